This is an optimization exercise on Yosys and OpenROAD, whose aim is small area and a short achievable clock period, not a production implementation. RTL that was checked went through simulation tests only; none was proved equivalent to the original. Runs are listed by start time; runs that overlapped did not see each other's results, and the first one shown may already differ from the original design. Not every run is shown, and edits may drop behaviour that the tests do not exercise. For run 15, only the layout was checked, not whether the RTL still works.

===== design/flow/run.sh =====
#!/bin/bash
# synth_recipe.tcl (not shown) runs the flow's synth.tcl, then flattens the netlist and writes it again
# the make line also repeats each setting of config.mk as NAME=value (left out here)
make -C /OpenROAD-flow-scripts/flow DESIGN_CONFIG=/design/flow/config.mk WORK_HOME=/design/flow/orfs CLKGATE_MAP_FILE= SYNTH_SCRIPT=/design/flow/synth_recipe.tcl finish

===== design/flow/config.mk =====
export PLATFORM = sky130hd
export DESIGN_NAME = mbox
export DESIGN_NICKNAME = mbox
export VERILOG_FILES = /design/flow/design.v
export SDC_FILE = /design/flow/constraint.sdc
export NUM_CORES = 4
export LEC_CHECK = 0
export CAP_MARGIN = 20
export CORE_MARGIN = 2
export CORE_UTILIZATION = 40
export SLEW_MARGIN = 20

===== design/flow/design.v =====
module mbox(
 			 clk,
  			 rst,
  			 op1,
  			 op2,
  			 mdsel,
			 out  			 
);
  parameter XLEN = 32;
  input logic clk;
  input logic rst;
  input logic [(XLEN/2)-1:0] op1;
  input logic [(XLEN/2)-1:0] op2;
  input logic mdsel;
  output logic [XLEN-1:0] out;
  always @(posedge clk) begin
    if(rst) 
      out <= 0;
    else if(mdsel == 0)
      out <= op1 * op2;
    else if(op2 == 0)
      out <= {XLEN{1'b1}};
    else
      out <= op1 / op2;
  end
endmodule

===== design/flow/constraint.sdc =====
create_clock -name core_clock -period 125.0 [get_ports {clk}]
set_input_delay 25.0000 -clock core_clock [delete_from_list [all_inputs] [get_ports {clk}]]
set_output_delay 25.0000 -clock core_clock [all_outputs]
set_load 0.01 [all_outputs]

==> impl_metrics.ini, run 1 <==
[synthesis]
synthesis.instances = 4199
leading_register_cell_type_out_of_synthesis = sky130_fd_sc_hd__dfxtp_1
postSynthRegisterBits = 32
syn_area_per_cell_um2 = 7.41
synth_edf_count = 0
netlist_area_mm2 = 0.0311
async_reset_ff_share_pct = 0
ys.warnings.count = 1
yosysUniqueCellTypes = 128
synth-seq-area-share_pct = 2.06

[detailed_routing]
vias = 30800
route.detailed.drc = 0
wl_um = 99500
route.detailed.vias_per_inst = 5.88
avgRoutedWirePerCell_um = 19.0
antenna_violating_nets_post_route = 0
dr.first_iter.drc_count = 2229
drt_first_pass_iters = 6

[timing]
timing.final.max_slew_violations = 0
fin_crit_ps = 118070
slew-limit-headroom_pct = 26.7
setup_viol = 0
period_share_pct = 94.5
report.final.hold_viol_count = 0
setup_tns_ps = 0
clock.fmax_ghz = 0.00847
timing_worst_slew_pin_value_ps = 1080

[critical_path]
crit_slowest_cell = sky130_fd_sc_hd__or4b_2
setup.worst_path.start_class = input pin
required_time_of_the_critical_path_ps = 125180
slowest_delay_ps = 600
crit_path_end_kind = flop
crit_path_max_fanout = 32
criticalPathCategory = input pin to flop
critical_path_arrival_ps = 118240
crit_path_frequent_cell = sky130_fd_sc_hd__o21a_1

[cells_and_area]
most_common_library_cell_in_the_layout_ignoring_fill_and_taps = sky130_fd_sc_hd__ha_1
syn_to_final_growth_pct = 7.31
nets = 4933
layout_common_cells = sky130_fd_sc_hd__ha_1 (500), sky130_fd_sc_hd__nand2_1 (445), sky130_fd_sc_hd__nor2_1 (393), sky130_fd_sc_hd__inv_1 (301), sky130_fd_sc_hd__a21oi_1 (275)
finish.instance_area_mm2 = 0.0334
fin_util_pct = 43.2
largestRegisters = out: 32 flops
regMostFlops = out
nFillCells = 7955
largest_reg_flops = 32
post_route_cells_drive_above_1_share_pct = 8.63

[die]
floorplan.io_pins = 67
initial_utilization_pct = 40.3
number_of_placement_rows = 102
chipWidth_um = 283
design.core.area_mm2 = 0.0772
floorplan.die_area_mm2 = 0.0800
dieHeight_um = 283

[placement]
buffer_ports.inserted = 66
detailed_place_hpwl_um = 76500
placement.cell_area_mm2 = 0.0329
routability_congestion = 0.974

[clock_tree]
clock_tree.root_cell = sky130_fd_sc_hd__clkbuf_16
tritoncts_num_sinks = 32
tritoncts = built
htree_num_levels = 2
clock_path_buffers = 2
cts_hold_buf = 0
tritoncts.num_buffers = 5
cts.clk_slew.worst_paths_ps = 70

[global_routing]
grt_pass1_vias = 29400
grt_max_degree = 43
globalRouteOverflowTotal = 0
grt_use_total_pct = 24.6
first_pass_grt_wire_length_um = 158000
initial_antenna_violation_count = 2

[hold_path]
worstHoldPathType = input pin to flop

[status]
status = finished clean

[job]
timing.max_cap.violations = 0
==> cells in the mapped netlist (all sizes together) (25+ instances only) <==
master  instances  area share (%)
dfxtp          32             2.1
o22ai          33            0.66
o31ai          76             1.9
nor2b          28            0.56
buf            49             1.0
nor4           37            0.92
and2           83             1.7
o21ai         154             2.6
o21bai         32            0.78
a21o           85             2.1
or3            40            0.80
o211ai         48             1.2
clkbuf        106             1.3
ha            500              20
o21a          188             4.5
xor2           70             2.0
a31oi          41            0.84
nand2         451             5.5
nand3          59             1.0
a21oi         280             4.5
a211oi         55             1.4
nand2b         30            0.60
nor3          225             3.8
mux2           83             3.0
nor2          405             4.9
fa            194              12
inv           306             3.7
or2            81             1.6
xnor2         129             3.6
mux2i          25            0.80
==> timing repair <==
item / CTS / global route
endpoints found under the setup margin: 0 / 2
hold endpoints to repair: 0 / 0
buffers inserted: 0 / 5
gates resized for setup: 0 / 54
==> final timing paths <==
check / start / endpoint / slack (ps) / cells after the start
setup / recovery: op2[0] / out[0]$_SDFF_PP0_ / 6930 / 413
hold / removal: rst / out[6]$_SDFF_PP0_ / 25560 / 3
==> layer usage <==
metal / routed length [µm] / part of all wire (%) / GRT usage (%)
met1: 47200 / 47 / 34.4
met2: 44500 / 45 / 40.8
met3: 5260 / 5.3 / 1.61
met4: 2570 / 2.6 / 6.25
met5: 0 / 0 / 0
==> through the flow <==
stage	std cells	worst slack, ps	hold WS, ps
after global routing	5246	-12.9	25610
after CTS	5237	1570	25560
after floorplan	4214	10980	25070
final	5246	6930	25560
after detailed placement	5229	1600	25740
after global placement	5229	3520	25740
==> area by class of cell <==
cell class / count / area [µm²] / area share [%]
timing repair buffer: 135 / 1180 / 3.53
sequential: 32 / 641 / 1.92
tap: 1040 / 1300 / 3.90
inverter: 308 / 1160 / 3.46
clock inverter: 1 / 30.0 / 0.0900
multi-input combinational: 3722 / 28900 / 86.6
clock buffer: 7 / 153 / 0.457
antenna: 1 / 2.50 / 0.00750
==> worst max-delay path: cells and delay by family <==
family / cells / cell delay [ps]
buf+inv: 15 / 3270
mux: 9 / 2780
fa+ha+maj: 30 / 9170
compound gates: 259 / 56940
simple gates: 100 / 20830
==> logic make-up (layout without fill, tap and decap cells) <==
| logic type | Yosys count | count (layout) | share of synthesized area [%] |
|---|---|---|---|
| xor gates and xnor gates | 199 | 199 | 5.60 |
| buffers and inverters | 463 | 451 | 6.04 |
| and+or+nand+nor | 1530 | 1533 | 23.7 |
| AOI/OAI and AO/OA | 1171 | 1171 | 26.2 |
| DFF | 32 | 32 | 2.06 |
| muxes | 108 | 108 | 3.82 |
| other | 1 | 17 | 0.0121 |
| adders and majority gates | 695 | 695 | 32.6 |
Power of run 1 is not shown: default switching activity piles up to over one toggle a cycle in this logic, so the estimate is an artifact.
==> run 2: changes to the inputs <==
==> design/flow/design.v (replaced) <==
module mbox(
  clk,
  rst,
  op1,
  op2,
  mdsel,
  out
);
  parameter XLEN = 32;
  localparam N = XLEN/2;
  input logic clk;
  input logic rst;
  input logic [N-1:0] op1;
  input logic [N-1:0] op2;
  input logic mdsel;
  output logic [XLEN-1:0] out;
  logic [N:0]   ms [0:N-1];    
  logic [N-1:0] mc [0:N-1];    
  logic [XLEN-1:0] prod;
  genvar i, j, k;
  generate
    for (j = 0; j < N; j = j + 1) begin : g_r0
      assign ms[0][j] = op1[j] & op2[0];
      assign mc[0][j] = 1'b0;
    end
    assign ms[0][N] = 1'b0;
    for (i = 1; i < N; i = i + 1) begin : g_row
      assign ms[i][N] = 1'b0;
      for (j = 0; j < N; j = j + 1) begin : g_col
        logic a, b, c;
        assign a = op1[j] & op2[i];
        assign b = ms[i-1][j+1];
        assign c = mc[i-1][j];
        assign ms[i][j] = a ^ b ^ c;
        assign mc[i][j] = (a & b) | (c & (a | b));
      end
    end
    for (i = 0; i < N; i = i + 1) begin : g_plo
      assign prod[i] = ms[i][0];
    end
    logic [N:0] fc;
    assign fc[0] = 1'b0;
    for (j = 0; j < N; j = j + 1) begin : g_fin
      logic a, b;
      assign a = ms[N-1][j+1];
      assign b = mc[N-1][j];
      assign prod[N+j] = a ^ b ^ fc[j];
      assign fc[j+1] = (a & b) | (fc[j] & (a | b));
    end
  endgenerate
  logic [N:0] hz;
  assign hz[N] = 1'b1;
  generate
    for (j = N-1; j >= 0; j = j - 1) begin : g_hz
      assign hz[j] = hz[j+1] & ~op2[j];
    end
  endgenerate
  logic [N-1:0] quo;
  logic [N-1:0] rem [0:N];     
  assign rem[0] = '0;
  generate
    for (k = N-1; k >= 0; k = k - 1) begin : g_div
      localparam W = N - k;
      logic [W-1:0] t, d;
      logic [W:0] cy;
      if (W > 1) begin : g_t
        assign t = {rem[W-1][W-2:0], op1[k]};
      end else begin : g_t1
        assign t = op1[k];
      end
      assign cy[0] = 1'b1;
      for (j = 0; j < W; j = j + 1) begin : g_bit
        logic nb;
        assign nb = ~op2[j];
        assign d[j] = t[j] ^ nb ^ cy[j];
        assign cy[j+1] = (t[j] & nb) | (cy[j] & (t[j] | nb));
      end
      assign quo[k] = hz[W] & cy[W];
      if (k > 0) begin : g_rem
        assign rem[W] = {{(N-W){1'b0}}, (quo[k] ? d : t)};
      end else begin : g_last
        assign rem[W] = '0;
      end
    end
  endgenerate
  logic [XLEN-1:0] divres;
  assign divres = {{N{hz[0]}}, quo};
  always @(posedge clk) begin
    if (rst)
      out <= 0;
    else if (mdsel == 0)
      out <= prod;
    else
      out <= divres;
  end
endmodule
==> run 2 against run 1 <==
  * Synthesized cell count is 67% lower
  * Die area is 59% lower
  * Highest routed layer unchanged
  * Maximum frequency is 52% higher
  * Critical endpoint unchanged
  * Non-clock buffer count is 43 lower
  * Critical path depth is 217 lower
==> impl_metrics.ini, run 2 <==
[placement]
routability_congestion = 0.857
placement.cell_area_mm2 = 0.0137
placedCellCount = 1813
detailed_place_hpwl_um = 27800
buffer_ports.inserted = 66

[detailed_routing]
drt_first_pass_iters = 5
antenna_violating_nets_post_route = 0
route.detailed.drc = 0
avgRoutedWirePerCell_um = 18.8
vias = 9908
route.detailed.vias_per_inst = 5.44
wl_um = 34200
dr.first_iter.drc_count = 489

[critical_path]
crit_slowest_cell = sky130_fd_sc_hd__clkdlybuf4s50_1
crit_path_max_fanout = 25
crit_path_frequent_cell = sky130_fd_sc_hd__fa_1
slowest_delay_ps = 780
setup.worst_path.start_class = input pin
criticalPathCategory = input pin to flop
required_time_of_the_critical_path_ps = 125110
critical_path_arrival_ps = 77670
crit_path_end_kind = flop

[job]
timing.max_cap.violations = 0

[clock_tree]
tritoncts_num_sinks = 32
clock_path_buffers = 2
cts_hold_buf = 0
post-cts-setup-buffer-count = 0
cts.clk_slew.worst_paths_ps = 50
htree_num_levels = 2
clock_tree.root_cell = sky130_fd_sc_hd__clkbuf_16
tritoncts = built
cts.repair.resized = 0
tritoncts.num_buffers = 5

[global_routing]
globalRouteOverflowTotal = 0
grt_use_total_pct = 22.0
first_pass_grt_wire_length_um = 57400
grt_max_degree = 48
grt_pass1_vias = 10800
initial_antenna_violation_count = 0

[cells_and_area]
layout_common_cells = sky130_fd_sc_hd__fa_1 (322), sky130_fd_sc_hd__nor2_1 (287), sky130_fd_sc_hd__inv_1 (161), sky130_fd_sc_hd__nand2_1 (129)
largest_reg_flops = 32
antenna-diode-count = 0
fin_util_pct = 44.2
finish.instance_area_mm2 = 0.0139
nets = 1828
largestRegisters = out: 32 flops
most_common_library_cell_in_the_layout_ignoring_fill_and_taps = sky130_fd_sc_hd__fa_1
syn_to_final_growth_pct = 9.37
fin_cells = 1821
regMostFlops = out
post_route_cells_drive_above_1_share_pct = 5.21

[synthesis]
synth_largest_type_area_fraction_pct = 50.8
cell_with_the_most_instances_after_synthesis = sky130_fd_sc_hd__fa_1
synthTopCellsByArea = sky130_fd_sc_hd__fa_1 (51%), sky130_fd_sc_hd__nor2_1 (8.5%), sky130_fd_sc_hd__ha_1 (5.2%)
synthesis.instances = 1402
postSynthRegisterBits = 32
netlist_top_cells_count = sky130_fd_sc_hd__fa_1 (322), sky130_fd_sc_hd__nor2_1 (287), sky130_fd_sc_hd__inv_1 (161)
async_reset_ff_share_pct = 0
leading_register_cell_type_out_of_synthesis = sky130_fd_sc_hd__dfxtp_1
synth-seq-area-share_pct = 5.05
netlist.top_cell.by_area = sky130_fd_sc_hd__fa_1
syn_area_per_cell_um2 = 9.05
yosysUniqueCellTypes = 85
netlist_area_mm2 = 0.0127
synth_edf_count = 0
ys.warnings.count = 4

[status]
status = finished clean

[hold_path]
worstHoldPathType = input pin to flop
hold_depth = 3

[timing]
timing.final.max_slew_violations = 0
timing_worst_slew_pin_value_ps = 876
unrepaired_setup_endpoints_after_global_routing = no
period_share_pct = 62.0
report.final.hold_viol_count = 0
clock.fmax_ghz = 0.0129
setup_tns_ps = 0
setup_viol = 0
slew-limit-headroom_pct = 41.1
fin_crit_ps = 77560

[die]
initial_utilization_pct = 40.4
floorplan.die_area_mm2 = 0.0332
dieHeight_um = 182
number_of_placement_rows = 65
chipWidth_um = 182
floorplan.io_pins = 67
design.core.area_mm2 = 0.0314
## run 2: changes by cell type after synthesis, sizes merged, moves of 76 or more
cell   delta
o21a    -185
nor3    -210
a21o     -80
xnor2   -126
inv     -145
nand2   -322
fa      +128
a21oi   -213
ha      -447
or2      -76
nor2    -117
o21ai   -124
## run 2: final timing paths
| kind | to | start |
|---|---|---|
| worst min-delay path | out[3]$_SDFF_PP0_ | rst |
| worst max-delay path | out[0]$_SDFF_PP0_ | op2[14] |
## run 2: layout make-up
| type | count | area (µm²) |
|---|---|---|
| multi-input cells | 1126 | 11100 |
| clock inverters | 1 | 30.0 |
| fillers | 3103 | 17500 |
| inverters | 161 | 604 |
| well taps | 402 | 503 |
| flip-flops and latches | 32 | 641 |
| clock buffers | 7 | 153 |
| repair buffers | 92 | 856 |
## run 2: worst max-delay path, delay by kind of cell
family	cells	cell delay, ps
mux	4	1530
fa+ha+maj	103	34830
compound gates	22	3650
buf+inv	35	3580
simple gates	32	9070
## run 2: metal layers
metal  global-route usage [%]  part of all wire (%)  wire length [µm]
met1                     28.8                    42             14400
met2                     39.0                    51             17400
met4                     6.32                   3.1              1060
met3                     2.22                   4.1              1400
met5                        0                     0                 0
## run 2: cell families (layout without fill, tap and decap cells)
kind of cell	Yosys count	count (layout)	synth area share (%)
multiplexers	25	25	2.09
XOR/XNOR	7	7	0.483
flip-flops	32	32	5.05
AND/OR/NAND/NOR	527	527	18.4
buffers and inverters	244	261	7.61
AO/OA/AOI/OAI	187	187	9.90
adder cells (fa/ha/maj)	380	380	56.4
## run 2: through the flow
| stage | setup slack, ps | hold slack, ps |
|---|---|---|
| global route | 44510 | 25570 |
| global placement | 48010 | 25740 |
| finish | 47440 | 25530 |
| CTS | 47590 | 25530 |
| detailed placement | 47510 | 25740 |
| floorplan | 52420 | 25070 |
Power of run 2 is left out for the same reason.
==> run 3: changes to the inputs <==
==> design/flow/design.v (replaced) <==
module mbox(
  clk,
  rst,
  op1,
  op2,
  mdsel,
  out
);
  parameter XLEN = 32;
  localparam N = XLEN/2;
  input logic clk;
  input logic rst;
  input logic [N-1:0] op1;
  input logic [N-1:0] op2;
  input logic mdsel;
  output logic [XLEN-1:0] out;
  logic [N:0]   msn [0:N-1];   
  logic [N-1:0] mcn [0:N-1];   
  logic [XLEN-1:0] prodn;
  genvar i, j, k;
  generate
    for (j = 0; j < N; j = j + 1) begin : g_r0
      assign msn[0][j] = ~(op1[j] & op2[0]);
      assign mcn[0][j] = 1'b1;
    end
    assign msn[0][N] = 1'b1;
    for (i = 1; i < N; i = i + 1) begin : g_row
      assign msn[i][N] = 1'b1;
      for (j = 0; j < N; j = j + 1) begin : g_col
        logic a, b, c;
        assign a = ~(op1[j] & op2[i]);
        assign b = msn[i-1][j+1];
        assign c = mcn[i-1][j];
        assign msn[i][j] = a ^ b ^ c;
        assign mcn[i][j] = (a & b) | (c & (a | b));
      end
    end
    for (i = 0; i < N; i = i + 1) begin : g_plo
      assign prodn[i] = msn[i][0];
    end
    logic [N:0] fcn;
    assign fcn[0] = 1'b1;
    for (j = 0; j < N; j = j + 1) begin : g_fin
      logic a, b;
      assign a = msn[N-1][j+1];
      assign b = mcn[N-1][j];
      assign prodn[N+j] = a ^ b ^ fcn[j];
      assign fcn[j+1] = (a & b) | (fcn[j] & (a | b));
    end
  endgenerate
  logic [N:0] hz;
  assign hz[N] = 1'b1;
  generate
    for (j = N-1; j >= 0; j = j - 1) begin : g_hz
      assign hz[j] = hz[j+1] & ~op2[j];
    end
  endgenerate
  logic [N-1:0] quo;
  logic [N-1:0] rem [0:N];     
  assign rem[0] = '0;
  generate
    for (k = N-1; k >= 0; k = k - 1) begin : g_div
      localparam W = N - k;
      logic [W-1:0] t, dx;
      logic [W:0] cy;
      if (W > 1) begin : g_t
        assign t = {rem[W-1][W-2:0], op1[k]};
      end else begin : g_t1
        assign t = op1[k];
      end
      assign cy[0] = 1'b1;
      for (j = 0; j < W; j = j + 1) begin : g_bit
        logic nb;
        assign nb = ~op2[j];
        assign dx[j] = nb ^ cy[j];
        assign cy[j+1] = (t[j] & nb) | (cy[j] & (t[j] | nb));
      end
      assign quo[k] = hz[W] & cy[W];
      if (k > 0) begin : g_rem
        assign rem[W] = {{(N-W){1'b0}}, (t ^ ({W{quo[k]}} & dx))};
      end else begin : g_last
        assign rem[W] = '0;
      end
    end
  endgenerate
  logic [XLEN-1:0] divres;
  assign divres = {{N{hz[0]}}, quo};
  always @(posedge clk) begin
    if (rst)
      out <= 0;
    else if (mdsel == 0)
      out <= ~prodn;
    else
      out <= divres;
  end
endmodule
--- a/design/flow/config.mk
+++ b/design/flow/config.mk
@@ -5,6 +5,7 @@
 export SDC_FILE = /design/flow/constraint.sdc
 export NUM_CORES = 4
 export LEC_CHECK = 0
+export ABC_AREA = 1
 export CAP_MARGIN = 20
 export CORE_MARGIN = 2
 export CORE_UTILIZATION = 40
==> run 3 against run 2 <==
  * Still clean on timing, DRC and antenna
  * Cell count is 48% higher
  * Maximum frequency rose by 80%
  * Worst setup slack improved by 35000 ps
  * Via count up 31%
  * Global-route usage decreased by 1.6 points
  * Sequential share of layout area is 0.57 points lower
  * Sequential cell count unchanged
  * Area after synthesis is 19% higher
  * Clock-buffer cell count is 2 lower
  * Core utilization fell by 1.9 points
  * Non-clock buffer count fell by 7
  * First-iteration DRC count up 39%
  * Critical endpoint unchanged
  * Highest routed layer unchanged
==> impl_metrics.ini, run 3 <==
[status]
status = finished clean

[synthesis]
synth-seq-area-share_pct = 4.25
synth-adder-area-share_pct = 31.1
synth-simple-area-share_pct = 36.4
netlist_area_mm2 = 0.0151
synthXorXnorAreaFrac_pct = 5.80
synth_largest_type_area_fraction_pct = 29.8
combinational_family_with_the_most_area_after_synthesis = simple AND/OR/NAND/NOR gates
cell_with_the_most_instances_after_synthesis = sky130_fd_sc_hd__nand2_1
syn_area_per_cell_um2 = 6.82
synth_edf_count = 0
async_reset_ff_share_pct = 0
ys.warnings.count = 4
yosysUniqueCellTypes = 52
synthesis.instances = 2209
netlist_top_cells_count = sky130_fd_sc_hd__nand2_1 (672), sky130_fd_sc_hd__inv_1 (478), sky130_fd_sc_hd__fa_1 (224)
synthTopCellsByArea = sky130_fd_sc_hd__fa_1 (30%), sky130_fd_sc_hd__nand2_1 (17%), sky130_fd_sc_hd__inv_1 (12%)
postSynthRegisterBits = 32
synth.mux.area_fraction_pct = 0
synth_compound_gate_area_share_pct = 3.38
leading_register_cell_type_out_of_synthesis = sky130_fd_sc_hd__dfxtp_1
netlist.top_cell.by_area = sky130_fd_sc_hd__fa_1

[timing]
timing.final.max_slew_violations = 0
fin_crit_ps = 43020
clock.fmax_ghz = 0.0232
setup_viol = 0
report.final.hold_viol_count = 0
setup_tns_ps = 0
period_share_pct = 34.4
slew-limit-headroom_pct = 26.9
timing_worst_slew_pin_value_ps = 1090
unrepaired_setup_endpoints_after_global_routing = no
final_critical_path_setup_slack_ps = 81980

[die]
initial_utilization_pct = 40.3
floorplan.die_area_mm2 = 0.0392
design.core.area_mm2 = 0.0374
chipWidth_um = 198
dieHeight_um = 198
number_of_placement_rows = 71
floorplan.io_pins = 67

[global_routing]
grt_pass1_vias = 13300
initial_antenna_violation_count = 0
grt_max_degree = 46
grt_use_total_pct = 20.4
first_pass_grt_wire_length_um = 64700
globalRouteOverflowTotal = 0

[critical_path]
criticalPathCategory = input pin to flop
startpoint = op2[14]
crit_slowest_cell = sky130_fd_sc_hd__clkdlybuf4s50_1
setup.worst_path.start_class = input pin
critical_path_arrival_ps = 43270
required_time_of_the_critical_path_ps = 125250
crit_path_end_kind = flop
slowest_delay_ps = 870
crit_path_max_fanout = 20
worstSetupEndpoint = out[0]$_SDFF_PP0_
crit_path_frequent_cell = sky130_fd_sc_hd__nand3_2

[clock_tree]
clock_tree.root_cell = sky130_fd_sc_hd__clkbuf_16
tritoncts_num_sinks = 32
tritoncts = built
cts.repair.resized = 0
cts.clk_slew.worst_paths_ps = 80
cts_hold_buf = 0
clock_path_buffers = 2
tritoncts.num_buffers = 5
htree_num_levels = 2
post-cts-setup-buffer-count = 0

[cells_and_area]
largest_reg_flops = 32
regMostFlops = out
post_route_cells_drive_above_1_share_pct = 11.7
area.sequential_um2 = 641
multi_input_area_mm2 = 0.0116
fin_cells = 2704
syn_to_final_growth_pct = 5.19
nFillCells = 3896
nets = 2467
most_common_library_cell_in_the_layout_ignoring_fill_and_taps = sky130_fd_sc_hd__nand2_1
antenna-diode-count = 0
largestRegisters = out: 32 flops
layout_common_cells = sky130_fd_sc_hd__nand2_1 (672), sky130_fd_sc_hd__inv_1 (478), sky130_fd_sc_hd__fa_1 (224), sky130_fd_sc_hd__nand3_1 (152), sky130_fd_sc_hd__xor2_1 (80)

[job]
timing.max_cap.violations = 0

[placement]
preCtsSetupSlack_ps = 81810
routability_congestion = 0.885
buffer_ports.inserted = 66
detailed_place_hpwl_um = 29700
placedCellCount = 2696

[detailed_routing]
avgRoutedWirePerCell_um = 13.9
route.detailed.vias_per_inst = 4.79
antenna_violating_nets_post_route = 0
drt_first_pass_iters = 5
route.detailed.drc = 0
wl_um = 37700
vias = 13000
dr.first_iter.drc_count = 682

[hold_path]
hold_depth = 6
worstHoldPathType = input pin to flop
[run 3: area by class of cell]
cell class                 count  share of cell area, %
multi-input combinational   1549                   73.0
inverter                     519                   12.9
timing repair buffer          85                   4.95
sequential                    32                   4.04
tap                          511                   4.04
clock buffer                   5                  0.790
clock inverter                 3                  0.292
[run 3: worst max-delay path, delay by kind of cell]
family | cells | cell delay [ps]
xor+xnor | 7 | 1380
compound gates | 3 | 610
buf+inv | 22 | 2540
simple gates | 147 | 13700
[run 3: kinds of logic after synthesis]
family / count (synthesis)
adder cells (fa/ha/maj): 240
flip-flops: 32
AND/OR/NAND/NOR: 1119
AO/OA/AOI/OAI: 92
buffers and inverters: 628
XOR/XNOR: 98
[run 3: how the worst min path moves through the flow]
stage / from / slack, ps / endpoint
finish: op2[0] / 25410 / out[0]$_SDFF_PP0_
global route: op2[0] / 25480 / out[0]$_SDFF_PP0_
CTS: op2[0] / 25400 / out[0]$_SDFF_PP0_
detailed placement: out[4]$_SDFF_PP0_ / 25740 / out[4]
global placement: out[4]$_SDFF_PP0_ / 25740 / out[4]
floorplan: mdsel / 25180 / out[23]$_SDFF_PP0_
[run 3: routing by layer]
| metal | global-route usage, % | part of all wire (%) | vias up |
|---|---|---|---|
| li1 | - | - | 6436 |
| met1 | 24.5 | 43 | 6229 |
| met2 | 38.4 | 52 | 218 |
| met3 | 1.19 | 2.6 | 68 |
| met4 | 7.02 | 3.2 | 0 |
| met5 | 0 | 0 | - |
[run 3: per-stage QoR]
stage	hold slack, ps	instance area, µm²	utilization (%)
global placement	25740	15700	41.9
finish	25410	15800	42.4
CTS	25400	15800	42.4
global route	25480	15800	42.4
detailed placement	25740	15700	41.9
floorplan	25180	15100	-
Power of run 3 is not shown: the default activity estimate is doubtful for this run.
--- run 4: outline of the changes from run 3 ---
design/flow/design.v: 96 -> 1408 lines; modules unchanged: 0
  c_inv: new, 1 line
  c_nand2: new, 1 line
  c_nor2: new, 1 line
  c_aoi21: new, 3 lines
  c_oai21: new, 3 lines
  c_xor2: new, 1 line
  c_xnor2: new, 1 line
  c_fa: new, 4 lines
  c_ha: new, 4 lines
  mbox: edited, 96 -> 1389 lines, shown in part
==> module c_inv as of run 4 <==
module c_inv  (input logic a, output logic y); assign y = ~a; endmodule
==> module c_nand2 as of run 4 <==
module c_nand2(input logic a, input logic b, output logic y); assign y = ~(a & b); endmodule
==> module c_nor2 as of run 4 <==
module c_nor2 (input logic a, input logic b, output logic y); assign y = ~(a | b); endmodule
==> module c_aoi21 as of run 4 <==
module c_aoi21(input logic a1, input logic a2, input logic b1, output logic y);
  assign y = ~((a1 & a2) | b1);
endmodule
==> module c_oai21 as of run 4 <==
module c_oai21(input logic a1, input logic a2, input logic b1, output logic y);
  assign y = ~((a1 | a2) & b1);
endmodule
==> module c_xor2 as of run 4 <==
module c_xor2 (input logic a, input logic b, output logic y); assign y = a ^ b; endmodule
==> module c_xnor2 as of run 4 <==
module c_xnor2(input logic a, input logic b, output logic y); assign y = ~(a ^ b); endmodule
==> module c_fa as of run 4 <==
module c_fa (input logic a, input logic b, input logic c, output logic s, output logic co);
  assign s  = a ^ b ^ c;
  assign co = (a & b) | (c & (a | b));
endmodule
==> module c_ha as of run 4 <==
module c_ha (input logic a, input logic b, output logic s, output logic co);
  assign s  = a ^ b;
  assign co = a & b;
endmodule
==> module mbox as of run 4, first 47 of 1389 lines <==
module mbox(clk, rst, op1, op2, mdsel, out);
  parameter XLEN = 32;
  input logic clk;
  input logic rst;
  input logic [(XLEN/2)-1:0] op1;
  input logic [(XLEN/2)-1:0] op2;
  input logic mdsel;
  output logic [XLEN-1:0] out;
  logic [15:0] a_n, b_n;    
  c_inv u1 (.a(op1[0]), .y(a_n[0]));
  c_inv u2 (.a(op2[0]), .y(b_n[0]));
  c_inv u3 (.a(op1[1]), .y(a_n[1]));
  c_inv u4 (.a(op2[1]), .y(b_n[1]));
  c_inv u5 (.a(op1[2]), .y(a_n[2]));
  c_inv u6 (.a(op2[2]), .y(b_n[2]));
  c_inv u7 (.a(op1[3]), .y(a_n[3]));
  c_inv u8 (.a(op2[3]), .y(b_n[3]));
  c_inv u9 (.a(op1[4]), .y(a_n[4]));
  c_inv u10 (.a(op2[4]), .y(b_n[4]));
  c_inv u11 (.a(op1[5]), .y(a_n[5]));
  c_inv u12 (.a(op2[5]), .y(b_n[5]));
  c_inv u13 (.a(op1[6]), .y(a_n[6]));
  c_inv u14 (.a(op2[6]), .y(b_n[6]));
  c_inv u15 (.a(op1[7]), .y(a_n[7]));
  c_inv u16 (.a(op2[7]), .y(b_n[7]));
  c_inv u17 (.a(op1[8]), .y(a_n[8]));
  c_inv u18 (.a(op2[8]), .y(b_n[8]));
  c_inv u19 (.a(op1[9]), .y(a_n[9]));
  c_inv u20 (.a(op2[9]), .y(b_n[9]));
  c_inv u21 (.a(op1[10]), .y(a_n[10]));
  c_inv u22 (.a(op2[10]), .y(b_n[10]));
  c_inv u23 (.a(op1[11]), .y(a_n[11]));
  c_inv u24 (.a(op2[11]), .y(b_n[11]));
  c_inv u25 (.a(op1[12]), .y(a_n[12]));
  c_inv u26 (.a(op2[12]), .y(b_n[12]));
  c_inv u27 (.a(op1[13]), .y(a_n[13]));
  c_inv u28 (.a(op2[13]), .y(b_n[13]));
  c_inv u29 (.a(op1[14]), .y(a_n[14]));
  c_inv u30 (.a(op2[14]), .y(b_n[14]));
  c_inv u31 (.a(op1[15]), .y(a_n[15]));
  c_inv u32 (.a(op2[15]), .y(b_n[15]));
  logic [31:0] prod;
  logic pp [0:15][0:15];    
  c_nor2 u33 (.a(a_n[0]), .b(b_n[0]), .y(pp[0][0]));
  c_nor2 u34 (.a(a_n[1]), .b(b_n[0]), .y(pp[0][1]));
  c_nor2 u35 (.a(a_n[2]), .b(b_n[0]), .y(pp[0][2]));
  c_nor2 u36 (.a(a_n[3]), .b(b_n[0]), .y(pp[0][3]));
--- a/design/flow/config.mk
+++ b/design/flow/config.mk
@@ -5,8 +5,9 @@
 export SDC_FILE = /design/flow/constraint.sdc
 export NUM_CORES = 4
 export LEC_CHECK = 0
-export ABC_AREA = 1
 export CAP_MARGIN = 20
 export CORE_MARGIN = 2
 export CORE_UTILIZATION = 40
 export SLEW_MARGIN = 20
+export SYNTH_HIERARCHICAL = 1
+export SYNTH_MINIMUM_KEEP_SIZE = 0
==> run 4 against run 3 <==
  * Synthesized cell count is 36% lower
  * Via count down 26%
  * Non-clock buffer count stayed put
==> impl_metrics.ini, run 4 <==
[timing]
fin_crit_ps = 58550
period_share_pct = 46.8
whs_ps = 25640
timing.final.max_slew_violations = 0
unrepaired_setup_endpoints_after_global_routing = no
clock.fmax_ghz = 0.0171
report.final.hold_viol_count = 0
setup_viol = 0
setup_tns_ps = 0
slew-limit-headroom_pct = 33.6
timing_worst_slew_pin_value_ps = 988

[global_routing]
top_usage_layer_grt = met2
globalRouteOverflowTotal = 0
grt_use_total_pct = 21.1
grt.met2_usage_pct = 37.2
first_pass_grt_wire_length_um = 51000
grt_max_degree = 47
grtUsageMet1_pct = 29.1
grt_pass1_vias = 9747
use_met3_pct = 1.97
initial_antenna_violation_count = 1

[synthesis]
synthTopCellsByArea = sky130_fd_sc_hd__fa_1 (39%), sky130_fd_sc_hd__xor2_1 (13%), sky130_fd_sc_hd__nor2_1 (13%)
synth-adder-area-share_pct = 42.3
combinational_family_with_the_most_area_after_synthesis = adder cells
yosysUniqueCellTypes = 35
synth.mux.area_fraction_pct = 0.175
synth-seq-area-share_pct = 5.59
postSynthRegisterBits = 32
synthXorXnorAreaFrac_pct = 17.3
netlist_area_mm2 = 0.0115
synth_compound_gate_area_share_pct = 9.20
synth-simple-area-share_pct = 23.9
synth_edf_count = 0
netlist_top_cells_count = sky130_fd_sc_hd__nor2_1 (392), sky130_fd_sc_hd__nand2_1 (287), sky130_fd_sc_hd__fa_1 (224)
ys.warnings.count = 12
synthesis.instances = 1415
netlist.top_cell.by_area = sky130_fd_sc_hd__fa_1
leading_register_cell_type_out_of_synthesis = sky130_fd_sc_hd__dfxtp_1
synth_largest_type_area_fraction_pct = 39.1
syn_area_per_cell_um2 = 8.10
async_reset_ff_share_pct = 0
cell_with_the_most_instances_after_synthesis = sky130_fd_sc_hd__nor2_1

[detailed_routing]
wl_um = 30200
avgRoutedWirePerCell_um = 16.1
dr.first_iter.drc_count = 569
antenna_violating_nets_post_route = 0
drt_first_pass_iters = 6
route.detailed.vias_per_inst = 5.10
route.detailed.drc = 0
vias = 9583

[clock_tree]
cts_hold_buf = 0
tritoncts = built
clock_path_buffers = 2
tritoncts_num_sinks = 32
clock_tree.root_cell = sky130_fd_sc_hd__clkbuf_16
post-cts-setup-buffer-count = 0
cts.repair.resized = 0
tritoncts.num_buffers = 5
cts.clk_slew.worst_paths_ps = 70
htree_num_levels = 2

[cells_and_area]
most_common_library_cell_in_the_layout_ignoring_fill_and_taps = sky130_fd_sc_hd__nor2_1
multi_input_area_mm2 = 0.0106
antenna-diode-count = 0
syn_to_final_growth_pct = 12.2
largestRegisters = out: 32 flops
largest_reg_flops = 32
area.sequential_um2 = 641
fin_util_pct = 45.9
layout_common_cells = sky130_fd_sc_hd__nor2_1 (392), sky130_fd_sc_hd__nand2_1 (287), sky130_fd_sc_hd__fa_1 (224), sky130_fd_sc_hd__xor2_1 (170)
regMostFlops = out
nFillCells = 2827
post_route_cells_drive_above_1_share_pct = 7.07
nets = 1787

[die]
dieHeight_um = 173
floorplan.die_area_mm2 = 0.0300
floorplan.io_pins = 67
chipWidth_um = 173
number_of_placement_rows = 61
initial_utilization_pct = 40.9
design.core.area_mm2 = 0.0280

[job]
timing.max_cap.violations = 0

[placement]
buffer_ports.inserted = 66
detailed_place_hpwl_um = 23700
routability_congestion = 0.826

[critical_path]
startpoint = op2[13]
slowest_delay_ps = 790
crit_path_frequent_cell = sky130_fd_sc_hd__a21oi_2
criticalPathCategory = input pin to flop
critical_path_arrival_ps = 58780
crit_path_end_kind = flop
crit_path_max_fanout = 24
crit_slowest_cell = sky130_fd_sc_hd__nor3_1
setup.worst_path.start_class = input pin
required_time_of_the_critical_path_ps = 125230

[hold_path]
worstHoldPathType = input pin to flop
hp-start = rst

[status]
status = finished clean
run 4: area by class of cell:
cell class | instances | share of cell area, %
clock buffers | 5 | 0.973
clock inverters | 3 | 0.331
repair buffers | 85 | 6.17
well taps | 378 | 3.68
inverters | 36 | 1.05
flip-flops and latches | 32 | 4.98
multi-input cells | 1339 | 82.8
run 4: final timing paths:
check / end / depth (start not counted) / slack (ps)
setup / recovery: out[0]$_SDFF_PP0_ / 190 / 66450
hold / removal: out[2]$_SDFF_PP0_ / 2 / 25640
run 4: routing by layer:
| layer | share of wire (%) | wire length [µm] | up-vias |
|---|---|---|---|
| met2 | 49 | 14900 | 192 |
| met4 | 0.56 | 170 | 0 |
| met1 | 46 | 13800 | 4762 |
| met3 | 4.5 | 1350 | 19 |
| li1 | - | - | 4610 |
| met5 | 0 | 0 | - |
run 4: worst max-delay path: cells and delay by family:
family | cells | cell delay (ps)
AO/OA/AOI/OAI | 116 | 17780
AND/OR/NAND/NOR | 54 | 10440
XOR/XNOR | 15 | 3910
buffers and inverters | 5 | 1500
run 4: per-stage QoR:
step	setup WS (ps)	area [µm²]	cells
2_1_floorplan	70800	11500	1415
3_3_place_gp	67280	12700	1870
6_report	66450	12900	1878
3_5_place_dp	66300	12700	1870
4_1_cts	66530	12900	1878
5_1_grt	62700	12900	1878
run 4: kinds of logic (layout without fill, tap and decap cells):
group           after synthesis  in the layout
simple gates                707            707
fa+ha+maj                   253            253
xor+xnor                    226            226
compound gates              150            150
buf+inv                      44            129
flops                        32             32
mux                           2              2
other cells                   1              1
run 4: Yosys stat by module, one instance, submodules excluded:
module / area [µm²] / times used
c_oai21: 5.00 / 56
c_xnor2: 8.76 / 56
c_ha: 12.5 / 29
c_nand2: 3.75 / 256
c_aoi21: 8.76 / 64
c_nor2: 3.75 / 376
c_fa: 20.0 / 224
c_inv: 3.75 / 32
c_xor2: 8.76 / 170
mbox: 1310 / 1
Power of run 4 is left out: the tool's default activity adds up to more than one toggle a clock period on the data nets, which glitch-free logic cannot reach.
==> run 5: changes to the inputs <==
==> design/flow/design.v (replaced) <==
module c_inv  (input logic a, output logic y); assign y = ~a; endmodule
module c_nand2(input logic a, input logic b, output logic y); assign y = ~(a & b); endmodule
module c_nor2 (input logic a, input logic b, output logic y); assign y = ~(a | b); endmodule
module c_aoi21(input logic a1, input logic a2, input logic b1, output logic y);
  assign y = ~((a1 & a2) | b1);
endmodule
module c_oai21(input logic a1, input logic a2, input logic b1, output logic y);
  assign y = ~((a1 | a2) & b1);
endmodule
module c_xor2 (input logic a, input logic b, output logic y); assign y = a ^ b; endmodule
module c_xnor2(input logic a, input logic b, output logic y); assign y = ~(a ^ b); endmodule
module c_fa (input logic a, input logic b, input logic c, output logic s, output logic co);
  assign s  = a ^ b ^ c;
  assign co = (a & b) | (c & (a | b));
endmodule
module c_ha (input logic a, input logic b, output logic s, output logic co);
  assign s  = a ^ b;
  assign co = a & b;
endmodule
module mb_div (input logic [15:0] n, input logic [15:0] d,
               output logic [15:0] q, output logic dz);
  localparam N = 16;
  logic [N:0] hz;      
  assign hz[N] = 1'b1;
  genvar j, k;
  generate
    for (j = N-1; j >= 0; j = j - 1) begin : g_hz
      assign hz[j] = hz[j+1] & ~d[j];
    end
  endgenerate
  assign dz = hz[0];
  logic [N-1:0] rem [0:N];     
  assign rem[0] = '0;
  generate
    for (k = N-1; k >= 0; k = k - 1) begin : g_row
      localparam W = N - k;
      logic [W-1:0] t, dx;
      logic [W:0] cy;
      if (W > 1) begin : g_t
        assign t = {rem[W-1][W-2:0], n[k]};
      end else begin : g_t1
        assign t = n[k];
      end
      assign cy[0] = 1'b1;
      for (j = 0; j < W; j = j + 1) begin : g_bit
        logic nb;
        assign nb = ~d[j];
        assign dx[j] = nb ^ cy[j];
        assign cy[j+1] = (t[j] & nb) | (cy[j] & (t[j] | nb));
      end
      assign q[k] = hz[W] & cy[W];
      if (k > 0) begin : g_rem
        assign rem[W] = {{(N-W){1'b0}}, (t ^ ({W{q[k]}} & dx))};
      end else begin : g_last
        assign rem[W] = '0;
      end
    end
  endgenerate
endmodule
module mbox(clk, rst, op1, op2, mdsel, out);
  parameter XLEN = 32;
  input logic clk;
  input logic rst;
  input logic [(XLEN/2)-1:0] op1;
  input logic [(XLEN/2)-1:0] op2;
  input logic mdsel;
  output logic [XLEN-1:0] out;
  logic [15:0] a_n, b_n;    
  c_inv u1 (.a(op1[0]), .y(a_n[0]));
  c_inv u2 (.a(op2[0]), .y(b_n[0]));
  c_inv u3 (.a(op1[1]), .y(a_n[1]));
  c_inv u4 (.a(op2[1]), .y(b_n[1]));
  c_inv u5 (.a(op1[2]), .y(a_n[2]));
  c_inv u6 (.a(op2[2]), .y(b_n[2]));
  c_inv u7 (.a(op1[3]), .y(a_n[3]));
  c_inv u8 (.a(op2[3]), .y(b_n[3]));
  c_inv u9 (.a(op1[4]), .y(a_n[4]));
  c_inv u10 (.a(op2[4]), .y(b_n[4]));
  c_inv u11 (.a(op1[5]), .y(a_n[5]));
  c_inv u12 (.a(op2[5]), .y(b_n[5]));
  c_inv u13 (.a(op1[6]), .y(a_n[6]));
  c_inv u14 (.a(op2[6]), .y(b_n[6]));
  c_inv u15 (.a(op1[7]), .y(a_n[7]));
  c_inv u16 (.a(op2[7]), .y(b_n[7]));
  c_inv u17 (.a(op1[8]), .y(a_n[8]));
  c_inv u18 (.a(op2[8]), .y(b_n[8]));
  c_inv u19 (.a(op1[9]), .y(a_n[9]));
  c_inv u20 (.a(op2[9]), .y(b_n[9]));
  c_inv u21 (.a(op1[10]), .y(a_n[10]));
  c_inv u22 (.a(op2[10]), .y(b_n[10]));
  c_inv u23 (.a(op1[11]), .y(a_n[11]));
  c_inv u24 (.a(op2[11]), .y(b_n[11]));
  c_inv u25 (.a(op1[12]), .y(a_n[12]));
  c_inv u26 (.a(op2[12]), .y(b_n[12]));
  c_inv u27 (.a(op1[13]), .y(a_n[13]));
  c_inv u28 (.a(op2[13]), .y(b_n[13]));
  c_inv u29 (.a(op1[14]), .y(a_n[14]));
  c_inv u30 (.a(op2[14]), .y(b_n[14]));
  c_inv u31 (.a(op1[15]), .y(a_n[15]));
  c_inv u32 (.a(op2[15]), .y(b_n[15]));
  logic [31:0] prod;
  logic pp [0:15][0:15];    
  c_nor2 u33 (.a(a_n[0]), .b(b_n[0]), .y(pp[0][0]));
  c_nor2 u34 (.a(a_n[1]), .b(b_n[0]), .y(pp[0][1]));
  c_nor2 u35 (.a(a_n[2]), .b(b_n[0]), .y(pp[0][2]));
  c_nor2 u36 (.a(a_n[3]), .b(b_n[0]), .y(pp[0][3]));
  c_nor2 u37 (.a(a_n[4]), .b(b_n[0]), .y(pp[0][4]));
  c_nor2 u38 (.a(a_n[5]), .b(b_n[0]), .y(pp[0][5]));
  c_nor2 u39 (.a(a_n[6]), .b(b_n[0]), .y(pp[0][6]));
  c_nor2 u40 (.a(a_n[7]), .b(b_n[0]), .y(pp[0][7]));
  c_nor2 u41 (.a(a_n[8]), .b(b_n[0]), .y(pp[0][8]));
  c_nor2 u42 (.a(a_n[9]), .b(b_n[0]), .y(pp[0][9]));
  c_nor2 u43 (.a(a_n[10]), .b(b_n[0]), .y(pp[0][10]));
  c_nor2 u44 (.a(a_n[11]), .b(b_n[0]), .y(pp[0][11]));
  c_nor2 u45 (.a(a_n[12]), .b(b_n[0]), .y(pp[0][12]));
  c_nor2 u46 (.a(a_n[13]), .b(b_n[0]), .y(pp[0][13]));
  c_nor2 u47 (.a(a_n[14]), .b(b_n[0]), .y(pp[0][14]));
  c_nor2 u48 (.a(a_n[15]), .b(b_n[0]), .y(pp[0][15]));
  c_nor2 u49 (.a(a_n[0]), .b(b_n[1]), .y(pp[1][0]));
  c_nor2 u50 (.a(a_n[1]), .b(b_n[1]), .y(pp[1][1]));
  c_nor2 u51 (.a(a_n[2]), .b(b_n[1]), .y(pp[1][2]));
  c_nor2 u52 (.a(a_n[3]), .b(b_n[1]), .y(pp[1][3]));
  c_nor2 u53 (.a(a_n[4]), .b(b_n[1]), .y(pp[1][4]));
  c_nor2 u54 (.a(a_n[5]), .b(b_n[1]), .y(pp[1][5]));
  c_nor2 u55 (.a(a_n[6]), .b(b_n[1]), .y(pp[1][6]));
  c_nor2 u56 (.a(a_n[7]), .b(b_n[1]), .y(pp[1][7]));
  c_nor2 u57 (.a(a_n[8]), .b(b_n[1]), .y(pp[1][8]));
  c_nor2 u58 (.a(a_n[9]), .b(b_n[1]), .y(pp[1][9]));
  c_nor2 u59 (.a(a_n[10]), .b(b_n[1]), .y(pp[1][10]));
  c_nor2 u60 (.a(a_n[11]), .b(b_n[1]), .y(pp[1][11]));
  c_nor2 u61 (.a(a_n[12]), .b(b_n[1]), .y(pp[1][12]));
  c_nor2 u62 (.a(a_n[13]), .b(b_n[1]), .y(pp[1][13]));
  c_nor2 u63 (.a(a_n[14]), .b(b_n[1]), .y(pp[1][14]));
  c_nor2 u64 (.a(a_n[15]), .b(b_n[1]), .y(pp[1][15]));
  c_nor2 u65 (.a(a_n[0]), .b(b_n[2]), .y(pp[2][0]));
  c_nor2 u66 (.a(a_n[1]), .b(b_n[2]), .y(pp[2][1]));
  c_nor2 u67 (.a(a_n[2]), .b(b_n[2]), .y(pp[2][2]));
  c_nor2 u68 (.a(a_n[3]), .b(b_n[2]), .y(pp[2][3]));
  c_nor2 u69 (.a(a_n[4]), .b(b_n[2]), .y(pp[2][4]));
  c_nor2 u70 (.a(a_n[5]), .b(b_n[2]), .y(pp[2][5]));
  c_nor2 u71 (.a(a_n[6]), .b(b_n[2]), .y(pp[2][6]));
  c_nor2 u72 (.a(a_n[7]), .b(b_n[2]), .y(pp[2][7]));
  c_nor2 u73 (.a(a_n[8]), .b(b_n[2]), .y(pp[2][8]));
  c_nor2 u74 (.a(a_n[9]), .b(b_n[2]), .y(pp[2][9]));
  c_nor2 u75 (.a(a_n[10]), .b(b_n[2]), .y(pp[2][10]));
  c_nor2 u76 (.a(a_n[11]), .b(b_n[2]), .y(pp[2][11]));
  c_nor2 u77 (.a(a_n[12]), .b(b_n[2]), .y(pp[2][12]));
  c_nor2 u78 (.a(a_n[13]), .b(b_n[2]), .y(pp[2][13]));
  c_nor2 u79 (.a(a_n[14]), .b(b_n[2]), .y(pp[2][14]));
  c_nor2 u80 (.a(a_n[15]), .b(b_n[2]), .y(pp[2][15]));
  c_nor2 u81 (.a(a_n[0]), .b(b_n[3]), .y(pp[3][0]));
  c_nor2 u82 (.a(a_n[1]), .b(b_n[3]), .y(pp[3][1]));
  c_nor2 u83 (.a(a_n[2]), .b(b_n[3]), .y(pp[3][2]));
  c_nor2 u84 (.a(a_n[3]), .b(b_n[3]), .y(pp[3][3]));
  c_nor2 u85 (.a(a_n[4]), .b(b_n[3]), .y(pp[3][4]));
  c_nor2 u86 (.a(a_n[5]), .b(b_n[3]), .y(pp[3][5]));
  c_nor2 u87 (.a(a_n[6]), .b(b_n[3]), .y(pp[3][6]));
  c_nor2 u88 (.a(a_n[7]), .b(b_n[3]), .y(pp[3][7]));
  c_nor2 u89 (.a(a_n[8]), .b(b_n[3]), .y(pp[3][8]));
  c_nor2 u90 (.a(a_n[9]), .b(b_n[3]), .y(pp[3][9]));
  c_nor2 u91 (.a(a_n[10]), .b(b_n[3]), .y(pp[3][10]));
  c_nor2 u92 (.a(a_n[11]), .b(b_n[3]), .y(pp[3][11]));
  c_nor2 u93 (.a(a_n[12]), .b(b_n[3]), .y(pp[3][12]));
  c_nor2 u94 (.a(a_n[13]), .b(b_n[3]), .y(pp[3][13]));
  c_nor2 u95 (.a(a_n[14]), .b(b_n[3]), .y(pp[3][14]));
  c_nor2 u96 (.a(a_n[15]), .b(b_n[3]), .y(pp[3][15]));
  c_nor2 u97 (.a(a_n[0]), .b(b_n[4]), .y(pp[4][0]));
  c_nor2 u98 (.a(a_n[1]), .b(b_n[4]), .y(pp[4][1]));
  c_nor2 u99 (.a(a_n[2]), .b(b_n[4]), .y(pp[4][2]));
  c_nor2 u100 (.a(a_n[3]), .b(b_n[4]), .y(pp[4][3]));
  c_nor2 u101 (.a(a_n[4]), .b(b_n[4]), .y(pp[4][4]));
  c_nor2 u102 (.a(a_n[5]), .b(b_n[4]), .y(pp[4][5]));
  c_nor2 u103 (.a(a_n[6]), .b(b_n[4]), .y(pp[4][6]));
  c_nor2 u104 (.a(a_n[7]), .b(b_n[4]), .y(pp[4][7]));
  c_nor2 u105 (.a(a_n[8]), .b(b_n[4]), .y(pp[4][8]));
  c_nor2 u106 (.a(a_n[9]), .b(b_n[4]), .y(pp[4][9]));
  c_nor2 u107 (.a(a_n[10]), .b(b_n[4]), .y(pp[4][10]));
  c_nor2 u108 (.a(a_n[11]), .b(b_n[4]), .y(pp[4][11]));
  c_nor2 u109 (.a(a_n[12]), .b(b_n[4]), .y(pp[4][12]));
  c_nor2 u110 (.a(a_n[13]), .b(b_n[4]), .y(pp[4][13]));
  c_nor2 u111 (.a(a_n[14]), .b(b_n[4]), .y(pp[4][14]));
  c_nor2 u112 (.a(a_n[15]), .b(b_n[4]), .y(pp[4][15]));
  c_nor2 u113 (.a(a_n[0]), .b(b_n[5]), .y(pp[5][0]));
  c_nor2 u114 (.a(a_n[1]), .b(b_n[5]), .y(pp[5][1]));
  c_nor2 u115 (.a(a_n[2]), .b(b_n[5]), .y(pp[5][2]));
  c_nor2 u116 (.a(a_n[3]), .b(b_n[5]), .y(pp[5][3]));
  c_nor2 u117 (.a(a_n[4]), .b(b_n[5]), .y(pp[5][4]));
  c_nor2 u118 (.a(a_n[5]), .b(b_n[5]), .y(pp[5][5]));
  c_nor2 u119 (.a(a_n[6]), .b(b_n[5]), .y(pp[5][6]));
  c_nor2 u120 (.a(a_n[7]), .b(b_n[5]), .y(pp[5][7]));
  c_nor2 u121 (.a(a_n[8]), .b(b_n[5]), .y(pp[5][8]));
  c_nor2 u122 (.a(a_n[9]), .b(b_n[5]), .y(pp[5][9]));
  c_nor2 u123 (.a(a_n[10]), .b(b_n[5]), .y(pp[5][10]));
  c_nor2 u124 (.a(a_n[11]), .b(b_n[5]), .y(pp[5][11]));
  c_nor2 u125 (.a(a_n[12]), .b(b_n[5]), .y(pp[5][12]));
  c_nor2 u126 (.a(a_n[13]), .b(b_n[5]), .y(pp[5][13]));
  c_nor2 u127 (.a(a_n[14]), .b(b_n[5]), .y(pp[5][14]));
  c_nor2 u128 (.a(a_n[15]), .b(b_n[5]), .y(pp[5][15]));
  c_nor2 u129 (.a(a_n[0]), .b(b_n[6]), .y(pp[6][0]));
  c_nor2 u130 (.a(a_n[1]), .b(b_n[6]), .y(pp[6][1]));
  c_nor2 u131 (.a(a_n[2]), .b(b_n[6]), .y(pp[6][2]));
  c_nor2 u132 (.a(a_n[3]), .b(b_n[6]), .y(pp[6][3]));
  c_nor2 u133 (.a(a_n[4]), .b(b_n[6]), .y(pp[6][4]));
  c_nor2 u134 (.a(a_n[5]), .b(b_n[6]), .y(pp[6][5]));
  c_nor2 u135 (.a(a_n[6]), .b(b_n[6]), .y(pp[6][6]));
  c_nor2 u136 (.a(a_n[7]), .b(b_n[6]), .y(pp[6][7]));
  c_nor2 u137 (.a(a_n[8]), .b(b_n[6]), .y(pp[6][8]));
  c_nor2 u138 (.a(a_n[9]), .b(b_n[6]), .y(pp[6][9]));
  c_nor2 u139 (.a(a_n[10]), .b(b_n[6]), .y(pp[6][10]));
  c_nor2 u140 (.a(a_n[11]), .b(b_n[6]), .y(pp[6][11]));
  c_nor2 u141 (.a(a_n[12]), .b(b_n[6]), .y(pp[6][12]));
  c_nor2 u142 (.a(a_n[13]), .b(b_n[6]), .y(pp[6][13]));
  c_nor2 u143 (.a(a_n[14]), .b(b_n[6]), .y(pp[6][14]));
  c_nor2 u144 (.a(a_n[15]), .b(b_n[6]), .y(pp[6][15]));
  c_nor2 u145 (.a(a_n[0]), .b(b_n[7]), .y(pp[7][0]));
  c_nor2 u146 (.a(a_n[1]), .b(b_n[7]), .y(pp[7][1]));
  c_nor2 u147 (.a(a_n[2]), .b(b_n[7]), .y(pp[7][2]));
  c_nor2 u148 (.a(a_n[3]), .b(b_n[7]), .y(pp[7][3]));
  c_nor2 u149 (.a(a_n[4]), .b(b_n[7]), .y(pp[7][4]));
  c_nor2 u150 (.a(a_n[5]), .b(b_n[7]), .y(pp[7][5]));
  c_nor2 u151 (.a(a_n[6]), .b(b_n[7]), .y(pp[7][6]));
  c_nor2 u152 (.a(a_n[7]), .b(b_n[7]), .y(pp[7][7]));
  c_nor2 u153 (.a(a_n[8]), .b(b_n[7]), .y(pp[7][8]));
  c_nor2 u154 (.a(a_n[9]), .b(b_n[7]), .y(pp[7][9]));
  c_nor2 u155 (.a(a_n[10]), .b(b_n[7]), .y(pp[7][10]));
  c_nor2 u156 (.a(a_n[11]), .b(b_n[7]), .y(pp[7][11]));
  c_nor2 u157 (.a(a_n[12]), .b(b_n[7]), .y(pp[7][12]));
  c_nor2 u158 (.a(a_n[13]), .b(b_n[7]), .y(pp[7][13]));
  c_nor2 u159 (.a(a_n[14]), .b(b_n[7]), .y(pp[7][14]));
  c_nor2 u160 (.a(a_n[15]), .b(b_n[7]), .y(pp[7][15]));
  c_nor2 u161 (.a(a_n[0]), .b(b_n[8]), .y(pp[8][0]));
  c_nor2 u162 (.a(a_n[1]), .b(b_n[8]), .y(pp[8][1]));
  c_nor2 u163 (.a(a_n[2]), .b(b_n[8]), .y(pp[8][2]));
  c_nor2 u164 (.a(a_n[3]), .b(b_n[8]), .y(pp[8][3]));
  c_nor2 u165 (.a(a_n[4]), .b(b_n[8]), .y(pp[8][4]));
  c_nor2 u166 (.a(a_n[5]), .b(b_n[8]), .y(pp[8][5]));
  c_nor2 u167 (.a(a_n[6]), .b(b_n[8]), .y(pp[8][6]));
  c_nor2 u168 (.a(a_n[7]), .b(b_n[8]), .y(pp[8][7]));
  c_nor2 u169 (.a(a_n[8]), .b(b_n[8]), .y(pp[8][8]));
  c_nor2 u170 (.a(a_n[9]), .b(b_n[8]), .y(pp[8][9]));
  c_nor2 u171 (.a(a_n[10]), .b(b_n[8]), .y(pp[8][10]));
  c_nor2 u172 (.a(a_n[11]), .b(b_n[8]), .y(pp[8][11]));
  c_nor2 u173 (.a(a_n[12]), .b(b_n[8]), .y(pp[8][12]));
  c_nor2 u174 (.a(a_n[13]), .b(b_n[8]), .y(pp[8][13]));
  c_nor2 u175 (.a(a_n[14]), .b(b_n[8]), .y(pp[8][14]));
  c_nor2 u176 (.a(a_n[15]), .b(b_n[8]), .y(pp[8][15]));
  c_nor2 u177 (.a(a_n[0]), .b(b_n[9]), .y(pp[9][0]));
  c_nor2 u178 (.a(a_n[1]), .b(b_n[9]), .y(pp[9][1]));
  c_nor2 u179 (.a(a_n[2]), .b(b_n[9]), .y(pp[9][2]));
  c_nor2 u180 (.a(a_n[3]), .b(b_n[9]), .y(pp[9][3]));
  c_nor2 u181 (.a(a_n[4]), .b(b_n[9]), .y(pp[9][4]));
  c_nor2 u182 (.a(a_n[5]), .b(b_n[9]), .y(pp[9][5]));
  c_nor2 u183 (.a(a_n[6]), .b(b_n[9]), .y(pp[9][6]));
  c_nor2 u184 (.a(a_n[7]), .b(b_n[9]), .y(pp[9][7]));
  c_nor2 u185 (.a(a_n[8]), .b(b_n[9]), .y(pp[9][8]));
  c_nor2 u186 (.a(a_n[9]), .b(b_n[9]), .y(pp[9][9]));
  c_nor2 u187 (.a(a_n[10]), .b(b_n[9]), .y(pp[9][10]));
  c_nor2 u188 (.a(a_n[11]), .b(b_n[9]), .y(pp[9][11]));
  c_nor2 u189 (.a(a_n[12]), .b(b_n[9]), .y(pp[9][12]));
  c_nor2 u190 (.a(a_n[13]), .b(b_n[9]), .y(pp[9][13]));
  c_nor2 u191 (.a(a_n[14]), .b(b_n[9]), .y(pp[9][14]));
  c_nor2 u192 (.a(a_n[15]), .b(b_n[9]), .y(pp[9][15]));
  c_nor2 u193 (.a(a_n[0]), .b(b_n[10]), .y(pp[10][0]));
  c_nor2 u194 (.a(a_n[1]), .b(b_n[10]), .y(pp[10][1]));
  c_nor2 u195 (.a(a_n[2]), .b(b_n[10]), .y(pp[10][2]));
  c_nor2 u196 (.a(a_n[3]), .b(b_n[10]), .y(pp[10][3]));
  c_nor2 u197 (.a(a_n[4]), .b(b_n[10]), .y(pp[10][4]));
  c_nor2 u198 (.a(a_n[5]), .b(b_n[10]), .y(pp[10][5]));
  c_nor2 u199 (.a(a_n[6]), .b(b_n[10]), .y(pp[10][6]));
  c_nor2 u200 (.a(a_n[7]), .b(b_n[10]), .y(pp[10][7]));
  c_nor2 u201 (.a(a_n[8]), .b(b_n[10]), .y(pp[10][8]));
  c_nor2 u202 (.a(a_n[9]), .b(b_n[10]), .y(pp[10][9]));
  c_nor2 u203 (.a(a_n[10]), .b(b_n[10]), .y(pp[10][10]));
  c_nor2 u204 (.a(a_n[11]), .b(b_n[10]), .y(pp[10][11]));
  c_nor2 u205 (.a(a_n[12]), .b(b_n[10]), .y(pp[10][12]));
  c_nor2 u206 (.a(a_n[13]), .b(b_n[10]), .y(pp[10][13]));
  c_nor2 u207 (.a(a_n[14]), .b(b_n[10]), .y(pp[10][14]));
  c_nor2 u208 (.a(a_n[15]), .b(b_n[10]), .y(pp[10][15]));
  c_nor2 u209 (.a(a_n[0]), .b(b_n[11]), .y(pp[11][0]));
  c_nor2 u210 (.a(a_n[1]), .b(b_n[11]), .y(pp[11][1]));
  c_nor2 u211 (.a(a_n[2]), .b(b_n[11]), .y(pp[11][2]));
  c_nor2 u212 (.a(a_n[3]), .b(b_n[11]), .y(pp[11][3]));
  c_nor2 u213 (.a(a_n[4]), .b(b_n[11]), .y(pp[11][4]));
  c_nor2 u214 (.a(a_n[5]), .b(b_n[11]), .y(pp[11][5]));
  c_nor2 u215 (.a(a_n[6]), .b(b_n[11]), .y(pp[11][6]));
  c_nor2 u216 (.a(a_n[7]), .b(b_n[11]), .y(pp[11][7]));
  c_nor2 u217 (.a(a_n[8]), .b(b_n[11]), .y(pp[11][8]));
  c_nor2 u218 (.a(a_n[9]), .b(b_n[11]), .y(pp[11][9]));
  c_nor2 u219 (.a(a_n[10]), .b(b_n[11]), .y(pp[11][10]));
  c_nor2 u220 (.a(a_n[11]), .b(b_n[11]), .y(pp[11][11]));
  c_nor2 u221 (.a(a_n[12]), .b(b_n[11]), .y(pp[11][12]));
  c_nor2 u222 (.a(a_n[13]), .b(b_n[11]), .y(pp[11][13]));
  c_nor2 u223 (.a(a_n[14]), .b(b_n[11]), .y(pp[11][14]));
  c_nor2 u224 (.a(a_n[15]), .b(b_n[11]), .y(pp[11][15]));
  c_nor2 u225 (.a(a_n[0]), .b(b_n[12]), .y(pp[12][0]));
  c_nor2 u226 (.a(a_n[1]), .b(b_n[12]), .y(pp[12][1]));
  c_nor2 u227 (.a(a_n[2]), .b(b_n[12]), .y(pp[12][2]));
  c_nor2 u228 (.a(a_n[3]), .b(b_n[12]), .y(pp[12][3]));
  c_nor2 u229 (.a(a_n[4]), .b(b_n[12]), .y(pp[12][4]));
  c_nor2 u230 (.a(a_n[5]), .b(b_n[12]), .y(pp[12][5]));
  c_nor2 u231 (.a(a_n[6]), .b(b_n[12]), .y(pp[12][6]));
  c_nor2 u232 (.a(a_n[7]), .b(b_n[12]), .y(pp[12][7]));
  c_nor2 u233 (.a(a_n[8]), .b(b_n[12]), .y(pp[12][8]));
  c_nor2 u234 (.a(a_n[9]), .b(b_n[12]), .y(pp[12][9]));
  c_nor2 u235 (.a(a_n[10]), .b(b_n[12]), .y(pp[12][10]));
  c_nor2 u236 (.a(a_n[11]), .b(b_n[12]), .y(pp[12][11]));
  c_nor2 u237 (.a(a_n[12]), .b(b_n[12]), .y(pp[12][12]));
  c_nor2 u238 (.a(a_n[13]), .b(b_n[12]), .y(pp[12][13]));
  c_nor2 u239 (.a(a_n[14]), .b(b_n[12]), .y(pp[12][14]));
  c_nor2 u240 (.a(a_n[15]), .b(b_n[12]), .y(pp[12][15]));
  c_nor2 u241 (.a(a_n[0]), .b(b_n[13]), .y(pp[13][0]));
  c_nor2 u242 (.a(a_n[1]), .b(b_n[13]), .y(pp[13][1]));
  c_nor2 u243 (.a(a_n[2]), .b(b_n[13]), .y(pp[13][2]));
  c_nor2 u244 (.a(a_n[3]), .b(b_n[13]), .y(pp[13][3]));
  c_nor2 u245 (.a(a_n[4]), .b(b_n[13]), .y(pp[13][4]));
  c_nor2 u246 (.a(a_n[5]), .b(b_n[13]), .y(pp[13][5]));
  c_nor2 u247 (.a(a_n[6]), .b(b_n[13]), .y(pp[13][6]));
  c_nor2 u248 (.a(a_n[7]), .b(b_n[13]), .y(pp[13][7]));
  c_nor2 u249 (.a(a_n[8]), .b(b_n[13]), .y(pp[13][8]));
  c_nor2 u250 (.a(a_n[9]), .b(b_n[13]), .y(pp[13][9]));
  c_nor2 u251 (.a(a_n[10]), .b(b_n[13]), .y(pp[13][10]));
  c_nor2 u252 (.a(a_n[11]), .b(b_n[13]), .y(pp[13][11]));
  c_nor2 u253 (.a(a_n[12]), .b(b_n[13]), .y(pp[13][12]));
  c_nor2 u254 (.a(a_n[13]), .b(b_n[13]), .y(pp[13][13]));
  c_nor2 u255 (.a(a_n[14]), .b(b_n[13]), .y(pp[13][14]));
  c_nor2 u256 (.a(a_n[15]), .b(b_n[13]), .y(pp[13][15]));
  c_nor2 u257 (.a(a_n[0]), .b(b_n[14]), .y(pp[14][0]));
  c_nor2 u258 (.a(a_n[1]), .b(b_n[14]), .y(pp[14][1]));
  c_nor2 u259 (.a(a_n[2]), .b(b_n[14]), .y(pp[14][2]));
  c_nor2 u260 (.a(a_n[3]), .b(b_n[14]), .y(pp[14][3]));
  c_nor2 u261 (.a(a_n[4]), .b(b_n[14]), .y(pp[14][4]));
  c_nor2 u262 (.a(a_n[5]), .b(b_n[14]), .y(pp[14][5]));
  c_nor2 u263 (.a(a_n[6]), .b(b_n[14]), .y(pp[14][6]));
  c_nor2 u264 (.a(a_n[7]), .b(b_n[14]), .y(pp[14][7]));
  c_nor2 u265 (.a(a_n[8]), .b(b_n[14]), .y(pp[14][8]));
  c_nor2 u266 (.a(a_n[9]), .b(b_n[14]), .y(pp[14][9]));
  c_nor2 u267 (.a(a_n[10]), .b(b_n[14]), .y(pp[14][10]));
  c_nor2 u268 (.a(a_n[11]), .b(b_n[14]), .y(pp[14][11]));
  c_nor2 u269 (.a(a_n[12]), .b(b_n[14]), .y(pp[14][12]));
  c_nor2 u270 (.a(a_n[13]), .b(b_n[14]), .y(pp[14][13]));
  c_nor2 u271 (.a(a_n[14]), .b(b_n[14]), .y(pp[14][14]));
  c_nor2 u272 (.a(a_n[15]), .b(b_n[14]), .y(pp[14][15]));
  c_nor2 u273 (.a(a_n[0]), .b(b_n[15]), .y(pp[15][0]));
  c_nor2 u274 (.a(a_n[1]), .b(b_n[15]), .y(pp[15][1]));
  c_nor2 u275 (.a(a_n[2]), .b(b_n[15]), .y(pp[15][2]));
  c_nor2 u276 (.a(a_n[3]), .b(b_n[15]), .y(pp[15][3]));
  c_nor2 u277 (.a(a_n[4]), .b(b_n[15]), .y(pp[15][4]));
  c_nor2 u278 (.a(a_n[5]), .b(b_n[15]), .y(pp[15][5]));
  c_nor2 u279 (.a(a_n[6]), .b(b_n[15]), .y(pp[15][6]));
  c_nor2 u280 (.a(a_n[7]), .b(b_n[15]), .y(pp[15][7]));
  c_nor2 u281 (.a(a_n[8]), .b(b_n[15]), .y(pp[15][8]));
  c_nor2 u282 (.a(a_n[9]), .b(b_n[15]), .y(pp[15][9]));
  c_nor2 u283 (.a(a_n[10]), .b(b_n[15]), .y(pp[15][10]));
  c_nor2 u284 (.a(a_n[11]), .b(b_n[15]), .y(pp[15][11]));
  c_nor2 u285 (.a(a_n[12]), .b(b_n[15]), .y(pp[15][12]));
  c_nor2 u286 (.a(a_n[13]), .b(b_n[15]), .y(pp[15][13]));
  c_nor2 u287 (.a(a_n[14]), .b(b_n[15]), .y(pp[15][14]));
  c_nor2 u288 (.a(a_n[15]), .b(b_n[15]), .y(pp[15][15]));
  logic ms [0:15][0:15];
  logic mc [1:15][0:15];
  assign ms[0][0] = pp[0][0];
  assign ms[0][1] = pp[0][1];
  assign ms[0][2] = pp[0][2];
  assign ms[0][3] = pp[0][3];
  assign ms[0][4] = pp[0][4];
  assign ms[0][5] = pp[0][5];
  assign ms[0][6] = pp[0][6];
  assign ms[0][7] = pp[0][7];
  assign ms[0][8] = pp[0][8];
  assign ms[0][9] = pp[0][9];
  assign ms[0][10] = pp[0][10];
  assign ms[0][11] = pp[0][11];
  assign ms[0][12] = pp[0][12];
  assign ms[0][13] = pp[0][13];
  assign ms[0][14] = pp[0][14];
  assign ms[0][15] = pp[0][15];
  c_ha u289 (.a(pp[1][0]), .b(ms[0][1]), .s(ms[1][0]), .co(mc[1][0]));
  c_ha u290 (.a(pp[1][1]), .b(ms[0][2]), .s(ms[1][1]), .co(mc[1][1]));
  c_ha u291 (.a(pp[1][2]), .b(ms[0][3]), .s(ms[1][2]), .co(mc[1][2]));
  c_ha u292 (.a(pp[1][3]), .b(ms[0][4]), .s(ms[1][3]), .co(mc[1][3]));
  c_ha u293 (.a(pp[1][4]), .b(ms[0][5]), .s(ms[1][4]), .co(mc[1][4]));
  c_ha u294 (.a(pp[1][5]), .b(ms[0][6]), .s(ms[1][5]), .co(mc[1][5]));
  c_ha u295 (.a(pp[1][6]), .b(ms[0][7]), .s(ms[1][6]), .co(mc[1][6]));
  c_ha u296 (.a(pp[1][7]), .b(ms[0][8]), .s(ms[1][7]), .co(mc[1][7]));
  c_ha u297 (.a(pp[1][8]), .b(ms[0][9]), .s(ms[1][8]), .co(mc[1][8]));
  c_ha u298 (.a(pp[1][9]), .b(ms[0][10]), .s(ms[1][9]), .co(mc[1][9]));
  c_ha u299 (.a(pp[1][10]), .b(ms[0][11]), .s(ms[1][10]), .co(mc[1][10]));
  c_ha u300 (.a(pp[1][11]), .b(ms[0][12]), .s(ms[1][11]), .co(mc[1][11]));
  c_ha u301 (.a(pp[1][12]), .b(ms[0][13]), .s(ms[1][12]), .co(mc[1][12]));
  c_ha u302 (.a(pp[1][13]), .b(ms[0][14]), .s(ms[1][13]), .co(mc[1][13]));
  c_ha u303 (.a(pp[1][14]), .b(ms[0][15]), .s(ms[1][14]), .co(mc[1][14]));
  assign ms[1][15] = pp[1][15];
  assign mc[1][15] = 1'b0;
  c_fa u304 (.a(pp[2][0]), .b(ms[1][1]), .c(mc[1][0]), .s(ms[2][0]), .co(mc[2][0]));
  c_fa u305 (.a(pp[2][1]), .b(ms[1][2]), .c(mc[1][1]), .s(ms[2][1]), .co(mc[2][1]));
  c_fa u306 (.a(pp[2][2]), .b(ms[1][3]), .c(mc[1][2]), .s(ms[2][2]), .co(mc[2][2]));
  c_fa u307 (.a(pp[2][3]), .b(ms[1][4]), .c(mc[1][3]), .s(ms[2][3]), .co(mc[2][3]));
  c_fa u308 (.a(pp[2][4]), .b(ms[1][5]), .c(mc[1][4]), .s(ms[2][4]), .co(mc[2][4]));
  c_fa u309 (.a(pp[2][5]), .b(ms[1][6]), .c(mc[1][5]), .s(ms[2][5]), .co(mc[2][5]));
  c_fa u310 (.a(pp[2][6]), .b(ms[1][7]), .c(mc[1][6]), .s(ms[2][6]), .co(mc[2][6]));
  c_fa u311 (.a(pp[2][7]), .b(ms[1][8]), .c(mc[1][7]), .s(ms[2][7]), .co(mc[2][7]));
  c_fa u312 (.a(pp[2][8]), .b(ms[1][9]), .c(mc[1][8]), .s(ms[2][8]), .co(mc[2][8]));
  c_fa u313 (.a(pp[2][9]), .b(ms[1][10]), .c(mc[1][9]), .s(ms[2][9]), .co(mc[2][9]));
  c_fa u314 (.a(pp[2][10]), .b(ms[1][11]), .c(mc[1][10]), .s(ms[2][10]), .co(mc[2][10]));
  c_fa u315 (.a(pp[2][11]), .b(ms[1][12]), .c(mc[1][11]), .s(ms[2][11]), .co(mc[2][11]));
  c_fa u316 (.a(pp[2][12]), .b(ms[1][13]), .c(mc[1][12]), .s(ms[2][12]), .co(mc[2][12]));
  c_fa u317 (.a(pp[2][13]), .b(ms[1][14]), .c(mc[1][13]), .s(ms[2][13]), .co(mc[2][13]));
  c_fa u318 (.a(pp[2][14]), .b(ms[1][15]), .c(mc[1][14]), .s(ms[2][14]), .co(mc[2][14]));
  assign ms[2][15] = pp[2][15];
  assign mc[2][15] = 1'b0;
  c_fa u319 (.a(pp[3][0]), .b(ms[2][1]), .c(mc[2][0]), .s(ms[3][0]), .co(mc[3][0]));
  c_fa u320 (.a(pp[3][1]), .b(ms[2][2]), .c(mc[2][1]), .s(ms[3][1]), .co(mc[3][1]));
  c_fa u321 (.a(pp[3][2]), .b(ms[2][3]), .c(mc[2][2]), .s(ms[3][2]), .co(mc[3][2]));
  c_fa u322 (.a(pp[3][3]), .b(ms[2][4]), .c(mc[2][3]), .s(ms[3][3]), .co(mc[3][3]));
  c_fa u323 (.a(pp[3][4]), .b(ms[2][5]), .c(mc[2][4]), .s(ms[3][4]), .co(mc[3][4]));
  c_fa u324 (.a(pp[3][5]), .b(ms[2][6]), .c(mc[2][5]), .s(ms[3][5]), .co(mc[3][5]));
  c_fa u325 (.a(pp[3][6]), .b(ms[2][7]), .c(mc[2][6]), .s(ms[3][6]), .co(mc[3][6]));
  c_fa u326 (.a(pp[3][7]), .b(ms[2][8]), .c(mc[2][7]), .s(ms[3][7]), .co(mc[3][7]));
  c_fa u327 (.a(pp[3][8]), .b(ms[2][9]), .c(mc[2][8]), .s(ms[3][8]), .co(mc[3][8]));
  c_fa u328 (.a(pp[3][9]), .b(ms[2][10]), .c(mc[2][9]), .s(ms[3][9]), .co(mc[3][9]));
  c_fa u329 (.a(pp[3][10]), .b(ms[2][11]), .c(mc[2][10]), .s(ms[3][10]), .co(mc[3][10]));
  c_fa u330 (.a(pp[3][11]), .b(ms[2][12]), .c(mc[2][11]), .s(ms[3][11]), .co(mc[3][11]));
  c_fa u331 (.a(pp[3][12]), .b(ms[2][13]), .c(mc[2][12]), .s(ms[3][12]), .co(mc[3][12]));
  c_fa u332 (.a(pp[3][13]), .b(ms[2][14]), .c(mc[2][13]), .s(ms[3][13]), .co(mc[3][13]));
  c_fa u333 (.a(pp[3][14]), .b(ms[2][15]), .c(mc[2][14]), .s(ms[3][14]), .co(mc[3][14]));
  c_ha u334 (.a(pp[3][15]), .b(mc[2][15]), .s(ms[3][15]), .co(mc[3][15]));
  c_fa u335 (.a(pp[4][0]), .b(ms[3][1]), .c(mc[3][0]), .s(ms[4][0]), .co(mc[4][0]));
  c_fa u336 (.a(pp[4][1]), .b(ms[3][2]), .c(mc[3][1]), .s(ms[4][1]), .co(mc[4][1]));
  c_fa u337 (.a(pp[4][2]), .b(ms[3][3]), .c(mc[3][2]), .s(ms[4][2]), .co(mc[4][2]));
  c_fa u338 (.a(pp[4][3]), .b(ms[3][4]), .c(mc[3][3]), .s(ms[4][3]), .co(mc[4][3]));
  c_fa u339 (.a(pp[4][4]), .b(ms[3][5]), .c(mc[3][4]), .s(ms[4][4]), .co(mc[4][4]));
  c_fa u340 (.a(pp[4][5]), .b(ms[3][6]), .c(mc[3][5]), .s(ms[4][5]), .co(mc[4][5]));
  c_fa u341 (.a(pp[4][6]), .b(ms[3][7]), .c(mc[3][6]), .s(ms[4][6]), .co(mc[4][6]));
  c_fa u342 (.a(pp[4][7]), .b(ms[3][8]), .c(mc[3][7]), .s(ms[4][7]), .co(mc[4][7]));
  c_fa u343 (.a(pp[4][8]), .b(ms[3][9]), .c(mc[3][8]), .s(ms[4][8]), .co(mc[4][8]));
  c_fa u344 (.a(pp[4][9]), .b(ms[3][10]), .c(mc[3][9]), .s(ms[4][9]), .co(mc[4][9]));
  c_fa u345 (.a(pp[4][10]), .b(ms[3][11]), .c(mc[3][10]), .s(ms[4][10]), .co(mc[4][10]));
  c_fa u346 (.a(pp[4][11]), .b(ms[3][12]), .c(mc[3][11]), .s(ms[4][11]), .co(mc[4][11]));
  c_fa u347 (.a(pp[4][12]), .b(ms[3][13]), .c(mc[3][12]), .s(ms[4][12]), .co(mc[4][12]));
  c_fa u348 (.a(pp[4][13]), .b(ms[3][14]), .c(mc[3][13]), .s(ms[4][13]), .co(mc[4][13]));
  c_fa u349 (.a(pp[4][14]), .b(ms[3][15]), .c(mc[3][14]), .s(ms[4][14]), .co(mc[4][14]));
  c_ha u350 (.a(pp[4][15]), .b(mc[3][15]), .s(ms[4][15]), .co(mc[4][15]));
  c_fa u351 (.a(pp[5][0]), .b(ms[4][1]), .c(mc[4][0]), .s(ms[5][0]), .co(mc[5][0]));
  c_fa u352 (.a(pp[5][1]), .b(ms[4][2]), .c(mc[4][1]), .s(ms[5][1]), .co(mc[5][1]));
  c_fa u353 (.a(pp[5][2]), .b(ms[4][3]), .c(mc[4][2]), .s(ms[5][2]), .co(mc[5][2]));
  c_fa u354 (.a(pp[5][3]), .b(ms[4][4]), .c(mc[4][3]), .s(ms[5][3]), .co(mc[5][3]));
  c_fa u355 (.a(pp[5][4]), .b(ms[4][5]), .c(mc[4][4]), .s(ms[5][4]), .co(mc[5][4]));
  c_fa u356 (.a(pp[5][5]), .b(ms[4][6]), .c(mc[4][5]), .s(ms[5][5]), .co(mc[5][5]));
  c_fa u357 (.a(pp[5][6]), .b(ms[4][7]), .c(mc[4][6]), .s(ms[5][6]), .co(mc[5][6]));
  c_fa u358 (.a(pp[5][7]), .b(ms[4][8]), .c(mc[4][7]), .s(ms[5][7]), .co(mc[5][7]));
  c_fa u359 (.a(pp[5][8]), .b(ms[4][9]), .c(mc[4][8]), .s(ms[5][8]), .co(mc[5][8]));
  c_fa u360 (.a(pp[5][9]), .b(ms[4][10]), .c(mc[4][9]), .s(ms[5][9]), .co(mc[5][9]));
  c_fa u361 (.a(pp[5][10]), .b(ms[4][11]), .c(mc[4][10]), .s(ms[5][10]), .co(mc[5][10]));
  c_fa u362 (.a(pp[5][11]), .b(ms[4][12]), .c(mc[4][11]), .s(ms[5][11]), .co(mc[5][11]));
  c_fa u363 (.a(pp[5][12]), .b(ms[4][13]), .c(mc[4][12]), .s(ms[5][12]), .co(mc[5][12]));
  c_fa u364 (.a(pp[5][13]), .b(ms[4][14]), .c(mc[4][13]), .s(ms[5][13]), .co(mc[5][13]));
  c_fa u365 (.a(pp[5][14]), .b(ms[4][15]), .c(mc[4][14]), .s(ms[5][14]), .co(mc[5][14]));
  c_ha u366 (.a(pp[5][15]), .b(mc[4][15]), .s(ms[5][15]), .co(mc[5][15]));
  c_fa u367 (.a(pp[6][0]), .b(ms[5][1]), .c(mc[5][0]), .s(ms[6][0]), .co(mc[6][0]));
  c_fa u368 (.a(pp[6][1]), .b(ms[5][2]), .c(mc[5][1]), .s(ms[6][1]), .co(mc[6][1]));
  c_fa u369 (.a(pp[6][2]), .b(ms[5][3]), .c(mc[5][2]), .s(ms[6][2]), .co(mc[6][2]));
  c_fa u370 (.a(pp[6][3]), .b(ms[5][4]), .c(mc[5][3]), .s(ms[6][3]), .co(mc[6][3]));
  c_fa u371 (.a(pp[6][4]), .b(ms[5][5]), .c(mc[5][4]), .s(ms[6][4]), .co(mc[6][4]));
  c_fa u372 (.a(pp[6][5]), .b(ms[5][6]), .c(mc[5][5]), .s(ms[6][5]), .co(mc[6][5]));
  c_fa u373 (.a(pp[6][6]), .b(ms[5][7]), .c(mc[5][6]), .s(ms[6][6]), .co(mc[6][6]));
  c_fa u374 (.a(pp[6][7]), .b(ms[5][8]), .c(mc[5][7]), .s(ms[6][7]), .co(mc[6][7]));
  c_fa u375 (.a(pp[6][8]), .b(ms[5][9]), .c(mc[5][8]), .s(ms[6][8]), .co(mc[6][8]));
  c_fa u376 (.a(pp[6][9]), .b(ms[5][10]), .c(mc[5][9]), .s(ms[6][9]), .co(mc[6][9]));
  c_fa u377 (.a(pp[6][10]), .b(ms[5][11]), .c(mc[5][10]), .s(ms[6][10]), .co(mc[6][10]));
  c_fa u378 (.a(pp[6][11]), .b(ms[5][12]), .c(mc[5][11]), .s(ms[6][11]), .co(mc[6][11]));
  c_fa u379 (.a(pp[6][12]), .b(ms[5][13]), .c(mc[5][12]), .s(ms[6][12]), .co(mc[6][12]));
  c_fa u380 (.a(pp[6][13]), .b(ms[5][14]), .c(mc[5][13]), .s(ms[6][13]), .co(mc[6][13]));
  c_fa u381 (.a(pp[6][14]), .b(ms[5][15]), .c(mc[5][14]), .s(ms[6][14]), .co(mc[6][14]));
  c_ha u382 (.a(pp[6][15]), .b(mc[5][15]), .s(ms[6][15]), .co(mc[6][15]));
  c_fa u383 (.a(pp[7][0]), .b(ms[6][1]), .c(mc[6][0]), .s(ms[7][0]), .co(mc[7][0]));
  c_fa u384 (.a(pp[7][1]), .b(ms[6][2]), .c(mc[6][1]), .s(ms[7][1]), .co(mc[7][1]));
  c_fa u385 (.a(pp[7][2]), .b(ms[6][3]), .c(mc[6][2]), .s(ms[7][2]), .co(mc[7][2]));
  c_fa u386 (.a(pp[7][3]), .b(ms[6][4]), .c(mc[6][3]), .s(ms[7][3]), .co(mc[7][3]));
  c_fa u387 (.a(pp[7][4]), .b(ms[6][5]), .c(mc[6][4]), .s(ms[7][4]), .co(mc[7][4]));
  c_fa u388 (.a(pp[7][5]), .b(ms[6][6]), .c(mc[6][5]), .s(ms[7][5]), .co(mc[7][5]));
  c_fa u389 (.a(pp[7][6]), .b(ms[6][7]), .c(mc[6][6]), .s(ms[7][6]), .co(mc[7][6]));
  c_fa u390 (.a(pp[7][7]), .b(ms[6][8]), .c(mc[6][7]), .s(ms[7][7]), .co(mc[7][7]));
  c_fa u391 (.a(pp[7][8]), .b(ms[6][9]), .c(mc[6][8]), .s(ms[7][8]), .co(mc[7][8]));
  c_fa u392 (.a(pp[7][9]), .b(ms[6][10]), .c(mc[6][9]), .s(ms[7][9]), .co(mc[7][9]));
  c_fa u393 (.a(pp[7][10]), .b(ms[6][11]), .c(mc[6][10]), .s(ms[7][10]), .co(mc[7][10]));
  c_fa u394 (.a(pp[7][11]), .b(ms[6][12]), .c(mc[6][11]), .s(ms[7][11]), .co(mc[7][11]));
  c_fa u395 (.a(pp[7][12]), .b(ms[6][13]), .c(mc[6][12]), .s(ms[7][12]), .co(mc[7][12]));
  c_fa u396 (.a(pp[7][13]), .b(ms[6][14]), .c(mc[6][13]), .s(ms[7][13]), .co(mc[7][13]));
  c_fa u397 (.a(pp[7][14]), .b(ms[6][15]), .c(mc[6][14]), .s(ms[7][14]), .co(mc[7][14]));
  c_ha u398 (.a(pp[7][15]), .b(mc[6][15]), .s(ms[7][15]), .co(mc[7][15]));
  c_fa u399 (.a(pp[8][0]), .b(ms[7][1]), .c(mc[7][0]), .s(ms[8][0]), .co(mc[8][0]));
  c_fa u400 (.a(pp[8][1]), .b(ms[7][2]), .c(mc[7][1]), .s(ms[8][1]), .co(mc[8][1]));
  c_fa u401 (.a(pp[8][2]), .b(ms[7][3]), .c(mc[7][2]), .s(ms[8][2]), .co(mc[8][2]));
  c_fa u402 (.a(pp[8][3]), .b(ms[7][4]), .c(mc[7][3]), .s(ms[8][3]), .co(mc[8][3]));
  c_fa u403 (.a(pp[8][4]), .b(ms[7][5]), .c(mc[7][4]), .s(ms[8][4]), .co(mc[8][4]));
  c_fa u404 (.a(pp[8][5]), .b(ms[7][6]), .c(mc[7][5]), .s(ms[8][5]), .co(mc[8][5]));
  c_fa u405 (.a(pp[8][6]), .b(ms[7][7]), .c(mc[7][6]), .s(ms[8][6]), .co(mc[8][6]));
  c_fa u406 (.a(pp[8][7]), .b(ms[7][8]), .c(mc[7][7]), .s(ms[8][7]), .co(mc[8][7]));
  c_fa u407 (.a(pp[8][8]), .b(ms[7][9]), .c(mc[7][8]), .s(ms[8][8]), .co(mc[8][8]));
  c_fa u408 (.a(pp[8][9]), .b(ms[7][10]), .c(mc[7][9]), .s(ms[8][9]), .co(mc[8][9]));
  c_fa u409 (.a(pp[8][10]), .b(ms[7][11]), .c(mc[7][10]), .s(ms[8][10]), .co(mc[8][10]));
  c_fa u410 (.a(pp[8][11]), .b(ms[7][12]), .c(mc[7][11]), .s(ms[8][11]), .co(mc[8][11]));
  c_fa u411 (.a(pp[8][12]), .b(ms[7][13]), .c(mc[7][12]), .s(ms[8][12]), .co(mc[8][12]));
  c_fa u412 (.a(pp[8][13]), .b(ms[7][14]), .c(mc[7][13]), .s(ms[8][13]), .co(mc[8][13]));
  c_fa u413 (.a(pp[8][14]), .b(ms[7][15]), .c(mc[7][14]), .s(ms[8][14]), .co(mc[8][14]));
  c_ha u414 (.a(pp[8][15]), .b(mc[7][15]), .s(ms[8][15]), .co(mc[8][15]));
  c_fa u415 (.a(pp[9][0]), .b(ms[8][1]), .c(mc[8][0]), .s(ms[9][0]), .co(mc[9][0]));
  c_fa u416 (.a(pp[9][1]), .b(ms[8][2]), .c(mc[8][1]), .s(ms[9][1]), .co(mc[9][1]));
  c_fa u417 (.a(pp[9][2]), .b(ms[8][3]), .c(mc[8][2]), .s(ms[9][2]), .co(mc[9][2]));
  c_fa u418 (.a(pp[9][3]), .b(ms[8][4]), .c(mc[8][3]), .s(ms[9][3]), .co(mc[9][3]));
  c_fa u419 (.a(pp[9][4]), .b(ms[8][5]), .c(mc[8][4]), .s(ms[9][4]), .co(mc[9][4]));
  c_fa u420 (.a(pp[9][5]), .b(ms[8][6]), .c(mc[8][5]), .s(ms[9][5]), .co(mc[9][5]));
  c_fa u421 (.a(pp[9][6]), .b(ms[8][7]), .c(mc[8][6]), .s(ms[9][6]), .co(mc[9][6]));
  c_fa u422 (.a(pp[9][7]), .b(ms[8][8]), .c(mc[8][7]), .s(ms[9][7]), .co(mc[9][7]));
  c_fa u423 (.a(pp[9][8]), .b(ms[8][9]), .c(mc[8][8]), .s(ms[9][8]), .co(mc[9][8]));
  c_fa u424 (.a(pp[9][9]), .b(ms[8][10]), .c(mc[8][9]), .s(ms[9][9]), .co(mc[9][9]));
  c_fa u425 (.a(pp[9][10]), .b(ms[8][11]), .c(mc[8][10]), .s(ms[9][10]), .co(mc[9][10]));
  c_fa u426 (.a(pp[9][11]), .b(ms[8][12]), .c(mc[8][11]), .s(ms[9][11]), .co(mc[9][11]));
  c_fa u427 (.a(pp[9][12]), .b(ms[8][13]), .c(mc[8][12]), .s(ms[9][12]), .co(mc[9][12]));
  c_fa u428 (.a(pp[9][13]), .b(ms[8][14]), .c(mc[8][13]), .s(ms[9][13]), .co(mc[9][13]));
  c_fa u429 (.a(pp[9][14]), .b(ms[8][15]), .c(mc[8][14]), .s(ms[9][14]), .co(mc[9][14]));
  c_ha u430 (.a(pp[9][15]), .b(mc[8][15]), .s(ms[9][15]), .co(mc[9][15]));
  c_fa u431 (.a(pp[10][0]), .b(ms[9][1]), .c(mc[9][0]), .s(ms[10][0]), .co(mc[10][0]));
  c_fa u432 (.a(pp[10][1]), .b(ms[9][2]), .c(mc[9][1]), .s(ms[10][1]), .co(mc[10][1]));
  c_fa u433 (.a(pp[10][2]), .b(ms[9][3]), .c(mc[9][2]), .s(ms[10][2]), .co(mc[10][2]));
  c_fa u434 (.a(pp[10][3]), .b(ms[9][4]), .c(mc[9][3]), .s(ms[10][3]), .co(mc[10][3]));
  c_fa u435 (.a(pp[10][4]), .b(ms[9][5]), .c(mc[9][4]), .s(ms[10][4]), .co(mc[10][4]));
  c_fa u436 (.a(pp[10][5]), .b(ms[9][6]), .c(mc[9][5]), .s(ms[10][5]), .co(mc[10][5]));
  c_fa u437 (.a(pp[10][6]), .b(ms[9][7]), .c(mc[9][6]), .s(ms[10][6]), .co(mc[10][6]));
  c_fa u438 (.a(pp[10][7]), .b(ms[9][8]), .c(mc[9][7]), .s(ms[10][7]), .co(mc[10][7]));
  c_fa u439 (.a(pp[10][8]), .b(ms[9][9]), .c(mc[9][8]), .s(ms[10][8]), .co(mc[10][8]));
  c_fa u440 (.a(pp[10][9]), .b(ms[9][10]), .c(mc[9][9]), .s(ms[10][9]), .co(mc[10][9]));
  c_fa u441 (.a(pp[10][10]), .b(ms[9][11]), .c(mc[9][10]), .s(ms[10][10]), .co(mc[10][10]));
  c_fa u442 (.a(pp[10][11]), .b(ms[9][12]), .c(mc[9][11]), .s(ms[10][11]), .co(mc[10][11]));
  c_fa u443 (.a(pp[10][12]), .b(ms[9][13]), .c(mc[9][12]), .s(ms[10][12]), .co(mc[10][12]));
  c_fa u444 (.a(pp[10][13]), .b(ms[9][14]), .c(mc[9][13]), .s(ms[10][13]), .co(mc[10][13]));
  c_fa u445 (.a(pp[10][14]), .b(ms[9][15]), .c(mc[9][14]), .s(ms[10][14]), .co(mc[10][14]));
  c_ha u446 (.a(pp[10][15]), .b(mc[9][15]), .s(ms[10][15]), .co(mc[10][15]));
  c_fa u447 (.a(pp[11][0]), .b(ms[10][1]), .c(mc[10][0]), .s(ms[11][0]), .co(mc[11][0]));
  c_fa u448 (.a(pp[11][1]), .b(ms[10][2]), .c(mc[10][1]), .s(ms[11][1]), .co(mc[11][1]));
  c_fa u449 (.a(pp[11][2]), .b(ms[10][3]), .c(mc[10][2]), .s(ms[11][2]), .co(mc[11][2]));
  c_fa u450 (.a(pp[11][3]), .b(ms[10][4]), .c(mc[10][3]), .s(ms[11][3]), .co(mc[11][3]));
  c_fa u451 (.a(pp[11][4]), .b(ms[10][5]), .c(mc[10][4]), .s(ms[11][4]), .co(mc[11][4]));
  c_fa u452 (.a(pp[11][5]), .b(ms[10][6]), .c(mc[10][5]), .s(ms[11][5]), .co(mc[11][5]));
  c_fa u453 (.a(pp[11][6]), .b(ms[10][7]), .c(mc[10][6]), .s(ms[11][6]), .co(mc[11][6]));
  c_fa u454 (.a(pp[11][7]), .b(ms[10][8]), .c(mc[10][7]), .s(ms[11][7]), .co(mc[11][7]));
  c_fa u455 (.a(pp[11][8]), .b(ms[10][9]), .c(mc[10][8]), .s(ms[11][8]), .co(mc[11][8]));
  c_fa u456 (.a(pp[11][9]), .b(ms[10][10]), .c(mc[10][9]), .s(ms[11][9]), .co(mc[11][9]));
  c_fa u457 (.a(pp[11][10]), .b(ms[10][11]), .c(mc[10][10]), .s(ms[11][10]), .co(mc[11][10]));
  c_fa u458 (.a(pp[11][11]), .b(ms[10][12]), .c(mc[10][11]), .s(ms[11][11]), .co(mc[11][11]));
  c_fa u459 (.a(pp[11][12]), .b(ms[10][13]), .c(mc[10][12]), .s(ms[11][12]), .co(mc[11][12]));
  c_fa u460 (.a(pp[11][13]), .b(ms[10][14]), .c(mc[10][13]), .s(ms[11][13]), .co(mc[11][13]));
  c_fa u461 (.a(pp[11][14]), .b(ms[10][15]), .c(mc[10][14]), .s(ms[11][14]), .co(mc[11][14]));
  c_ha u462 (.a(pp[11][15]), .b(mc[10][15]), .s(ms[11][15]), .co(mc[11][15]));
  c_fa u463 (.a(pp[12][0]), .b(ms[11][1]), .c(mc[11][0]), .s(ms[12][0]), .co(mc[12][0]));
  c_fa u464 (.a(pp[12][1]), .b(ms[11][2]), .c(mc[11][1]), .s(ms[12][1]), .co(mc[12][1]));
  c_fa u465 (.a(pp[12][2]), .b(ms[11][3]), .c(mc[11][2]), .s(ms[12][2]), .co(mc[12][2]));
  c_fa u466 (.a(pp[12][3]), .b(ms[11][4]), .c(mc[11][3]), .s(ms[12][3]), .co(mc[12][3]));
  c_fa u467 (.a(pp[12][4]), .b(ms[11][5]), .c(mc[11][4]), .s(ms[12][4]), .co(mc[12][4]));
  c_fa u468 (.a(pp[12][5]), .b(ms[11][6]), .c(mc[11][5]), .s(ms[12][5]), .co(mc[12][5]));
  c_fa u469 (.a(pp[12][6]), .b(ms[11][7]), .c(mc[11][6]), .s(ms[12][6]), .co(mc[12][6]));
  c_fa u470 (.a(pp[12][7]), .b(ms[11][8]), .c(mc[11][7]), .s(ms[12][7]), .co(mc[12][7]));
  c_fa u471 (.a(pp[12][8]), .b(ms[11][9]), .c(mc[11][8]), .s(ms[12][8]), .co(mc[12][8]));
  c_fa u472 (.a(pp[12][9]), .b(ms[11][10]), .c(mc[11][9]), .s(ms[12][9]), .co(mc[12][9]));
  c_fa u473 (.a(pp[12][10]), .b(ms[11][11]), .c(mc[11][10]), .s(ms[12][10]), .co(mc[12][10]));
  c_fa u474 (.a(pp[12][11]), .b(ms[11][12]), .c(mc[11][11]), .s(ms[12][11]), .co(mc[12][11]));
  c_fa u475 (.a(pp[12][12]), .b(ms[11][13]), .c(mc[11][12]), .s(ms[12][12]), .co(mc[12][12]));
  c_fa u476 (.a(pp[12][13]), .b(ms[11][14]), .c(mc[11][13]), .s(ms[12][13]), .co(mc[12][13]));
  c_fa u477 (.a(pp[12][14]), .b(ms[11][15]), .c(mc[11][14]), .s(ms[12][14]), .co(mc[12][14]));
  c_ha u478 (.a(pp[12][15]), .b(mc[11][15]), .s(ms[12][15]), .co(mc[12][15]));
  c_fa u479 (.a(pp[13][0]), .b(ms[12][1]), .c(mc[12][0]), .s(ms[13][0]), .co(mc[13][0]));
  c_fa u480 (.a(pp[13][1]), .b(ms[12][2]), .c(mc[12][1]), .s(ms[13][1]), .co(mc[13][1]));
  c_fa u481 (.a(pp[13][2]), .b(ms[12][3]), .c(mc[12][2]), .s(ms[13][2]), .co(mc[13][2]));
  c_fa u482 (.a(pp[13][3]), .b(ms[12][4]), .c(mc[12][3]), .s(ms[13][3]), .co(mc[13][3]));
  c_fa u483 (.a(pp[13][4]), .b(ms[12][5]), .c(mc[12][4]), .s(ms[13][4]), .co(mc[13][4]));
  c_fa u484 (.a(pp[13][5]), .b(ms[12][6]), .c(mc[12][5]), .s(ms[13][5]), .co(mc[13][5]));
  c_fa u485 (.a(pp[13][6]), .b(ms[12][7]), .c(mc[12][6]), .s(ms[13][6]), .co(mc[13][6]));
  c_fa u486 (.a(pp[13][7]), .b(ms[12][8]), .c(mc[12][7]), .s(ms[13][7]), .co(mc[13][7]));
  c_fa u487 (.a(pp[13][8]), .b(ms[12][9]), .c(mc[12][8]), .s(ms[13][8]), .co(mc[13][8]));
  c_fa u488 (.a(pp[13][9]), .b(ms[12][10]), .c(mc[12][9]), .s(ms[13][9]), .co(mc[13][9]));
  c_fa u489 (.a(pp[13][10]), .b(ms[12][11]), .c(mc[12][10]), .s(ms[13][10]), .co(mc[13][10]));
  c_fa u490 (.a(pp[13][11]), .b(ms[12][12]), .c(mc[12][11]), .s(ms[13][11]), .co(mc[13][11]));
  c_fa u491 (.a(pp[13][12]), .b(ms[12][13]), .c(mc[12][12]), .s(ms[13][12]), .co(mc[13][12]));
  c_fa u492 (.a(pp[13][13]), .b(ms[12][14]), .c(mc[12][13]), .s(ms[13][13]), .co(mc[13][13]));
  c_fa u493 (.a(pp[13][14]), .b(ms[12][15]), .c(mc[12][14]), .s(ms[13][14]), .co(mc[13][14]));
  c_ha u494 (.a(pp[13][15]), .b(mc[12][15]), .s(ms[13][15]), .co(mc[13][15]));
  c_fa u495 (.a(pp[14][0]), .b(ms[13][1]), .c(mc[13][0]), .s(ms[14][0]), .co(mc[14][0]));
  c_fa u496 (.a(pp[14][1]), .b(ms[13][2]), .c(mc[13][1]), .s(ms[14][1]), .co(mc[14][1]));
  c_fa u497 (.a(pp[14][2]), .b(ms[13][3]), .c(mc[13][2]), .s(ms[14][2]), .co(mc[14][2]));
  c_fa u498 (.a(pp[14][3]), .b(ms[13][4]), .c(mc[13][3]), .s(ms[14][3]), .co(mc[14][3]));
  c_fa u499 (.a(pp[14][4]), .b(ms[13][5]), .c(mc[13][4]), .s(ms[14][4]), .co(mc[14][4]));
  c_fa u500 (.a(pp[14][5]), .b(ms[13][6]), .c(mc[13][5]), .s(ms[14][5]), .co(mc[14][5]));
  c_fa u501 (.a(pp[14][6]), .b(ms[13][7]), .c(mc[13][6]), .s(ms[14][6]), .co(mc[14][6]));
  c_fa u502 (.a(pp[14][7]), .b(ms[13][8]), .c(mc[13][7]), .s(ms[14][7]), .co(mc[14][7]));
  c_fa u503 (.a(pp[14][8]), .b(ms[13][9]), .c(mc[13][8]), .s(ms[14][8]), .co(mc[14][8]));
  c_fa u504 (.a(pp[14][9]), .b(ms[13][10]), .c(mc[13][9]), .s(ms[14][9]), .co(mc[14][9]));
  c_fa u505 (.a(pp[14][10]), .b(ms[13][11]), .c(mc[13][10]), .s(ms[14][10]), .co(mc[14][10]));
  c_fa u506 (.a(pp[14][11]), .b(ms[13][12]), .c(mc[13][11]), .s(ms[14][11]), .co(mc[14][11]));
  c_fa u507 (.a(pp[14][12]), .b(ms[13][13]), .c(mc[13][12]), .s(ms[14][12]), .co(mc[14][12]));
  c_fa u508 (.a(pp[14][13]), .b(ms[13][14]), .c(mc[13][13]), .s(ms[14][13]), .co(mc[14][13]));
  c_fa u509 (.a(pp[14][14]), .b(ms[13][15]), .c(mc[13][14]), .s(ms[14][14]), .co(mc[14][14]));
  c_ha u510 (.a(pp[14][15]), .b(mc[13][15]), .s(ms[14][15]), .co(mc[14][15]));
  c_fa u511 (.a(pp[15][0]), .b(ms[14][1]), .c(mc[14][0]), .s(ms[15][0]), .co(mc[15][0]));
  c_fa u512 (.a(pp[15][1]), .b(ms[14][2]), .c(mc[14][1]), .s(ms[15][1]), .co(mc[15][1]));
  c_fa u513 (.a(pp[15][2]), .b(ms[14][3]), .c(mc[14][2]), .s(ms[15][2]), .co(mc[15][2]));
  c_fa u514 (.a(pp[15][3]), .b(ms[14][4]), .c(mc[14][3]), .s(ms[15][3]), .co(mc[15][3]));
  c_fa u515 (.a(pp[15][4]), .b(ms[14][5]), .c(mc[14][4]), .s(ms[15][4]), .co(mc[15][4]));
  c_fa u516 (.a(pp[15][5]), .b(ms[14][6]), .c(mc[14][5]), .s(ms[15][5]), .co(mc[15][5]));
  c_fa u517 (.a(pp[15][6]), .b(ms[14][7]), .c(mc[14][6]), .s(ms[15][6]), .co(mc[15][6]));
  c_fa u518 (.a(pp[15][7]), .b(ms[14][8]), .c(mc[14][7]), .s(ms[15][7]), .co(mc[15][7]));
  c_fa u519 (.a(pp[15][8]), .b(ms[14][9]), .c(mc[14][8]), .s(ms[15][8]), .co(mc[15][8]));
  c_fa u520 (.a(pp[15][9]), .b(ms[14][10]), .c(mc[14][9]), .s(ms[15][9]), .co(mc[15][9]));
  c_fa u521 (.a(pp[15][10]), .b(ms[14][11]), .c(mc[14][10]), .s(ms[15][10]), .co(mc[15][10]));
  c_fa u522 (.a(pp[15][11]), .b(ms[14][12]), .c(mc[14][11]), .s(ms[15][11]), .co(mc[15][11]));
  c_fa u523 (.a(pp[15][12]), .b(ms[14][13]), .c(mc[14][12]), .s(ms[15][12]), .co(mc[15][12]));
  c_fa u524 (.a(pp[15][13]), .b(ms[14][14]), .c(mc[14][13]), .s(ms[15][13]), .co(mc[15][13]));
  c_fa u525 (.a(pp[15][14]), .b(ms[14][15]), .c(mc[14][14]), .s(ms[15][14]), .co(mc[15][14]));
  c_ha u526 (.a(pp[15][15]), .b(mc[14][15]), .s(ms[15][15]), .co(mc[15][15]));
  assign prod[0] = ms[0][0];
  assign prod[1] = ms[1][0];
  assign prod[2] = ms[2][0];
  assign prod[3] = ms[3][0];
  assign prod[4] = ms[4][0];
  assign prod[5] = ms[5][0];
  assign prod[6] = ms[6][0];
  assign prod[7] = ms[7][0];
  assign prod[8] = ms[8][0];
  assign prod[9] = ms[9][0];
  assign prod[10] = ms[10][0];
  assign prod[11] = ms[11][0];
  assign prod[12] = ms[12][0];
  assign prod[13] = ms[13][0];
  assign prod[14] = ms[14][0];
  assign prod[15] = ms[15][0];
  logic [15:0] fc;
  c_ha u527 (.a(ms[15][1]), .b(mc[15][0]), .s(prod[16]), .co(fc[1]));
  c_fa u528 (.a(ms[15][2]), .b(mc[15][1]), .c(fc[1]), .s(prod[17]), .co(fc[2]));
  c_fa u529 (.a(ms[15][3]), .b(mc[15][2]), .c(fc[2]), .s(prod[18]), .co(fc[3]));
  c_fa u530 (.a(ms[15][4]), .b(mc[15][3]), .c(fc[3]), .s(prod[19]), .co(fc[4]));
  c_fa u531 (.a(ms[15][5]), .b(mc[15][4]), .c(fc[4]), .s(prod[20]), .co(fc[5]));
  c_fa u532 (.a(ms[15][6]), .b(mc[15][5]), .c(fc[5]), .s(prod[21]), .co(fc[6]));
  c_fa u533 (.a(ms[15][7]), .b(mc[15][6]), .c(fc[6]), .s(prod[22]), .co(fc[7]));
  c_fa u534 (.a(ms[15][8]), .b(mc[15][7]), .c(fc[7]), .s(prod[23]), .co(fc[8]));
  c_fa u535 (.a(ms[15][9]), .b(mc[15][8]), .c(fc[8]), .s(prod[24]), .co(fc[9]));
  c_fa u536 (.a(ms[15][10]), .b(mc[15][9]), .c(fc[9]), .s(prod[25]), .co(fc[10]));
  c_fa u537 (.a(ms[15][11]), .b(mc[15][10]), .c(fc[10]), .s(prod[26]), .co(fc[11]));
  c_fa u538 (.a(ms[15][12]), .b(mc[15][11]), .c(fc[11]), .s(prod[27]), .co(fc[12]));
  c_fa u539 (.a(ms[15][13]), .b(mc[15][12]), .c(fc[12]), .s(prod[28]), .co(fc[13]));
  c_fa u540 (.a(ms[15][14]), .b(mc[15][13]), .c(fc[13]), .s(prod[29]), .co(fc[14]));
  c_fa u541 (.a(ms[15][15]), .b(mc[15][14]), .c(fc[14]), .s(prod[30]), .co(fc[15]));
  c_xor2 u542 (.a(mc[15][15]), .b(fc[15]), .y(prod[31]));
  logic [15:0] quo;
  logic dz;
  mb_div u_div (.n(op1), .d(op2), .q(quo), .dz(dz));
  always @(posedge clk) begin
    if (rst)
      out <= 0;
    else if (mdsel == 0)
      out <= prod;
    else
      out <= {{16{dz}}, quo};
  end
endmodule
--- a/design/flow/config.mk
+++ b/design/flow/config.mk
@@ -5,9 +5,10 @@
 export SDC_FILE = /design/flow/constraint.sdc
 export NUM_CORES = 4
 export LEC_CHECK = 0
+export ABC_AREA = 1
 export CAP_MARGIN = 20
 export CORE_MARGIN = 2
-export CORE_UTILIZATION = 40
+export CORE_UTILIZATION = 65
 export SLEW_MARGIN = 20
 export SYNTH_HIERARCHICAL = 1
 export SYNTH_MINIMUM_KEEP_SIZE = 0
==> run 5 against run 4 <==
  * Global-route usage is 11 points higher
  * Hold slack worse by 170 ps
  * Maximum frequency is 35% higher
  * Cell area is 13% higher
  * Routed wire length is 16% higher
  * Via count is 27% higher
  * Cell count is 17% higher
  * Worst setup slack better by 15000 ps
  * Synthesized cell count is 33% higher
  * First-iteration DRC count is 14% higher
  * Critical path type unchanged
==> impl_metrics.ini, run 5 <==
[timing]
fin_crit_ps = 43380
setup_tns_ps = 0
timing.final.max_slew_violations = 0
timing_worst_slew_pin_value_ps = 1060
period_share_pct = 34.7
final_critical_path_setup_slack_ps = 81620
slew-limit-headroom_pct = 29.3
setup_viol = 0
clock.fmax_ghz = 0.0230
report.final.hold_viol_count = 0
unrepaired_setup_endpoints_after_global_routing = no

[clock_tree]
post-cts-setup-buffer-count = 0
clock_path_buffers = 2
tritoncts.num_buffers = 5
clock_tree.root_cell = sky130_fd_sc_hd__clkbuf_16
htree_num_levels = 2
tritoncts_num_sinks = 32
cts.clk_slew.worst_paths_ps = 70
cts.repair.resized = 0
cts_hold_buf = 0
tritoncts = built

[cells_and_area]
syn_to_final_growth_pct = 5.44
nets = 2213
antenna-diode-count = 0
layout_common_cells = sky130_fd_sc_hd__nand2_1 (443), sky130_fd_sc_hd__nor2_1 (360), sky130_fd_sc_hd__fa_1 (224), sky130_fd_sc_hd__inv_1 (171), sky130_fd_sc_hd__nand3_1 (139)
finish.instance_area_mm2 = 0.0146
regMostFlops = out
post_route_cells_drive_above_1_share_pct = 14.0
largest_reg_flops = 32
largestRegisters = out: 32 flops
fin_util_pct = 69.6
most_common_library_cell_in_the_layout_ignoring_fill_and_taps = sky130_fd_sc_hd__nand2_1

[synthesis]
cell_with_the_most_instances_after_synthesis = sky130_fd_sc_hd__nand2_1
netlist_area_mm2 = 0.0138
yosysUniqueCellTypes = 55
synthTopCellsByArea = sky130_fd_sc_hd__fa_1 (32%), sky130_fd_sc_hd__nand2_1 (12%), sky130_fd_sc_hd__nor2_1 (9.8%)
leading_register_cell_type_out_of_synthesis = sky130_fd_sc_hd__dfxtp_1
synth-seq-area-share_pct = 4.63
netlist_top_cells_count = sky130_fd_sc_hd__nand2_1 (443), sky130_fd_sc_hd__nor2_1 (360), sky130_fd_sc_hd__fa_1 (224)
synthesis.instances = 1889
ys.warnings.count = 14
synth_largest_type_area_fraction_pct = 32.4
synth_edf_count = 0
syn_area_per_cell_um2 = 7.32
postSynthRegisterBits = 32
netlist.top_cell.by_area = sky130_fd_sc_hd__fa_1
async_reset_ff_share_pct = 0

[die]
number_of_placement_rows = 53
chipWidth_um = 150
floorplan.io_pins = 67
dieHeight_um = 150
initial_utilization_pct = 66.0
floorplan.die_area_mm2 = 0.0225
design.core.area_mm2 = 0.0210

[detailed_routing]
avgRoutedWirePerCell_um = 15.9
dr.first_iter.drc_count = 650
route.detailed.vias_per_inst = 5.53
wl_um = 35000
antenna_violating_nets_post_route = 0
drt_first_pass_iters = 6
met3_wirelength_um = 1260
top_layer = met4
wl_met2_um = 18500
route.detailed.drc = 0
routedLengthMet1_um = 14000
vias = 12200

[global_routing]
grt_use_total_pct = 32.1
initial_antenna_violation_count = 0
globalRouteOverflowTotal = 0
first_pass_grt_wire_length_um = 57500
grt_max_degree = 41
grt_pass1_vias = 12200

[critical_path]
required_time_of_the_critical_path_ps = 125180
crit_slowest_cell = sky130_fd_sc_hd__clkdlybuf4s50_1
crit_path_end_kind = flop
crit_path_frequent_cell = sky130_fd_sc_hd__nand3_2
slowest_delay_ps = 830
criticalPathCategory = input pin to flop
critical_path_arrival_ps = 43570
setup.worst_path.start_class = input pin
crit_path_max_fanout = 19

[status]
status = finished clean

[job]
timing.max_cap.violations = 0

[hold_path]
worstHoldPathType = input pin to flop

[placement]
preCtsSetupSlack_ps = 81540
detailed_place_hpwl_um = 28000
placement.cell_area_mm2 = 0.0144
buffer_ports.inserted = 66
routability_congestion = 0.913
## run 5: cells by family (layout without fill, tap and decap cells)
group / Yosys count / in the layout / share of synthesized area (%)
AND/OR/NAND/NOR: 1155 / 1155 / 40.7
XOR/XNOR: 96 / 96 / 6.19
adder cells (fa/ha/maj): 253 / 253 / 35.0
AO/OA/AOI/OAI: 82 / 82 / 3.51
other: 1 / 1 / 0.0271
flip-flops: 32 / 32 / 4.63
buffers and inverters: 270 / 307 / 9.90
## run 5: worst paths after layout
check,from,to,cells after the start
setup / recovery,op2[8],out[0]$_SDFF_PP0_,184
hold / removal,rst,out[27]$_SDFF_PP0_,3
## run 5: area by class of cell
cell class / instances / area [µm²]
clock buffers: 5 / 125
clock inverters: 3 / 23.8
fillers: 1874 / 6370
inverters: 221 / 880
multi-input cells: 1587 / 11800
flip-flops and latches: 32 / 641
well taps: 275 / 344
repair buffers: 78 / 751
## run 5: critical path: cells and delay by family
family                    cells  cell delay, ps
and+or+nand+nor             149           13330
buffers and inverters        27            3350
xor gates and xnor gates      8            1760
## run 5: layer usage
layer	vias up	GRT usage [%]
met5	-	0
met1	5897	37.9
met3	71	2.04
met4	0	11.7
met2	296	60.9
li1	5904	-
## run 5: metrics by stage
step / hold slack [ps] / instances
after detailed placement: 25740 / 2193
after global placement: 25740 / 2193
final: 25470 / 2201
after global routing: 25470 / 2201
after CTS: 25460 / 2201
after floorplan: 25160 / 1889
## run 5: modules after synthesis (local to each module, per instance)
module | cells | flip-flops and latches | times used | cell area [µm²]
c_inv | 1 | 0 | 32 | 3.75
c_nor2 | 1 | 0 | 256 | 3.75
mb_div | 1219 | 0 | 1 | 6810
c_xor2 | 5 | 0 | 1 | 18.8
c_ha | 1 | 0 | 29 | 12.5
c_fa | 1 | 0 | 224 | 20.0
mbox | 124 | 32 | 1 | 1080
Power of run 5 is not shown: the default activity estimate is doubtful for this run.
==> run 6: changes to the inputs <==
==> design/flow/flow/run.sh (new file) <==
#!/bin/bash
# The standard layout, with plain buffers (buf_2) on the ports instead of the
# delay cell that buffer_ports picks by default. Every port still gets a buffer.
set -euo pipefail
export BUFFER_PORTS_ARGS="-buffer_cell sky130_fd_sc_hd__buf_2"
bash standard.sh > standard.log 2>&1
==> design/flow/standard.sh (new file) <==
#!/bin/bash
# synth_recipe.tcl (not shown) runs the flow's synth.tcl, then flattens the netlist and writes it again
# the make line also repeats each setting of config.mk as NAME=value (left out here)
make -C /OpenROAD-flow-scripts/flow DESIGN_CONFIG=/design/flow/config.mk WORK_HOME=/design/flow/orfs CLKGATE_MAP_FILE= SYNTH_SCRIPT=/design/flow/synth_recipe.tcl "${@:-finish}"
removed: design/flow/run.sh
==> run 6 against run 5 <==
  * Routed wire length decreased by 0.66%
  * Worst setup slack better by 790 ps
  * Maximum frequency grew 1.8%
  * First-iteration DRC count fell by 13%
  * Cell count is essentially flat
  * Sequential share of layout area increased by 0.11 points
  * Via count about the same
  * Clock-buffer cell count increased by 2
  * Area after synthesis unchanged
  * Critical path type unchanged
  * Cell area decreased by 2.4%
  * Global-route usage increased by 0.64 points
  * Non-clock buffer count down 4
  * Still clean
==> impl_metrics.ini, run 6 <==
[status]
status = finished clean

[synthesis]
netlist_area_mm2 = 0.0138
ys.warnings.count = 14
synthTopCellsByArea = sky130_fd_sc_hd__fa_1 (32%), sky130_fd_sc_hd__nand2_1 (12%), sky130_fd_sc_hd__nor2_1 (9.8%)
async_reset_ff_share_pct = 0
netlist.top_cell.by_area = sky130_fd_sc_hd__fa_1
postSynthRegisterBits = 32
synth_edf_count = 0
netlist_top_cells_count = sky130_fd_sc_hd__nand2_1 (443), sky130_fd_sc_hd__nor2_1 (360), sky130_fd_sc_hd__fa_1 (224)
synthesis.instances = 1889
leading_register_cell_type_out_of_synthesis = sky130_fd_sc_hd__dfxtp_1
synth-seq-area-share_pct = 4.63
yosysUniqueCellTypes = 55
cell_with_the_most_instances_after_synthesis = sky130_fd_sc_hd__nand2_1
synth_largest_type_area_fraction_pct = 32.4
syn_area_per_cell_um2 = 7.32

[global_routing]
grt_max_degree = 41
globalRouteOverflowTotal = 0
initial_antenna_violation_count = 2
first_pass_grt_wire_length_um = 59100
grt_use_total_pct = 32.7
grt_pass1_vias = 12400

[timing]
setup_viol = 0
setup_tns_ps = 0
clock.fmax_ghz = 0.0235
timing_worst_slew_pin_value_ps = 827
period_share_pct = 34.1
timing.final.max_slew_violations = 0
final_critical_path_setup_slack_ps = 82400
unrepaired_setup_endpoints_after_global_routing = no
slew-limit-headroom_pct = 44.5
report.final.hold_viol_count = 0
fin_crit_ps = 42600

[cells_and_area]
layout_common_cells = sky130_fd_sc_hd__nand2_1 (443), sky130_fd_sc_hd__nor2_1 (360), sky130_fd_sc_hd__fa_1 (224), sky130_fd_sc_hd__inv_1 (171), sky130_fd_sc_hd__nand3_1 (139)
syn_to_final_growth_pct = 2.88
regMostFlops = out
finish.instance_area_mm2 = 0.0142
fin_util_pct = 67.9
largest_reg_flops = 32
most_common_library_cell_in_the_layout_ignoring_fill_and_taps = sky130_fd_sc_hd__nand2_1
nets = 2209
post_route_cells_drive_above_1_share_pct = 17.2
largestRegisters = out: 32 flops

[clock_tree]
clock_path_buffers = 2
cts.clk_slew.worst_paths_ps = 60
tritoncts = built
post-cts-setup-buffer-count = 0
clock_tree.root_cell = sky130_fd_sc_hd__clkbuf_16
cts_hold_buf = 0
htree_num_levels = 2
tritoncts_num_sinks = 32
cts.repair.resized = 0
tritoncts.num_buffers = 5

[die]
floorplan.io_pins = 67
design.core.area_mm2 = 0.0210
dieHeight_um = 150
initial_utilization_pct = 66.0
floorplan.die_area_mm2 = 0.0225
number_of_placement_rows = 53
chipWidth_um = 150

[detailed_routing]
dr.first_iter.drc_count = 566
drt_first_pass_iters = 7
vias = 12200
wl_um = 34700
avgRoutedWirePerCell_um = 15.8
route.detailed.vias_per_inst = 5.53
route.detailed.drc = 0
antenna_violating_nets_post_route = 0

[critical_path]
crit_slowest_cell = sky130_fd_sc_hd__inv_1
setup.worst_path.start_class = input pin
slowest_delay_ps = 630
crit_path_frequent_cell = sky130_fd_sc_hd__nand3_2
criticalPathCategory = input pin to flop
required_time_of_the_critical_path_ps = 125180
critical_path_arrival_ps = 42780
crit_path_max_fanout = 25
crit_path_end_kind = flop

[placement]
placement.cell_area_mm2 = 0.0141
preCtsSetupSlack_ps = 82250
buffer_ports.inserted = 66
routability_congestion = 0.899
detailed_place_hpwl_um = 28200

[job]
timing.max_cap.violations = 0

[hold_path]
worstHoldPathType = input pin to flop
hold_depth = 2
hp-start = rst
hold_end = out[22]$_SDFF_PP0_
run 6: cell counts after synthesis:
No cell type changed its count.
run 6: final cells by class:
class / instances / area, µm²
repair buffers: 74 / 390
flip-flops and latches: 32 / 641
well taps: 275 / 344
fillers: 1932 / 6720
clock inverters: 1 / 7.51
diodes: 2 / 5.00
multi-input cells: 1587 / 11800
inverters: 221 / 880
clock buffers: 7 / 143
run 6: worst max-delay path, delay by kind of cell:
kind	cells	cell delay [ps]
and+or+nand+nor	150	13270
buffers and inverters	28	2920
xor gates and xnor gates	7	1520
run 6: per-layer routing:
metal	track usage [%]	vias to the layer above	wire (µm)
met2	60.2	270	18300
met1	40.0	5921	14100
met5	0	-	0
met3	2.59	77	1270
li1	-	5901	-
met4	12.0	0	1010
run 6: worst max path at each step:
stage,slack (ps),cells after the start,start,endpoint
after floorplan,85400,179,op2[15],out[0]$_SDFF_PP0_
after global placement,82670,185,op2[5],out[0]$_SDFF_PP0_
after detailed placement,82250,185,op2[5],out[0]$_SDFF_PP0_
after CTS,82460,185,op2[5],out[0]$_SDFF_PP0_
after global routing,80340,184,op2[5],out[0]$_SDFF_PP0_
final,82400,185,op2[5],out[0]$_SDFF_PP0_
run 6: cell families (layout without fill, tap and decap cells):
group | count (synthesis) | after routing | share of synthesized area (%)
xor gates and xnor gates | 96 | 96 | 6.19
AOI/OAI and AO/OA | 82 | 82 | 3.51
DFF | 32 | 32 | 4.63
adders and majority gates | 253 | 253 | 35.0
other | 1 | 3 | 0.0271
and+or+nand+nor | 1155 | 1155 | 40.7
buffers and inverters | 270 | 303 | 9.90
run 6: Yosys stat by module (local to each module, per instance):
module | area [µm²] | times used | cells inside | flip-flops and latches
c_fa | 20.0 | 224 | 1 | 0
c_ha | 12.5 | 29 | 1 | 0
c_inv | 3.75 | 32 | 1 | 0
c_nor2 | 3.75 | 256 | 1 | 0
c_xor2 | 18.8 | 1 | 5 | 0
mb_div | 6810 | 1 | 1219 | 0
mbox | 1080 | 1 | 124 | 32
run 6: metrics by stage:
step	std cells	hold slack [ps]
6_report	2199	25120
5_1_grt	2199	25140
4_1_cts	2197	25120
3_5_place_dp	2189	25400
3_3_place_gp	2189	25390
2_1_floorplan	1889	25160
Power of run 6 is not shown: the default activity estimate is doubtful for this run.
==> run 7: changes to the inputs <==
==> design/flow/flow/run.sh (replaced) <==
#!/bin/bash
# The standard layout with two changes:
#  - synthesis maps the logic with ABC using flow/abc.script (a yosys tcl
#    wrapper swaps the script; the rest of the standard synthesis is unchanged);
#  - plain buffers (buf_2) on the ports instead of the delay cell that
#    buffer_ports picks by default. Every port still gets a buffer.
set -euo pipefail
W=$(pwd)
cat > "$W/my_synth.tcl" <<EOT
proc abc {args} {
  set i [lsearch -exact \$args -script]
  if { \$i >= 0 } { lset args [expr {\$i+1}] $W/flow/abc.script }
  yosys abc {*}\$args
}
source $W/synth_recipe.tcl
EOT
sed "s#$W/synth_recipe.tcl#$W/my_synth.tcl#g" standard.sh > my_standard.sh
grep -q my_synth.tcl my_standard.sh
export BUFFER_PORTS_ARGS="-buffer_cell sky130_fd_sc_hd__buf_2"
bash my_standard.sh > standard.log 2>&1
==> design/flow/flow/abc.script (new file) <==
strash
dc2
dch
map -B 0.9
topo
stime -c
==> run 7 against run 6 <==
  * Global-route usage rose by 0.59 points
  * Die area fell by 18%
  * Largest cell class unchanged
  * Critical path depth rose by 62
  * Cell area fell by 15%
  * Cell count fell by 13%
  * Worst setup slack got worse by 9000 ps
  * Clock-buffer cell count fell by 2
  * First-iteration DRC count fell by 4.9%
  * Critical path type unchanged
  * Sequential share of layout area rose by 0.78 points
==> impl_metrics.ini, run 7 <==
[critical_path]
crit_path_max_fanout = 13
startpoint = op2[15]
crit_slowest_cell = sky130_fd_sc_hd__a21oi_1
crit_path_frequent_cell = sky130_fd_sc_hd__nand2_1
setup.worst_path.start_class = input pin
required_time_of_the_critical_path_ps = 125170
criticalPathCategory = input pin to flop
critical_path_arrival_ps = 51770
crit_path_end_kind = flop
slowest_delay_ps = 610

[synthesis]
netlist_area_mm2 = 0.0113
synth.mux.area_fraction_pct = 0
synth_edf_count = 0
synth_largest_type_area_fraction_pct = 39.6
combinational_family_with_the_most_area_after_synthesis = adder cells
cell_with_the_most_instances_after_synthesis = sky130_fd_sc_hd__nand2_1
async_reset_ff_share_pct = 0
ys.warnings.count = 14
syn_area_per_cell_um2 = 7.00
synthesis.instances = 1617
synthXorXnorAreaFrac_pct = 6.42
postSynthRegisterBits = 32
yosysUniqueCellTypes = 20
netlist_top_cells_count = sky130_fd_sc_hd__nand2_1 (407), sky130_fd_sc_hd__nor2_1 (343), sky130_fd_sc_hd__fa_1 (224)
netlist.top_cell.by_area = sky130_fd_sc_hd__fa_1
synth_compound_gate_area_share_pct = 2.92
synthTopCellsByArea = sky130_fd_sc_hd__fa_1 (40%), sky130_fd_sc_hd__nand2_1 (13%), sky130_fd_sc_hd__nor2_1 (11%)
synth-adder-area-share_pct = 42.8
leading_register_cell_type_out_of_synthesis = sky130_fd_sc_hd__dfxtp_1
synth-simple-area-share_pct = 35.4
synth-seq-area-share_pct = 5.66

[timing]
clock.fmax_ghz = 0.0194
setup_viol = 0
report.final.hold_viol_count = 0
final_critical_path_setup_slack_ps = 73400
timing.final.max_slew_violations = 0
slew-limit-headroom_pct = 47.4
period_share_pct = 41.3
fin_crit_ps = 51600
timing_worst_slew_pin_value_ps = 785
whs_ps = 25080
unrepaired_setup_endpoints_after_global_routing = no
setup_tns_ps = 0

[detailed_routing]
avgRoutedWirePerCell_um = 15.0
antenna_violating_nets_post_route = 0
dr.first_iter.drc_count = 538
drt_first_pass_iters = 5
vias = 10700
route.detailed.drc = 0
route.detailed.vias_per_inst = 5.59
wl_um = 28800

[clock_tree]
post-cts-setup-buffer-count = 0
clock_tree.root_cell = sky130_fd_sc_hd__clkbuf_16
cts_hold_buf = 0
clock_path_buffers = 2
tritoncts_num_sinks = 32
tritoncts = built
cts.clk_slew.worst_paths_ps = 60
cts.repair.resized = 0
htree_num_levels = 2
tritoncts.num_buffers = 5

[cells_and_area]
nets = 1981
largest_reg_flops = 32
antenna-diode-count = 0
syn_to_final_growth_pct = 7.26
most_common_library_cell_in_the_layout_ignoring_fill_and_taps = sky130_fd_sc_hd__nand2_1
nFillCells = 1551
largestRegisters = out: 32 flops
fin_cells = 1919
post_route_cells_drive_above_1_share_pct = 4.90
layout_common_cells = sky130_fd_sc_hd__nand2_1 (407), sky130_fd_sc_hd__nor2_1 (343), sky130_fd_sc_hd__fa_1 (224), sky130_fd_sc_hd__nand3_1 (221), sky130_fd_sc_hd__clkinv_1 (203)
regMostFlops = out

[global_routing]
grt_max_degree = 33
globalRouteOverflowTotal = 0
grt_use_total_pct = 33.3
first_pass_grt_wire_length_um = 49200
grt_pass1_vias = 10700
initial_antenna_violation_count = 0

[die]
initial_utilization_pct = 65.9
floorplan.io_pins = 67
dieHeight_um = 136
design.core.area_mm2 = 0.0172
floorplan.die_area_mm2 = 0.0185
number_of_placement_rows = 48
chipWidth_um = 136

[job]
timing.max_cap.violations = 0

[status]
status = finished clean

[placement]
placedCellCount = 1910
detailed_place_hpwl_um = 23500
routability_congestion = 0.941
preCtsSetupSlack_ps = 73540
buffer_ports.inserted = 66

[hold_path]
hp-start = rst
worstHoldPathType = input pin to flop
hold_end = out[24]$_SDFF_PP0_
hold_depth = 2
[run 7: kinds of logic (layout without fill, tap and decap cells)]
logic type | after synthesis | in the layout
AO/OA/AOI/OAI | 60 | 60
adder cells (fa/ha/maj) | 253 | 253
other | 1 | 1
flip-flops | 32 | 32
buffers and inverters | 203 | 280
XOR/XNOR | 83 | 83
AND/OR/NAND/NOR | 985 | 985
[run 7: worst max-delay path: cells and delay by family]
kind	cells	cell delay (ps)
compound gates	4	1050
buf+inv	18	2300
simple gates	214	21450
xor+xnor	11	1970
[run 7: final cells by class]
cell class	count	area (µm²)	area share, %
multi-input cells	1382	9920	81.7
inverters	203	762	6.28
flip-flops and latches	32	641	5.28
repair buffers	69	373	3.07
well taps	225	282	2.32
clock buffers	5	125	1.03
clock inverters	3	42.5	0.350
[run 7: Yosys stat by module, one instance, submodules excluded]
module  cells  area (µm²)  flops+latches  times used
mb_div    955        4380              0           1
mbox      116         996             32           1
c_fa        1        20.0              0         224
c_xor2      5        18.8              0           1
c_ha        1        12.5              0          29
c_inv       1        3.75              0          32
c_nor2      1        3.75              0         256
[run 7: per-stage QoR]
step                instance area [µm²]  utilization, %
floorplan                         11300               -
global placement                  11900            69.6
detailed placement                11900            69.6
CTS                               12100            70.5
global route                      12100            70.7
finish                            12100            70.7
[run 7: layer usage]
metal	up-vias	part of all wire (%)	track usage [%]
met3	84	5.4	3.28
met5	-	0	0
met1	5148	40	41.2
li1	5186	-	-
met4	0	3.3	12.4
met2	316	52	60.5
[run 7: worst max-delay path by stage]
stage | end | slack [ps]
2_1_floorplan | out[0]$_SDFF_PP0_ | 77970
3_3_place_gp | out[0]$_SDFF_PP0_ | 74270
3_5_place_dp | out[0]$_SDFF_PP0_ | 73540
4_1_cts | out[0]$_SDFF_PP0_ | 73770
5_1_grt | out[0]$_SDFF_PP0_ | 69190
6_report | out[0]$_SDFF_PP0_ | 73400
Power of run 7 is not shown: default switching activity piles up to over one toggle a cycle in this logic, so the estimate is an artifact.
==> run 8: changes to the inputs <==
--- a/design/flow/flow/run.sh
+++ b/design/flow/flow/run.sh
@@ -16,5 +16,6 @@
 EOT
 sed "s#$W/synth_recipe.tcl#$W/my_synth.tcl#g" standard.sh > my_standard.sh
 grep -q my_synth.tcl my_standard.sh
+export SETUP_SLACK_MARGIN=87
 export BUFFER_PORTS_ARGS="-buffer_cell sky130_fd_sc_hd__buf_2"
 bash my_standard.sh > standard.log 2>&1
==> design/flow/flow/abc.script (replaced) <==
strash
dch
map
topo
stime -c
buffer -c
upsize -c
dnsize -c
==> run 8 against run 7 <==
  * Sequential share of layout area is 1.5 points lower
  * Core utilization is 13 points higher
  * Synthesized cell count is 12% higher
  * Hold slack worse by 6.2 ps
  * Cell area is 40% higher
  * First-iteration DRC count grew to 3.1 times the previous value
  * Die area is 19% higher
  * Critical endpoint unchanged
  * Sequential cell count stayed put
  * Global-route usage is 4.4 points higher
==> impl_metrics.ini, run 8 <==
[status]
status = finished clean

[synthesis]
async_reset_ff_share_pct = 0
netlist_top_cells_count = sky130_fd_sc_hd__nand2_1 (373), sky130_fd_sc_hd__nor2_1 (352), sky130_fd_sc_hd__fa_1 (224)
synth-seq-area-share_pct = 4.74
cell_with_the_most_instances_after_synthesis = sky130_fd_sc_hd__nand2_1
postSynthRegisterBits = 32
synth_edf_count = 0
synthTopCellsByArea = sky130_fd_sc_hd__fa_1 (33%), sky130_fd_sc_hd__nand2_1 (10%), sky130_fd_sc_hd__nor2_1 (9.8%)
syn_area_per_cell_um2 = 7.44
netlist_area_mm2 = 0.0135
leading_register_cell_type_out_of_synthesis = sky130_fd_sc_hd__dfxtp_1
netlist.top_cell.by_area = sky130_fd_sc_hd__fa_1
yosysUniqueCellTypes = 71
synth_largest_type_area_fraction_pct = 33.2
synthesis.instances = 1815
ys.warnings.count = 14

[cells_and_area]
fin_cells = 2329
antenna-diode-count = 0
most_common_library_cell_in_the_layout_ignoring_fill_and_taps = sky130_fd_sc_hd__nand2_1
multi_input_area_mm2 = 0.0128
post_route_cells_drive_above_1_share_pct = 30.9
layout_common_cells = sky130_fd_sc_hd__nand2_1 (346), sky130_fd_sc_hd__nor2_1 (336), sky130_fd_sc_hd__buf_4 (191), sky130_fd_sc_hd__fa_1 (170), sky130_fd_sc_hd__inv_1 (157)
syn_to_final_growth_pct = 25.6
largestRegisters = out: 32 flops
largest_reg_flops = 32
nets = 2346
regMostFlops = out
nFillCells = 1232
area.sequential_um2 = 641

[critical_path]
crit_path_max_fanout = 10
crit_path_end_kind = flop
required_time_of_the_critical_path_ps = 125210
criticalPathCategory = input pin to flop
crit_slowest_cell = sky130_fd_sc_hd__a21oi_2
setup.worst_path.start_class = input pin
crit_path_frequent_cell = sky130_fd_sc_hd__nand3_2
critical_path_arrival_ps = 43980
slowest_delay_ps = 450

[clock_tree]
cts.clk_slew.worst_paths_ps = 70
tritoncts = built
clock_tree.root_cell = sky130_fd_sc_hd__clkbuf_16
htree_num_levels = 2
clock_path_buffers = 2
tritoncts_num_sinks = 32
tritoncts.num_buffers = 5

[global_routing]
first_pass_grt_wire_length_um = 67100
grt_pass1_vias = 14300
grt_max_degree = 50
initial_antenna_violation_count = 0
grt_use_total_pct = 37.7
globalRouteOverflowTotal = 0

[die]
number_of_placement_rows = 52
chipWidth_um = 148
dieHeight_um = 148
design.core.area_mm2 = 0.0203
floorplan.die_area_mm2 = 0.0219
initial_utilization_pct = 66.5
floorplan.io_pins = 67

[hold_path]
worstHoldPathType = input pin to flop

[timing]
period_share_pct = 35.0
final_critical_path_setup_slack_ps = 81220
setup_viol = 0
unrepaired_setup_endpoints_after_global_routing = yes
slew-limit-headroom_pct = 13.5
report.final.hold_viol_count = 0
fin_crit_ps = 43780
timing_worst_slew_pin_value_ps = 1300
timing.final.max_slew_violations = 0
setup_tns_ps = 0
clock.fmax_ghz = 0.0228

[job]
timing.max_cap.violations = 0

[detailed_routing]
vias = 14700
avgRoutedWirePerCell_um = 20.2
wl_um = 47100
dr.first_iter.drc_count = 1663
antenna_violating_nets_post_route = 0
route.detailed.vias_per_inst = 6.32
drt_first_pass_iters = 6
route.detailed.drc = 0

[placement]
routability_congestion = 0.914
placedCellCount = 2104
buffer_ports.inserted = 66
preCtsSetupSlack_ps = 82030
detailed_place_hpwl_um = 27400
==> run 8: what timing repair did <==
action,4_1_cts,5_1_grt
setup endpoints to repair,8,7
gates resized for setup,175,106
hold buffers,0,0
pin swaps,84,91
cloned,3,1
buffers inserted,160,53
==> run 8: area by class of cell <==
cell class	count	area share [%]
Clock buffer	5	0.738
Clock inverter	3	0.111
Inverter	193	4.73
Multi-Input combinational cell	1543	75.4
Sequential cell	32	3.78
Tap cell	270	1.99
Timing Repair Buffer	283	13.2
==> run 8: through the flow <==
stage          area (µm²)  util, %  hold WS, ps
2_1_floorplan       13600        -        25210
3_3_place_gp        13900     68.4        25370
3_5_place_dp        13900     68.4        25370
4_1_cts             16100     79.2        25080
5_1_grt             17000     83.5        25090
6_report            17000     83.5        25070
==> run 8: worst max-delay path, delay by kind of cell <==
family	cells	cell delay (ps)
xor gates and xnor gates	1	190
and+or+nand+nor	96	11860
buffers and inverters	4	380
AOI/OAI and AO/OA	36	6490
==> run 8: final timing paths <==
path	end	slack, ps	startpoint	depth (start not counted)
worst max-delay path	out[0]$_SDFF_PP0_	81220	op2[15]	137
worst min-delay path	out[30]$_SDFF_PP0_	25070	rst	2
==> run 8: per-module statistics from Yosys, one instance, submodules excluded <==
module / flops+latches / cell area, µm² / cells
mb_div: 0 / 6440 / 1147
mbox: 32 / 1110 / 124
c_fa: 0 / 20.0 / 1
c_inv: 0 / 3.75 / 1
c_nor2: 0 / 3.75 / 1
c_ha: 0 / 12.5 / 1
c_xor2: 0 / 16.3 / 3
==> run 8: kinds of logic after synthesis <==
logic type                 after synthesis  synth area share, %
DFF                                     32                 4.74
other                                    1               0.0278
xor gates and xnor gates               110                 7.13
AOI/OAI and AO/OA                      178                 9.13
adders and majority gates              254                 36.0
buffers and inverters                  241                 8.23
and+or+nand+nor                        999                 34.8
==> run 8: layer usage <==
metal / vias to the layer above / global-route usage (%) / routed length [µm]
li1: 6234 / - / -
met1: 7045 / 44.1 / 15900
met2: 1047 / 68.6 / 23000
met3: 403 / 4.23 / 4170
met4: 0 / 18.9 / 3990
met5: - / 0 / 0
Power of run 8 is not shown: the default activity estimate is doubtful for this run.
==> run 9: changes to the inputs <==
--- a/design/flow/flow/run.sh
+++ b/design/flow/flow/run.sh
@@ -16,6 +16,6 @@
 EOT
 sed "s#$W/synth_recipe.tcl#$W/my_synth.tcl#g" standard.sh > my_standard.sh
 grep -q my_synth.tcl my_standard.sh
-export SETUP_SLACK_MARGIN=87
+export SETUP_SLACK_MARGIN=82
 export BUFFER_PORTS_ARGS="-buffer_cell sky130_fd_sc_hd__buf_2"
 bash my_standard.sh > standard.log 2>&1
==> run 9 against run 8 <==
  * Hold slack improved by 11 ps
  * Area after synthesis did not move
  * Synthesized cell count did not move
  * Global-route usage fell by 5.3 points
  * Non-clock buffer count fell by 142
  * Critical path type unchanged
  * Largest cell class unchanged
==> impl_metrics.ini, run 9 <==
[synthesis]
postSynthRegisterBits = 32
synthTopCellsByArea = sky130_fd_sc_hd__fa_1 (33%), sky130_fd_sc_hd__nand2_1 (10%), sky130_fd_sc_hd__nor2_1 (9.8%)
synth_largest_type_area_fraction_pct = 33.2
netlist_area_mm2 = 0.0135
synth_edf_count = 0
synthesis.instances = 1815
yosysUniqueCellTypes = 71
cell_with_the_most_instances_after_synthesis = sky130_fd_sc_hd__nand2_1
async_reset_ff_share_pct = 0
leading_register_cell_type_out_of_synthesis = sky130_fd_sc_hd__dfxtp_1
netlist.top_cell.by_area = sky130_fd_sc_hd__fa_1
ys.warnings.count = 14
synth-seq-area-share_pct = 4.74
netlist_top_cells_count = sky130_fd_sc_hd__nand2_1 (373), sky130_fd_sc_hd__nor2_1 (352), sky130_fd_sc_hd__fa_1 (224)
syn_area_per_cell_um2 = 7.44

[cells_and_area]
largestRegisters = out: 32 flops
post_route_cells_drive_above_1_share_pct = 20.6
antenna-diode-count = 0
syn_to_final_growth_pct = 13.0
most_common_library_cell_in_the_layout_ignoring_fill_and_taps = sky130_fd_sc_hd__nand2_1
regMostFlops = out
layout_common_cells = sky130_fd_sc_hd__nand2_1 (351), sky130_fd_sc_hd__nor2_1 (346), sky130_fd_sc_hd__fa_1 (224), sky130_fd_sc_hd__inv_1 (169), sky130_fd_sc_hd__xor2_1 (94)
nets = 2205
largest_reg_flops = 32

[global_routing]
first_pass_grt_wire_length_um = 58300
grt_max_degree = 50
grt_pass1_vias = 12400
globalRouteOverflowTotal = 0
initial_antenna_violation_count = 0
grt_use_total_pct = 32.4

[detailed_routing]
avgRoutedWirePerCell_um = 16.5
antenna_violating_nets_post_route = 0
drt_first_pass_iters = 5
route.detailed.vias_per_inst = 5.81
vias = 12700
route.detailed.drc = 0
dr.first_iter.drc_count = 863
wl_um = 36100

[timing]
unrepaired_setup_endpoints_after_global_routing = yes
period_share_pct = 33.7
timing.final.max_slew_violations = 0
report.final.hold_viol_count = 0
setup_tns_ps = 0
setup_viol = 0
slew-limit-headroom_pct = 42.5
clock.fmax_ghz = 0.0237
timing_worst_slew_pin_value_ps = 862
fin_crit_ps = 42170

[die]
dieHeight_um = 148
floorplan.io_pins = 67
initial_utilization_pct = 66.5
design.core.area_mm2 = 0.0203
chipWidth_um = 148
number_of_placement_rows = 52
floorplan.die_area_mm2 = 0.0219

[critical_path]
crit_path_end_kind = flop
crit_slowest_cell = sky130_fd_sc_hd__nor4_4
criticalPathCategory = input pin to flop
critical_path_arrival_ps = 42330
crit_path_max_fanout = 8
setup.worst_path.start_class = input pin
cp_top_family = simple AND/OR/NAND/NOR gates
crit_path_frequent_cell = sky130_fd_sc_hd__nand3_2
slowest_delay_ps = 330
cp.buffers_inverters = 6
required_time_of_the_critical_path_ps = 125160

[clock_tree]
clock_tree.root_cell = sky130_fd_sc_hd__clkbuf_16
tritoncts_num_sinks = 32
tritoncts = built
clock_path_buffers = 2
cts_hold_buf = 0
tritoncts.num_buffers = 5
cts.clk_slew.worst_paths_ps = 70
htree_num_levels = 2

[hold_path]
worstHoldPathType = input pin to flop

[placement]
routability_congestion = 0.883
buffer_ports.inserted = 66
detailed_place_hpwl_um = 27100

[job]
timing.max_cap.violations = 0

[status]
status = finished clean
run 9: cell count changes in the layout (fill, tap and decap cells not counted), moves of 10 or more:
cell	delta
sky130_fd_sc_hd__buf_4	-117
sky130_fd_sc_hd__fa_1	+54
sky130_fd_sc_hd__nand3_2	-13
sky130_fd_sc_hd__nor2_1	+10
sky130_fd_sc_hd__fa_2	-54
sky130_fd_sc_hd__buf_6	-22
sky130_fd_sc_hd__clkinvlp_4	-10
sky130_fd_sc_hd__nand3_1	+12
sky130_fd_sc_hd__inv_1	+12
run 9: layout make-up:
cell class | instances | area (µm²)
repair buffers | 141 | 928
flip-flops and latches | 32 | 641
inverters | 193 | 763
clock inverters | 3 | 18.8
multi-input cells | 1544 | 12400
fillers | 1632 | 5040
clock buffers | 5 | 125
well taps | 270 | 338
run 9: final timing paths:
check,startpoint,to,slack (ps),cells after the start
setup / recovery,op2[14],out[0]$_SDFF_PP0_,82830,141
hold / removal,rst,out[16]$_SDFF_PP0_,25080,2
run 9: metrics by stage:
step / instance area (µm²) / instances / setup slack [ps] / hold WS [ps] / utilization (%)
after floorplan: 13500 / 1815 / 85630 / 25210 / -
after global placement: 13800 / 2105 / 82980 / 25370 / 68.0
after detailed placement: 13800 / 2105 / 82280 / 25370 / 68.0
after CTS: 14000 / 2113 / 82520 / 25070 / 68.8
after global routing: 15300 / 2188 / 81390 / 25110 / 75.1
final: 15300 / 2188 / 82830 / 25080 / 75.1
run 9: per-module statistics from Yosys (local to each module, per instance), a selection:
| module | copies in the design | area [µm²] |
|---|---|---|
| c_ha | 29 | 12.5 |
| mbox | 1 | 1110 |
| c_fa | 224 | 20.0 |
| c_inv | 32 | 3.75 |
| mb_div | 1 | 6440 |
| c_nor2 | 256 | 3.75 |
run 9: logic make-up after synthesis:
family	synth area share (%)
AO/OA/AOI/OAI	9.13
buffers and inverters	8.23
XOR/XNOR	7.13
flip-flops	4.74
other	0.0278
adder cells (fa/ha/maj)	36.0
AND/OR/NAND/NOR	34.8
run 9: layer usage:
layer  track usage (%)  vias up  part of all wire, %
met5                 0        -                    0
met4              9.86        0                  3.0
met3              2.06       96                  5.2
met2              60.8      396                   54
met1              40.0     6273                   38
li1                  -     5942                    -
run 9: timing repair:
item / CTS / global route
buffers inserted: 0 / 73
gates resized for setup: 0 / 142
setup endpoints to repair: 0 / 2
Power of run 9 is not shown: the default activity estimate is doubtful for this run.
==> run 10: changes to the inputs <==
--- a/design/flow/flow/run.sh
+++ b/design/flow/flow/run.sh
@@ -16,6 +16,5 @@
 EOT
 sed "s#$W/synth_recipe.tcl#$W/my_synth.tcl#g" standard.sh > my_standard.sh
 grep -q my_synth.tcl my_standard.sh
-export SETUP_SLACK_MARGIN=82
 export BUFFER_PORTS_ARGS="-buffer_cell sky130_fd_sc_hd__buf_2"
 bash my_standard.sh > standard.log 2>&1
==> run 10 against run 9 <==
  * Still clean
  * Worst setup slack got worse by 550 ps
  * Clock-buffer cell count unchanged
  * Hold slack got worse by 1.3 ps
  * Via count decreased by 4.6%
  * Critical endpoint unchanged
==> impl_metrics.ini, run 10 <==
[synthesis]
async_reset_ff_share_pct = 0
netlist_area_mm2 = 0.0135
synth_largest_type_area_fraction_pct = 33.2
synthTopCellsByArea = sky130_fd_sc_hd__fa_1 (33%), sky130_fd_sc_hd__nand2_1 (10%), sky130_fd_sc_hd__nor2_1 (9.8%)
netlist.top_cell.by_area = sky130_fd_sc_hd__fa_1
netlist_top_cells_count = sky130_fd_sc_hd__nand2_1 (373), sky130_fd_sc_hd__nor2_1 (352), sky130_fd_sc_hd__fa_1 (224)
synthesis.instances = 1815
yosysUniqueCellTypes = 71
leading_register_cell_type_out_of_synthesis = sky130_fd_sc_hd__dfxtp_1
ys.warnings.count = 14
syn_area_per_cell_um2 = 7.44
postSynthRegisterBits = 32
synth_edf_count = 0
cell_with_the_most_instances_after_synthesis = sky130_fd_sc_hd__nand2_1
synth-seq-area-share_pct = 4.74

[global_routing]
initial_antenna_violation_count = 0
grt_max_degree = 50
grt_use_total_pct = 32.4
grt_pass1_vias = 12400
first_pass_grt_wire_length_um = 58300
globalRouteOverflowTotal = 0

[detailed_routing]
met3_wirelength_um = 1380
dr.first_iter.drc_count = 714
antenna_violating_nets_post_route = 0
wl_met2_um = 17800
route.detailed.drc = 0
top_layer = met4
drt_first_pass_iters = 5
wl_um = 33600
vias = 12100
route.detailed.vias_per_inst = 5.74
avgRoutedWirePerCell_um = 15.9
routedLengthMet1_um = 13500

[die]
floorplan.die_area_mm2 = 0.0219
chipWidth_um = 148
number_of_placement_rows = 52
floorplan.io_pins = 67
initial_utilization_pct = 66.5
design.core.area_mm2 = 0.0203
dieHeight_um = 148

[clock_tree]
cts_hold_buf = 0
htree_num_levels = 2
post-cts-setup-buffer-count = 0
tritoncts_num_sinks = 32
tritoncts.num_buffers = 5
clock_tree.root_cell = sky130_fd_sc_hd__clkbuf_16
clock_path_buffers = 2
cts.clk_slew.worst_paths_ps = 70
cts.repair.resized = 0
tritoncts = built

[timing]
timing.final.max_slew_violations = 0
setup_viol = 0
report.final.hold_viol_count = 0
fin_crit_ps = 42720
whs_ps = 25080
setup_tns_ps = 0
timing_worst_slew_pin_value_ps = 820
slew-limit-headroom_pct = 45.4
period_share_pct = 34.2
final_critical_path_setup_slack_ps = 82280
clock.fmax_ghz = 0.0234
unrepaired_setup_endpoints_after_global_routing = no

[critical_path]
crit_path_frequent_cell = sky130_fd_sc_hd__nand3_2
crit_path_max_fanout = 30
crit_slowest_cell = sky130_fd_sc_hd__clkinv_1
setup.worst_path.start_class = input pin
criticalPathCategory = input pin to flop
slowest_delay_ps = 770
required_time_of_the_critical_path_ps = 125160
critical_path_arrival_ps = 42880
crit_path_end_kind = flop

[cells_and_area]
most_common_library_cell_in_the_layout_ignoring_fill_and_taps = sky130_fd_sc_hd__nand2_1
largestRegisters = out: 32 flops
regMostFlops = out
nets = 2130
syn_to_final_growth_pct = 3.34
finish.instance_area_mm2 = 0.0140
post_route_cells_drive_above_1_share_pct = 12.4
antenna-diode-count = 0
largest_reg_flops = 32
nFillCells = 1863
layout_common_cells = sky130_fd_sc_hd__nand2_1 (373), sky130_fd_sc_hd__nor2_1 (352), sky130_fd_sc_hd__fa_1 (224), sky130_fd_sc_hd__inv_1 (172), sky130_fd_sc_hd__xor2_1 (106)

[hold_path]
worstHoldPathType = input pin to flop

[placement]
routability_congestion = 0.883
detailed_place_hpwl_um = 27100
placement.cell_area_mm2 = 0.0138
preCtsSetupSlack_ps = 82280
buffer_ports.inserted = 66

[job]
timing.max_cap.violations = 0

[status]
status = finished clean
run 10: cells by family (layout without fill, tap and decap cells):
group,count (synthesis),after routing,synth area share [%]
buffers and inverters,241,269,8.23
DFF,32,32,4.74
other,1,1,0.0278
and+or+nand+nor,999,999,34.8
xor gates and xnor gates,110,110,7.13
adders and majority gates,254,254,36.0
AOI/OAI and AO/OA,178,178,9.13
run 10: worst paths after layout:
kind	start	to	slack [ps]	depth (start not counted)
setup / recovery	op2[0]	out[0]$_SDFF_PP0_	82280	138
hold / removal	rst	out[16]$_SDFF_PP0_	25080	2
run 10: final cells by class:
type                       count  area (µm²)  area share (%)
timing repair buffer          68         345            2.47
tap                          270         338            2.42
multi-input combinational   1542       11800            84.2
sequential                    32         641            4.59
clock buffer                   5         125           0.897
inverter                     193         736            5.27
clock inverter                 3        18.8           0.134
run 10: stage by stage:
step / utilization, % / instances
after detailed placement: 68.0 / 2105
after global placement: 68.0 / 2105
after global routing: 68.8 / 2113
after CTS: 68.8 / 2113
final: 68.8 / 2113
after floorplan: - / 1815
run 10: worst max-delay path, delay by kind of cell:
family          cells  cell delay (ps)
compound gates     32             5250
buf+inv             4             1430
xor+xnor            3              840
simple gates       99            10300
run 10: per-module statistics from Yosys (local to each module, per instance):
module,area (µm²),cells,copies in the design
c_fa,20.0,1,224
mbox,1110,124,1
mb_div,6440,1147,1
c_ha,12.5,1,29
c_nor2,3.75,1,256
c_xor2,16.3,3,1
c_inv,3.75,1,32
run 10: layer usage:
metal	track usage, %	vias up
met1	40.0	5976
met5	0	-
li1	-	5793
met4	9.86	0
met2	60.8	288
met3	2.06	62
Power of run 10 is not shown: the default activity estimate is doubtful for this run.
==> run 11: changes to the inputs <==
--- a/design/flow/config.mk
+++ b/design/flow/config.mk
@@ -8,7 +8,8 @@
 export ABC_AREA = 1
 export CAP_MARGIN = 20
 export CORE_MARGIN = 2
-export CORE_UTILIZATION = 65
+export CORE_UTILIZATION = 80
+export PLACE_DENSITY = 0.85
 export SLEW_MARGIN = 20
 export SYNTH_HIERARCHICAL = 1
 export SYNTH_MINIMUM_KEEP_SIZE = 0
==> run 11 against run 10 <==
  * Worst setup slack worse by 380 ps
  * Maximum frequency decreased by 0.87%
  * Non-clock buffer count stayed put
  * Sequential share of layout area hardly changed
  * Largest cell class unchanged
  * Cell count fell by 2.4%
==> impl_metrics.ini, run 11 <==
[placement]
preCtsSetupSlack_ps = 82010
routability_congestion = 0.916
buffer_ports.inserted = 66
placedCellCount = 2055
detailed_place_hpwl_um = 29200

[clock_tree]
htree_num_levels = 2
tritoncts.num_buffers = 5
clock_path_buffers = 2
cts.repair.resized = 0
tritoncts = built
cts_hold_buf = 0
tritoncts_num_sinks = 32
post-cts-setup-buffer-count = 0
cts.clk_slew.worst_paths_ps = 60
clock_tree.root_cell = sky130_fd_sc_hd__clkbuf_16

[global_routing]
grt_use_total_pct = 42.0
globalRouteOverflowTotal = 0
initial_antenna_violation_count = 0
grt_pass1_vias = 13300
grt_max_degree = 50
first_pass_grt_wire_length_um = 60500

[cells_and_area]
nets = 2130
regMostFlops = out
largestRegisters = out: 32 flops
most_common_library_cell_in_the_layout_ignoring_fill_and_taps = sky130_fd_sc_hd__nand2_1
nFillCells = 1107
largest_reg_flops = 32
syn_to_final_growth_pct = 3.06
fin_cells = 2063
antenna-diode-count = 0
layout_common_cells = sky130_fd_sc_hd__nand2_1 (373), sky130_fd_sc_hd__nor2_1 (352), sky130_fd_sc_hd__fa_1 (224), sky130_fd_sc_hd__inv_1 (172), sky130_fd_sc_hd__xor2_1 (106)
multi_input_area_mm2 = 0.0118
post_route_cells_drive_above_1_share_pct = 12.4
area.sequential_um2 = 641

[critical_path]
setup.worst_path.start_class = input pin
crit_path_end_kind = flop
required_time_of_the_critical_path_ps = 125140
crit_path_max_fanout = 30
crit_path_frequent_cell = sky130_fd_sc_hd__nand3_2
slowest_delay_ps = 740
crit_slowest_cell = sky130_fd_sc_hd__clkinv_1
criticalPathCategory = input pin to flop
critical_path_arrival_ps = 43240

[die]
initial_utilization_pct = 81.7
floorplan.die_area_mm2 = 0.0179
design.core.area_mm2 = 0.0165
dieHeight_um = 134
number_of_placement_rows = 47
floorplan.io_pins = 67
chipWidth_um = 134

[synthesis]
netlist_top_cells_count = sky130_fd_sc_hd__nand2_1 (373), sky130_fd_sc_hd__nor2_1 (352), sky130_fd_sc_hd__fa_1 (224)
synth-seq-area-share_pct = 4.74
netlist_area_mm2 = 0.0135
cell_with_the_most_instances_after_synthesis = sky130_fd_sc_hd__nand2_1
netlist.top_cell.by_area = sky130_fd_sc_hd__fa_1
postSynthRegisterBits = 32
yosysUniqueCellTypes = 71
ys.warnings.count = 14
synthesis.instances = 1815
syn_area_per_cell_um2 = 7.44
async_reset_ff_share_pct = 0
leading_register_cell_type_out_of_synthesis = sky130_fd_sc_hd__dfxtp_1
synth_edf_count = 0
synth_largest_type_area_fraction_pct = 33.2
synthTopCellsByArea = sky130_fd_sc_hd__fa_1 (33%), sky130_fd_sc_hd__nand2_1 (10%), sky130_fd_sc_hd__nor2_1 (9.8%)

[timing]
setup_viol = 0
unrepaired_setup_endpoints_after_global_routing = no
timing.final.max_slew_violations = 0
timing_worst_slew_pin_value_ps = 824
fin_crit_ps = 43100
slew-limit-headroom_pct = 45.0
period_share_pct = 34.5
final_critical_path_setup_slack_ps = 81900
report.final.hold_viol_count = 0
setup_tns_ps = 0
clock.fmax_ghz = 0.0232

[detailed_routing]
route.detailed.vias_per_inst = 6.27
avgRoutedWirePerCell_um = 17.9
wl_um = 36900
route.detailed.drc = 0
vias = 12900
drt_first_pass_iters = 7
antenna_violating_nets_post_route = 0
dr.first_iter.drc_count = 1211

[hold_path]
hold_depth = 2
worstHoldPathType = input pin to flop

[job]
timing.max_cap.violations = 0

[status]
status = finished clean
run 11: cell counts after synthesis:
No cell type changed its count.
run 11: critical path, delay by kind of cell:
kind	cells	cell delay, ps
buffers and inverters	6	1550
AO/OA/AOI/OAI	26	4620
AND/OR/NAND/NOR	100	11040
XOR/XNOR	4	950
run 11: cell families (layout without fill, tap and decap cells):
kind of cell | after synthesis | in the layout | share of synthesized area [%]
adder cells (fa/ha/maj) | 254 | 254 | 36.0
flip-flops | 32 | 32 | 4.74
AND/OR/NAND/NOR | 999 | 999 | 34.8
AO/OA/AOI/OAI | 178 | 178 | 9.13
buffers and inverters | 241 | 269 | 8.23
other | 1 | 1 | 0.0278
XOR/XNOR | 110 | 110 | 7.13
run 11: final timing paths:
path | start | slack, ps | to
worst max-delay path | op2[0] | 81900 | out[0]$_SDFF_PP0_
worst min-delay path | rst | 25090 | out[29]$_SDFF_PP0_
run 11: stage by stage:
stage	area (µm²)	util (%)	hold WS, ps
floorplan	13500	-	25210
global placement	13700	83.2	25370
detailed placement	13700	83.2	25390
CTS	13900	84.2	25090
global route	13900	84.2	25110
finish	13900	84.2	25090
run 11: final cells by class:
class                      instances  share of cell area (%)
tap                              220                    1.98
inverter                         193                    5.29
clock buffer                       5                   0.899
multi-input combinational       1542                    84.4
sequential                        32                    4.60
timing repair buffer              68                    2.48
clock inverter                     3                   0.306
run 11: routing by layer:
metal | vias up | track usage [%] | share of wire [%]
met2 | 729 | 76.0 | 52
met4 | 0 | 25.2 | 6.0
met5 | - | 0 | 0
met1 | 6137 | 47.4 | 35
li1 | 5804 | - | -
met3 | 258 | 5.33 | 7.5
run 11: per-module statistics from Yosys (local to each module, per instance):
module / copies in the design / cells
mb_div: 1 / 1147
c_xor2: 1 / 3
c_inv: 32 / 1
c_nor2: 256 / 1
mbox: 1 / 124
c_fa: 224 / 1
c_ha: 29 / 1
Power of run 11 is left out: the tool's default activity adds up to more than one toggle a clock period on the data nets, which glitch-free logic cannot reach.
==> run 12: changes to the inputs <==
--- a/design/flow/flow/run.sh
+++ b/design/flow/flow/run.sh
@@ -16,5 +16,5 @@
 EOT
 sed "s#$W/synth_recipe.tcl#$W/my_synth.tcl#g" standard.sh > my_standard.sh
 grep -q my_synth.tcl my_standard.sh
-export BUFFER_PORTS_ARGS="-buffer_cell sky130_fd_sc_hd__buf_2"
+export BUFFER_PORTS_ARGS="-buffer_cell sky130_fd_sc_hd__buf_4"
 bash my_standard.sh > standard.log 2>&1
--- a/design/flow/config.mk
+++ b/design/flow/config.mk
@@ -8,8 +8,7 @@
 export ABC_AREA = 1
 export CAP_MARGIN = 20
 export CORE_MARGIN = 2
-export CORE_UTILIZATION = 80
-export PLACE_DENSITY = 0.85
+export CORE_UTILIZATION = 65
 export SLEW_MARGIN = 20
 export SYNTH_HIERARCHICAL = 1
 export SYNTH_MINIMUM_KEEP_SIZE = 0
==> run 12 against run 11 <==
  * Maximum frequency rose by 1.5%
  * Hold slack got worse by 85 ps
  * Non-clock buffer count down 1
  * Critical path depth up 7
  * Cell count rose by 2.4%
  * Sequential cell count stayed put
  * Synthesized cell count is the same
  * Area after synthesis stayed put
  * Cell area up 1.4%
  * Critical path type unchanged
  * Critical endpoint unchanged
==> impl_metrics.ini, run 12 <==
[cells_and_area]
fin_cells = 2112
layout_common_cells = sky130_fd_sc_hd__nand2_1 (373), sky130_fd_sc_hd__nor2_1 (352), sky130_fd_sc_hd__fa_1 (224), sky130_fd_sc_hd__inv_1 (172), sky130_fd_sc_hd__xor2_1 (106)
nets = 2129
largest_reg_flops = 32
nFillCells = 1794
largestRegisters = out: 32 flops
most_common_library_cell_in_the_layout_ignoring_fill_and_taps = sky130_fd_sc_hd__nand2_1
post_route_cells_drive_above_1_share_pct = 12.3
antenna-diode-count = 0
syn_to_final_growth_pct = 4.51
regMostFlops = out

[die]
chipWidth_um = 148
floorplan.die_area_mm2 = 0.0219
floorplan.io_pins = 67
design.core.area_mm2 = 0.0203
dieHeight_um = 148
initial_utilization_pct = 66.5
number_of_placement_rows = 52

[detailed_routing]
avgRoutedWirePerCell_um = 16.1
vias = 12100
dr.first_iter.drc_count = 534
route.detailed.vias_per_inst = 5.74
antenna_violating_nets_post_route = 0
route.detailed.drc = 0
wl_um = 34000
drt_first_pass_iters = 5

[synthesis]
ys.warnings.count = 14
synthTopCellsByArea = sky130_fd_sc_hd__fa_1 (33%), sky130_fd_sc_hd__nand2_1 (10%), sky130_fd_sc_hd__nor2_1 (9.8%)
synthesis.instances = 1815
synth_largest_type_area_fraction_pct = 33.2
async_reset_ff_share_pct = 0
yosysUniqueCellTypes = 71
netlist_area_mm2 = 0.0135
syn_area_per_cell_um2 = 7.44
synth-seq-area-share_pct = 4.74
synth_edf_count = 0
netlist_top_cells_count = sky130_fd_sc_hd__nand2_1 (373), sky130_fd_sc_hd__nor2_1 (352), sky130_fd_sc_hd__fa_1 (224)
postSynthRegisterBits = 32
cell_with_the_most_instances_after_synthesis = sky130_fd_sc_hd__nand2_1
leading_register_cell_type_out_of_synthesis = sky130_fd_sc_hd__dfxtp_1
netlist.top_cell.by_area = sky130_fd_sc_hd__fa_1

[clock_tree]
clock_path_buffers = 2
cts.repair.resized = 0
tritoncts.num_buffers = 5
tritoncts = built
cts_hold_buf = 0
htree_num_levels = 2
tritoncts_num_sinks = 32
clock_tree.root_cell = sky130_fd_sc_hd__clkbuf_16
cts.clk_slew.worst_paths_ps = 70
post-cts-setup-buffer-count = 0

[critical_path]
setup.worst_path.start_class = input pin
worstSetupEndpoint = out[0]$_SDFF_PP0_
crit_path_frequent_cell = sky130_fd_sc_hd__nand3_2
critical_path_arrival_ps = 42660
slowest_delay_ps = 510
crit_path_end_kind = flop
startpoint = op2[12]
required_time_of_the_critical_path_ps = 125180
crit_slowest_cell = sky130_fd_sc_hd__o21a_1
crit_path_max_fanout = 17
criticalPathCategory = input pin to flop

[global_routing]
grt_max_degree = 50
grt.met2_usage_pct = 60.3
grtUsageMet1_pct = 41.0
initial_antenna_violation_count = 0
top_usage_layer_grt = met2
globalRouteOverflowTotal = 0
first_pass_grt_wire_length_um = 59100
grt_pass1_vias = 12600
grt_use_total_pct = 32.9
use_met3_pct = 2.27

[placement]
buffer_ports.inserted = 66
placedCellCount = 2104
detailed_place_hpwl_um = 27400
routability_congestion = 0.886

[timing]
setup_viol = 0
timing.final.max_slew_violations = 0
clock.fmax_ghz = 0.0235
slew-limit-headroom_pct = 33.9
unrepaired_setup_endpoints_after_global_routing = no
fin_crit_ps = 42480
period_share_pct = 34.0
setup_tns_ps = 0
timing_worst_slew_pin_value_ps = 990
report.final.hold_viol_count = 0

[job]
timing.max_cap.violations = 0

[status]
status = finished clean

[hold_path]
worstHoldPathType = input pin to flop
## run 12: cell counts after synthesis
Identical to the previous run, type by type.
## run 12: logic make-up after synthesis
group           Yosys count  share of synthesized area [%]
other cells               1                         0.0278
compound gates          178                           9.13
xor+xnor                110                           7.13
flops                    32                           4.74
buf+inv                 241                           8.23
simple gates            999                           34.8
fa+ha+maj               254                           36.0
## run 12: how the worst min path moves through the flow
stage	start	to	slack, ps	cells after the start
after detailed placement	rst	out[29]$_SDFF_PP0_	25300	2
after global placement	rst	out[24]$_SDFF_PP0_	25300	2
final	rst	out[18]$_SDFF_PP0_	25010	2
after CTS	rst	out[24]$_SDFF_PP0_	24990	2
after global routing	rst	out[24]$_SDFF_PP0_	25020	2
after floorplan	mdsel	out[16]$_SDFF_PP0_	25210	2
## run 12: through the flow
stage / util, % / hold WS (ps) / worst slack [ps] / cell area (µm²)
6_report: 69.5 / 25010 / 82520 / 14100
5_1_grt: 69.5 / 25020 / 80520 / 14100
4_1_cts: 69.5 / 24990 / 82640 / 14100
3_5_place_dp: 68.8 / 25300 / 82350 / 14000
3_3_place_gp: 68.8 / 25300 / 83000 / 14000
2_1_floorplan: - / 25210 / 85630 / 13500
## run 12: worst max-delay path, delay by kind of cell
kind	cells	cell delay [ps]
xor+xnor	2	350
compound gates	34	5720
simple gates	102	10980
buf+inv	5	590
## run 12: per-module statistics from Yosys, one instance, submodules excluded, excerpt
module | flops+latches | times used
c_nor2 | 0 | 256
c_ha | 0 | 29
mbox | 32 | 1
c_xor2 | 0 | 1
c_inv | 0 | 32
c_fa | 0 | 224
## run 12: layout make-up
| type | count | area (µm²) | share of cell area (%) |
|---|---|---|---|
| Multi-Input combinational cell | 1542 | 11800 | 83.3 |
| Inverter | 193 | 736 | 5.21 |
| Sequential cell | 32 | 641 | 4.54 |
| Timing Repair Buffer | 67 | 503 | 3.56 |
| Tap cell | 270 | 338 | 2.39 |
| Clock buffer | 5 | 125 | 0.887 |
| Clock inverter | 3 | 18.8 | 0.133 |
## run 12: metal layers
layer	vias up	routed length (µm)
met4	0	1170
met2	327	17700
met1	5892	13900
li1	5801	-
met3	95	1260
met5	-	0
Power of run 12 is not shown: the default activity estimate is doubtful for this run.
==> run 13: changes to the inputs <==
--- a/design/flow/flow/run.sh
+++ b/design/flow/flow/run.sh
@@ -16,5 +16,5 @@
 EOT
 sed "s#$W/synth_recipe.tcl#$W/my_synth.tcl#g" standard.sh > my_standard.sh
 grep -q my_synth.tcl my_standard.sh
-export BUFFER_PORTS_ARGS="-buffer_cell sky130_fd_sc_hd__buf_4"
+export BUFFER_PORTS_ARGS="-buffer_cell sky130_fd_sc_hd__buf_2"
 bash my_standard.sh > standard.log 2>&1
--- a/design/flow/config.mk
+++ b/design/flow/config.mk
@@ -9,6 +9,7 @@
 export CAP_MARGIN = 20
 export CORE_MARGIN = 2
 export CORE_UTILIZATION = 65
+export GPL_TIMING_DRIVEN = 0
 export SLEW_MARGIN = 20
 export SYNTH_HIERARCHICAL = 1
 export SYNTH_MINIMUM_KEEP_SIZE = 0
==> run 13 against run 12 <==
  * Still clean on timing, DRC and antenna
  * Global-route usage is 0.70 points lower
  * Core utilization is 0.99 points higher
  * Die area stayed put
  * Area after synthesis stayed put
  * Cell area is 1.4% higher
==> impl_metrics.ini, run 13 <==
[status]
status = finished clean

[detailed_routing]
drt_first_pass_iters = 5
route.detailed.drc = 0
dr.first_iter.drc_count = 508
antenna_violating_nets_post_route = 0
route.detailed.vias_per_inst = 5.63
vias = 12200
wl_um = 33800
avgRoutedWirePerCell_um = 15.7

[clock_tree]
post-cts-setup-buffer-count = 0
clock_path_buffers = 2
tritoncts_num_sinks = 32
clock_tree.root_cell = sky130_fd_sc_hd__clkbuf_16
cts_hold_buf = 0
cts.repair.resized = 0
cts.clk_slew.worst_paths_ps = 70
htree_num_levels = 2
tritoncts.num_buffers = 5
tritoncts = built

[die]
design.core.area_mm2 = 0.0203
chipWidth_um = 148
floorplan.io_pins = 67
floorplan.die_area_mm2 = 0.0219
number_of_placement_rows = 52
dieHeight_um = 148
initial_utilization_pct = 66.5

[global_routing]
globalRouteOverflowTotal = 0
grt_use_total_pct = 32.2
grt_max_degree = 17
initial_antenna_violation_count = 0
grt_pass1_vias = 12400
first_pass_grt_wire_length_um = 57800

[critical_path]
cp_top_family = simple AND/OR/NAND/NOR gates
required_time_of_the_critical_path_ps = 125190
crit_path_max_fanout = 10
critical_path_arrival_ps = 42350
crit_path_frequent_cell = sky130_fd_sc_hd__nand3_2
cp.buffers_inverters = 6
setup.worst_path.start_class = input pin
crit_path_end_kind = flop
crit_slowest_cell = sky130_fd_sc_hd__nor4_4
criticalPathCategory = input pin to flop
slowest_delay_ps = 340

[timing]
timing.final.max_slew_violations = 0
setup_viol = 0
fin_crit_ps = 42150
report.final.hold_viol_count = 0
setup_tns_ps = 0
slew-limit-headroom_pct = 54.9
period_share_pct = 33.7
unrepaired_setup_endpoints_after_global_routing = no
timing_worst_slew_pin_value_ps = 675
clock.fmax_ghz = 0.0237

[cells_and_area]
post_route_cells_drive_above_1_share_pct = 14.3
nets = 2175
syn_to_final_growth_pct = 5.99
largestRegisters = out: 32 flops
layout_common_cells = sky130_fd_sc_hd__nand2_1 (373), sky130_fd_sc_hd__nor2_1 (352), sky130_fd_sc_hd__fa_1 (224), sky130_fd_sc_hd__inv_1 (172), sky130_fd_sc_hd__xor2_1 (106)
largest_reg_flops = 32
regMostFlops = out
most_common_library_cell_in_the_layout_ignoring_fill_and_taps = sky130_fd_sc_hd__nand2_1

[synthesis]
synth-seq-area-share_pct = 4.74
netlist.top_cell.by_area = sky130_fd_sc_hd__fa_1
async_reset_ff_share_pct = 0
synthTopCellsByArea = sky130_fd_sc_hd__fa_1 (33%), sky130_fd_sc_hd__nand2_1 (10%), sky130_fd_sc_hd__nor2_1 (9.8%)
cell_with_the_most_instances_after_synthesis = sky130_fd_sc_hd__nand2_1
synth_largest_type_area_fraction_pct = 33.2
yosysUniqueCellTypes = 71
syn_area_per_cell_um2 = 7.44
ys.warnings.count = 14
synthesis.instances = 1815
postSynthRegisterBits = 32
synth_edf_count = 0
netlist_top_cells_count = sky130_fd_sc_hd__nand2_1 (373), sky130_fd_sc_hd__nor2_1 (352), sky130_fd_sc_hd__fa_1 (224)
leading_register_cell_type_out_of_synthesis = sky130_fd_sc_hd__dfxtp_1
netlist_area_mm2 = 0.0135

[placement]
routability_congestion = 0.896
buffer_ports.inserted = 65
detailed_place_hpwl_um = 28100

[job]
timing.max_cap.violations = 0

[hold_path]
worstHoldPathType = input pin to flop
## run 13: metrics by stage
step | hold WS [ps] | cells | worst slack [ps] | util (%) | area, µm²
finish | 24980 | 2159 | 82850 | 70.5 | 14300
global route | 25000 | 2158 | 80990 | 70.5 | 14300
CTS | 24970 | 2158 | 83030 | 70.5 | 14300
detailed placement | 25280 | 2150 | 82720 | 69.8 | 14200
global placement | 25280 | 2150 | 83210 | 69.8 | 14200
floorplan | 25210 | 1815 | 85630 | - | 13500
## run 13: Yosys stat by module (local to each module, per instance)
module / flip-flops and latches / area, µm²
c_nor2: 0 / 3.75
c_xor2: 0 / 16.3
c_ha: 0 / 12.5
mbox: 32 / 1110
mb_div: 0 / 6440
c_inv: 0 / 3.75
c_fa: 0 / 20.0
## run 13: cell families after synthesis
| family | count (synthesis) | share of synthesized area (%) |
|---|---|---|
| flops | 32 | 4.74 |
| compound gates | 178 | 9.13 |
| simple gates | 999 | 34.8 |
| xor+xnor | 110 | 7.13 |
| buf+inv | 241 | 8.23 |
| other cells | 1 | 0.0278 |
| fa+ha+maj | 254 | 36.0 |
## run 13: layer usage
layer	vias to the layer above	share of wire, %	track usage (%)
met4	0	3.1	11.3
li1	5892	-	-
met5	-	0	0
met3	68	3.8	2.91
met1	5922	41	39.4
met2	283	52	59.5
## run 13: final cells by class
cell class	instances	area [µm²]
Antenna cell	1	2.50
Buffer	48	375
Clock buffer	5	125
Clock inverter	3	18.8
Fill cell	1766	5990
Inverter	193	736
Multi-Input combinational cell	1542	11800
Sequential cell	32	641
Tap cell	270	338
Timing Repair Buffer	65	325
## run 13: worst paths after layout
| check | cells after the start | slack [ps] | from | end |
|---|---|---|---|---|
| setup / recovery | 135 | 82850 | op2[12] | out[0]$_SDFF_PP0_ |
| hold / removal | 2 | 24980 | rst | out[18]$_SDFF_PP0_ |
Power of run 13 is not shown: the default activity estimate is doubtful for this run.
==> run 14: changes to the inputs <==
==> design/flow/flow/abc.script (replaced) <==
strash
dch
map -D 15000
topo
stime -c
buffer -c
upsize -c -D 15000
dnsize -c -D 15000
--- a/design/flow/config.mk
+++ b/design/flow/config.mk
@@ -9,7 +9,6 @@
 export CAP_MARGIN = 20
 export CORE_MARGIN = 2
 export CORE_UTILIZATION = 65
-export GPL_TIMING_DRIVEN = 0
 export SLEW_MARGIN = 20
 export SYNTH_HIERARCHICAL = 1
 export SYNTH_MINIMUM_KEEP_SIZE = 0
==> run 14 against run 13 <==
  * Synthesized cell count shrank 1.8%
  * Global-route usage shrank 0.41 points
  * Core utilization shrank 0.74 points
  * Sequential cell count is the same
  * Non-clock buffer count shrank 42
  * Sequential share of layout area grew 0.23 points
  * Routed wire length shrank 3.2%
  * Cell count shrank 3.6%
  * Critical path depth grew 13
  * Area after synthesis shrank 3.7%
  * Clock-buffer cell count is the same
==> impl_metrics.ini, run 14 <==
[clock_tree]
tritoncts_num_sinks = 32
cts.clk_slew.worst_paths_ps = 70
cts_hold_buf = 0
tritoncts.num_buffers = 5
clock_path_buffers = 2
cts.repair.resized = 0
tritoncts = built
clock_tree.root_cell = sky130_fd_sc_hd__clkbuf_16
post-cts-setup-buffer-count = 0
htree_num_levels = 2

[detailed_routing]
wl_um = 32700
dr.first_iter.drc_count = 586
route.detailed.vias_per_inst = 5.69
drt_first_pass_iters = 7
route.detailed.drc = 0
vias = 11900
antenna_violating_nets_post_route = 0
avgRoutedWirePerCell_um = 15.7

[synthesis]
async_reset_ff_share_pct = 0
netlist.top_cell.by_area = sky130_fd_sc_hd__fa_1
synth_edf_count = 0
synth-seq-area-share_pct = 4.93
syn_area_per_cell_um2 = 7.29
netlist_area_mm2 = 0.0130
postSynthRegisterBits = 32
synthesis.instances = 1783
ys.warnings.count = 14
synth_largest_type_area_fraction_pct = 34.5
cell_with_the_most_instances_after_synthesis = sky130_fd_sc_hd__nor2_1
netlist_top_cells_count = sky130_fd_sc_hd__nor2_1 (381), sky130_fd_sc_hd__nand2_1 (374), sky130_fd_sc_hd__fa_1 (224)
leading_register_cell_type_out_of_synthesis = sky130_fd_sc_hd__dfxtp_1
yosysUniqueCellTypes = 61
synthTopCellsByArea = sky130_fd_sc_hd__fa_1 (34%), sky130_fd_sc_hd__nor2_1 (11%), sky130_fd_sc_hd__nand2_1 (11%)

[die]
floorplan.die_area_mm2 = 0.0212
dieHeight_um = 145
chipWidth_um = 145
number_of_placement_rows = 51
floorplan.io_pins = 67
initial_utilization_pct = 66.6
design.core.area_mm2 = 0.0195

[hold_path]
worstHoldPathType = input pin to flop

[timing]
setup_viol = 0
setup_tns_ps = 0
report.final.hold_viol_count = 0
timing_worst_slew_pin_value_ps = 755
unrepaired_setup_endpoints_after_global_routing = no
whs_ps = 25070
clock.fmax_ghz = 0.0229
period_share_pct = 34.9
slew-limit-headroom_pct = 49.5
fin_crit_ps = 43660
timing.final.max_slew_violations = 0

[critical_path]
required_time_of_the_critical_path_ps = 125170
crit_slowest_cell = sky130_fd_sc_hd__nor2_1
setup.worst_path.start_class = input pin
crit_path_max_fanout = 13
critical_path_arrival_ps = 43830
crit_path_frequent_cell = sky130_fd_sc_hd__nand3_2
slowest_delay_ps = 580
criticalPathCategory = input pin to flop
crit_path_end_kind = flop

[placement]
placedCellCount = 2073
detailed_place_hpwl_um = 26700
routability_congestion = 0.920
placement.cell_area_mm2 = 0.0135
buffer_ports.inserted = 66

[job]
timing.max_cap.violations = 0

[cells_and_area]
layout_common_cells = sky130_fd_sc_hd__nor2_1 (381), sky130_fd_sc_hd__nand2_1 (374), sky130_fd_sc_hd__fa_1 (224), sky130_fd_sc_hd__inv_1 (150), sky130_fd_sc_hd__nand3_1 (102)
syn_to_final_growth_pct = 4.78
fin_cells = 2082
nFillCells = 1761
nets = 2103
finish.instance_area_mm2 = 0.0136
regMostFlops = out
largestRegisters = out: 32 flops
post_route_cells_drive_above_1_share_pct = 12.0
most_common_library_cell_in_the_layout_ignoring_fill_and_taps = sky130_fd_sc_hd__nor2_1
largest_reg_flops = 32

[global_routing]
first_pass_grt_wire_length_um = 56000
initial_antenna_violation_count = 2
grt_max_degree = 35
globalRouteOverflowTotal = 0
grt_pass1_vias = 11900
grt_use_total_pct = 31.8

[status]
status = finished clean
[run 14: cell families (layout without fill, tap and decap cells)]
family	Yosys count	in the layout	share of synthesized area [%]
buffers and inverters	214	247	6.63
AOI/OAI and AO/OA	167	167	8.58
and+or+nand+nor	1013	1013	35.6
xor gates and xnor gates	103	103	7.00
DFF	32	32	4.93
adders and majority gates	253	253	37.3
other	1	2	0.0288
[run 14: final timing paths]
check | depth (start not counted) | start | end | slack, ps
worst max-delay path | 148 | op2[15] | out[0]$_SDFF_PP0_ | 81340
worst min-delay path | 2 | rst | out[16]$_SDFF_PP0_ | 25070
[run 14: layout make-up]
class,instances,area [µm²],area share (%)
clock buffers,5,125,0.918
well taps,265,332,2.43
multi-input cells,1537,11500,84.4
clock inverters,3,23.8,0.174
flip-flops and latches,32,641,4.70
repair buffers,71,368,2.70
inverters,168,633,4.65
diodes,1,2.50,0.0184
[run 14: through the flow]
step           setup WS (ps)  util (%)
2_1_floorplan          84700         -
3_3_place_gp           81970      69.0
3_5_place_dp           81380      69.0
4_1_cts                81640      69.8
5_1_grt                78900      69.8
6_report               81340      69.8
[run 14: worst max-delay path: cells and delay by family]
kind / cells / cell delay [ps]
compound gates: 35 / 5230
xor+xnor: 3 / 640
buf+inv: 4 / 570
simple gates: 106 / 12400
[run 14: Yosys stat by module, one instance, submodules excluded]
module  flops+latches  cells
c_xor2              0      1
c_nor2              0      1
mbox               32    124
c_inv               0      1
c_ha                0      1
mb_div              0   1117
c_fa                0      1
[run 14: routing by layer]
metal  GRT usage (%)  share of wire, %  wire [µm]
met2            58.5                52      16900
met3            2.10               3.8       1260
met1            39.3                41      13600
met5               0             0.040         13
met4            12.1               3.0        995
Power of run 14 is not shown: the default activity estimate is doubtful for this run.
==> run 15: changes to the inputs <==
--- a/design/flow/design.v
+++ b/design/flow/design.v
@@ -18,6 +18,7 @@
   assign co = a & b;
 endmodule
 module mb_div (input logic [15:0] n, input logic [15:0] d,
+               input logic [15:0] dnh, input logic [15:0] dnl,
                output logic [15:0] q, output logic dz);
   localparam N = 16;
   logic [N:0] hz;      
@@ -44,7 +45,7 @@
       assign cy[0] = 1'b1;
       for (j = 0; j < W; j = j + 1) begin : g_bit
         logic nb;
-        assign nb = ~d[j];
+        assign nb = (k >= 8) ? dnh[j] : dnl[j];
         assign dx[j] = nb ^ cy[j];
         assign cy[j+1] = (t[j] & nb) | (cy[j] & (t[j] | nb));
       end
@@ -651,7 +652,40 @@
   c_xor2 u542 (.a(mc[15][15]), .b(fc[15]), .y(prod[31]));
   logic [15:0] quo;
   logic dz;
-  mb_div u_div (.n(op1), .d(op2), .q(quo), .dz(dz));
+  logic [15:0] dnh, dnl;
+  c_inv u543 (.a(op2[0]), .y(dnh[0]));
+  c_inv u544 (.a(op2[0]), .y(dnl[0]));
+  c_inv u545 (.a(op2[1]), .y(dnh[1]));
+  c_inv u546 (.a(op2[1]), .y(dnl[1]));
+  c_inv u547 (.a(op2[2]), .y(dnh[2]));
+  c_inv u548 (.a(op2[2]), .y(dnl[2]));
+  c_inv u549 (.a(op2[3]), .y(dnh[3]));
+  c_inv u550 (.a(op2[3]), .y(dnl[3]));
+  c_inv u551 (.a(op2[4]), .y(dnh[4]));
+  c_inv u552 (.a(op2[4]), .y(dnl[4]));
+  c_inv u553 (.a(op2[5]), .y(dnh[5]));
+  c_inv u554 (.a(op2[5]), .y(dnl[5]));
+  c_inv u555 (.a(op2[6]), .y(dnh[6]));
+  c_inv u556 (.a(op2[6]), .y(dnl[6]));
+  c_inv u557 (.a(op2[7]), .y(dnh[7]));
+  c_inv u558 (.a(op2[7]), .y(dnl[7]));
+  c_inv u559 (.a(op2[8]), .y(dnh[8]));
+  c_inv u560 (.a(op2[8]), .y(dnl[8]));
+  c_inv u561 (.a(op2[9]), .y(dnh[9]));
+  c_inv u562 (.a(op2[9]), .y(dnl[9]));
+  c_inv u563 (.a(op2[10]), .y(dnh[10]));
+  c_inv u564 (.a(op2[10]), .y(dnl[10]));
+  c_inv u565 (.a(op2[11]), .y(dnh[11]));
+  c_inv u566 (.a(op2[11]), .y(dnl[11]));
+  c_inv u567 (.a(op2[12]), .y(dnh[12]));
+  c_inv u568 (.a(op2[12]), .y(dnl[12]));
+  c_inv u569 (.a(op2[13]), .y(dnh[13]));
+  c_inv u570 (.a(op2[13]), .y(dnl[13]));
+  c_inv u571 (.a(op2[14]), .y(dnh[14]));
+  c_inv u572 (.a(op2[14]), .y(dnl[14]));
+  c_inv u573 (.a(op2[15]), .y(dnh[15]));
+  c_inv u574 (.a(op2[15]), .y(dnl[15]));
+  mb_div u_div (.n(op1), .d(op2), .dnh(dnh), .dnl(dnl), .q(quo), .dz(dz));
   always @(posedge clk) begin
     if (rst)
       out <= 0;
==> run 15 against run 14 <==
  * Cell count rose by 4.2%
  * Hold slack improved by 1.6 ps
  * Highest routed layer is now met4
  * Critical path depth rose by 4
  * Routed wire length increased by 4.2%
  * Die area up 4.8%
  * Sequential share of layout area shrank 0.16 points
  * Maximum frequency rose by 0.97%
  * Cell area increased by 3.5%
  * Area after synthesis grew 5.0%
  * Core utilization decreased by 2.1 points
  * Non-clock buffer count fell by 4
==> impl_metrics.ini, run 15 <==
[critical_path]
crit_path_frequent_cell = sky130_fd_sc_hd__nand3_2
crit_path_end_kind = flop
crit_path_max_fanout = 14
setup.worst_path.start_class = input pin
required_time_of_the_critical_path_ps = 125170
criticalPathCategory = input pin to flop
crit_slowest_cell = sky130_fd_sc_hd__xor2_1
slowest_delay_ps = 320
critical_path_arrival_ps = 43420

[clock_tree]
cts_hold_buf = 0
htree_num_levels = 2
tritoncts.num_buffers = 5
clock_path_buffers = 2
clock_tree.root_cell = sky130_fd_sc_hd__clkbuf_16
tritoncts_num_sinks = 32
tritoncts = built
cts.repair.resized = 0
cts.clk_slew.worst_paths_ps = 60
post-cts-setup-buffer-count = 0

[timing]
slew-limit-headroom_pct = 49.4
unrepaired_setup_endpoints_after_global_routing = no
fin_crit_ps = 43240
timing.final.max_slew_violations = 0
clock.fmax_ghz = 0.0231
setup_tns_ps = 0
period_share_pct = 34.6
report.final.hold_viol_count = 0
setup_viol = 0
timing_worst_slew_pin_value_ps = 758

[die]
initial_utilization_pct = 65.5
floorplan.die_area_mm2 = 0.0222
dieHeight_um = 149
floorplan.io_pins = 67
number_of_placement_rows = 53
chipWidth_um = 149
design.core.area_mm2 = 0.0208

[job]
timing.max_cap.violations = 0

[global_routing]
globalRouteOverflowTotal = 0
first_pass_grt_wire_length_um = 58000
grt_use_total_pct = 32.3
grt_max_degree = 25
initial_antenna_violation_count = 1
grt_pass1_vias = 12300

[synthesis]
ys.warnings.count = 14
synthesis.instances = 1860
netlist_area_mm2 = 0.0136
syn_area_per_cell_um2 = 7.34

[placement]
buffer_ports.inserted = 66
routability_congestion = 0.901
detailed_place_hpwl_um = 28300

[detailed_routing]
vias = 12100
dr.first_iter.drc_count = 695
antenna_violating_nets_post_route = 0
wl_um = 34100
drt_first_pass_iters = 5
route.detailed.vias_per_inst = 5.59
route.detailed.drc = 0
avgRoutedWirePerCell_um = 15.7

[cells_and_area]
regMostFlops = out
largest_reg_flops = 32
most_common_library_cell_in_the_layout_ignoring_fill_and_taps = sky130_fd_sc_hd__nand2_1
syn_to_final_growth_pct = 3.27
nets = 2180
post_route_cells_drive_above_1_share_pct = 12.6
layout_common_cells = sky130_fd_sc_hd__nand2_1 (395), sky130_fd_sc_hd__nor2_1 (379), sky130_fd_sc_hd__fa_1 (224), sky130_fd_sc_hd__inv_1 (205), sky130_fd_sc_hd__xor2_1 (101)
fin_util_pct = 67.7
largestRegisters = out: 32 flops

[hold_path]
worstHoldPathType = input pin to flop

[status]
status = finished clean
-- run 15: cell types whose count changed in the layout (fill, tap and decap cells not counted), sizes merged, moves of 6 or more --
cell	change
nand3	-20
o21ai	+11
a21oi	-18
nand2	+46
nor2	-6
inv	+57
or2	-6
nand4	+7
-- run 15: final cells by class --
cell class	instances	area, µm²
tap	275	344
fill	1903	6730
timing repair buffer	67	338
clock buffer	5	125
antenna	1	2.50
multi-input combinational	1561	11800
sequential	32	641
clock inverter	3	18.8
inverter	225	865
-- run 15: through the flow --
step	cells	setup slack [ps]	hold slack, ps	instance area [µm²]
final	2169	81760	25070	14100
after global routing	2168	79490	25090	14100
after CTS	2168	81900	25070	14100
after detailed placement	2160	81630	25370	13900
after global placement	2160	82170	25370	13900
after floorplan	1860	84820	25180	13600
-- run 15: critical path, delay by kind of cell --
kind / cells / cell delay [ps]
AOI/OAI and AO/OA: 27 / 4340
xor gates and xnor gates: 5 / 1100
buffers and inverters: 3 / 270
and+or+nand+nor: 117 / 12660
-- run 15: routing by layer --
metal | vias up | share of wire (%) | global-route usage, %
li1 | 5883 | - | -
met1 | 5894 | 42 | 41.1
met2 | 287 | 51 | 59.0
met3 | 61 | 4.4 | 2.57
met4 | 0 | 2.5 | 9.14
met5 | - | 0 | 0
-- run 15: final timing paths --
path / start / end / depth (start not counted)
setup / recovery: op2[15] / out[0]$_SDFF_PP0_ / 152
hold / removal: rst / out[21]$_SDFF_PP0_ / 2
Power of run 15 is not shown: the default activity estimate is doubtful for this run.
==> run 16: changes to the inputs <==
--- a/design/flow/design.v
+++ b/design/flow/design.v
@@ -18,7 +18,6 @@
   assign co = a & b;
 endmodule
 module mb_div (input logic [15:0] n, input logic [15:0] d,
-               input logic [15:0] dnh, input logic [15:0] dnl,
                output logic [15:0] q, output logic dz);
   localparam N = 16;
   logic [N:0] hz;      
@@ -45,7 +44,7 @@
       assign cy[0] = 1'b1;
       for (j = 0; j < W; j = j + 1) begin : g_bit
         logic nb;
-        assign nb = (k >= 8) ? dnh[j] : dnl[j];
+        assign nb = ~d[j];
         assign dx[j] = nb ^ cy[j];
         assign cy[j+1] = (t[j] & nb) | (cy[j] & (t[j] | nb));
       end
@@ -652,40 +651,7 @@
   c_xor2 u542 (.a(mc[15][15]), .b(fc[15]), .y(prod[31]));
   logic [15:0] quo;
   logic dz;
-  logic [15:0] dnh, dnl;
-  c_inv u543 (.a(op2[0]), .y(dnh[0]));
-  c_inv u544 (.a(op2[0]), .y(dnl[0]));
-  c_inv u545 (.a(op2[1]), .y(dnh[1]));
-  c_inv u546 (.a(op2[1]), .y(dnl[1]));
-  c_inv u547 (.a(op2[2]), .y(dnh[2]));
-  c_inv u548 (.a(op2[2]), .y(dnl[2]));
-  c_inv u549 (.a(op2[3]), .y(dnh[3]));
-  c_inv u550 (.a(op2[3]), .y(dnl[3]));
-  c_inv u551 (.a(op2[4]), .y(dnh[4]));
-  c_inv u552 (.a(op2[4]), .y(dnl[4]));
-  c_inv u553 (.a(op2[5]), .y(dnh[5]));
-  c_inv u554 (.a(op2[5]), .y(dnl[5]));
-  c_inv u555 (.a(op2[6]), .y(dnh[6]));
-  c_inv u556 (.a(op2[6]), .y(dnl[6]));
-  c_inv u557 (.a(op2[7]), .y(dnh[7]));
-  c_inv u558 (.a(op2[7]), .y(dnl[7]));
-  c_inv u559 (.a(op2[8]), .y(dnh[8]));
-  c_inv u560 (.a(op2[8]), .y(dnl[8]));
-  c_inv u561 (.a(op2[9]), .y(dnh[9]));
-  c_inv u562 (.a(op2[9]), .y(dnl[9]));
-  c_inv u563 (.a(op2[10]), .y(dnh[10]));
-  c_inv u564 (.a(op2[10]), .y(dnl[10]));
-  c_inv u565 (.a(op2[11]), .y(dnh[11]));
-  c_inv u566 (.a(op2[11]), .y(dnl[11]));
-  c_inv u567 (.a(op2[12]), .y(dnh[12]));
-  c_inv u568 (.a(op2[12]), .y(dnl[12]));
-  c_inv u569 (.a(op2[13]), .y(dnh[13]));
-  c_inv u570 (.a(op2[13]), .y(dnl[13]));
-  c_inv u571 (.a(op2[14]), .y(dnh[14]));
-  c_inv u572 (.a(op2[14]), .y(dnl[14]));
-  c_inv u573 (.a(op2[15]), .y(dnh[15]));
-  c_inv u574 (.a(op2[15]), .y(dnl[15]));
-  mb_div u_div (.n(op1), .d(op2), .dnh(dnh), .dnl(dnl), .q(quo), .dz(dz));
+  mb_div u_div (.n(op1), .d(op2), .q(quo), .dz(dz));
   always @(posedge clk) begin
     if (rst)
       out <= 0;
==> design/flow/flow/abc.script (replaced) <==
strash
dch
map -D 16000
topo
stime -c
buffer -c
upsize -c -D 16000
dnsize -c -D 16000
==> run 16 against run 15 <==
  * Routed wire length fell by 3.1%
  * Non-clock buffer count is 4 higher
  * Global-route usage rose by 0.86 points
  * Highest routed layer unchanged
==> impl_metrics.ini, run 16 <==
[critical_path]
setup.worst_path.start_class = input pin
crit_path_frequent_cell = sky130_fd_sc_hd__nand3_2
criticalPathCategory = input pin to flop
crit_slowest_cell = sky130_fd_sc_hd__nor2_2
critical_path_arrival_ps = 44800
crit_path_end_kind = flop
crit_path_max_fanout = 17
required_time_of_the_critical_path_ps = 125190
slowest_delay_ps = 370

[die]
floorplan.die_area_mm2 = 0.0210
chipWidth_um = 145
initial_utilization_pct = 66.3
number_of_placement_rows = 51
floorplan.io_pins = 67
design.core.area_mm2 = 0.0195
dieHeight_um = 145

[synthesis]
yosysUniqueCellTypes = 66
synthesis.instances = 1751
synth-seq-area-share_pct = 4.96
synthTopCellsByArea = sky130_fd_sc_hd__fa_1 (35%), sky130_fd_sc_hd__nand2_1 (12%), sky130_fd_sc_hd__nor2_1 (11%)
ys.warnings.count = 14
leading_register_cell_type_out_of_synthesis = sky130_fd_sc_hd__dfxtp_1
cell_with_the_most_instances_after_synthesis = sky130_fd_sc_hd__nand2_1
synth_largest_type_area_fraction_pct = 34.7
postSynthRegisterBits = 32
netlist.top_cell.by_area = sky130_fd_sc_hd__fa_1
netlist_area_mm2 = 0.0129
netlist_top_cells_count = sky130_fd_sc_hd__nand2_1 (399), sky130_fd_sc_hd__nor2_1 (368), sky130_fd_sc_hd__fa_1 (224)
async_reset_ff_share_pct = 0
syn_area_per_cell_um2 = 7.37
synth_edf_count = 0

[clock_tree]
clock_path_buffers = 2
htree_num_levels = 2
cts.clk_slew.worst_paths_ps = 80
tritoncts = built
tritoncts_num_sinks = 32
cts.repair.resized = 0
clock_tree.root_cell = sky130_fd_sc_hd__clkbuf_16
tritoncts.num_buffers = 5
post-cts-setup-buffer-count = 0
cts_hold_buf = 0

[detailed_routing]
wl_um = 33100
drt_first_pass_iters = 5
route.detailed.vias_per_inst = 5.72
vias = 11700
dr.first_iter.drc_count = 646
avgRoutedWirePerCell_um = 16.1
antenna_violating_nets_post_route = 0
route.detailed.drc = 0

[placement]
buffer_ports.inserted = 66
routability_congestion = 0.874
detailed_place_hpwl_um = 26600

[cells_and_area]
antenna-diode-count = 0
syn_to_final_growth_pct = 4.53
multi_input_area_mm2 = 0.0114
largestRegisters = out: 32 flops
nets = 2070
most_common_library_cell_in_the_layout_ignoring_fill_and_taps = sky130_fd_sc_hd__nand2_1
fin_util_pct = 69.4
largest_reg_flops = 32
layout_common_cells = sky130_fd_sc_hd__nand2_1 (399), sky130_fd_sc_hd__nor2_1 (368), sky130_fd_sc_hd__fa_1 (224), sky130_fd_sc_hd__inv_1 (145), sky130_fd_sc_hd__xor2_1 (105)
area.sequential_um2 = 641
post_route_cells_drive_above_1_share_pct = 11.6
nFillCells = 1736
regMostFlops = out

[timing]
setup_viol = 0
timing_worst_slew_pin_value_ps = 688
period_share_pct = 35.7
unrepaired_setup_endpoints_after_global_routing = no
timing.final.max_slew_violations = 0
whs_ps = 25080
clock.fmax_ghz = 0.0224
fin_crit_ps = 44610
report.final.hold_viol_count = 0
slew-limit-headroom_pct = 54.1
setup_tns_ps = 0

[global_routing]
first_pass_grt_wire_length_um = 58000
globalRouteOverflowTotal = 0
initial_antenna_violation_count = 0
grt_use_total_pct = 33.2
grt_max_degree = 35
grt_pass1_vias = 12200

[hold_path]
worstHoldPathType = input pin to flop

[job]
timing.max_cap.violations = 0

[status]
status = finished clean
==> run 16: cell count changes in the layout (fill, tap and decap cells not counted), moves of 5 or more <==
cell | before | now
sky130_fd_sc_hd__inv_1 | 205 | 145
sky130_fd_sc_hd__nand2_2 | 31 | 16
sky130_fd_sc_hd__nand4_1 | 39 | 27
sky130_fd_sc_hd__nor2_1 | 379 | 368
sky130_fd_sc_hd__nand2_4 | 7 | 0
sky130_fd_sc_hd__xnor2_1 | 4 | 9
==> run 16: cells by family (layout without fill, tap and decap cells) <==
group	Yosys count	after routing	share of synthesized area, %
XOR/XNOR	114	114	7.73
other	1	1	0.0290
buffers and inverters	208	240	6.68
AND/OR/NAND/NOR	981	981	34.3
flip-flops	32	32	4.96
AO/OA/AOI/OAI	162	162	8.75
adder cells (fa/ha/maj)	253	253	37.5
==> run 16: metal layers <==
| metal | vias up | routed length, µm | track usage (%) |
|---|---|---|---|
| li1 | 5586 | - | - |
| met1 | 5774 | 13400 | 41.2 |
| met2 | 291 | 17300 | 61.3 |
| met3 | 73 | 1290 | 2.20 |
| met4 | 0 | 1080 | 11.3 |
| met5 | - | 0 | 0 |
==> run 16: per-stage QoR <==
stage	std cells	setup WS [ps]	cell area, µm²
6_report	2048	80390	13500
5_1_grt	2048	78110	13500
4_1_cts	2048	80660	13500
3_5_place_dp	2040	80330	13400
3_3_place_gp	2040	81160	13400
2_1_floorplan	1751	83790	12900
==> run 16: final timing paths <==
kind / from / cells past startpoint / end
setup / recovery: op2[15] / 165 / out[0]$_SDFF_PP0_
hold / removal: rst / 2 / out[19]$_SDFF_PP0_
==> run 16: cell type report <==
cell class,count,share of cell area (%)
clock buffer,5,0.927
clock inverter,3,0.139
inverter,161,4.48
multi-input combinational,1511,84.5
sequential,32,4.75
tap,265,2.46
timing repair buffer,71,2.73
==> run 16: worst max-delay path, delay by kind of cell <==
kind                   cells  cell delay (ps)
XOR/XNOR                   4             1060
AND/OR/NAND/NOR          110            11060
AO/OA/AOI/OAI             41             6230
buffers and inverters     10             1310
==> run 16: per-module statistics from Yosys (local to each module, per instance) <==
module | area [µm²] | flip-flops and latches | times used
c_inv | 3.75 | 0 | 32
c_xor2 | 8.76 | 0 | 1
c_nor2 | 3.75 | 0 | 256
mb_div | 5950 | 0 | 1
c_fa | 20.0 | 0 | 224
c_ha | 12.5 | 0 | 29
mbox | 1030 | 32 | 1
Power of run 16 is not shown: the default activity estimate is doubtful for this run.
==> run 17: changes to the inputs <==
==> design/flow/flow/abc.script (replaced) <==
strash
dch
map -D 14000
topo
stime -c
buffer -c
upsize -c -D 14000
dnsize -c -D 14000
==> run 17 against run 16 <==
  * Sequential share of layout area decreased by 0.14 points
  * Via count increased by 3.7%
  * Clock-buffer cell count unchanged
  * First-iteration DRC count increased by 15%
  * Core utilization decreased by 0.34 points
  * Routed wire length increased by 4.5%
  * Sequential cell count unchanged
  * Synthesized cell count increased by 3.1%
  * Worst setup slack improved by 2400 ps
  * Maximum frequency increased by 5.6%
  * Die area increased by 3.0%
  * Largest cell class unchanged
==> impl_metrics.ini, run 17 <==
[status]
status = finished clean

[timing]
unrepaired_setup_endpoints_after_global_routing = no
report.final.hold_viol_count = 0
timing_worst_slew_pin_value_ps = 691
timing.final.max_slew_violations = 0
setup_tns_ps = 0
final_critical_path_setup_slack_ps = 82770
period_share_pct = 33.8
fin_crit_ps = 42230
setup_viol = 0
slew-limit-headroom_pct = 53.9
clock.fmax_ghz = 0.0237

[critical_path]
criticalPathCategory = input pin to flop
cp_top_family = simple AND/OR/NAND/NOR gates
crit_path_frequent_cell = sky130_fd_sc_hd__nand3_2
crit_path_end_kind = flop
critical_path_arrival_ps = 42430
cp.buffers_inverters = 8
setup.worst_path.start_class = input pin
crit_slowest_cell = sky130_fd_sc_hd__inv_1
required_time_of_the_critical_path_ps = 125200
crit_path_max_fanout = 18
slowest_delay_ps = 540
crit_cells = 132

[cells_and_area]
largest_reg_flops = 32
finish.instance_area_mm2 = 0.0139
layout_common_cells = sky130_fd_sc_hd__nand2_1 (397), sky130_fd_sc_hd__nor2_1 (380), sky130_fd_sc_hd__fa_1 (224), sky130_fd_sc_hd__inv_1 (165), sky130_fd_sc_hd__xor2_1 (111)
antenna-diode-count = 0
fin_cells = 2106
post_route_cells_drive_above_1_share_pct = 12.1
most_common_library_cell_in_the_layout_ignoring_fill_and_taps = sky130_fd_sc_hd__nand2_1
largestRegisters = out: 32 flops
nets = 2123
syn_to_final_growth_pct = 4.61
regMostFlops = out
nFillCells = 1760

[synthesis]
syn_area_per_cell_um2 = 7.37
yosysUniqueCellTypes = 71
netlist_area_mm2 = 0.0133
cell_with_the_most_instances_after_synthesis = sky130_fd_sc_hd__nand2_1
synth_edf_count = 0
synthesis.instances = 1805
netlist.top_cell.by_area = sky130_fd_sc_hd__fa_1
synth-seq-area-share_pct = 4.81
ys.warnings.count = 14
async_reset_ff_share_pct = 0
netlist_top_cells_count = sky130_fd_sc_hd__nand2_1 (397), sky130_fd_sc_hd__nor2_1 (380), sky130_fd_sc_hd__fa_1 (224)
synth_largest_type_area_fraction_pct = 33.7
leading_register_cell_type_out_of_synthesis = sky130_fd_sc_hd__dfxtp_1
postSynthRegisterBits = 32
synthTopCellsByArea = sky130_fd_sc_hd__fa_1 (34%), sky130_fd_sc_hd__nand2_1 (11%), sky130_fd_sc_hd__nor2_1 (11%)

[detailed_routing]
avgRoutedWirePerCell_um = 16.4
wl_um = 34600
antenna_violating_nets_post_route = 0
route.detailed.drc = 0
drt_first_pass_iters = 6
route.detailed.vias_per_inst = 5.77
dr.first_iter.drc_count = 745
vias = 12200

[global_routing]
initial_antenna_violation_count = 0
grt_pass1_vias = 12500
grt_use_total_pct = 33.6
first_pass_grt_wire_length_um = 59300
grt_max_degree = 34
globalRouteOverflowTotal = 0

[job]
timing.max_cap.violations = 0

[placement]
buffer_ports.inserted = 66
placedCellCount = 2098
placement.cell_area_mm2 = 0.0138
preCtsSetupSlack_ps = 82760
routability_congestion = 0.913
detailed_place_hpwl_um = 27900

[die]
floorplan.io_pins = 67
chipWidth_um = 147
initial_utilization_pct = 66.0
dieHeight_um = 147
floorplan.die_area_mm2 = 0.0216
design.core.area_mm2 = 0.0202
number_of_placement_rows = 52

[clock_tree]
tritoncts_num_sinks = 32
cts_hold_buf = 0
cts.repair.resized = 0
clock_tree.root_cell = sky130_fd_sc_hd__clkbuf_16
cts.clk_slew.worst_paths_ps = 80
tritoncts.num_buffers = 5
clock_path_buffers = 2
post-cts-setup-buffer-count = 0
tritoncts = built
htree_num_levels = 2

[hold_path]
hold_depth = 2
worstHoldPathType = input pin to flop
run 17: cell count changes after synthesis, moves of 6 or more:
| cell | change |
|---|---|
| sky130_fd_sc_hd__inv_1 | +19 |
| sky130_fd_sc_hd__nor2_1 | +12 |
| sky130_fd_sc_hd__nand4_1 | +15 |
| sky130_fd_sc_hd__xor2_1 | +6 |
| sky130_fd_sc_hd__buf_2 | -12 |
| sky130_fd_sc_hd__nand3_1 | +8 |
| sky130_fd_sc_hd__xnor2_1 | -7 |
run 17: worst paths after layout:
path,startpoint,end,slack (ps)
worst min-delay path,rst,out[30]$_SDFF_PP0_,25070
worst max-delay path,op2[7],out[0]$_SDFF_PP0_,82770
run 17: area by class of cell:
class                   instances  area, µm²  area share, %
well taps                     270        338           2.43
clock buffers                   5        125          0.899
inverters                     182        691           4.96
multi-input cells            1545      11700           84.3
repair buffers                 69        353           2.53
flip-flops and latches         32        641           4.60
clock inverters                 3       42.5          0.306
run 17: metal layers:
metal  share of wire (%)  up-vias  wire [µm]  global-route usage [%]
li1                    -     5777          -                       -
met2                  52      362      18100                    62.2
met4                 3.4        0       1190                    12.8
met3                 4.6       81       1600                    1.12
met1                  40     5942      13700                    41.7
met5                   0        -          0                       0
run 17: kinds of logic after synthesis:
| group | after synthesis | synth area share (%) |
|---|---|---|
| and+or+nand+nor | 1017 | 35.3 |
| DFF | 32 | 4.81 |
| xor gates and xnor gates | 114 | 7.56 |
| buffers and inverters | 228 | 7.03 |
| AOI/OAI and AO/OA | 160 | 8.81 |
| other | 1 | 0.0282 |
| adders and majority gates | 253 | 36.4 |
run 17: metrics by stage:
step / util (%) / hold WS [ps]
6_report: 69.0 / 25070
3_3_place_gp: 68.2 / 25370
5_1_grt: 69.0 / 25100
4_1_cts: 69.0 / 25070
3_5_place_dp: 68.2 / 25370
2_1_floorplan: - / 25180
run 17: Yosys stat by module, one instance, submodules excluded:
| module | copies in the design | flip-flops and latches | cells | cell area (µm²) |
|---|---|---|---|---|
| c_fa | 224 | 0 | 1 | 20.0 |
| c_ha | 29 | 0 | 1 | 12.5 |
| c_inv | 32 | 0 | 1 | 3.75 |
| c_nor2 | 256 | 0 | 1 | 3.75 |
| c_xor2 | 1 | 0 | 1 | 8.76 |
| mb_div | 1 | 0 | 1139 | 6340 |
| mbox | 1 | 32 | 124 | 1030 |
Power of run 17 is not shown: the default activity estimate is doubtful for this run.
==> run 18: changes to the inputs <==
==> design/flow/flow/run.sh (replaced) <==
#!/bin/bash
# The standard layout with two changes:
#  - synthesis maps the logic with ABC using flow/abc.script (a yosys tcl
#    wrapper swaps the script; the rest of the standard synthesis is unchanged);
#  - plain buffers (buf_4) on the ports instead of the delay cell that
#    buffer_ports picks by default. Every port still gets a buffer.
set -euo pipefail
W=$(pwd)
cat > "$W/my_synth.tcl" <<EOT
proc abc {args} {
  set i [lsearch -exact \$args -script]
  if { \$i >= 0 } { lset args [expr {\$i+1}] $W/flow/abc.script }
  yosys abc {*}\$args
}
source $W/synth_recipe.tcl
EOT
sed "s#$W/synth_recipe.tcl#$W/my_synth.tcl#g" standard.sh > my_standard.sh
grep -q my_synth.tcl my_standard.sh
export BUFFER_PORTS_ARGS="-buffer_cell sky130_fd_sc_hd__buf_4"
bash my_standard.sh > standard.log 2>&1
==> run 18 against run 17 <==
  * Still clean
  * Sequential share of layout area is 0.054 points lower
  * Non-clock buffer count is the same
  * First-iteration DRC count shrank 7.9%
  * Largest cell class unchanged
==> impl_metrics.ini, run 18 <==
[critical_path]
criticalPathCategory = input pin to flop
crit_path_frequent_cell = sky130_fd_sc_hd__nand3_2
setup.worst_path.start_class = input pin
required_time_of_the_critical_path_ps = 125190
startpoint = op2[15]
crit_path_max_fanout = 17
crit_slowest_cell = sky130_fd_sc_hd__nor2_1
crit_path_end_kind = flop
slowest_delay_ps = 480
critical_path_arrival_ps = 42300

[timing]
setup_tns_ps = 0
report.final.hold_viol_count = 0
fin_crit_ps = 42110
unrepaired_setup_endpoints_after_global_routing = no
timing_worst_slew_pin_value_ps = 679
slew-limit-headroom_pct = 54.7
period_share_pct = 33.7
setup_viol = 0
clock.fmax_ghz = 0.0237
timing.final.max_slew_violations = 0

[clock_tree]
clock_path_buffers = 2
cts.clk_slew.worst_paths_ps = 70
tritoncts = built
tritoncts_num_sinks = 32
post-cts-setup-buffer-count = 0
cts_hold_buf = 0
htree_num_levels = 2
tritoncts.num_buffers = 5
clock_tree.root_cell = sky130_fd_sc_hd__clkbuf_16
cts.repair.resized = 0

[die]
initial_utilization_pct = 66.0
chipWidth_um = 147
floorplan.io_pins = 67
design.core.area_mm2 = 0.0202
dieHeight_um = 147
floorplan.die_area_mm2 = 0.0216
number_of_placement_rows = 52

[synthesis]
syn_area_per_cell_um2 = 7.37
synthesis.instances = 1805
postSynthRegisterBits = 32
yosysUniqueCellTypes = 71
async_reset_ff_share_pct = 0
netlist_area_mm2 = 0.0133
netlist.top_cell.by_area = sky130_fd_sc_hd__fa_1
synth_largest_type_area_fraction_pct = 33.7
netlist_top_cells_count = sky130_fd_sc_hd__nand2_1 (397), sky130_fd_sc_hd__nor2_1 (380), sky130_fd_sc_hd__fa_1 (224)
cell_with_the_most_instances_after_synthesis = sky130_fd_sc_hd__nand2_1
synthTopCellsByArea = sky130_fd_sc_hd__fa_1 (34%), sky130_fd_sc_hd__nand2_1 (11%), sky130_fd_sc_hd__nor2_1 (11%)
synth-seq-area-share_pct = 4.81
synth_edf_count = 0
ys.warnings.count = 14
leading_register_cell_type_out_of_synthesis = sky130_fd_sc_hd__dfxtp_1

[job]
timing.max_cap.violations = 0

[placement]
detailed_place_hpwl_um = 27600
routability_congestion = 0.909
buffer_ports.inserted = 66
placement.cell_area_mm2 = 0.0139

[hold_path]
worstHoldPathType = input pin to flop
hp-start = rst

[status]
status = finished clean

[detailed_routing]
dr.first_iter.drc_count = 686
vias = 12100
avgRoutedWirePerCell_um = 16.4
wl_um = 34400
antenna_violating_nets_post_route = 0
route.detailed.vias_per_inst = 5.76
route.detailed.drc = 0
drt_first_pass_iters = 6

[cells_and_area]
nets = 2123
layout_common_cells = sky130_fd_sc_hd__nand2_1 (397), sky130_fd_sc_hd__nor2_1 (380), sky130_fd_sc_hd__fa_1 (224), sky130_fd_sc_hd__inv_1 (165), sky130_fd_sc_hd__xor2_1 (111)
largest_reg_flops = 32
regMostFlops = out
finish.instance_area_mm2 = 0.0141
antenna-diode-count = 0
most_common_library_cell_in_the_layout_ignoring_fill_and_taps = sky130_fd_sc_hd__nand2_1
syn_to_final_growth_pct = 5.85
largestRegisters = out: 32 flops
post_route_cells_drive_above_1_share_pct = 12.1

[global_routing]
grt_pass1_vias = 12400
grt_use_total_pct = 33.0
globalRouteOverflowTotal = 0
first_pass_grt_wire_length_um = 58400
grt_max_degree = 34
initial_antenna_violation_count = 0
run 18: cell families (layout without fill, tap and decap cells):
logic type	after synthesis	after routing	synth area share (%)
other cells	1	1	0.0282
simple gates	1017	1017	35.3
fa+ha+maj	253	253	36.4
flops	32	32	4.81
compound gates	160	160	8.81
xor+xnor	114	114	7.56
buf+inv	228	259	7.03
run 18: path summary, 6_finish.rpt:
kind	slack, ps	to	cells past startpoint
max	82890	out[0]$_SDFF_PP0_	141
min	25010	out[17]$_SDFF_PP0_	2
run 18: per-stage QoR:
step                      hold WS (ps)  instances  util [%]  setup WS (ps)
final                            25010       2106      69.8          82890
after detailed placement         25300       2098      69.0          82810
after CTS                        25000       2106      69.8          83090
after global routing             25030       2106      69.8          80830
after floorplan                  25180       1805         -          85620
after global placement           25300       2098      69.0          83580
run 18: layer usage:
| metal | global-route usage (%) | up-vias | part of all wire (%) |
|---|---|---|---|
| met3 | 1.55 | 67 | 4.4 |
| met5 | 0 | - | 0 |
| met4 | 10.4 | 0 | 2.6 |
| met1 | 41.5 | 5990 | 40 |
| li1 | - | 5767 | - |
| met2 | 61.4 | 313 | 53 |
run 18: final cells by class:
type | count | area [µm²]
Inverter | 182 | 691
Clock buffer | 5 | 125
Timing Repair Buffer | 69 | 518
Tap cell | 270 | 338
Sequential cell | 32 | 641
Multi-Input combinational cell | 1545 | 11700
Clock inverter | 3 | 42.5
Fill cell | 1788 | 6080
run 18: Yosys stat by module, one instance, submodules excluded:
module	cells inside	times used	flops+latches
mb_div	1139	1	0
mbox	124	1	32
c_fa	1	224	0
c_ha	1	29	0
c_xor2	1	1	0
c_inv	1	32	0
c_nor2	1	256	0
run 18: critical path, delay by kind of cell:
kind	cells	cell delay, ps
and+or+nand+nor	103	10950
AOI/OAI and AO/OA	27	4240
xor gates and xnor gates	4	1260
buffers and inverters	7	830
Power of run 18 is not shown: the default activity estimate is doubtful for this run.
==> run 19: changes to the inputs <==
==> design/flow/flow/run.sh (replaced) <==
#!/bin/bash
# The standard layout with two changes:
#  - synthesis maps the logic with ABC using flow/abc.script (a yosys tcl
#    wrapper swaps the script; the rest of the standard synthesis is unchanged);
#  - plain buffers (buf_2) on the ports instead of the delay cell that
#    buffer_ports picks by default. Every port still gets a buffer.
set -euo pipefail
W=$(pwd)
cat > "$W/my_synth.tcl" <<EOT
proc abc {args} {
  set i [lsearch -exact \$args -script]
  if { \$i >= 0 } { lset args [expr {\$i+1}] $W/flow/abc.script }
  yosys abc {*}\$args
}
source $W/synth_recipe.tcl
EOT
sed "s#$W/synth_recipe.tcl#$W/my_synth.tcl#g" standard.sh > my_standard.sh
grep -q my_synth.tcl my_standard.sh
export BUFFER_PORTS_ARGS="-buffer_cell sky130_fd_sc_hd__buf_2"
bash my_standard.sh > standard.log 2>&1
==> design/flow/flow/abc.script (replaced) <==
strash
dch
map -D 14000
topo
stime -c
upsize -c -D 14000
dnsize -c -D 14000
==> run 19 against run 18 <==
  * Die area decreased by 2.8%
  * Clock-buffer cell count unchanged
  * Cell count decreased by 0.19%
  * First-iteration DRC count decreased by 20%
  * Via count decreased by 1.4%
  * Critical path type unchanged
==> impl_metrics.ini, run 19 <==
[status]
status = finished clean

[synthesis]
ys.warnings.count = 14
synthesis.instances = 1759
synthTopCellsByArea = sky130_fd_sc_hd__fa_1 (35%), sky130_fd_sc_hd__nand2_1 (12%), sky130_fd_sc_hd__nor2_1 (11%)
yosysUniqueCellTypes = 67
synth_compound_gate_area_share_pct = 8.66
synth.mux.area_fraction_pct = 0
postSynthRegisterBits = 32
synth_largest_type_area_fraction_pct = 34.7
async_reset_ff_share_pct = 0
synth-adder-area-share_pct = 37.5
netlist_top_cells_count = sky130_fd_sc_hd__nand2_1 (400), sky130_fd_sc_hd__nor2_1 (379), sky130_fd_sc_hd__fa_1 (224)
synth-simple-area-share_pct = 35.6
netlist_area_mm2 = 0.0129
syn_area_per_cell_um2 = 7.35
combinational_family_with_the_most_area_after_synthesis = adder cells
cell_with_the_most_instances_after_synthesis = sky130_fd_sc_hd__nand2_1
netlist.top_cell.by_area = sky130_fd_sc_hd__fa_1
synth-seq-area-share_pct = 4.96
synth_edf_count = 0
leading_register_cell_type_out_of_synthesis = sky130_fd_sc_hd__dfxtp_1
synthXorXnorAreaFrac_pct = 7.78

[global_routing]
initial_antenna_violation_count = 0
grt_pass1_vias = 11900
globalRouteOverflowTotal = 0
first_pass_grt_wire_length_um = 56800
grt_max_degree = 34
grt_use_total_pct = 33.1

[detailed_routing]
antenna_violating_nets_post_route = 0
vias = 12000
dr.first_iter.drc_count = 546
route.detailed.drc = 0
route.detailed.vias_per_inst = 5.69
avgRoutedWirePerCell_um = 15.7
drt_first_pass_iters = 7
wl_um = 33100

[critical_path]
startpoint = op2[15]
crit_path_frequent_cell = sky130_fd_sc_hd__nand3_2
critical_path_arrival_ps = 42450
crit_slowest_cell = sky130_fd_sc_hd__xor2_1
criticalPathCategory = input pin to flop
slowest_delay_ps = 340
setup.worst_path.start_class = input pin
cp_top_family = simple AND/OR/NAND/NOR gates
required_time_of_the_critical_path_ps = 125180
cp.buffers_inverters = 7
crit_path_end_kind = flop
crit_path_max_fanout = 16

[cells_and_area]
nets = 2124
fin_util_pct = 70.7
regMostFlops = out
post_route_cells_drive_above_1_share_pct = 11.2
antenna-diode-count = 0
syn_to_final_growth_pct = 6.51
layout_common_cells = sky130_fd_sc_hd__nand2_1 (400), sky130_fd_sc_hd__nor2_1 (379), sky130_fd_sc_hd__fa_1 (224), sky130_fd_sc_hd__clkinv_1 (129), sky130_fd_sc_hd__xor2_1 (111)
largest_reg_flops = 32
largestRegisters = out: 32 flops
most_common_library_cell_in_the_layout_ignoring_fill_and_taps = sky130_fd_sc_hd__nand2_1
nFillCells = 1664

[hold_path]
worstHoldPathType = input pin to flop
hold_end = out[19]$_SDFF_PP0_
hold_depth = 2
hp-start = rst

[die]
design.core.area_mm2 = 0.0195
floorplan.io_pins = 67
number_of_placement_rows = 51
floorplan.die_area_mm2 = 0.0210
initial_utilization_pct = 66.4
chipWidth_um = 145
dieHeight_um = 145

[timing]
timing.final.max_slew_violations = 0
unrepaired_setup_endpoints_after_global_routing = no
report.final.hold_viol_count = 0
slew-limit-headroom_pct = 43.1
setup_viol = 0
timing_worst_slew_pin_value_ps = 848
clock.fmax_ghz = 0.0237
whs_ps = 25060
setup_tns_ps = 0
period_share_pct = 33.8
fin_crit_ps = 42270

[clock_tree]
tritoncts = built
cts_hold_buf = 0
cts.repair.resized = 0
clock_path_buffers = 2
cts.clk_slew.worst_paths_ps = 70
htree_num_levels = 2
clock_tree.root_cell = sky130_fd_sc_hd__clkbuf_16
tritoncts_num_sinks = 32
tritoncts.num_buffers = 5
post-cts-setup-buffer-count = 0

[placement]
routability_congestion = 0.896
detailed_place_hpwl_um = 26800
buffer_ports.inserted = 66

[job]
timing.max_cap.violations = 0
-- run 19: how the worst max path moves through the flow --
stage / endpoint / cells past startpoint
finish: out[0]$_SDFF_PP0_ / 142
global placement: out[0]$_SDFF_PP0_ / 140
floorplan: out[0]$_SDFF_PP0_ / 136
CTS: out[0]$_SDFF_PP0_ / 142
global route: out[0]$_SDFF_PP0_ / 145
detailed placement: out[0]$_SDFF_PP0_ / 141
-- run 19: stage by stage --
| step | cell area, µm² | setup WS, ps | cells |
|---|---|---|---|
| 4_1_cts | 13800 | 82910 | 2102 |
| 5_1_grt | 13800 | 80480 | 2102 |
| 6_report | 13800 | 82730 | 2102 |
| 3_3_place_gp | 13600 | 83220 | 2094 |
| 3_5_place_dp | 13600 | 82590 | 2094 |
| 2_1_floorplan | 12900 | 85240 | 1759 |
-- run 19: area by class of cell --
class | count | area [µm²] | area share [%]
Tap cell | 265 | 332 | 2.41
Multi-Input combinational cell | 1545 | 11600 | 84.1
Inverter | 182 | 709 | 5.15
Clock inverter | 3 | 23.8 | 0.173
Sequential cell | 32 | 641 | 4.65
Timing Repair Buffer | 70 | 360 | 2.62
Clock buffer | 5 | 125 | 0.909
-- run 19: layer usage --
| layer | GRT usage (%) | vias up | routed length [µm] |
|---|---|---|---|
| met3 | 3.36 | 68 | 1550 |
| met1 | 40.7 | 5815 | 13500 |
| met5 | 0 | - | 0 |
| met2 | 59.8 | 288 | 17000 |
| li1 | - | 5792 | - |
| met4 | 13.1 | 0 | 1050 |
-- run 19: Yosys stat by module (local to each module, per instance) --
module,times used,cells inside,flip-flops and latches,area [µm²]
c_ha,29,1,0,12.5
c_nor2,256,1,0,3.75
c_inv,32,1,0,3.75
mbox,1,116,32,996
c_xor2,1,1,0,8.76
c_fa,224,1,0,20.0
mb_div,1,1101,0,5990
-- run 19: cells by family (layout without fill, tap and decap cells) --
group	count (synthesis)	after routing
AND/OR/NAND/NOR	1017	1017
adder cells (fa/ha/maj)	253	253
buffers and inverters	182	260
AO/OA/AOI/OAI	160	160
XOR/XNOR	114	114
flip-flops	32	32
other	1	1
Power of run 19 is not shown: the default activity estimate is doubtful for this run.
==> run 20: changes to the inputs <==
==> design/flow/flow/abc.script (replaced) <==
strash
dch
map -D 15000
topo
stime -c
upsize -c -D 15000
dnsize -c -D 15000
==> run 20 against run 19 <==
  * Still clean on timing, DRC and antenna
  * Non-clock buffer count shrank 1
  * Area after synthesis fell by 0.70%
  * Critical path depth rose by 9
  * Die area fell by 0.68%
  * Core utilization fell by 0.058 points
  * Largest cell class unchanged
==> impl_metrics.ini, run 20 <==
[clock_tree]
tritoncts.num_buffers = 5
cts.repair.resized = 0
cts.clk_slew.worst_paths_ps = 60
cts_hold_buf = 0
post-cts-setup-buffer-count = 0
tritoncts = built
htree_num_levels = 2
clock_path_buffers = 2
tritoncts_num_sinks = 32
clock_tree.root_cell = sky130_fd_sc_hd__clkbuf_16

[synthesis]
synth.mux.area_fraction_pct = 0
synthesis.instances = 1737
synth-adder-area-share_pct = 37.8
synth-seq-area-share_pct = 4.99
synth_compound_gate_area_share_pct = 8.88
netlist_area_mm2 = 0.0128
synth-simple-area-share_pct = 36.2
postSynthRegisterBits = 32
netlist.top_cell.by_area = sky130_fd_sc_hd__fa_1
netlist_top_cells_count = sky130_fd_sc_hd__nor2_1 (379), sky130_fd_sc_hd__nand2_1 (368), sky130_fd_sc_hd__fa_1 (224)
synthTopCellsByArea = sky130_fd_sc_hd__fa_1 (35%), sky130_fd_sc_hd__nor2_1 (11%), sky130_fd_sc_hd__nand2_1 (11%)
synthXorXnorAreaFrac_pct = 7.09
synth_edf_count = 0
yosysUniqueCellTypes = 61
combinational_family_with_the_most_area_after_synthesis = adder cells
syn_area_per_cell_um2 = 7.39
cell_with_the_most_instances_after_synthesis = sky130_fd_sc_hd__nor2_1
synth_largest_type_area_fraction_pct = 34.9
async_reset_ff_share_pct = 0
ys.warnings.count = 14
leading_register_cell_type_out_of_synthesis = sky130_fd_sc_hd__dfxtp_1

[placement]
detailed_place_hpwl_um = 26600
placedCellCount = 2071
buffer_ports.inserted = 66
preCtsSetupSlack_ps = 81610
routability_congestion = 0.925

[cells_and_area]
regMostFlops = out
area.sequential_um2 = 641
most_common_library_cell_in_the_layout_ignoring_fill_and_taps = sky130_fd_sc_hd__nor2_1
post_route_cells_drive_above_1_share_pct = 12.7
multi_input_area_mm2 = 0.0115
fin_cells = 2080
nets = 2101
nFillCells = 1744
syn_to_final_growth_pct = 6.82
largest_reg_flops = 32
largestRegisters = out: 32 flops
layout_common_cells = sky130_fd_sc_hd__nor2_1 (379), sky130_fd_sc_hd__nand2_1 (368), sky130_fd_sc_hd__fa_1 (224), sky130_fd_sc_hd__clkinv_1 (110), sky130_fd_sc_hd__nand3_1 (101)

[timing]
timing.final.max_slew_violations = 0
clock.fmax_ghz = 0.0231
period_share_pct = 34.6
report.final.hold_viol_count = 0
timing_worst_slew_pin_value_ps = 767
final_critical_path_setup_slack_ps = 81710
setup_viol = 0
slew-limit-headroom_pct = 48.8
unrepaired_setup_endpoints_after_global_routing = no
fin_crit_ps = 43290
setup_tns_ps = 0

[critical_path]
cp_top_family = simple AND/OR/NAND/NOR gates
cp.buffers_inverters = 4
setup.worst_path.start_class = input pin
critical_path_arrival_ps = 43450
slowest_delay_ps = 400
crit_path_max_fanout = 13
criticalPathCategory = input pin to flop
crit_path_frequent_cell = sky130_fd_sc_hd__nand3_2
required_time_of_the_critical_path_ps = 125170
startpoint = op2[15]
crit_slowest_cell = sky130_fd_sc_hd__xnor2_1
crit_path_end_kind = flop

[hold_path]
worstHoldPathType = input pin to flop
hp-start = rst

[global_routing]
grt_max_degree = 35
grt_pass1_vias = 11800
grt_use_total_pct = 33.2
first_pass_grt_wire_length_um = 55100
initial_antenna_violation_count = 0
globalRouteOverflowTotal = 0

[job]
timing.max_cap.violations = 0

[die]
dieHeight_um = 145
design.core.area_mm2 = 0.0194
floorplan.io_pins = 67
floorplan.die_area_mm2 = 0.0209
number_of_placement_rows = 51
initial_utilization_pct = 66.2
chipWidth_um = 145

[status]
status = finished clean

[detailed_routing]
drt_first_pass_iters = 6
wl_um = 33000
route.detailed.vias_per_inst = 5.74
avgRoutedWirePerCell_um = 15.9
vias = 11900
dr.first_iter.drc_count = 685
route.detailed.drc = 0
antenna_violating_nets_post_route = 0
-- run 20: cells by family after synthesis --
logic type | after synthesis
and+or+nand+nor | 1013
adders and majority gates | 253
buffers and inverters | 168
AOI/OAI and AO/OA | 167
xor gates and xnor gates | 103
DFF | 32
other | 1
-- run 20: cell type report --
type / count / share of cell area [%]
diodes: 1 / 0.0183
clock buffers: 5 / 0.913
clock inverters: 3 / 0.310
inverters: 168 / 4.71
multi-input cells: 1537 / 84.2
flip-flops and latches: 32 / 4.67
well taps: 265 / 2.42
repair buffers: 69 / 2.72
-- run 20: metrics by stage --
| step | area, µm² | util (%) | hold WS [ps] |
|---|---|---|---|
| after global placement | 13500 | 69.6 | 25360 |
| after global routing | 13700 | 70.6 | 25090 |
| after CTS | 13700 | 70.6 | 25060 |
| after floorplan | 12800 | - | 25070 |
| after detailed placement | 13500 | 69.8 | 25360 |
| final | 13700 | 70.7 | 25060 |
-- run 20: worst paths after layout --
kind	to	slack, ps	depth (start not counted)
worst max-delay path	out[0]$_SDFF_PP0_	81710	151
worst min-delay path	out[30]$_SDFF_PP0_	25060	2
-- run 20: modules after synthesis (local to each module, per instance) --
module,copies in the design,cells,area [µm²]
c_nor2,256,1,3.75
mbox,1,116,996
c_ha,29,1,12.5
c_fa,224,1,20.0
mb_div,1,1079,5900
c_inv,32,1,3.75
c_xor2,1,1,8.76
-- run 20: routing by layer --
| metal | share of wire, % | up-vias | track usage (%) |
|---|---|---|---|
| met5 | 0 | - | 0 |
| met1 | 40 | 5795 | 41.2 |
| met4 | 3.4 | 0 | 13.1 |
| met2 | 52 | 332 | 60.4 |
| li1 | - | 5727 | - |
| met3 | 5.0 | 83 | 2.48 |
Power of run 20 is not shown: the default activity estimate is doubtful for this run.

[separate check: timing with driven ports]
The results above use ideal ports. As a check the final layouts listed here were re-extracted and re-timed, cells and wires unchanged.
Step 1 (the two cells are an assumption about what drives the block):
set clk [get_ports {clk}]
set_driving_cell -lib_cell sky130_fd_sc_hd__clkbuf_16 $clk
set_driving_cell -lib_cell sky130_fd_sc_hd__buf_2 [delete_from_list [all_inputs] $clk]
Step 2 times the ports against the registers' clock, not the clock port: input delays grow and output delays shrink by t, the midpoint of the rising clock arrivals with the driver on.
a / b / c = ideal ports / drivers / drivers and shift; a / b = the first two.
| run | shift t [ns] | slack for setup (ns) | worst register clock-pin slew, ns | worst slew at a driven data input, ns |
|---|---|---|---|---|
| run 1 | 0.363 | 6.934 / 6.965 / 6.602 | 0.07 / 0.07 | 0.12 |
| run 2 | 0.307 | 47.439 / 47.449 / 47.142 | 0.05 / 0.05 | 0.04 |
| run 3 | 0.346 | 81.983 / 82.001 / 81.655 | 0.08 / 0.08 | 0.04 |
| run 4 | 0.345 | 66.447 / 66.466 / 66.122 | 0.07 / 0.07 | 0.05 |
| run 5 | 0.332 | 81.615 / 81.610 / 81.278 | 0.07 / 0.07 | 0.07 |
| run 6 | 0.327 | 82.403 / 82.423 / 82.096 | 0.06 / 0.06 | 0.08 |
| run 7 | 0.325 | 73.401 / 73.413 / 73.088 | 0.06 / 0.06 | 0.05 |
| run 8 | 0.332 | 81.225 / 81.225 / 80.894 | 0.07 / 0.07 | 0.20 |
| run 9 | 0.331 | 82.831 / 82.817 / 82.486 | 0.07 / 0.07 | 0.06 |
| run 10 | 0.330 | 82.277 / 82.287 / 81.957 | 0.07 / 0.07 | 0.03 |
| run 11 | 0.326 | 81.900 / 81.906 / 81.580 | 0.06 / 0.06 | 0.04 |
| run 12 | 0.329 | 82.519 / 82.530 / 82.202 | 0.07 / 0.07 | 0.03 |
| run 13 | 0.330 | 82.848 / 82.863 / 82.533 | 0.07 / 0.07 | 0.07 |
| run 14 | 0.335 | 81.338 / 81.357 / 81.022 | 0.07 / 0.07 | 0.07 |
| run 15 | 0.332 | 81.758 / 81.779 / 81.447 | 0.06 / 0.06 | 0.06 |
| run 16 | 0.330 | 80.388 / 80.400 / 80.070 | 0.08 / 0.08 | 0.04 |
| run 17 | 0.336 | 82.767 / 82.784 / 82.448 | 0.08 / 0.08 | 0.03 |
| run 18 | 0.330 | 82.889 / 82.897 / 82.568 | 0.07 / 0.07 | 0.04 |
| run 19 | 0.349 | 82.726 / 82.750 / 82.401 | 0.07 / 0.07 | 0.07 |
| run 20 | 0.332 | 81.714 / 81.735 / 81.403 | 0.06 / 0.06 | 0.06 |
After both steps setup and hold are still met in every run listed. The setup slack of run 9, which loses most, moves by -0.014 ns with the drivers and by -0.345 ns with both steps.
